What follows belongs to an exercise in optimizing a design on an open flow for small area; a production flow would make more cautious choices. At most, simulation tests tie the RTL to the original design; equivalence was not proved. Order is by start time. A run may have started before the one above it ended, and the first run may already hold edits. Not every run is shown, and edits may drop behaviour that the tests do not exercise. The RTL of runs 5 to 12 was laid out without a check of its function. Power figures rest on the tool's default switching activity, not on a simulated workload.

`flow/run.sh`:
```
#!/bin/bash
# synth_recipe.tcl (not shown) runs the flow's synth.tcl, then flattens the netlist and writes it again
# the make line also repeats each setting of config.mk as NAME=value (left out here)
make -C /OpenROAD-flow-scripts/flow DESIGN_CONFIG=/design/flow/config.mk WORK_HOME=/design/flow/orfs CLKGATE_MAP_FILE= SYNTH_SCRIPT=/design/flow/synth_recipe.tcl finish
```
`flow/config.mk`:
```
export PLATFORM = sky130hd
export DESIGN_NAME = channel_avg
export DESIGN_NICKNAME = channel_avg
export VERILOG_FILES = /design/flow/design.v
export SDC_FILE = /design/flow/constraint.sdc
export NUM_CORES = 4
export LEC_CHECK = 0
export CAP_MARGIN = 20
export CORE_MARGIN = 2
export CORE_UTILIZATION = 40
export PLACE_DENSITY = 0.6
export SLEW_MARGIN = 20
```
`flow/constraint.sdc`:
```
create_clock -name core_clock -period 10.0 [get_ports {CLK}]
set_input_delay 2.0000 -clock core_clock [delete_from_list [all_inputs] [get_ports {CLK}]]
set_output_delay 2.0000 -clock core_clock [all_outputs]
set_load 0.01 [all_outputs]
```
`flow/design.v`:
```
`timescale 1ns / 1ps
module channel_avg #(
  parameter NCH            = 16,
  parameter OUTCH_WIDTH    = 16,
  parameter INTERNAL_WIDTH = 32,
  parameter INDATA_WIDTH   = 256,
  parameter OUTDATA_WIDTH  = 256
) (
  input                          RESET,
  input                          CLK,
  input      [7:0]               CONFIG,
  input                          TRIG,
  input      [INDATA_WIDTH-1:0]  INDATA_Q,
  output reg                     OUTVALID,
  output     [OUTDATA_WIDTH-1:0] OUTDATA_Q
);
  reg trig_prev;
  reg trig_prev1;
  reg trig_prev2;
  wire trig_synced = (trig_prev2 == 1'b0) && (trig_prev1 == 1'b1);
  wire [3:0] avg_n = CONFIG[3:0];
  reg  [15:0] j;
  wire [15:0] j_now = trig_synced ? ({12'd0, CONFIG[7:4]} + 16'd1) : j;
  genvar g;
  generate
    for (g = 0; g < NCH; g = g + 1) begin : ch
      wire [INTERNAL_WIDTH-1:0] inch_val = {{(INTERNAL_WIDTH-16){INDATA_Q[16*g+15]}}, INDATA_Q[16*g +: 16]};
      reg  [INTERNAL_WIDTH-1:0] internal_val;
      always @(posedge CLK or posedge RESET) begin
        if (RESET) begin
          internal_val <= {INTERNAL_WIDTH{1'b0}};
        end else if (j_now == 16'd1) begin
          internal_val <= inch_val;
        end else begin
          internal_val <= internal_val + inch_val;
        end
      end
      assign OUTDATA_Q[OUTCH_WIDTH*g +: OUTCH_WIDTH] = internal_val[avg_n +: OUTCH_WIDTH];
    end
  endgenerate
  always @(posedge CLK or posedge RESET) begin
    if (RESET) begin
      trig_prev  <= 1'b0;
      trig_prev1 <= 1'b0;
      trig_prev2 <= 1'b0;
    end else begin
      trig_prev  <= TRIG;
      trig_prev1 <= trig_prev;
      trig_prev2 <= trig_prev1;
    end
  end
  always @(posedge CLK or posedge RESET) begin
    if (RESET) begin
      OUTVALID <= 1'b0;
      j        <= 16'd0;
    end else if (j_now[avg_n]) begin
      j        <= 16'd1;
      OUTVALID <= 1'b1;
    end else begin
      j        <= j_now + 16'd1;
      OUTVALID <= 1'b0;
    end
  end
endmodule
```
==> metrics.md, run 1 <==
| Metric | Value |
|---|---|
| CTS buffer count | `76` |
| Slew HR | `13.0%` |
| Worst flop-to-flop path startpoint | `trig_prev2` |
| Endpoint, Worst Hold | `trig_prev1` |
| DIE AREA | `145000 um2` |
| Flop2flop setup slack | `5.56 ns` |
| Share of the synthesized area in the top cell type | `22.7%` |
| Worst Hold Path Cells | `0` |
| Setup Viol. Count Final | `0` |
| Core Footprint | `141000 um2` |
| Share of cells above drive strength 1 | `7.28%` |
| RSZ-0062 raised after global routing | `no` |
| Worst path slowest cell | `o21ai_0` |
| Post-synth EDFFs | `0` |
| Tot GR Track Use | `25.5%` |
| Post-synthesis register bit count | `516` |
| R2R cell count | `10` |
| Final wirelength | `190000 um` |
| WS Path Type | `in -> out` |
| Maximum buffer depth of the clock tree | `3` |
| Fraction of registers with async set/reset | `100%` |
| Initial antenna violation count | `5` |
| Max incr delay on CP | `1.01 ns` |
| Total grt overflow | `0` |
| Hold buffer count at CTS | `0` |
| DR WL/cell | `20.7 um` |
| Worst slew pin tran | `1.29 ns` |
| Sink Count | `516` |
| # DRC | `0` |
| Pre-CTS setup slack | `2.54 ns` |
| Commonest non-fill, non-tap cell in the layout | `nand2_1` |
| Final setup TNS | `0 ns` |
| Worst vdd ir | `0.170 mV` |
| Post-synthesis sequential area ratio | `22.7%` |
| Syn Inst Count | `6991` |
| H-Tree Level Count | `3` |
| Seq pwr share | `20.3%` |
| Psw | `10.4 mW` |
| Root Buffer | `clkbuf_16` |
| Max-cap violations | `0` |
| Mapped Area | `57000 um2` |
| Final Hold Fails | `0` |
| CP startpoint kind | `primary input` |
| Synth cell types | `87` |
| # resized after CTS | `0` |
| Antenna Nets Post-Route | `0` |
| Final WS setup | `2.50 ns` |
| Vias per Instance | `5.82` |
| Total Nets Final | `7999` |
| Max Slew Vio Count | `0` |
| Leakage power | `29.1 nW` |
| FF+latch area | `12900 um2` |
| Area grow syn2layout | `16.2%` |
| Vias | `53417` |
| Largest net degree at the start of global routing | `163` |
| Mapped Avg Cell Area | `8.15 um2` |
| Multi-input logic area | `42000 um2` |
| Synth area leaders | `dfrtp_1 23%, ha_1 11%, mux4_2 8.1%, a21oi_1 6.6%, nand2_1 6.4%` |
| Status | `complete, no violations` |
| FILL cells | `13743` |
| FP Rows | `138` |
| 1st-pass router iterations | `5` |
| Hold crit path type | `reg -> reg` |
| Crit path capture type | `output pin` |
| Final Cycle Share | `75.0%` |
| Vias in the first global route | `51091` |
| Area leader, netlist | `dfrtp_1` |
| Min Tclk post-route | `7.50 ns` |
| Commonest cells after routing, fill and taps aside | `971 x nand2_1, 747 x a21oi_1, 656 x o21ai_0` |
| Tot Pwr | `22.2 mW` |
| Utilization after layout | `46.8%` |
| Fmax | `133 MHz` |
| I/O Pins | `524` |
| Worst Clk Skew | `0.0335 ns` |
| DRT iter0 DRCs | `3876` |
| RePlAce Congestion | `0.908` |
| Initial Util | `40.3%` |
| HP Start | `trig_prev` |
| Crit. Startpoint | `CONFIG[2]` |
| Worst path cell trace | `buf_8 > inv_8 > buf_4 > mux2i_1 > o21ai_0 > clkdlybuf4s50_1` |
| Worst-path clk slew | `0.06 ns` |
| First-pass GRT wire length | `298000 um` |
| Port buffer count | `523` |
| CTS tree | `yes` |
| Critical path peak fanout | `126` |
| Clock latency on the worst-skew pair | `0.68 ns` |
| Die Height | `381 um` |
| CP required | `8.00 ns` |
| Cell-internal power | `11.8 mW` |
| Clock Power Share | `13.3%` |
| Die W | `381 um` |
| DP HPWL | `143000 um` |
| Net Sw Frac | `46.9%` |
| Main synth FF type | `dfrtp_1` |
| P per Cell Area | `336 nW/um2` |
| Crit Reg-Reg Endpoint | `ch[10].internal_val[15]` |
| Combinational power share | `66.4%` |
| Yosys warns | `1` |
| Crit path DAT | `5.50 ns` |
| Post-CTS Setup Inserts | `0` |
==> critical path: cells and delay by family <==
family	cells	cell delay (ns)
muxes	1	0.18
AOI/OAI and AO/OA	1	1.01
buffers and inverters	4	2.16
==> power groups by stage <==
stage,Sequential (mW),Clock [mW],Combinational (mW)
2_1_floorplan,3.94,0,11.0
3_3_place_gp,4.52,0,14.4
3_5_place_dp,4.53,0,14.6
4_1_cts,4.50,3.02,14.7
5_1_grt,4.67,3.08,16.5
6_report,4.52,2.95,14.8
==> cells by family after synthesis <==
| group | after synthesis | synth area share, % |
|---|---|---|
| simple gates | 2122 | 16.3 |
| buf+inv | 529 | 3.55 |
| flops | 516 | 22.7 |
| compound gates | 2275 | 24.1 |
| fa+ha+maj | 499 | 11.2 |
| xor+xnor | 433 | 6.66 |
| mux | 617 | 15.6 |
==> synthesized netlist by cell type (all sizes together) (39+ instances only) <==
| library cell | count |
|---|---|
| nand2 | 971 |
| a21oi | 749 |
| o21ai | 663 |
| nor2 | 567 |
| dfrtp | 516 |
| ha | 483 |
| mux2i | 307 |
| clkbuf | 295 |
| a21o | 283 |
| xnor2 | 233 |
| mux4 | 204 |
| xor2 | 200 |
| inv | 132 |
| nand3 | 115 |
| a211oi | 106 |
| mux2 | 106 |
| a31oi | 104 |
| nor2b | 102 |
| buf | 100 |
| nor3 | 69 |
| o21bai | 65 |
| o21a | 61 |
| and3 | 59 |
| and2 | 48 |
| nand2b | 47 |
| o31ai | 42 |
| nand4 | 39 |
==> layer usage <==
| metal | track usage [%] | up-vias | part of all wire (%) |
|---|---|---|---|
| met3 | 5.69 | 213 | 7.2 |
| met1 | 35.3 | 25695 | 46 |
| met4 | 5.66 | 10 | 2.1 |
| met5 | 0 | - | 0.035 |
| met2 | 40.5 | 1385 | 45 |
| li1 | - | 26114 | - |
==> per-stage QoR <==
| step | cells | instance area [um2] | hold slack [ns] |
|---|---|---|---|
| after floorplan | 6991 | 57000 | 0.331 |
| after global placement | 9045 | 63600 | 0.337 |
| after detailed placement | 9045 | 63600 | 0.338 |
| after CTS | 9181 | 66200 | 0.357 |
| after global routing | 9181 | 66200 | 0.358 |
| final | 9182 | 66200 | 0.355 |
==> flip-flops by register name (all words and copies together), names as in the netlist <==
register         count
trig_prev2           1
trig_prev            1
trig_prev1           1
OUTVALID             1
j                   16
ch.internal_val    496
==> how the worst max path moves through the flow <==
stage / end / cells past startpoint
final: OUTDATA_Q[229] / 6
after global routing: OUTDATA_Q[111] / 10
after CTS: OUTDATA_Q[244] / 8
after detailed placement: OUTDATA_Q[244] / 8
after global placement: OUTDATA_Q[117] / 8
after floorplan: OUTVALID / 1
==> area by class of cell <==
cell class,instances,share of cell area [%]
Antenna cell,1,0.00378
Clock buffer,107,3.35
Clock inverter,29,0.643
Inverter,134,0.788
Multi-Input combinational cell,5946,63.5
Sequential cell,516,19.5
Tap cell,1890,3.57
Timing Repair Buffer,559,8.63
==> run 2: changes to the inputs <==
--- a/flow/design.v
+++ b/flow/design.v
@@ -16,2 +16,3 @@
 );
+  localparam AW = 31;
   reg trig_prev;
@@ -23,17 +24,23 @@
   wire [15:0] j_now = trig_synced ? ({12'd0, CONFIG[7:4]} + 16'd1) : j;
-  genvar g;
+  wire        load  = (j_now == 16'd1);
+  genvar g, b;
   generate
     for (g = 0; g < NCH; g = g + 1) begin : ch
-      wire [INTERNAL_WIDTH-1:0] inch_val = {{(INTERNAL_WIDTH-16){INDATA_Q[16*g+15]}}, INDATA_Q[16*g +: 16]};
-      reg  [INTERNAL_WIDTH-1:0] internal_val;
-      always @(posedge CLK or posedge RESET) begin
-        if (RESET) begin
-          internal_val <= {INTERNAL_WIDTH{1'b0}};
-        end else if (j_now == 16'd1) begin
-          internal_val <= inch_val;
-        end else begin
-          internal_val <= internal_val + inch_val;
-        end
+      wire [15:0]   x = INDATA_Q[16*g +: 16];
+      reg  [AW-1:0] acc;
+      wire [AW-1:0] a = acc & {AW{~load}};
+      wire [AW-1:0] s;
+      wire [AW:0]   c;
+      assign c[0] = 1'b0;
+      for (b = 0; b < AW; b = b + 1) begin : bit_
+        wire xb = (b < 16) ? x[b] : x[15];
+        assign s[b]   = a[b] ^ xb ^ c[b];
+        assign c[b+1] = (a[b] & xb) | (c[b] & (a[b] ^ xb));
       end
-      assign OUTDATA_Q[OUTCH_WIDTH*g +: OUTCH_WIDTH] = internal_val[avg_n +: OUTCH_WIDTH];
+      always @(posedge CLK) acc <= s;
+      wire [22:0] u3 = avg_n[3] ? acc[30:8] : acc[22:0];
+      wire [18:0] u2 = avg_n[2] ? u3[22:4]  : u3[18:0];
+      wire [16:0] u1 = avg_n[1] ? u2[18:2]  : u2[16:0];
+      wire [15:0] u0 = avg_n[0] ? u1[16:1]  : u1[15:0];
+      assign OUTDATA_Q[OUTCH_WIDTH*g +: OUTCH_WIDTH] = u0;
     end
==> metrics.md, run 2 <==
| Metric | Value |
|---|---|
| Share of cells above drive strength 1 | `35.7% (+28 points)` |
| Worst flop-to-flop path startpoint | `j[8]` |
| CP startpoint kind | `primary input` |
| Fmax | `73.3 MHz (-45%)` |
| Clock Power Share | `14.4% (+1.1 points)` |
| Crit path capture type | `flop` |
| Post-synth EDFFs | `0 (unchanged)` |
| Crit path DAT | `14.16 ns (+8.66 ns)` |
| Dpl cells | `4642 (-49%)` |
| Area grow syn2layout | `29.4%` |
| Worst path slowest cell | `fa_2` |
| SO Viols | `negative setup slack` |
| Worst Clk Skew | `0.0280 ns (-0.00553 ns)` |
| Yosys warns | `1 (unchanged)` |
| Crit Reg-Reg Endpoint | `ch[7].acc[30]` |
| I/O Pins | `524 (unchanged)` |
| Final wirelength | `111000 um (-41%)` |
| Cell-internal power | `9.98 mW (-15%)` |
| DIE AREA | `96800 um2 (-33%)` |
| Seq pwr share | `26.7% (+6.4 points)` |
| Net Sw Frac | `38.7% (-8.2 points)` |
| Max-cap violations | `0 (unchanged)` |
| CP required | `10.52 ns (+2.52 ns)` |
| Crit. Startpoint | `CONFIG[5]` |
| Register with the most flip-flops | `ch.acc` |
| FP Rows | `112 (-19%)` |
| Worst-path clk slew | `0.06 ns (about the same)` |
| Leakage power | `18.0 nW (-38%)` |
| Commonest non-fill, non-tap cell in the layout | `clkdlybuf4s50_1` |
| Port buffer count | `523 (unchanged)` |
| Pre-CTS setup slack | `-5.63 ns (-8.17 ns)` |
| Max FFs per register | `496 (unchanged)` |
| Combinational power share | `58.9% (-7.5 points)` |
| Min Tclk post-route | `13.64 ns (+6.15 ns)` |
| RePlAce Congestion | `0.880 (-3.1%)` |
| First-pass GRT wire length | `176000 um (-41%)` |
| Total Nets Final | `4221 (-47%)` |
| Clock latency on the worst-skew pair | `0.64 ns (-0.04 ns)` |
| Initial Util | `40.4% (+0.14 points)` |
| Fraction of registers with async set/reset | `3.88% (-96 points)` |
| Flop2flop setup slack | `-2.59 ns (-8.15 ns)` |
| CTS buffer count | `61 (-20%)` |
| Mapped Avg Cell Area | `13.0 um2 (+59%)` |
| WS Path Type | `in -> reg` |
| Main synth FF type | `dfxtp_1` |
| CP delay by family, top | `adder cells` |
| Maximum buffer depth of the clock tree | `3 (unchanged)` |
| Syn Inst Count | `2911 (-58%)` |
| Final Cycle Share | `136% (+61 points)` |
| # DRC | `0 (unchanged)` |
| Vias in the first global route | `28470 (-44%)` |
| Worst vdd ir | `0.204 mV (+20%)` |
| Final WS setup | `-3.64 ns (-6.15 ns)` |
| Die Height | `311 um (-18%)` |
| Total grt overflow | `0 (unchanged)` |
| Largest registers | `ch.acc: 496 flops, j: 16 flops` |
| Worst Hold Path Cells | `0 (unchanged)` |
| Post-synthesis sequential area ratio | `27.6% (+5.0 points)` |
| Largest net degree at the start of global routing | `177 (+8.6%)` |
| Status | `finished with violations` |
| Hold buffer count at CTS | `0 (unchanged)` |
| RSZ-0062 raised after global routing | `yes` |
| Worst path bufs/invs | `6 (+2)` |
| Vias | `25996 (-51%)` |
| Synth area leaders | `dfxtp_1 26%, fa_1 25%, mux4_2 22%, and2_1 8.0%, mux2i_1 5.1%` |
| Tot GR Track Use | `23.3% (-2.2 points)` |
| Most common cell in the netlist | `dfxtp_1` |
| Top post-synthesis cells by count | `496 x dfxtp_1, 480 x and2_1, 464 x fa_1` |
| Antenna Nets Post-Route | `0 (unchanged)` |
| Commonest cells after routing, fill and taps aside | `515 x clkdlybuf4s50_1, 496 x dfxtp_1, 465 x and2_1` |
| DR WL/cell | `23.3 um (+13%)` |
| Psw | `6.31 mW (-40%)` |
| FILL cells | `7885 (-43%)` |
| Area leader, netlist | `dfxtp_1` |
| 1st-pass router iterations | `5 (unchanged)` |
| Slew HR | `29.3% (+16 points)` |
| Final Hold Fails | `0 (unchanged)` |
| Root Buffer | `clkbuf_16` |
| Vias per Instance | `5.44 (-6.6%)` |
| DRT iter0 DRCs | `1716 (-56%)` |
| Utilization after layout | `52.3% (+5.5 points)` |
| Die W | `311 um (-18%)` |
| Initial antenna violation count | `8 (+3)` |
| Core Footprint | `93300 um2 (-34%)` |
| Fin cells | `4782 (-48%)` |
| Mapped Area | `37700 um2 (-34%)` |
| H-Tree Level Count | `2 (-1)` |
| Setup Viol. Count Final | `177 (+177)` |
| CTS tree | `yes` |
| HP Start | `trig_prev` |
| Share of the synthesized area in the top cell type | `26.3% (+3.7 points)` |
| Post-synthesis register bit count | `516 (unchanged)` |
| Worst slew pin tran | `1.06 ns (-0.231 ns)` |
| Max incr delay on CP | `0.36 ns (-0.65 ns)` |
| Synth cell types | `42 (-52%)` |
| Most used cell along the critical path | `fa_2` |
| WHS | `0.350 ns (-0.00530 ns)` |
| R2R cell count | `42 (+32)` |
| Max Slew Vio Count | `0 (unchanged)` |
| Endpoint, Worst Hold | `trig_prev1` |
| Hold crit path type | `reg -> reg` |
| DP HPWL | `83200 um (-42%)` |
| Sink Count | `516 (unchanged)` |
| P per Cell Area | `334 nW/um2 (-0.61%)` |
| Critical path peak fanout | `6 (-95%)` |
## run 2: kinds of logic (layout without fill, tap and decap cells)
logic type / after synthesis / after routing / synth area share [%]
and+or+nand+nor: 753 / 753 / 11.0
muxes: 605 / 605 / 28.5
DFF: 516 / 516 / 27.6
adders and majority gates: 483 / 483 / 25.3
buffers and inverters: 291 / 903 / 3.44
AOI/OAI and AO/OA: 216 / 216 / 3.15
xor gates and xnor gates: 47 / 47 / 1.09
other: 0 / 5 / 0
## run 2: per-layer routing
metal  vias up  track usage [%]  part of all wire, %
met3       150             3.85                  5.6
li1      11375                -                    -
met2       829             39.5                   50
met1     13636             31.2                   42
met5         -                0                0.024
met4         6             6.12                  2.5
## run 2: final cells by class
type	instances	area (um2)	area share, %
diodes	5	12.5	0.0256
clock inverters	25	292	0.597
inverters	75	290	0.595
clock buffers	90	1810	3.71
repair buffers	713	6930	14.2
well taps	1254	1570	3.21
flip-flops and latches	516	10400	21.4
multi-input cells	2104	27500	56.3
## run 2: worst reg2reg max path: cells and delay by family, from the launching register on
kind | cells | cell delay, ns
xor+xnor | 2 | 0.31
fa+ha+maj | 30 | 10.05
flops | 1 | 0.38
buf+inv | 5 | 0.66
compound gates | 1 | 0.29
simple gates | 4 | 0.81
## run 2: power by group through the flow
stage                     sequential [mW]  clock (mW)  combinational [mW]
after detailed placement             4.34           0                9.59
after CTS                            4.34        2.40                9.72
after floorplan                      3.84           0                6.25
after global placement               4.33           0                9.10
after global routing                 4.50        2.48                10.7
final                                4.36        2.34                9.59
## run 2: stage by stage
stage               TNS (ns)  area [um2]  total power [mW]
floorplan            -543.58       39100              10.1
global placement     -709.11       46100              13.4
detailed placement   -727.33       46100              13.9
CTS                  -345.47       48700              16.5
global route         -380.77       48800              17.7
finish               -347.26       48800              16.3
## run 2: worst max path at each step
stage | endpoint | slack, ns | depth (start not counted)
floorplan | ch[15].acc[30] | -4.73 | 44
global placement | ch[4].acc[30] | -5.51 | 44
detailed placement | ch[0].acc[30] | -5.63 | 45
CTS | ch[1].acc[30] | -3.64 | 45
global route | ch[1].acc[30] | -3.92 | 45
finish | ch[7].acc[30] | -3.64 | 45
## run 2: what timing repair did
| item | CTS | global route |
|---|---|---|
| hold endpoints to repair | 0 | 0 |
| cloned | 3 | 0 |
| gates resized for setup | 95 | 10 |
| pin swaps | 493 | 4 |
| setup buffers | 16 | 1 |
| setup endpoints to repair | 224 | 190 |
==> run 3: changes to the inputs <==
--- a/flow/design.v
+++ b/flow/design.v
@@ -17,2 +17,3 @@
   localparam AW = 31;
+  localparam TB = 18;
   reg trig_prev;
@@ -22,5 +23,14 @@
   wire [3:0] avg_n = CONFIG[3:0];
+  reg [3:0] sh, sh_n;
+  always @(posedge CLK) begin
+    sh   <= avg_n;
+    sh_n <= ~avg_n;
+  end
   reg  [15:0] j;
   wire [15:0] j_now = trig_synced ? ({12'd0, CONFIG[7:4]} + 16'd1) : j;
-  wire        load  = (j_now == 16'd1);
+  wire        wrap  = j_now[avg_n];
+  wire [15:0] j_nxt = wrap ? 16'd1 : j_now + 16'd1;
+  wire trig_synced_nxt = trig_prev & ~trig_prev1;
+  wire load_nxt = trig_synced_nxt ? (CONFIG[7:4] == 4'd0) : (j_nxt == 16'd1);
+  reg  load;
   genvar g, b;
@@ -29,2 +39,3 @@
       wire [15:0]   x = INDATA_Q[16*g +: 16];
+      wire          sg = x[15];
       reg  [AW-1:0] acc;
@@ -32,6 +43,6 @@
       wire [AW-1:0] s;
-      wire [AW:0]   c;
+      wire [TB:0]   c;
       assign c[0] = 1'b0;
-      for (b = 0; b < AW; b = b + 1) begin : bit_
-        wire xb = (b < 16) ? x[b] : x[15];
+      for (b = 0; b < TB; b = b + 1) begin : lo
+        wire xb = (b < 16) ? x[b] : sg;
         assign s[b]   = a[b] ^ xb ^ c[b];
@@ -39,7 +50,25 @@
       end
+      wire          e = c[TB] ^ sg;
+      wire [AW:TB]  p;
+      assign p[TB] = 1'b1;
+      for (b = TB; b < AW; b = b + 1) begin : hi
+        ca_hbit u (.a(a[b]), .sg(sg), .e(e), .p_in(p[b]), .s(s[b]), .p_out(p[b+1]));
+      end
       always @(posedge CLK) acc <= s;
-      wire [22:0] u3 = avg_n[3] ? acc[30:8] : acc[22:0];
-      wire [18:0] u2 = avg_n[2] ? u3[22:4]  : u3[18:0];
-      wire [16:0] u1 = avg_n[1] ? u2[18:2]  : u2[16:0];
-      wire [15:0] u0 = avg_n[0] ? u1[16:1]  : u1[15:0];
+      wire [22:0] u3;
+      wire [18:0] u2;
+      wire [16:0] u1;
+      wire [15:0] u0;
+      for (b = 0; b < 23; b = b + 1) begin : m3
+        ca_sel u (.sn(sh_n[3]), .hi(acc[b+8]), .s(sh[3]), .lo(acc[b]), .y(u3[b]));
+      end
+      for (b = 0; b < 19; b = b + 1) begin : m2
+        ca_sel u (.sn(sh_n[2]), .hi(u3[b+4]), .s(sh[2]), .lo(u3[b]), .y(u2[b]));
+      end
+      for (b = 0; b < 17; b = b + 1) begin : m1
+        ca_sel u (.sn(sh_n[1]), .hi(u2[b+2]), .s(sh[1]), .lo(u2[b]), .y(u1[b]));
+      end
+      for (b = 0; b < 16; b = b + 1) begin : m0
+        ca_sel u (.sn(sh_n[0]), .hi(u1[b+1]), .s(sh[0]), .lo(u1[b]), .y(u0[b]));
+      end
       assign OUTDATA_Q[OUTCH_WIDTH*g +: OUTCH_WIDTH] = u0;
@@ -62,8 +91,7 @@
       j        <= 16'd0;
-    end else if (j_now[avg_n]) begin
-      j        <= 16'd1;
-      OUTVALID <= 1'b1;
+      load     <= 1'b0;
     end else begin
-      j        <= j_now + 16'd1;
-      OUTVALID <= 1'b0;
+      OUTVALID <= wrap;
+      j        <= j_nxt;
+      load     <= load_nxt;
     end
@@ -71 +99,8 @@
 endmodule
+module ca_hbit (input a, input sg, input e, input p_in, output s, output p_out);
+  assign p_out = p_in & (a ^ sg);
+  assign s     = a ^ (e & p_in);
+endmodule
+module ca_sel (input sn, input hi, input s, input lo, output y);
+  assign y = ~((sn | hi) & (s | lo));
+endmodule
--- a/flow/config.mk
+++ b/flow/config.mk
@@ -12 +12,2 @@
 export SLEW_MARGIN = 20
+export SYNTH_HIERARCHICAL = 1
==> metrics.md, run 3 <==
| Metric | Value |
|---|---|
| Total grt overflow | `0 (unchanged)` |
| Initial Util | `40.4% (about the same)` |
| Register with the most flip-flops | `ch.acc` |
| Worst vdd ir | `0.125 mV (-39%)` |
| Pre-CTS setup slack | `-0.655 ns (+4.97 ns)` |
| Fmax | `103 MHz (+40%)` |
| Worst path slowest cell | `fa_1` |
| Vias | `30204 (+16%)` |
| Largest registers | `ch.acc: 496 flops, j: 16 flops` |
| # DRC | `0 (unchanged)` |
| WS Path Type | `in -> reg` |
| Clock latency on the worst-skew pair | `0.61 ns (-0.03 ns)` |
| CTS buffer count | `66 (+8.2%)` |
| Vias in the first global route | `29185 (+2.5%)` |
| Maximum buffer depth of the clock tree | `3 (unchanged)` |
| First-pass GRT wire length | `164000 um (-6.8%)` |
| Min Tclk post-route | `9.73 ns (-3.91 ns)` |
| Final Hold Fails | `0 (unchanged)` |
| Hold crit path type | `reg -> reg` |
| Port buffer count | `523 (unchanged)` |
| 1st-pass router iterations | `6 (+1)` |
| Commonest non-fill, non-tap cell in the layout | `o22ai_1` |
| Mapped Avg Cell Area | `9.45 um2 (-27%)` |
| Syn Inst Count | `3576 (+23%)` |
| Worst-path clk slew | `0.06 ns (about the same)` |
| Total Nets Final | `4764 (+13%)` |
| Vias per Instance | `5.60 (+3.1%)` |
| Worst slew pin tran | `1.09 ns (+0.0302 ns)` |
| Commonest cells after routing, fill and taps aside | `1201 x o22ai_1, 523 x clkdlybuf4s50_1, 496 x dfxtp_1` |
| Max FFs per register | `496 (unchanged)` |
| P per Cell Area | `251 nW/um2 (-25%)` |
| Critical path peak fanout | `13 (+7)` |
| DP HPWL | `77400 um (-7.0%)` |
| Die W | `295 um (-5.3%)` |
| Most used cell along the critical path | `fa_1` |
| I/O Pins | `524 (unchanged)` |
| Crit path capture type | `flop` |
| Worst Hold Path Cells | `0 (unchanged)` |
| Slew HR | `27.0% (-2.2 points)` |
| FP Rows | `106 (-5.4%)` |
| Leakage power | `16.1 nW (-11%)` |
| RePlAce Congestion | `0.861 (-2.2%)` |
| Final wirelength | `106000 um (-5.0%)` |
| Final Cycle Share | `97.3% (-39 points)` |
| Crit path DAT | `10.20 ns (-3.96 ns)` |
| RSZ-0062 raised after global routing | `no` |
| CTS tree | `yes` |
| Sink Count | `525 (+1.7%)` |
| Yosys warns | `7 (+6)` |
| Largest net degree at the start of global routing | `185 (+4.5%)` |
| Worst Clk Skew | `0.0382 ns (+0.0102 ns)` |
| Fin cells | `5391 (+13%)` |
| Area grow syn2layout | `29.0%` |
| Max incr delay on CP | `0.45 ns (+0.09 ns)` |
| Root Buffer | `clkbuf_16` |
| CP startpoint kind | `primary input` |
| DIE AREA | `86900 um2 (-10%)` |
| Initial antenna violation count | `8 (unchanged)` |
| Tot GR Track Use | `23.7% (+0.36 points)` |
| CP required | `10.46 ns (-0.06 ns)` |
| Setup Viol. Count Final | `0 (-100%)` |
| Dpl cells | `5271 (+14%)` |
| Antenna Nets Post-Route | `0 (unchanged)` |
| Core Footprint | `83700 um2 (-10%)` |
| Tot Pwr | `10.9 mW (-33%)` |
| WHS | `0.366 ns (+0.0162 ns)` |
| DRT iter0 DRCs | `2215 (+29%)` |
| Die Height | `295 um (-5.3%)` |
| Status | `complete, no violations` |
| FILL cells | `7766 (-1.5%)` |
| Final WS setup | `0.265 ns (+3.91 ns)` |
| H-Tree Level Count | `3 (+1)` |
| Mapped Area | `33800 um2 (-10%)` |
| Share of cells above drive strength 1 | `6.44% (-29 points)` |
| Max Slew Vio Count | `0 (unchanged)` |
| R2R cell count | `26 (-38%)` |
| Max-cap violations | `0 (unchanged)` |
| DR WL/cell | `19.6 um (-16%)` |
==> run 3: area by class of cell <==
cell class	instances	area [um2]	area share, %
Sequential cell	525	10600	24.4
Timing Repair Buffer	593	6040	13.8
Clock inverter	23	209	0.479
Tap cell	1134	1420	3.25
Antenna cell	1	2.50	0.00574
Clock buffer	95	1930	4.43
Multi-Input combinational cell	2947	23100	52.9
Inverter	73	274	0.628
==> run 3: worst max-delay path, delay by kind of cell <==
kind	cells	cell delay, ns
buffers and inverters	4	0.72
and+or+nand+nor	1	0.07
adders and majority gates	18	7.11
xor gates and xnor gates	2	0.30
==> run 3: power by group <==
part           leakage, nW  switching (mW)  internal [mW]
registers             4.47           0.694           2.95
clock network         1.06           0.989           1.40
logic                 10.6            2.44           2.46
total                 16.1            4.12           6.81
==> run 3: layer usage <==
metal	vias up	GRT usage (%)	routed length, um
li1	14553	-	-
met5	-	0	75
met1	14399	31.5	45900
met3	183	4.44	6630
met4	12	6.84	2690
met2	1057	39.1	50600
==> run 3: path summary, 6_finish.rpt <==
check	slack [ns]	end	startpoint
max	0.27	ch[1].acc[25]	INDATA_Q[16]
min	0.37	trig_prev1	trig_prev
max reg2reg	1.05	ch[0].acc[28]	load
min reg2reg	0.37	trig_prev1	trig_prev
max in group asynchronous	7.54	load	RESET
min in group asynchronous	1.85	j[7]	RESET
==> run 3: stage by stage <==
step	TNS (ns)	area, um2	utilization [%]
2_1_floorplan	0	34000	-
3_3_place_gp	-112.07	41200	49.3
3_5_place_dp	-120.71	41200	49.3
4_1_cts	0	43400	51.9
5_1_grt	0	43600	52.1
6_report	0	43600	52.1
==> run 3: what timing repair did <==
action / CTS / global route
hold buffers: 0 / 0
cloned: 0 / 0
gates resized for setup: 6 / 68
endpoints found under the setup margin: 64 / 208
setup buffers: 0 / 0
pin swaps: 1 / 4
==> run 4: changes to the inputs <==
==> flow/flow/run.sh (new file) <==
#!/bin/bash
set -e
cp standard.sh standard_sh.copy.log
export BUFFER_PORTS_ARGS="-buffer_cell sky130_fd_sc_hd__buf_1"
bash standard.sh > standard.log 2>&1
==> flow/standard.sh (new file) <==
#!/bin/bash
# synth_recipe.tcl (not shown) runs the flow's synth.tcl, then flattens the netlist and writes it again
# the make line also repeats each setting of config.mk as NAME=value (left out here)
make -C /OpenROAD-flow-scripts/flow DESIGN_CONFIG=/design/flow/config.mk WORK_HOME=/design/flow/orfs CLKGATE_MAP_FILE= SYNTH_SCRIPT=/design/flow/synth_recipe.tcl "${@:-finish}"
removed: flow/run.sh
==> metrics.md, run 4 <==
| Metric | Value |
|---|---|
| Setup Viol. Count Final | `0 (unchanged)` |
| Die W | `295 um (unchanged)` |
| Max-cap violations | `0 (unchanged)` |
| Net Sw Frac | `38.3% (+0.54 points)` |
| Area grow syn2layout | `19.3%` |
| Antenna Nets Post-Route | `0 (unchanged)` |
| CTS tree | `yes` |
| Initial Util | `40.4% (unchanged)` |
| # DRC | `0 (unchanged)` |
| P per Cell Area | `264 nW/um2 (+5.5%)` |
| Mapped Avg Cell Area | `9.45 um2 (unchanged)` |
| Placement Cell Area | `38100 um2 (-7.7%)` |
| Worst slew pin tran | `1.12 ns (+0.0314 ns)` |
| Total Nets Final | `4770 (+0.13%)` |
| Worst vdd ir | `0.167 mV (+34%)` |
| Final Hold Fails | `0 (unchanged)` |
| I/O Pins | `524 (unchanged)` |
| Yosys warns | `7 (unchanged)` |
| Vias in the first global route | `29262 (+0.26%)` |
| Combinational power share | `42.2% (-2.6 points)` |
| Mapped Area | `33800 um2 (unchanged)` |
| Fmax | `104 MHz (+0.78%)` |
| Core Footprint | `83700 um2 (unchanged)` |
| Hold crit path type | `reg -> reg` |
| Final wirelength | `104000 um (-1.9%)` |
| DRT iter0 DRCs | `1944 (-12%)` |
| First-pass GRT wire length | `162000 um (-1.1%)` |
| Total grt overflow | `0 (unchanged)` |
| Largest net degree at the start of global routing | `187 (+1.1%)` |
| CP required | `10.47 ns (about the same)` |
| Final WS setup | `0.341 ns (+0.0757 ns)` |
| # resized after CTS | `0 (-6)` |
| Clock latency on the worst-skew pair | `0.60 ns (about the same)` |
| Clock Power Share | `23.7% (+1.8 points)` |
| Leakage power | `14.9 nW (-7.7%)` |
| DP HPWL | `75600 um (-2.4%)` |
| DR WL/cell | `19.2 um (-2.0%)` |
| Min Tclk post-route | `9.66 ns (-0.0757 ns)` |
| Share of cells above drive strength 1 | `4.95% (-1.5 points)` |
| Worst Clk Skew | `0.0198 ns (-0.0183 ns)` |
| Final Cycle Share | `96.6% (-0.76 points)` |
| Seq pwr share | `34.1% (+0.8 points)` |
| Critical path peak fanout | `13 (unchanged)` |
| Maximum buffer depth of the clock tree | `3 (unchanged)` |
| RSZ-0062 raised after global routing | `no` |
| Tot GR Track Use | `23.3% (-0.42 points)` |
| Psw | `4.08 mW (-1.0%)` |
| FP Rows | `106 (unchanged)` |
| Status | `complete, no violations` |
| RePlAce Congestion | `0.867 (+0.66%)` |
| Commonest non-fill, non-tap cell in the layout | `o22ai_1` |
| Crit path capture type | `flop` |
| Die Height | `295 um (unchanged)` |
| Root Buffer | `clkbuf_16` |
| Crit path DAT | `10.13 ns (-0.07 ns)` |
| Commonest cells after routing, fill and taps aside | `1201 x o22ai_1, 523 x buf_1, 496 x dfxtp_1` |
| H-Tree Level Count | `3 (unchanged)` |
| Port buffer count | `523 (unchanged)` |
| CTS buffer count | `67 (+1.5%)` |
| DIE AREA | `86900 um2 (unchanged)` |
| Largest registers | `ch.acc: 496 flops, j: 16 flops` |
| Tot Pwr | `10.7 mW (-2.4%)` |
| WS Path Type | `in -> reg` |
| Post-CTS Setup Inserts | `0 (unchanged)` |
| CP startpoint kind | `primary input` |
| Max FFs per register | `496 (unchanged)` |
| Vias | `30298 (+0.31%)` |
| Register with the most flip-flops | `ch.acc` |
| Slew HR | `25.1% (-1.9 points)` |
| Initial antenna violation count | `8 (unchanged)` |
| 1st-pass router iterations | `5 (-1)` |
| Vias per Instance | `5.61 (+0.22%)` |
| Max Slew Vio Count | `0 (unchanged)` |
| Worst-path clk slew | `0.06 ns (about the same)` |
| Cell-internal power | `6.59 mW (-3.3%)` |
| Hold buffer count at CTS | `0 (unchanged)` |
| Pre-CTS setup slack | `-0.310 ns (+0.346 ns)` |
| Final instance area | `40300 um2 (-7.5%)` |
| Syn Inst Count | `3576 (unchanged)` |
| Sink Count | `525 (unchanged)` |
-- run 4: cell count changes in the layout (fill, tap and decap cells not counted), moves of 4 or more --
cell	change
buf_6	-5
buf_4	+7
buf_12	+4
fa_1	+68
bufinv_16	+6
fa_2	-68
buf_1	+523
clkdlybuf4s50_1	-523
-- run 4: worst paths after layout --
kind / start / end / slack (ns) / depth (start not counted)
setup / recovery: INDATA_Q[96] / ch[6].acc[19] / 0.34 / 25
hold / removal: trig_prev / trig_prev1 / 0.37 / 0
setup reg to reg: load / ch[11].acc[21] / 0.89 / 26
hold reg to reg: trig_prev / trig_prev1 / 0.37 / 0
max in group asynchronous: RESET / load / 7.83 / 2
min in group asynchronous: RESET / j[3] / 1.55 / 2
-- run 4: power groups by stage --
stage	Sequential [mW]	Clock, mW	Combinational [mW]
after floorplan	3.41	0	3.25
after global placement	3.66	0	4.40
after detailed placement	3.65	0	4.53
after CTS	3.63	2.60	4.54
after global routing	3.73	2.68	5.10
final	3.64	2.53	4.50
-- run 4: final cells by class --
type                       count  area, um2
fill                        8083      43400
clock buffer                  96       1950
sequential                   525      10600
clock inverter                22        322
antenna                        1       2.50
multi-input combinational   2947      22900
tap                         1134       1420
timing repair buffer         598       2810
inverter                      73        274
-- run 4: routing by layer --
layer  part of all wire (%)  global-route usage [%]  vias up
met3                    6.0                    3.91      175
met1                     44                    31.3    14516
met4                    2.6                    7.02       10
met5                  0.062                       0        -
li1                       -                       -    14581
met2                     47                    38.3     1016
-- run 4: per-stage QoR --
step	hold slack (ns)	TNS (ns)	utilization [%]	instances
floorplan	0.348	0	-	3607
detailed placement	0.358	-45.78	45.5	5277
global placement	0.351	-35.88	45.5	5277
finish	0.366	0	48.2	5396
global route	0.399	0	48.2	5395
CTS	0.368	0	48.2	5395
-- run 4: critical path: stages --
cell	delay, ns
buf_1	0.08
ha_1	0.18
inv_1	0.07
fa_1	0.17
inv_1	0.05
fa_1	0.43
fa_1	0.46
fa_1	0.44
fa_1	0.43
fa_1	0.43
fa_1	0.43
fa_1	0.43
fa_1	0.44
fa_1	0.43
fa_1	0.45
fa_1	0.45
fa_1	0.43
fa_1	0.46
fa_1	0.44
fa_1	0.44
fa_1	0.45
xor2_2	0.19
buf_12	0.15
nand2_1	0.06
xnor2_1	0.13
==> run 5: changes to the inputs <==
--- a/flow/design.v
+++ b/flow/design.v
@@ -23,7 +23,4 @@
   wire [3:0] avg_n = CONFIG[3:0];
-  reg [3:0] sh, sh_n;
-  always @(posedge CLK) begin
-    sh   <= avg_n;
-    sh_n <= ~avg_n;
-  end
+  wire [3:0] sh   = avg_n;
+  wire [3:0] sh_n = ~avg_n;
   reg  [15:0] j;
@@ -43,14 +40,17 @@
       wire [AW-1:0] s;
-      wire [TB:0]   c;
-      assign c[0] = 1'b0;
-      for (b = 0; b < TB; b = b + 1) begin : lo
-        wire xb = (b < 16) ? x[b] : sg;
-        assign s[b]   = a[b] ^ xb ^ c[b];
-        assign c[b+1] = (a[b] & xb) | (c[b] & (a[b] ^ xb));
+      wire [TB:1]   c;
+      ca_fbit0 ub (.a(a[0]), .x(x[0]), .s(s[0]), .co(c[1]));
+      for (b = 1; b < TB; b = b + 1) begin : lo
+        ca_fbit u (.a(a[b]), .x((b < 16) ? x[b] : sg), .ci(c[b]), .s(s[b]), .co(c[b+1]));
       end
       wire          e = c[TB] ^ sg;
-      wire [AW:TB]  p;
-      assign p[TB] = 1'b1;
-      for (b = TB; b < AW; b = b + 1) begin : hi
-        ca_hbit u (.a(a[b]), .sg(sg), .e(e), .p_in(p[b]), .s(s[b]), .p_out(p[b+1]));
+      wire          e_n = ~e;
+      wire [AW:TB+1] p;
+      ca_hfirst uh (.a(a[TB]), .sg(sg), .e(e), .s(s[TB]), .p_out(p[TB+1]));
+      for (b = TB + 1; b < AW; b = b + 1) begin : hi
+        if ((b - TB) % 2 == 1) begin : odd
+          ca_hodd u (.a(a[b]), .sg(sg), .e(e), .p_in(p[b]), .s(s[b]), .p_out(p[b+1]));
+        end else begin : even
+          ca_heven u (.a(a[b]), .sg(sg), .e_n(e_n), .p_in_n(p[b]), .s(s[b]), .p_out(p[b+1]));
+        end
       end
@@ -99,5 +99,21 @@
 endmodule
-module ca_hbit (input a, input sg, input e, input p_in, output s, output p_out);
-  assign p_out = p_in & (a ^ sg);
+module ca_fbit (input a, input x, input ci, output s, output co);
+  assign s  = a ^ x ^ ci;
+  assign co = (a & x) | (ci & (a ^ x));
+endmodule
+module ca_fbit0 (input a, input x, output s, output co);
+  assign s  = a ^ x;
+  assign co = a & x;
+endmodule
+module ca_hfirst (input a, input sg, input e, output s, output p_out);
+  assign p_out = a ^ sg;
+  assign s     = a ^ e;
+endmodule
+module ca_hodd (input a, input sg, input e, input p_in, output s, output p_out);
+  assign p_out = ~(p_in & (a ^ sg));
   assign s     = a ^ (e & p_in);
+endmodule
+module ca_heven (input a, input sg, input e_n, input p_in_n, output s, output p_out);
+  assign p_out = ~(p_in_n | ~(a ^ sg));
+  assign s     = a ^ ~(e_n | p_in_n);
 endmodule
==> metrics.md, run 5 <==
| Metric | Value |
|---|---|
| Mapped Area | `33000 um2 (-2.4%)` |
| WS Path Type | `in -> reg` |
| First-pass GRT wire length | `161000 um (-0.91%)` |
| 1st-pass router iterations | `8 (+3)` |
| Syn Inst Count | `3502 (-2.1%)` |
| Cell-internal power | `6.54 mW (-0.70%)` |
| RSZ-0062 raised after global routing | `no` |
| Largest registers | `ch.acc: 496 flops, j: 16 flops` |
| Register with the most flip-flops | `ch.acc` |
| DRT iter0 DRCs | `2385 (+23%)` |
| Critical path peak fanout | `6 (-7)` |
| Leakage power | `14.5 nW (-2.8%)` |
| Vias in the first global route | `28911 (-1.2%)` |
| Setup Viol. Count Final | `0 (unchanged)` |
| Psw | `4.35 mW (+6.7%)` |
| Hold crit path type | `reg -> reg` |
| Area grow syn2layout | `17.9%` |
| DIE AREA | `84800 um2 (-2.4%)` |
| Post-CTS Setup Inserts | `0 (unchanged)` |
| Share of cells above drive strength 1 | `4.82% (-0.13 points)` |
| Crit path capture type | `flop` |
| # DRC | `0 (unchanged)` |
| Max Slew Vio Count | `0 (unchanged)` |
| Max FFs per register | `496 (unchanged)` |
| CP startpoint kind | `primary input` |
| Die Height | `291 um (-1.2%)` |
| Commonest cells after routing, fill and taps aside | `1201 x o22ai_1, 515 x buf_1, 497 x nor2b_1` |
| Die W | `291 um (-1.2%)` |
| Sink Count | `517 (-1.5%)` |
| Vias per Instance | `5.72 (+1.8%)` |
| Initial antenna violation count | `10 (+2)` |
| # resized after CTS | `0 (unchanged)` |
| Maximum buffer depth of the clock tree | `3 (unchanged)` |
| Root Buffer | `clkbuf_16` |
| Max-cap violations | `0 (unchanged)` |
| FP Rows | `105 (-0.94%)` |
| Antenna Nets Post-Route | `0 (unchanged)` |
| Hold buffer count at CTS | `0 (unchanged)` |
| DR WL/cell | `19.5 um (+1.6%)` |
| Slew HR | `27.2% (+2.1 points)` |
| Clock Power Share | `22.3% (-1.4 points)` |
| Mapped Avg Cell Area | `9.42 um2 (-0.38%)` |
| Port buffer count | `523 (unchanged)` |
| Worst slew pin tran | `1.09 ns (-0.0309 ns)` |
| Min Tclk post-route | `9.24 ns (-0.414 ns)` |
| Combinational power share | `44.0% (+1.8 points)` |
| RePlAce Congestion | `0.871 (+0.50%)` |
| Final setup TNS | `0 ns (unchanged)` |
| I/O Pins | `524 (unchanged)` |
| Seq pwr share | `33.7% (-0.4 points)` |
| Status | `complete, no violations` |
| Vias | `29859 (-1.4%)` |
| Fin cells | `5222 (-3.2%)` |
| Yosys warns | `7 (unchanged)` |
| CTS tree | `yes` |
| Final Cycle Share | `92.4% (-4.1 points)` |
| DP HPWL | `73100 um (-3.2%)` |
| Final Hold Fails | `0 (unchanged)` |
| Total grt overflow | `0 (unchanged)` |
| P per Cell Area | `280 nW/um2 (+5.9%)` |
| CP required | `10.49 ns (+0.02 ns)` |
| Worst Clk Skew | `0.0374 ns (+0.0176 ns)` |
| Final wirelength | `102000 um (-1.7%)` |
| Fmax | `108 MHz (+4.5%)` |
| Core Footprint | `81800 um2 (-2.2%)` |
| Largest net degree at the start of global routing | `184 (-1.6%)` |
| Dpl cells | `5096 (-3.4%)` |
| Worst vdd ir | `0.137 mV (-18%)` |
| Clock latency on the worst-skew pair | `0.60 ns (about the same)` |
| Initial Util | `40.3% (-0.10 points)` |
| Total Nets Final | `4652 (-2.5%)` |
| Crit path DAT | `9.73 ns (-0.40 ns)` |
| FILL cells | `8037 (-0.57%)` |
| Tot GR Track Use | `23.3% (+0.073 points)` |
| Worst-path clk slew | `0.06 ns (about the same)` |
| Net Sw Frac | `40.0% (+1.7 points)` |
| CTS buffer count | `66 (-1.5%)` |
| Commonest non-fill, non-tap cell in the layout | `o22ai_1` |
| H-Tree Level Count | `3 (unchanged)` |
## run 5: per-stage QoR
step                      hold slack (ns)  cell area (um2)  util [%]  power, mW  worst slack (ns)
final                               0.374            38900      47.5       10.9             0.755
after global routing                0.400            38900      47.5       11.8             0.497
after CTS                           0.375            38900      47.5       10.9             0.850
after detailed placement            0.359            36700      44.8       8.44             0.224
after global placement              0.363            36700      44.8       8.36             0.269
after floorplan                     0.347            33000         -       6.89             0.476
## run 5: power groups by stage
stage / clock network [mW] / logic (mW) / registers [mW]
after floorplan: 0 / 3.53 / 3.37
after global placement: 0 / 4.65 / 3.70
after detailed placement: 0 / 4.76 / 3.69
after CTS: 2.48 / 4.80 / 3.66
after global routing: 2.57 / 5.43 / 3.77
final: 2.43 / 4.79 / 3.67
## run 5: worst paths after layout
check                         startpoint             end  slack [ns]  depth (start not counted)
hold reg to reg                trig_prev      trig_prev1        0.37                          0
max in group asynchronous          RESET            load        7.79                          2
setup / recovery           INDATA_Q[128]   ch[8].acc[24]        0.76                         23
setup reg to reg                    load  ch[11].acc[26]        1.03                         24
hold / removal                 trig_prev      trig_prev1        0.37                          0
min in group asynchronous          RESET       trig_prev        1.57                          2
## run 5: cell type report
cell class              count  area (um2)  area share, %
diodes                      6        15.0         0.0386
clock buffers              90        1900           4.90
clock inverters            30         317          0.814
inverters                  26         124          0.318
multi-input cells        2896       22200           57.0
flip-flops and latches    517       10500           26.9
well taps                1070        1340           3.44
repair buffers            587        2560           6.59
## run 5: worst max-delay path: stages
cell    delay (ns)
buf_1         0.07
ha_1          0.19
fa_1          0.38
fa_1          0.38
fa_1          0.38
fa_1          0.39
fa_1          0.40
fa_1          0.40
fa_1          0.41
fa_1          0.42
fa_1          0.42
fa_1          0.40
fa_1          0.39
fa_1          0.39
fa_1          0.40
fa_1          0.41
fa_1          0.40
fa_1          0.40
fa_1          0.39
xor2_1        0.21
inv_1         0.15
nor2_1        0.15
xor2_1        0.17
## run 5: metal layers
metal / wire (um) / track usage [%] / share of wire [%] / up-vias
met5: 44 / 0 / 0.043 / -
met4: 2370 / 6.65 / 2.3 / 8
met3: 7200 / 4.73 / 7.1 / 169
met2: 47200 / 37.3 / 46 / 1066
met1: 45200 / 31.9 / 44 / 14278
li1: - / - / - / 14338
==> run 6: changes to the inputs <==
--- a/flow/config.mk
+++ b/flow/config.mk
@@ -10,2 +10,5 @@
 export CORE_UTILIZATION = 40
+export CTS_BUF_LIST = sky130_fd_sc_hd__clkbuf_4
+export CTS_CLUSTER_DIAMETER = 60
+export CTS_CLUSTER_SIZE = 10
 export PLACE_DENSITY = 0.6
==> metrics.md, run 6 <==
| Metric | Value |
|---|---|
| Mapped Avg Cell Area | `9.42 um2 (unchanged)` |
| FF+latch area | `10500 um2 (unchanged)` |
| Mapped Area | `33000 um2 (unchanged)` |
| Commonest cells after routing, fill and taps aside | `1201 x o22ai_1, 515 x buf_1, 497 x nor2b_1` |
| Final wirelength | `102000 um (-0.21%)` |
| Commonest non-fill, non-tap cell in the layout | `o22ai_1` |
| Min Tclk post-route | `8.95 ns (-0.296 ns)` |
| Status | `complete, no violations` |
| Fmax | `112 MHz (+3.3%)` |
| Hold buffer count at CTS | `0 (unchanged)` |
| DP HPWL | `73100 um (unchanged)` |
| Vias in the first global route | `28914 (+0.010%)` |
| Root Buffer | `clkbuf_4` |
| Tot GR Track Use | `23.3% (about the same)` |
| Leakage power | `13.9 nW (-4.1%)` |
| Total Nets Final | `4655 (+0.064%)` |
| Worst slew pin tran | `1.08 ns (-0.00795 ns)` |
| Port buffer count | `523 (unchanged)` |
| FILL cells | `8180 (+1.8%)` |
| Die W | `291 um (unchanged)` |
| DR WL/cell | `19.5 um (about the same)` |
| Max-cap violations | `0 (unchanged)` |
| RSZ-0062 raised after global routing | `no` |
| WS Path Type | `reg -> reg` |
| P per Cell Area | `260 nW/um2 (-7.2%)` |
| # resized after CTS | `0 (unchanged)` |
| Largest registers | `ch.acc: 496 flops, j: 16 flops` |
| Final setup TNS | `0 ns (unchanged)` |
| FP Rows | `105 (unchanged)` |
| DIE AREA | `84800 um2 (unchanged)` |
| Vias per Instance | `5.72 (about the same)` |
| Slew HR | `27.7% (+0.53 points)` |
| Flop2flop setup slack | `1.05 ns (+0.02 ns)` |
| Clock latency on the worst-skew pair | `0.90 ns (+0.30 ns)` |
| Setup Viol. Count Final | `0 (unchanged)` |
| Total grt overflow | `0 (unchanged)` |
| Maximum buffer depth of the clock tree | `3 (unchanged)` |
| H-Tree Level Count | `3 (unchanged)` |
| Sink Count | `517 (unchanged)` |
| # DRC | `0 (unchanged)` |
| Worst Clk Skew | `0.0803 ns (+0.0429 ns)` |
| Hold crit path type | `reg -> reg` |
| CTS buffer count | `69 (+4.5%)` |
| Post-CTS Setup Inserts | `0 (unchanged)` |
| 1st-pass router iterations | `7 (-1)` |
| Final Hold Fails | `0 (unchanged)` |
| Initial antenna violation count | `12 (+2)` |
| Antenna Nets Post-Route | `0 (unchanged)` |
| DRT iter0 DRCs | `2231 (-6.5%)` |
| Largest net degree at the start of global routing | `184 (unchanged)` |
| Register with the most flip-flops | `ch.acc` |
| I/O Pins | `524 (unchanged)` |
| Yosys warns | `7 (unchanged)` |
| Utilization after layout | `45.8% (-1.7 points)` |
| Vias | `29795 (-0.21%)` |
| Syn Inst Count | `3502 (unchanged)` |
| Multi-input logic area | `22200 um2 (unchanged)` |
| WHS | `0.391 ns (+0.0173 ns)` |
| CTS tree | `yes` |
| Worst-path clk slew | `0.12 ns (+0.06 ns)` |
| Critical path peak fanout | `67 (+61)` |
| Area grow syn2layout | `13.7%` |
| Crit path DAT | `9.77 ns (+0.04 ns)` |
| Share of cells above drive strength 1 | `4.62% (-0.20 points)` |
| Max Slew Vio Count | `0 (unchanged)` |
| Die Height | `291 um (unchanged)` |
| Final Cycle Share | `89.5% (-3.0 points)` |
| Max FFs per register | `496 (unchanged)` |
| First-pass GRT wire length | `160000 um (-0.22%)` |
| CP required | `10.82 ns (+0.33 ns)` |
| Initial Util | `40.3% (unchanged)` |
| Core Footprint | `81800 um2 (unchanged)` |
| Worst vdd ir | `0.137 mV (-0.25%)` |
| CP startpoint kind | `flop` |
| Crit path capture type | `flop` |
| RePlAce Congestion | `0.871 (unchanged)` |
-- run 6: per-layer routing --
layer	GRT usage [%]	routed length [um]
met2	37.2	47000
met4	6.39	2510
met3	5.11	6860
met5	0	44
met1	31.9	45400
-- run 6: path summary, 6_finish.rpt --
kind / startpoint / to / depth (start not counted)
worst max-delay path: load / ch[11].acc[26] / 24
worst min-delay path: trig_prev / trig_prev1 / 0
worst max register to register: load / ch[11].acc[26] / 24
worst min register to register: trig_prev / trig_prev1 / 0
max in group asynchronous: RESET / load / 2
min in group asynchronous: RESET / trig_prev / 2
-- run 6: cell type report --
cell class                 instances  area share (%)
sequential                       517            27.9
clock inverter                    22           0.527
clock buffer                      84            1.68
multi-input combinational       2896            59.1
timing repair buffer             587            6.83
inverter                          26           0.330
antenna                            9          0.0600
tap                             1070            3.57
-- run 6: stage by stage --
stage | area, um2 | power, mW | setup WS (ns) | cells
after floorplan | 33000 | 6.89 | 0.476 | 3502
after global placement | 36700 | 8.36 | 0.269 | 5096
after detailed placement | 36700 | 8.44 | 0.224 | 5096
after CTS | 37500 | 9.79 | 1.05 | 5202
after global routing | 37500 | 10.6 | 0.650 | 5210
final | 37500 | 9.75 | 1.05 | 5211
-- run 6: power by group --
part           leakage, nW  internal, mW  switching, mW
Combinational         8.97          2.11           2.67
Clock                0.487         0.481          0.818
Sequential            4.40          2.97          0.695
Total                 13.9          5.56           4.18
-- run 6: critical path: stages (launching register included) --
cell     delay (ns)
dfrtp_4        0.74
buf_12         0.34
nor2b_1        0.09
ha_1           0.22
fa_1           0.40
fa_1           0.40
fa_1           0.40
fa_1           0.39
fa_1           0.40
fa_1           0.41
fa_1           0.39
fa_1           0.39
fa_1           0.39
fa_1           0.39
fa_1           0.43
fa_1           0.41
fa_1           0.40
fa_1           0.42
fa_1           0.39
fa_1           0.40
fa_1           0.40
xor2_1         0.19
inv_1          0.15
nor2_1         0.17
xor2_1         0.16
==> run 7: changes to the inputs <==
--- a/flow/config.mk
+++ b/flow/config.mk
@@ -10,5 +10,5 @@
 export CORE_UTILIZATION = 40
-export CTS_BUF_LIST = sky130_fd_sc_hd__clkbuf_4
-export CTS_CLUSTER_DIAMETER = 60
-export CTS_CLUSTER_SIZE = 10
+export CTS_BUF_LIST = sky130_fd_sc_hd__clkbuf_8
+export CTS_CLUSTER_DIAMETER = 80
+export CTS_CLUSTER_SIZE = 18
 export PLACE_DENSITY = 0.6
==> metrics.md, run 7 <==
| Metric | Value |
|---|---|
| Status | `complete, no violations` |
| Yosys warns | `7 (unchanged)` |
| Slew HR | `28.5% (+0.81 points)` |
| Clock latency on the worst-skew pair | `0.66 ns (-0.24 ns)` |
| Commonest cells after routing, fill and taps aside | `1201 x o22ai_1, 515 x buf_1, 497 x nor2b_1` |
| CTS tree | `yes` |
| I/O Pins | `524 (unchanged)` |
| Worst Hold Path Cells | `0 (unchanged)` |
| 1st-pass router iterations | `8 (+1)` |
| DRT iter0 DRCs | `2286 (+2.5%)` |
| Root Buffer | `clkbuf_8` |
| Setup Viol. Count Final | `0 (unchanged)` |
| WS Path Type | `in -> reg` |
| Area grow syn2layout | `14.1%` |
| Dpl cells | `5096 (unchanged)` |
| Critical path peak fanout | `6 (-91%)` |
| Crit path capture type | `flop` |
| Mapped Area | `33000 um2 (unchanged)` |
| Worst slew pin tran | `1.07 ns (-0.0121 ns)` |
| Share of cells above drive strength 1 | `3.90% (-0.72 points)` |
| DR WL/cell | `19.5 um (-0.18%)` |
| Sink Count | `517 (unchanged)` |
| Crit Reg-Reg Endpoint | `ch[11].acc[26]` |
| Initial antenna violation count | `10 (-2)` |
| Max FFs per register | `496 (unchanged)` |
| Die W | `291 um (unchanged)` |
| Total grt overflow | `0 (unchanged)` |
| Largest net degree at the start of global routing | `184 (unchanged)` |
| Total Nets Final | `4629 (-0.56%)` |
| Largest registers | `ch.acc: 496 flops, j: 16 flops` |
| Mapped Avg Cell Area | `9.42 um2 (unchanged)` |
| Worst flop-to-flop path startpoint | `load` |
| Vias in the first global route | `28748 (-0.57%)` |
| Max Slew Vio Count | `0 (unchanged)` |
| FP Rows | `105 (unchanged)` |
| Worst-path clk slew | `0.11 ns (about the same)` |
| Final Cycle Share | `91.4% (+1.9 points)` |
| P per Cell Area | `261 nW/um2 (+0.55%)` |
| Fmax | `109 MHz (-2.0%)` |
| R2R cell count | `24 (unchanged)` |
| Maximum buffer depth of the clock tree | `3 (unchanged)` |
| H-Tree Level Count | `2 (-1)` |
| Port buffer count | `523 (unchanged)` |
| Syn Inst Count | `3502 (unchanged)` |
| Leakage power | `13.8 nW (-0.11%)` |
| Flop2flop setup slack | `1.03 ns (-0.02 ns)` |
| First-pass GRT wire length | `159000 um (-0.55%)` |
| CP required | `10.60 ns (-0.22 ns)` |
| CTS buffer count | `43 (-38%)` |
| Vias per Instance | `5.73 (+0.16%)` |
| HP Start | `trig_prev` |
| Worst Clk Skew | `0.0422 ns (-0.0381 ns)` |
| Worst vdd ir | `0.148 mV (+8.4%)` |
| RSZ-0062 raised after global routing | `no` |
| # DRC | `0 (unchanged)` |
| CP startpoint kind | `primary input` |
| Final wirelength | `101000 um (-0.83%)` |
| RePlAce Congestion | `0.871 (unchanged)` |
| Vias | `29647 (-0.50%)` |
| Post-CTS Setup Inserts | `0 (unchanged)` |
| Commonest non-fill, non-tap cell in the layout | `o22ai_1` |
| Endpoint, Worst Hold | `trig_prev1` |
| Max-cap violations | `0 (unchanged)` |
| DIE AREA | `84800 um2 (unchanged)` |
| Initial Util | `40.3% (unchanged)` |
| Core Footprint | `81800 um2 (unchanged)` |
| Final Hold Fails | `0 (unchanged)` |
| Hold buffer count at CTS | `0 (unchanged)` |
| Crit path DAT | `9.73 ns (-0.04 ns)` |
| Fin cells | `5177 (-0.65%)` |
| Final setup TNS | `0 ns (unchanged)` |
| Die Height | `291 um (unchanged)` |
| Register with the most flip-flops | `ch.acc` |
| Antenna Nets Post-Route | `0 (unchanged)` |
| Min Tclk post-route | `9.14 ns (+0.187 ns)` |
| Tot GR Track Use | `23.1% (-0.26 points)` |
| Hold crit path type | `reg -> reg` |
| # resized after CTS | `0 (unchanged)` |
| DP HPWL | `73100 um (unchanged)` |
==> run 7: where the power goes <==
part	switching (mW)	total [mW]	internal [mW]	leakage (nW)
sequential	0.692	3.66	2.97	4.40
combinational	2.67	4.78	2.11	8.97
clock	0.840	1.39	0.550	0.472
==> run 7: final cells by class <==
class | instances | area [um2]
fillers | 8164 | 44200
multi-input cells | 2896 | 22200
flip-flops and latches | 517 | 10500
repair buffers | 587 | 2560
well taps | 1070 | 1340
clock buffers | 44 | 606
clock inverters | 31 | 352
inverters | 26 | 124
diodes | 6 | 15.0
==> run 7: through the flow <==
step / setup slack [ns] / hold WS [ns] / total power [mW] / utilization (%) / area, um2
CTS: 0.940 / 0.392 / 9.89 / 46.0 / 37600
global placement: 0.269 / 0.363 / 8.36 / 44.8 / 36700
detailed placement: 0.224 / 0.359 / 8.44 / 44.8 / 36700
finish: 0.865 / 0.385 / 9.83 / 46.0 / 37600
floorplan: 0.476 / 0.347 / 6.89 / - / 33000
global route: 0.611 / 0.406 / 10.7 / 46.0 / 37600
==> run 7: metal layers <==
metal	wire, um	GRT usage [%]	vias up
met3	6990	4.38	142
met1	45300	31.9	14191
met5	42	0	-
li1	-	-	14282
met4	1980	5.69	8
met2	46700	37.1	1024
==> run 7: worst max-delay path, stage by stage <==
cell and delay (ns):
buf_1 0.07, ha_1 0.18, fa_1 0.40, fa_1 0.41, fa_1 0.40, fa_1 0.39
fa_1 0.40, fa_1 0.41, fa_1 0.39, fa_1 0.39, fa_1 0.39, fa_1 0.39
fa_1 0.43, fa_1 0.41, fa_1 0.40, fa_1 0.42, fa_1 0.39, fa_1 0.40
fa_1 0.40, xor2_1 0.19, inv_1 0.16, nor2_1 0.17, xor2_1 0.17
==> run 7: how the worst max path moves through the flow <==
stage / startpoint / endpoint
after global placement: INDATA_Q[240] / ch[15].acc[30]
after global routing: INDATA_Q[16] / ch[1].acc[24]
after detailed placement: INDATA_Q[240] / ch[15].acc[22]
final: INDATA_Q[176] / ch[11].acc[26]
after CTS: INDATA_Q[240] / ch[15].acc[24]
after floorplan: INDATA_Q[0] / ch[0].acc[20]
==> run 8: changes to the inputs <==
--- a/flow/config.mk
+++ b/flow/config.mk
@@ -10,5 +10,5 @@
 export CORE_UTILIZATION = 40
-export CTS_BUF_LIST = sky130_fd_sc_hd__clkbuf_8
-export CTS_CLUSTER_DIAMETER = 80
-export CTS_CLUSTER_SIZE = 18
+export CTS_BUF_LIST = sky130_fd_sc_hd__clkbuf_4
+export CTS_CLUSTER_DIAMETER = 50
+export CTS_CLUSTER_SIZE = 8
 export PLACE_DENSITY = 0.6
==> metrics.md, run 8 <==
| Metric | Value |
|---|---|
| Status | `complete, no violations` |
| # resized after CTS | `0 (unchanged)` |
| Commonest non-fill, non-tap cell in the layout | `o22ai_1` |
| DIE AREA | `84800 um2 (unchanged)` |
| Leakage power | `14.0 nW (+0.97%)` |
| Tot Pwr | `9.93 mW (+1.1%)` |
| RSZ-0062 raised after global routing | `no` |
| Psw | `4.22 mW (+0.54%)` |
| Hold crit path type | `reg -> reg` |
| Register with the most flip-flops | `ch.acc` |
| DP HPWL | `73100 um (unchanged)` |
| Combinational power share | `48.1% (-0.5 points)` |
| Crit path capture type | `flop` |
| Critical path peak fanout | `6 (unchanged)` |
| FILL cells | `8170 (+0.073%)` |
| Tot GR Track Use | `23.3% (+0.25 points)` |
| Die Height | `291 um (unchanged)` |
| Core Footprint | `81800 um2 (unchanged)` |
| Worst-path clk slew | `0.10 ns (about the same)` |
| RePlAce Congestion | `0.871 (unchanged)` |
| Fin cells | `5244 (+1.3%)` |
| Setup Viol. Count Final | `0 (unchanged)` |
| Max incr delay on CP | `0.42 ns (about the same)` |
| Worst path cell trace | `buf_1 > ha_1 > fa_1 > fa_1 > fa_1 > fa_1 > fa_1 > fa_1 > fa_1 > fa_1 > fa_1 > fa_1 > fa_1 > fa_1 > fa_1 > fa_1 > fa_1 > fa_1 > fa_1 > xor2_1 > inv_1 > nor2_1 > xor2_1` |
| Mapped Avg Cell Area | `9.42 um2 (unchanged)` |
| Commonest cells after routing, fill and taps aside | `1201 x o22ai_1, 515 x buf_1, 497 x nor2b_1` |
| Placement Cell Area | `36700 um2 (unchanged)` |
| Die W | `291 um (unchanged)` |
| Cell-internal power | `5.71 mW (+1.4%)` |
| P per Cell Area | `263 nW/um2 (+0.65%)` |
| Port buffer count | `523 (unchanged)` |
| DR WL/cell | `19.4 um (-0.66%)` |
| CTS buffer count | `88 (+100%)` |
| Post-CTS Setup Inserts | `0 (unchanged)` |
| CP required | `10.70 ns (+0.10 ns)` |
| Worst slew pin tran | `1.07 ns (+0.00281 ns)` |
| Initial antenna violation count | `12 (+2)` |
| Mapped Area | `33000 um2 (unchanged)` |
| R2R cell count | `24 (unchanged)` |
| Max Slew Vio Count | `0 (unchanged)` |
| Final setup TNS | `0 ns (unchanged)` |
| Most used cell along the critical path | `fa_1` |
| Worst flop-to-flop path startpoint | `load` |
| FF+latch area | `10500 um2 (unchanged)` |
| First-pass GRT wire length | `161000 um (+0.68%)` |
| WS Path Type | `in -> reg` |
| Worst Clk Skew | `0.105 ns (+0.0625 ns)` |
| Largest registers | `ch.acc: 496 flops, j: 16 flops` |
| Area grow syn2layout | `14.6%` |
| Fmax | `111 MHz (+1.4%)` |
| Yosys warns | `7 (unchanged)` |
| Maximum buffer depth of the clock tree | `3 (unchanged)` |
| Seq pwr share | `36.9% (-0.4 points)` |
| Worst path slowest cell | `fa_1` |
| Hold buffer count at CTS | `0 (unchanged)` |
| DRT iter0 DRCs | `2129 (-6.9%)` |
| CTS tree | `yes` |
| Max-cap violations | `0 (unchanged)` |
| 1st-pass router iterations | `5 (-3)` |
| Antenna Nets Post-Route | `0 (unchanged)` |
| Final instance area | `37800 um2 (+0.40%)` |
| Total Nets Final | `4674 (+0.97%)` |
| Sink Count | `517 (unchanged)` |
| Utilization after layout | `46.2% (+0.18 points)` |
| Setup crit end | `ch[8].acc[24]` |
| Net Sw Frac | `42.5% (-0.22 points)` |
| Syn Inst Count | `3502 (unchanged)` |
| Final Hold Fails | `0 (unchanged)` |
| Final Cycle Share | `90.1% (-1.3 points)` |
| Root Buffer | `clkbuf_4` |
| Multi-input logic area | `22200 um2 (unchanged)` |
| Crit path DAT | `9.71 ns (-0.02 ns)` |
| Slew HR | `28.4% (-0.19 points)` |
| Share of cells above drive strength 1 | `5.24% (+1.3 points)` |
| # DRC | `0 (unchanged)` |
| Worst vdd ir | `0.135 mV (-8.8%)` |
| Crit. Startpoint | `INDATA_Q[128]` |
| Vias in the first global route | `29092 (+1.2%)` |
| I/O Pins | `524 (unchanged)` |
| Largest net degree at the start of global routing | `184 (unchanged)` |
| FP Rows | `105 (unchanged)` |
| Vias | `30026 (+1.3%)` |
| H-Tree Level Count | `3 (+1)` |
| Dpl cells | `5096 (unchanged)` |
| CP startpoint kind | `primary input` |
| Min Tclk post-route | `9.01 ns (-0.126 ns)` |
| Clock latency on the worst-skew pair | `0.89 ns (+0.23 ns)` |
| Initial Util | `40.3% (unchanged)` |
| Crit Reg-Reg Endpoint | `ch[11].acc[26]` |
| Total grt overflow | `0 (unchanged)` |
| Max FFs per register | `496 (unchanged)` |
| Clock Power Share | `15.0% (+0.9 points)` |
| Flop2flop setup slack | `1.04 ns (about the same)` |
| Final wirelength | `102000 um (+0.63%)` |
| Vias per Instance | `5.73 (about the same)` |
[run 8: final cells by class]
type                       count  area share, %
antenna                       10         0.0662
inverter                      26          0.328
tap                         1070           3.54
clock buffer                 104           2.07
clock inverter                34          0.841
multi-input combinational   2896           58.7
timing repair buffer         587           6.78
sequential                   517           27.7
[run 8: metal layers]
layer	GRT usage (%)	wire [um]	up-vias
li1	-	-	14415
met1	31.8	45100	14364
met2	37.2	46800	1062
met3	5.24	7270	177
met4	6.41	2450	8
met5	0	44	-
[run 8: critical path: cells and delay by family]
kind                     cells  cell delay [ns]
adder cells (fa/ha/maj)     18             6.92
AND/OR/NAND/NOR              1             0.15
buffers and inverters        2             0.22
XOR/XNOR                     2             0.40
[run 8: worst min-delay path by stage]
stage | start | to | slack, ns | cells past startpoint
after detailed placement | trig_prev | trig_prev1 | 0.36 | 0
after floorplan | trig_prev | trig_prev1 | 0.35 | 0
after CTS | trig_prev | trig_prev1 | 0.39 | 0
after global placement | trig_prev | trig_prev1 | 0.36 | 0
final | trig_prev | trig_prev1 | 0.39 | 0
after global routing | trig_prev | trig_prev1 | 0.41 | 0
[run 8: per-stage QoR]
stage	hold WS (ns)	setup WS, ns
floorplan	0.347	0.476
global placement	0.363	0.269
detailed placement	0.359	0.224
CTS	0.391	1.03
global route	0.405	0.618
finish	0.390	0.991
[run 8: power by group through the flow]
stage / clock (mW) / combinational (mW) / sequential, mW
after floorplan: 0 / 3.53 / 3.37
after global placement: 0 / 4.65 / 3.70
after detailed placement: 0 / 4.76 / 3.69
after CTS: 1.54 / 4.79 / 3.66
after global routing: 1.63 / 5.42 / 3.76
final: 1.49 / 4.78 / 3.67
==> run 9: changes to the inputs <==
--- a/flow/config.mk
+++ b/flow/config.mk
@@ -9,3 +9,3 @@
 export CORE_MARGIN = 2
-export CORE_UTILIZATION = 40
+export CORE_UTILIZATION = 60
 export CTS_BUF_LIST = sky130_fd_sc_hd__clkbuf_4
@@ -13,3 +13,3 @@
 export CTS_CLUSTER_SIZE = 8
-export PLACE_DENSITY = 0.6
+export PLACE_DENSITY = 0.75
 export SLEW_MARGIN = 20
==> metrics.md, run 9 <==
| Metric | Value |
|---|---|
| FP Rows | `85 (-19%)` |
| Slew HR | `30.0% (+1.6 points)` |
| Total grt overflow | `0 (unchanged)` |
| WHS | `0.418 ns (+0.0286 ns)` |
| Worst-path clk slew | `0.10 ns (about the same)` |
| Hold buffer count at CTS | `0 (unchanged)` |
| 1st-pass router iterations | `9 (+4)` |
| Crit. Startpoint | `INDATA_Q[16]` |
| DIE AREA | `56900 um2 (-33%)` |
| Vias | `30491 (+1.5%)` |
| WS Path Type | `in -> reg` |
| Placement Cell Area | `36200 um2 (-1.3%)` |
| DR WL/cell | `19.8 um (+2.2%)` |
| Pre-CTS setup slack | `0.129 ns (-0.0955 ns)` |
| Initial Util | `60.9% (+21 points)` |
| Share of cells above drive strength 1 | `4.81% (-0.42 points)` |
| CP required | `10.77 ns (+0.07 ns)` |
| Setup Viol. Count Final | `0 (unchanged)` |
| Worst flop-to-flop path startpoint | `load` |
| Initial antenna violation count | `25 (+13)` |
| Register with the most flip-flops | `ch.acc` |
| Max FFs per register | `496 (unchanged)` |
| CTS buffer count | `79 (-10%)` |
| CP startpoint kind | `primary input` |
| # resized after CTS | `0 (unchanged)` |
| Tot GR Track Use | `33.2% (+9.9 points)` |
| Total Nets Final | `4665 (-0.19%)` |
| Largest registers | `ch.acc: 496 flops, j: 16 flops` |
| Critical path peak fanout | `6 (unchanged)` |
| Clock latency on the worst-skew pair | `0.87 ns (-0.02 ns)` |
| Die Height | `238 um (-18%)` |
| Die W | `238 um (-18%)` |
| RSZ-0062 raised after global routing | `no` |
| Syn Inst Count | `3502 (unchanged)` |
| Maximum buffer depth of the clock tree | `3 (unchanged)` |
| Tot Pwr | `9.73 mW (-2.0%)` |
| Root Buffer | `clkbuf_4` |
| Final wirelength | `95900 um (-5.6%)` |
| Commonest cells after routing, fill and taps aside | `1201 x o22ai_1, 511 x buf_1, 497 x nor2b_1` |
| Status | `complete, no violations` |
| Crit path capture type | `flop` |
| Vias per Instance | `6.30 (+10%)` |
| Final setup TNS | `0 ns (unchanged)` |
| Mapped Avg Cell Area | `9.42 um2 (unchanged)` |
| Vias in the first global route | `28552 (-1.9%)` |
| Fmax | `110 MHz (-1.3%)` |
| Final WS setup | `0.872 ns (-0.119 ns)` |
| # DRC | `0 (unchanged)` |
| Hold crit path type | `reg -> reg` |
| Yosys warns | `7 (unchanged)` |
| Final Cycle Share | `91.3% (+1.2 points)` |
| Max Slew Vio Count | `0 (unchanged)` |
| Final instance area | `37100 um2 (-1.8%)` |
| CTS tree | `yes` |
| Leakage power | `13.9 nW (-0.52%)` |
| I/O Pins | `524 (unchanged)` |
| Largest net degree at the start of global routing | `215 (+17%)` |
| Antenna Nets Post-Route | `0 (unchanged)` |
| DRT iter0 DRCs | `2714 (+27%)` |
| Sink Count | `517 (unchanged)` |
| Mapped Area | `33000 um2 (unchanged)` |
| H-Tree Level Count | `3 (unchanged)` |
| Worst Clk Skew | `0.0548 ns (-0.0499 ns)` |
| HP Start | `trig_prev` |
| Final Hold Fails | `0 (unchanged)` |
| Worst vdd ir | `0.160 mV (+18%)` |
| Post-CTS Setup Inserts | `0 (unchanged)` |
| P per Cell Area | `262 nW/um2 (-0.25%)` |
| Max-cap violations | `0 (unchanged)` |
| Core Footprint | `54100 um2 (-34%)` |
| Min Tclk post-route | `9.13 ns (+0.119 ns)` |
| Crit path DAT | `9.90 ns (+0.19 ns)` |
| Worst slew pin tran | `1.05 ns (-0.0241 ns)` |
| Port buffer count | `523 (unchanged)` |
| First-pass GRT wire length | `152000 um (-5.3%)` |
| RePlAce Congestion | `0.898 (+3.1%)` |
| Commonest non-fill, non-tap cell in the layout | `o22ai_1` |
| DP HPWL | `68300 um (-6.6%)` |
| Area grow syn2layout | `12.5%` |
run 9: area by class of cell:
cell class,count,area [um2]
fill,4561,17000
inverter,26,124
sequential,517,10500
antenna,10,25.0
tap,696,871
multi-input combinational,2896,22200
timing repair buffer,587,2600
clock buffer,95,713
clock inverter,15,143
run 9: critical path: stages:
cell	delay, ns
buf_1	0.08
ha_1	0.19
fa_1	0.40
fa_1	0.41
fa_1	0.39
fa_1	0.40
fa_1	0.41
fa_1	0.41
fa_1	0.41
fa_1	0.41
fa_1	0.41
fa_1	0.41
fa_1	0.40
fa_1	0.43
fa_1	0.41
fa_1	0.40
fa_1	0.39
fa_1	0.42
fa_1	0.41
xor2_1	0.20
inv_1	0.17
nor2_1	0.18
xor2_1	0.18
run 9: worst paths after layout:
path / endpoint / slack (ns) / depth (start not counted)
setup / recovery: ch[1].acc[24] / 0.87 / 23
hold / removal: trig_prev1 / 0.42 / 0
setup reg to reg: ch[1].acc[24] / 0.95 / 24
hold reg to reg: trig_prev1 / 0.42 / 0
max in group asynchronous: load / 8.00 / 2
min in group asynchronous: trig_prev / 1.29 / 2
run 9: through the flow:
stage | util (%) | instances
2_1_floorplan | - | 3502
3_3_place_gp | 66.8 | 4719
3_5_place_dp | 66.8 | 4719
4_1_cts | 68.4 | 4829
5_1_grt | 68.5 | 4841
6_report | 68.5 | 4842
run 9: per-layer routing:
metal | routed length, um | global-route usage (%) | vias up
met2 | 43100 | 50.3 | 1565
li1 | - | - | 14387
met4 | 3600 | 13.7 | 30
met3 | 8710 | 8.51 | 286
met1 | 40300 | 45.5 | 14223
met5 | 194 | 0 | -
run 9: where the power goes:
part	internal [mW]	total [mW]	leakage (nW)	switching (mW)
Combinational	2.12	4.77	8.99	2.65
Clock	0.518	1.30	0.512	0.777
Sequential	2.97	3.67	4.40	0.693
==> run 10: changes to the inputs <==
--- a/flow/config.mk
+++ b/flow/config.mk
@@ -9,7 +9,7 @@
 export CORE_MARGIN = 2
-export CORE_UTILIZATION = 60
+export CORE_UTILIZATION = 70
 export CTS_BUF_LIST = sky130_fd_sc_hd__clkbuf_4
-export CTS_CLUSTER_DIAMETER = 50
+export CTS_CLUSTER_DIAMETER = 40
 export CTS_CLUSTER_SIZE = 8
-export PLACE_DENSITY = 0.75
+export PLACE_DENSITY = 0.85
 export SLEW_MARGIN = 20
==> metrics.md, run 10 <==
| Metric | Value |
|---|---|
| Total grt overflow | `0 (unchanged)` |
| Fmax | `109 MHz (-0.37%)` |
| Critical path peak fanout | `6 (unchanged)` |
| Area grow syn2layout | `13.2%` |
| Tot GR Track Use | `38.6% (+5.4 points)` |
| Crit path capture type | `flop` |
| Status | `complete, no violations` |
| Die W | `221 um (-7.3%)` |
| Commonest cells after routing, fill and taps aside | `1201 x o22ai_1, 512 x buf_1, 497 x nor2b_1` |
| Mapped Avg Cell Area | `9.42 um2 (unchanged)` |
| Multi-input logic area | `22200 um2 (unchanged)` |
| Antenna Nets Post-Route | `0 (unchanged)` |
| CTS buffer count | `91 (+15%)` |
| Commonest non-fill, non-tap cell in the layout | `o22ai_1` |
| Final setup TNS | `0 ns (unchanged)` |
| # resized after CTS | `0 (unchanged)` |
| Dpl cells | `4628 (-1.9%)` |
| Utilization after layout | `80.2% (+12 points)` |
| Share of cells above drive strength 1 | `5.33% (+0.51 points)` |
| 1st-pass router iterations | `8 (-1)` |
| Largest registers | `ch.acc: 496 flops, j: 16 flops` |
| H-Tree Level Count | `3 (unchanged)` |
| Register with the most flip-flops | `ch.acc` |
| Routing usage on met2 | `60.3% (+10 points)` |
| Initial Util | `70.8% (+9.9 points)` |
| P per Cell Area | `272 nW/um2 (+3.7%)` |
| Max FFs per register | `496 (unchanged)` |
| CP startpoint kind | `primary input` |
| Total Nets Final | `4673 (+0.17%)` |
| DP HPWL | `67800 um (-0.81%)` |
| Mapped Area | `33000 um2 (unchanged)` |
| Clock latency on the worst-skew pair | `0.89 ns (+0.02 ns)` |
| Crit path DAT | `9.94 ns (+0.04 ns)` |
| FF+latch area | `10500 um2 (unchanged)` |
| Leakage power | `14.1 nW (+1.1%)` |
| Die Height | `221 um (-7.3%)` |
| Worst Clk Skew | `0.0415 ns (-0.0132 ns)` |
| # DRC | `0 (unchanged)` |
| Port buffer count | `523 (unchanged)` |
| FP Rows | `79 (-7.1%)` |
| Core Footprint | `46600 um2 (-14%)` |
| Worst vdd ir | `0.204 mV (+27%)` |
| Worst slew pin tran | `1.13 ns (+0.0768 ns)` |
| Post-CTS Setup Inserts | `0 (unchanged)` |
| CTS tree | `yes` |
| Sink Count | `517 (unchanged)` |
| Yosys warns | `7 (unchanged)` |
| Final Hold Fails | `0 (unchanged)` |
| Vias | `31309 (+2.7%)` |
| Initial antenna violation count | `10 (-60%)` |
| GR Layer Usage met3 | `8.17% (-0.35 points)` |
| DR WL/cell | `20.2 um (+1.7%)` |
| Vias per Instance | `6.55 (+3.9%)` |
| Tot Pwr | `10.2 mW (+4.3%)` |
| Pre-CTS setup slack | `0.0796 ns (-0.0489 ns)` |
| FILL cells | `3264 (-28%)` |
| Vias in the first global route | `29393 (+2.9%)` |
| RSZ-0062 raised after global routing | `no` |
| Most Crowded Layer GR | `met2` |
| Final Cycle Share | `91.6% (+0.34 points)` |
| Final wirelength | `96400 um (+0.50%)` |
| Syn Inst Count | `3502 (unchanged)` |
| DIE AREA | `48900 um2 (-14%)` |
| Max Slew Vio Count | `0 (unchanged)` |
| Met1 global-route usage | `52.2% (+6.8 points)` |
| Slew HR | `24.8% (-5.1 points)` |
| Hold crit path type | `reg -> reg` |
| First-pass GRT wire length | `154000 um (+1.4%)` |
| RePlAce Congestion | `0.973 (+8.3%)` |
| I/O Pins | `524 (unchanged)` |
| Worst-path clk slew | `0.09 ns (about the same)` |
| CP required | `10.78 ns (about the same)` |
| Root Buffer | `clkbuf_4` |
| Hold buffer count at CTS | `0 (unchanged)` |
| WS Path Type | `in -> reg` |
| Maximum buffer depth of the clock tree | `3 (unchanged)` |
| Fin cells | `4783 (-1.2%)` |
| DRT iter0 DRCs | `3774 (+39%)` |
| Max-cap violations | `0 (unchanged)` |
| Largest net degree at the start of global routing | `231 (+7.4%)` |
| Min Tclk post-route | `9.16 ns (+0.0339 ns)` |
| Setup Viol. Count Final | `0 (unchanged)` |
| Final WS setup | `0.838 ns (-0.0340 ns)` |
==> run 10: worst paths after layout <==
path                       cells after the start             to  slack [ns]    startpoint
setup / recovery                              23  ch[3].acc[30]        0.84  INDATA_Q[48]
hold / removal                                 0     trig_prev1        0.37     trig_prev
setup reg to reg                              24  ch[3].acc[30]        0.87          load
hold reg to reg                                0     trig_prev1        0.37     trig_prev
max in group asynchronous                      2           load        8.12         RESET
min in group asynchronous                      2           j[2]        1.24         RESET
==> run 10: report_power, final <==
part,total (mW),switching (mW),internal (mW),leakage [nW]
Sequential,3.68,0.706,2.97,4.40
Combinational,4.83,2.70,2.13,8.95
Clock,1.64,0.847,0.790,0.708
==> run 10: per-layer routing <==
metal,share of wire (%),vias to the layer above
met3,9.4,351
met2,46,1892
met5,0.063,-
met1,40,14648
li1,-,14410
met4,4.7,8
==> run 10: cell type report <==
type | instances | area share [%]
clock inverters | 42 | 1.32
multi-input cells | 2896 | 59.4
well taps | 607 | 2.03
clock buffers | 104 | 2.09
flip-flops and latches | 517 | 28.0
diodes | 8 | 0.0536
inverters | 26 | 0.332
repair buffers | 583 | 6.74
==> run 10: metrics by stage <==
step	hold WS (ns)	area, um2
2_1_floorplan	0.347	33000
3_3_place_gp	0.350	36000
3_5_place_dp	0.360	36000
4_1_cts	0.376	37300
5_1_grt	0.393	37300
6_report	0.374	37300
==> run 10: worst max-delay path, stage by stage <==
cell and delay [ns]:
buf_1 0.09, ha_1 0.20, fa_1 0.39, fa_1 0.40, fa_1 0.43, fa_1 0.41, fa_1 0.41, fa_1 0.40
fa_1 0.39, fa_1 0.42, fa_1 0.40, fa_1 0.40, fa_1 0.43, fa_1 0.42, fa_1 0.42, fa_1 0.40
fa_1 0.40, fa_1 0.43, fa_1 0.43, xor2_1 0.22, inv_1 0.16, nor2_1 0.16, xor2_1 0.17
==> run 11: changes to the inputs <==
--- a/flow/design.v
+++ b/flow/design.v
@@ -17,3 +17,3 @@
   localparam AW = 31;
-  localparam TB = 18;
+  localparam TB = 20;
   reg trig_prev;
--- a/flow/config.mk
+++ b/flow/config.mk
@@ -9,7 +9,7 @@
 export CORE_MARGIN = 2
-export CORE_UTILIZATION = 70
+export CORE_UTILIZATION = 60
 export CTS_BUF_LIST = sky130_fd_sc_hd__clkbuf_4
-export CTS_CLUSTER_DIAMETER = 40
+export CTS_CLUSTER_DIAMETER = 50
 export CTS_CLUSTER_SIZE = 8
-export PLACE_DENSITY = 0.85
+export PLACE_DENSITY = 0.75
 export SLEW_MARGIN = 20
==> metrics.md, run 11 <==
| Metric | Value |
|---|---|
| Slew HR | `23.9% (-0.91 points)` |
| Final Cycle Share | `97.4% (+5.7 points)` |
| Combinational power share | `50.8% (+3.2 points)` |
| Hold crit path type | `reg -> reg` |
| Max-cap violations | `0 (unchanged)` |
| Antenna Nets Post-Route | `0 (unchanged)` |
| WS Path Type | `in -> reg` |
| Worst-path clk slew | `0.10 ns (about the same)` |
| Dpl cells | `4629 (+0.022%)` |
| FILL cells | `4467 (+37%)` |
| Worst path bufs/invs | `2 (unchanged)` |
| R2R cell count | `27 (+13%)` |
| CTS buffer count | `78 (-14%)` |
| DRT iter0 DRCs | `2760 (-27%)` |
| H-Tree Level Count | `3 (unchanged)` |
| Clock latency on the worst-skew pair | `0.86 ns (-0.03 ns)` |
| Worst path slowest cell | `fa_1` |
| Max incr delay on CP | `0.44 ns (about the same)` |
| Port buffer count | `523 (unchanged)` |
| Cell-internal power | `5.81 mW (-1.4%)` |
| Initial Util | `60.9% (-10 points)` |
| Area grow syn2layout | `13.6%` |
| Fmax | `103 MHz (-5.9%)` |
| Min Tclk post-route | `9.74 ns (+0.575 ns)` |
| # DRC | `0 (unchanged)` |
| Net Sw Frac | `42.8% (+0.88 points)` |
| Setup crit end | `ch[3].acc[28]` |
| Largest net degree at the start of global routing | `207 (-10%)` |
| Tot GR Track Use | `33.5% (-5.1 points)` |
| Commonest cells after routing, fill and taps aside | `1201 x o22ai_1, 519 x buf_1, 497 x nor2b_1` |
| Worst vdd ir | `0.170 mV (-16%)` |
| Post-CTS Setup Inserts | `0 (unchanged)` |
| Maximum buffer depth of the clock tree | `3 (unchanged)` |
| CP required | `10.75 ns (-0.03 ns)` |
| Seq pwr share | `37.2% (+0.9 points)` |
| WHS | `0.385 ns (+0.0108 ns)` |
| Share of cells above drive strength 1 | `7.15% (+1.8 points)` |
| Vias | `29957 (-4.3%)` |
| Crit path DAT | `10.49 ns (+0.55 ns)` |
| First-pass GRT wire length | `152000 um (-1.4%)` |
| CP delay by family, top | `adder cells` |
| Yosys warns | `7 (unchanged)` |
| FP Rows | `85 (+7.6%)` |
| Clock Power Share | `12.1% (-4.0 points)` |
| P per Cell Area | `273 nW/um2 (+0.27%)` |
| Mapped Avg Cell Area | `9.64 um2 (+2.3%)` |
| Worst Clk Skew | `0.0526 ns (+0.0111 ns)` |
| FF+latch area | `10500 um2 (unchanged)` |
| Hold buffer count at CTS | `0 (unchanged)` |
| Status | `complete, no violations` |
| Crit. Startpoint | `INDATA_Q[48]` |
| Psw | `4.35 mW (+2.2%)` |
| I/O Pins | `524 (unchanged)` |
| 1st-pass router iterations | `8 (unchanged)` |
| Multi-input logic area | `22500 um2 (+1.4%)` |
| Core Footprint | `53900 um2 (+16%)` |
| Flop2flop setup slack | `0.40 ns (-0.47 ns)` |
| Final Hold Fails | `0 (unchanged)` |
| Syn Inst Count | `3406 (-2.7%)` |
| Utilization after layout | `69.1% (-11 points)` |
| Crit Reg-Reg Endpoint | `ch[5].acc[30]` |
| Register with the most flip-flops | `ch.acc` |
| # resized after CTS | `0 (unchanged)` |
| Final wirelength | `96400 um (about the same)` |
| Total Nets Final | `4603 (-1.5%)` |
| Largest registers | `ch.acc: 496 flops, j: 16 flops` |
| RSZ-0062 raised after global routing | `no` |
| Commonest non-fill, non-tap cell in the layout | `o22ai_1` |
| Critical path peak fanout | `7 (+1)` |
| Vias per Instance | `6.31 (-3.5%)` |
| Max Slew Vio Count | `0 (unchanged)` |
| DIE AREA | `56600 um2 (+16%)` |
| Mapped Area | `32800 um2 (-0.49%)` |
| Crit path capture type | `flop` |
| Vias in the first global route | `28280 (-3.8%)` |
| CTS tree | `yes` |
| Sink Count | `517 (unchanged)` |
| Root Buffer | `clkbuf_4` |
| Total grt overflow | `0 (unchanged)` |
| DP HPWL | `68700 um (+1.4%)` |
| Fin cells | `4744 (-0.82%)` |
| Setup Viol. Count Final | `0 (unchanged)` |
| Leakage power | `13.7 nW (-2.5%)` |
| CP startpoint kind | `primary input` |
| Die W | `238 um (+7.6%)` |
| Initial antenna violation count | `8 (-2)` |
| Die Height | `238 um (+7.6%)` |
| Most used cell along the critical path | `fa_1` |
| DR WL/cell | `20.3 um (+0.76%)` |
| CP Depth | `25 (+8.7%)` |
| Max FFs per register | `496 (unchanged)` |
| RePlAce Congestion | `0.902 (-7.2%)` |
| Worst slew pin tran | `1.14 ns (+0.0136 ns)` |
| Worst flop-to-flop path startpoint | `load` |
run 11: cell types whose count changed in the layout (fill, tap and decap cells not counted), sizes merged, moves of 11 or more:
cell	delta
buf	+14
bufinv	-11
clkbuf	-15
clkinv	-14
fa	+32
nand2	-32
nor2	-32
xnor2	-32
xor2	-32
run 11: area by class of cell:
type | count | area share, %
antenna | 5 | 0.0336
clock buffer | 96 | 1.93
clock inverter | 14 | 0.168
inverter | 26 | 0.332
multi-input combinational | 2800 | 60.3
sequential | 517 | 28.1
tap | 696 | 2.34
timing repair buffer | 590 | 6.83
run 11: worst register-to-register path: cells and delay by family (launching register included):
family | cells | cell delay (ns)
DFF | 1 | 0.64
and+or+nand+nor | 2 | 0.20
buffers and inverters | 3 | 0.64
adders and majority gates | 20 | 7.61
xor gates and xnor gates | 2 | 0.42
run 11: worst min path at each step:
stage / endpoint / startpoint / slack (ns) / depth (start not counted)
4_1_cts: trig_prev1 / trig_prev / 0.38 / 0
3_3_place_gp: trig_prev1 / trig_prev / 0.36 / 0
2_1_floorplan: trig_prev1 / trig_prev / 0.35 / 0
5_1_grt: trig_prev1 / trig_prev / 0.42 / 0
3_5_place_dp: trig_prev1 / trig_prev / 0.37 / 0
6_report: trig_prev1 / trig_prev / 0.38 / 0
run 11: power by group through the flow:
stage | Combinational, mW | Sequential [mW] | Clock (mW)
after floorplan | 3.88 | 3.46 | 0
after global placement | 4.93 | 3.79 | 0
after detailed placement | 5.11 | 3.79 | 0
after CTS | 5.14 | 3.76 | 1.25
after global routing | 5.82 | 3.87 | 1.33
final | 5.16 | 3.78 | 1.23
run 11: metrics by stage:
stage          power (mW)  worst slack, ns  setup TNS, ns  instance area, um2
2_1_floorplan        7.35          0.00306              0               33300
3_3_place_gp         8.72           -0.442         -54.35               36500
3_5_place_dp         8.89           -0.557         -69.54               36500
4_1_cts              10.2            0.362              0               37300
5_1_grt              11.0           0.0352              0               37300
6_report             10.2            0.263              0               37300
run 11: routing by layer:
metal  up-vias  wire length, um  track usage, %
met5         -               55               0
met4         8             3660            12.9
met3       239             7200            6.52
met2      1259            44800            52.3
met1     14358            40600            46.2
li1      14093                -               -
==> run 12: changes to the inputs <==
--- a/flow/design.v
+++ b/flow/design.v
@@ -17,3 +17,3 @@
   localparam AW = 31;
-  localparam TB = 20;
+  localparam TB = 18;
   reg trig_prev;
@@ -26,7 +26,11 @@
   reg  [15:0] j;
-  wire [15:0] j_now = trig_synced ? ({12'd0, CONFIG[7:4]} + 16'd1) : j;
-  wire        wrap  = j_now[avg_n];
-  wire [15:0] j_nxt = wrap ? 16'd1 : j_now + 16'd1;
+  wire [4:0]  cfg1 = {1'b0, CONFIG[7:4]} + 5'd1;
+  wire [4:0]  cfg2 = {1'b0, CONFIG[7:4]} + 5'd2;
+  wire [15:0] cfg1_w = {11'd0, cfg1};
+  wire        wrap  = trig_synced ? cfg1_w[avg_n] : j[avg_n];
+  wire [15:0] j_inc = j + 16'd1;
+  wire [15:0] j_nxt = wrap ? 16'd1 : (trig_synced ? {11'd0, cfg2} : j_inc);
   wire trig_synced_nxt = trig_prev & ~trig_prev1;
-  wire load_nxt = trig_synced_nxt ? (CONFIG[7:4] == 4'd0) : (j_nxt == 16'd1);
+  wire load_nxt = trig_synced_nxt ? (CONFIG[7:4] == 4'd0)
+                                  : (wrap | (~trig_synced & (j == 16'd0)));
   reg  load;
@@ -47,5 +51,5 @@
       wire          e_n = ~e;
-      wire [AW:TB+1] p;
+      wire [AW-1:TB+1] p;
       ca_hfirst uh (.a(a[TB]), .sg(sg), .e(e), .s(s[TB]), .p_out(p[TB+1]));
-      for (b = TB + 1; b < AW; b = b + 1) begin : hi
+      for (b = TB + 1; b < AW - 1; b = b + 1) begin : hi
         if ((b - TB) % 2 == 1) begin : odd
@@ -55,2 +59,7 @@
         end
+      end
+      if ((AW - 1 - TB) % 2 == 1) begin : last_odd
+        ca_hlast_odd ul (.a(a[AW-1]), .e(e), .p_in(p[AW-1]), .s(s[AW-1]));
+      end else begin : last_even
+        ca_hlast_even ul (.a(a[AW-1]), .e_n(e_n), .p_in_n(p[AW-1]), .s(s[AW-1]));
       end
@@ -119,2 +128,8 @@
 endmodule
+module ca_hlast_odd (input a, input e, input p_in, output s);
+  assign s = a ^ (e & p_in);
+endmodule
+module ca_hlast_even (input a, input e_n, input p_in_n, output s);
+  assign s = a ^ ~(e_n | p_in_n);
+endmodule
 module ca_sel (input sn, input hi, input s, input lo, output y);
==> metrics.md, run 12 <==
| Metric | Value |
|---|---|
| Mapped Avg Cell Area | `9.44 um2 (-2.0%)` |
| Worst path slowest cell | `fa_1` |
| Worst-path clk slew | `0.10 ns (about the same)` |
| Vias in the first global route | `29113 (+2.9%)` |
| Main synth FF type | `dfxtp_1` |
| Setup Viol. Count Final | `0 (unchanged)` |
| Hold crit path type | `reg -> reg` |
| Die Height | `238 um (+0.13%)` |
| Maximum buffer depth of the clock tree | `3 (unchanged)` |
| Slew HR | `31.6% (+7.7 points)` |
| Die W | `238 um (+0.13%)` |
| Min Tclk post-route | `9.07 ns (-0.671 ns)` |
| CP required | `10.78 ns (+0.03 ns)` |
| Final setup TNS | `0 ns (unchanged)` |
| Status | `complete, no violations` |
| CP delay by family, top | `adder cells` |
| I/O Pins | `524 (unchanged)` |
| Commonest non-fill, non-tap cell in the layout | `o22ai_1` |
| Post-synthesis sequential area ratio | `31.8%` |
| First-pass GRT wire length | `156000 um (+2.3%)` |
| Max FFs per register | `496 (unchanged)` |
| Area leader, netlist | `dfxtp_1` |
| Syn Inst Count | `3486 (+2.3%)` |
| Post-synth EDFFs | `0` |
| Setup crit end | `ch[2].acc[26]` |
| Root Buffer | `clkbuf_4` |
| Sink Count | `517 (unchanged)` |
| Yosys warns | `7 (unchanged)` |
| Area grow syn2layout | `12.3%` |
| Total Nets Final | `4652 (+1.1%)` |
| Worst path bufs/invs | `2 (unchanged)` |
| Worst Clk Skew | `0.0375 ns (-0.0152 ns)` |
| RePlAce Congestion | `0.937 (+3.9%)` |
| Routed metal-1 wirelength | `41800 um (+3.1%)` |
| Leakage power | `13.9 nW (+1.0%)` |
| Worst vdd ir | `0.159 mV (-6.4%)` |
| Crit. Startpoint | `INDATA_Q[32]` |
| Multi-input logic area | `22100 um2 (-1.7%)` |
| DR top layer | `met5` |
| Antenna Nets Post-Route | `0 (unchanged)` |
| RSZ-0062 raised after global routing | `no` |
| Share of cells above drive strength 1 | `4.59% (-2.6 points)` |
| Worst path cell trace | `buf_1 > ha_1 > fa_1 > fa_1 > fa_1 > fa_1 > fa_1 > fa_1 > fa_1 > fa_1 > fa_1 > fa_1 > fa_1 > fa_1 > fa_1 > fa_1 > fa_1 > fa_1 > fa_1 > xor2_1 > inv_1 > nor2_1 > xor2_1` |
| Post-CTS Setup Inserts | `0 (unchanged)` |
| 1st-pass router iterations | `8 (unchanged)` |
| DIE AREA | `56700 um2 (+0.27%)` |
| Worst slew pin tran | `1.03 ns (-0.115 ns)` |
| Synth area leaders | `dfxtp_1 30%, o22ai_1 23%, fa_1 17%, nor2b_1 9.5%, xor2_1 6.5%` |
| CTS tree | `yes` |
| Dpl cells | `4706 (+1.7%)` |
| Max incr delay on CP | `0.43 ns (about the same)` |
| WHS | `0.392 ns (+0.00741 ns)` |
| FILL cells | `4557 (+2.0%)` |
| Mapped Area | `32900 um2 (+0.27%)` |
| Hold buffer count at CTS | `0 (unchanged)` |
| Total grt overflow | `0 (unchanged)` |
| Most common cell in the netlist | `o22ai_1` |
| Final Cycle Share | `90.7% (-6.7 points)` |
| Vias per Instance | `6.32 (+0.12%)` |
| # resized after CTS | `0 (unchanged)` |
| Largest registers | `ch.acc: 496 flops, j: 16 flops` |
| Max Slew Vio Count | `0 (unchanged)` |
| WS Path Type | `in -> reg` |
| Most used cell along the critical path | `fa_1` |
| Utilization after layout | `68.4% (-0.74 points)` |
| Critical path peak fanout | `6 (-1)` |
| DR WL met2 | `44700 um (-0.28%)` |
| Crit Reg-Reg Endpoint | `ch[12].acc[26]` |
| CP Depth | `23 (-8.0%)` |
| Core Footprint | `54000 um2 (+0.20%)` |
| Tot GR Track Use | `34.1% (+0.66 points)` |
| FF+latch area | `10500 um2 (unchanged)` |
| Clock latency on the worst-skew pair | `0.87 ns (about the same)` |
| CP startpoint kind | `primary input` |
| R2R cell count | `24 (-11%)` |
| Share of the synthesized area in the top cell type | `30.2%` |
| DRT iter0 DRCs | `2889 (+4.7%)` |
| Port buffer count | `523 (unchanged)` |
| Final instance area | `36900 um2 (-0.87%)` |
| Post-synthesis register bit count | `517` |
| WL met3 | `7760 um (+7.7%)` |
| Fin cells | `4825 (+1.7%)` |
| Worst flop-to-flop path startpoint | `load` |
| Final Hold Fails | `0 (unchanged)` |
| Largest net degree at the start of global routing | `198 (-4.3%)` |
| Fraction of registers with async set/reset | `4.06%` |
| Initial Util | `60.9% (about the same)` |
| Final wirelength | `97700 um (+1.4%)` |
| P per Cell Area | `249 nW/um2 (-8.5%)` |
| CTS buffer count | `79 (+1.3%)` |
| Placement Cell Area | `36100 um2 (-1.0%)` |
| Fmax | `110 MHz (+7.4%)` |
| FP Rows | `85 (unchanged)` |
| DR WL/cell | `20.2 um (-0.32%)` |
| Initial antenna violation count | `18 (+10)` |
| Top post-synthesis cells by count | `1200 x o22ai_1, 498 x nor2b_1, 496 x dfxtp_1` |
| Register with the most flip-flops | `ch.acc` |
| Flop2flop setup slack | `1.19 ns (+0.79 ns)` |
| # DRC | `0 (unchanged)` |
| DP HPWL | `69500 um (+1.2%)` |
| Crit path capture type | `flop` |
| Commonest cells after routing, fill and taps aside | `1200 x o22ai_1, 514 x buf_1, 498 x nor2b_1` |
| Synth cell types | `45` |
| Crit path DAT | `9.85 ns (-0.64 ns)` |
| H-Tree Level Count | `3 (unchanged)` |
| Vias | `30504 (+1.8%)` |
| Max-cap violations | `0 (unchanged)` |
## run 12: cell types whose count changed in the layout (fill, tap and decap cells not counted), moves of 6 or more
cell     delta
fa_1       +16
inv_2      -18
nor2_2     -16
nor2_1     +45
xor2_1     +48
xor2_4     -16
diode_2     +6
xnor2_1    +33
nand2_1    +34
fa_2       -48
inv_1      +17
## run 12: how the worst min path moves through the flow
stage / startpoint / end / slack (ns) / cells past startpoint
2_1_floorplan: trig_prev / trig_prev1 / 0.35 / 0
3_3_place_gp: trig_prev / trig_prev1 / 0.36 / 0
3_5_place_dp: trig_prev / trig_prev1 / 0.37 / 0
4_1_cts: trig_prev / trig_prev1 / 0.39 / 0
5_1_grt: trig_prev / trig_prev1 / 0.40 / 0
6_report: trig_prev / trig_prev1 / 0.39 / 0
## run 12: area by class of cell
type | count | area share [%]
well taps | 696 | 2.36
multi-input cells | 2881 | 59.8
repair buffers | 587 | 6.92
flip-flops and latches | 517 | 28.3
inverters | 26 | 0.335
diodes | 11 | 0.0745
clock inverters | 16 | 0.339
clock buffers | 91 | 1.85
## run 12: logic make-up (layout without fill, tap and decap cells)
group	after synthesis	in the layout	share of synthesized area, %
compound gates	1220	1220	23.3
buf+inv	88	720	1.07
mux	6	6	0.312
fa+ha+maj	293	293	17.3
flops	517	517	31.8
other cells	0	11	0
xor+xnor	431	431	11.5
simple gates	931	931	14.7
## run 12: layer usage
layer,vias up,global-route usage (%)
li1,14323,-
met1,14536,46.8
met2,1387,53.7
met3,236,7.11
met4,22,12.2
met5,-,0
## run 12: modules after synthesis, one instance, submodules excluded
module         copies in the design  flops+latches  cells  area [um2]
ca_sel                         1200              0      1        6.26
channel_avg                       1            517   1230       14900
ca_heven                         80              0      4        25.0
ca_hlast_even                    16              0      2        12.5
ca_fbit0                         16              0      1        12.5
ca_hodd                          96              0      4        25.0
ca_hfirst                        16              0      2        17.5
ca_fbit                         272              0      1        20.0
## run 12: metrics by stage
stage | setup WS (ns) | power (mW)
2_1_floorplan | 0.477 | 6.49
3_3_place_gp | 0.276 | 7.76
3_5_place_dp | 0.135 | 7.92
4_1_cts | 1.03 | 9.19
5_1_grt | 0.670 | 9.97
6_report | 0.934 | 9.21
## run 12: power breakdown
part | internal (mW) | total [mW] | switching, mW
sequential | 2.91 | 3.54 | 0.636
combinational | 1.93 | 4.41 | 2.48
clock | 0.476 | 1.25 | 0.778
==> run 13: changes to the inputs <==
--- a/flow/design.v
+++ b/flow/design.v
@@ -17,3 +17,3 @@
   localparam AW = 31;
-  localparam TB = 18;
+  localparam TB = 19;
   reg trig_prev;
==> metrics.md, run 13 <==
| Metric | Value |
|---|---|
| Status | `complete, no violations` |
| Routing usage on met2 | `52.5% (-1.2 points)` |
| Worst vdd ir | `0.154 mV (-3.5%)` |
| Sink Count | `517 (unchanged)` |
| Initial antenna violation count | `19 (+1)` |
| Tot Pwr | `9.37 mW (+1.7%)` |
| Largest net degree at the start of global routing | `207 (+4.5%)` |
| CP Depth | `24 (+4.3%)` |
| Total Nets Final | `4623 (-0.62%)` |
| Area grow syn2layout | `12.2% (about the same)` |
| Crit path DAT | `10.16 ns (+0.31 ns)` |
| DRT iter0 DRCs | `3273 (+13%)` |
| Worst slew pin tran | `1.24 ns (+0.215 ns)` |
| First-pass GRT wire length | `153000 um (-1.6%)` |
| Commonest cells after routing, fill and taps aside | `1200 x o22ai_1, 517 x buf_1, 498 x nor2b_1` |
| Mapped Avg Cell Area | `9.55 um2 (+1.1%)` |
| DP HPWL | `69100 um (-0.54%)` |
| Tot GR Track Use | `33.7% (-0.44 points)` |
| DR WL/cell | `20.3 um (about the same)` |
| Met1 global-route usage | `46.6% (-0.16 points)` |
| Vias | `30200 (-1.0%)` |
| P per Cell Area | `254 nW/um2 (+2.1%)` |
| CTS tree | `yes` |
| Leakage power | `13.7 nW (-1.1%)` |
| Pre-CTS setup slack | `-0.182 ns (-0.317 ns)` |
| WS Path Type | `in -> reg` |
| Max Slew Vio Count | `0 (unchanged)` |
| Post-CTS Setup Inserts | `0 (unchanged)` |
| I/O Pins | `524 (unchanged)` |
| GR Layer Usage met3 | `7.60% (+0.49 points)` |
| Worst Hold Path Cells | `0 (unchanged)` |
| Clock latency on the worst-skew pair | `0.87 ns (about the same)` |
| FP Rows | `85 (unchanged)` |
| Most common cell in the netlist | `o22ai_1` |
| Die Height | `238 um (-0.12%)` |
| RSZ-0062 raised after global routing | `no` |
| Main synth FF type | `dfxtp_1` |
| Crit path capture type | `flop` |
| Post-synthesis sequential area ratio | `31.8% (+0.077 points)` |
| 1st-pass router iterations | `8 (unchanged)` |
| Mapped Area | `32800 um2 (-0.24%)` |
| RePlAce Congestion | `0.936 (-0.16%)` |
| Final instance area | `36800 um2 (-0.33%)` |
| Largest registers | `ch.acc: 496 flops, j: 16 flops` |
| Fmax | `107 MHz (-3.4%)` |
| Final wirelength | `96800 um (-0.89%)` |
| Worst path cell trace | `buf_1 > ha_1 > fa_1 > fa_1 > fa_1 > fa_1 > fa_1 > fa_1 > fa_1 > fa_1 > fa_1 > fa_1 > fa_1 > fa_1 > fa_1 > fa_1 > fa_1 > fa_1 > fa_1 > fa_1 > xor2_1 > inv_1 > nor2_1 > xor2_1` |
| Synth cell types | `45 (unchanged)` |
| Share of cells above drive strength 1 | `4.71% (+0.12 points)` |
| Worst path slowest cell | `fa_1` |
| Register with the most flip-flops | `ch.acc` |
| CP delay by family, top | `adder cells` |
| Dpl cells | `4662 (-0.93%)` |
| Share of the synthesized area in the top cell type | `30.2% (+0.074 points)` |
| Min Tclk post-route | `9.38 ns (+0.317 ns)` |
| Final Cycle Share | `93.8% (+3.2 points)` |
| Max FFs per register | `496 (unchanged)` |
| CP startpoint kind | `primary input` |
| Fin cells | `4780 (-0.93%)` |
| Die W | `238 um (-0.12%)` |
| Maximum buffer depth of the clock tree | `3 (unchanged)` |
| Placement Cell Area | `36000 um2 (-0.17%)` |
| Worst Clk Skew | `0.0535 ns (+0.0160 ns)` |
| Max incr delay on CP | `0.43 ns (about the same)` |
| Worst-path clk slew | `0.09 ns (about the same)` |
| # resized after CTS | `0 (unchanged)` |
| Initial Util | `60.9% (about the same)` |
| Synth area leaders | `dfxtp_1 30%, o22ai_1 23%, fa_1 18%, nor2b_1 9.5%, xor2_1 5.7%` |
| Antenna Nets Post-Route | `0 (unchanged)` |
| Fraction of registers with async set/reset | `4.06% (unchanged)` |
| Critical path peak fanout | `5 (-1)` |
| Final Hold Fails | `0 (unchanged)` |
| Setup Viol. Count Final | `0 (unchanged)` |
| Top post-synthesis cells by count | `1200 x o22ai_1, 498 x nor2b_1, 496 x dfxtp_1` |
| DIE AREA | `56600 um2 (-0.24%)` |
| Total grt overflow | `0 (unchanged)` |
| Final WS setup | `0.617 ns (-0.317 ns)` |
| Vias per Instance | `6.32 (about the same)` |
| Max-cap violations | `0 (unchanged)` |
| R2R cell count | `25 (+4.2%)` |
| Root Buffer | `clkbuf_4` |
| Most Crowded Layer GR | `met2` |
| Area leader, netlist | `dfxtp_1` |
| Slew HR | `17.3% (-14 points)` |
| Yosys warns | `7 (unchanged)` |
| Port buffer count | `523 (unchanged)` |
| Utilization after layout | `68.3% (-0.088 points)` |
| CTS buffer count | `79 (unchanged)` |
| Syn Inst Count | `3438 (-1.4%)` |
| Vias in the first global route | `28141 (-3.3%)` |
| Post-synthesis register bit count | `517 (unchanged)` |
| Core Footprint | `53900 um2 (-0.20%)` |
| Hold crit path type | `reg -> reg` |
| CP required | `10.78 ns (about the same)` |
| H-Tree Level Count | `3 (unchanged)` |
| # DRC | `0 (unchanged)` |
| Most used cell along the critical path | `fa_1` |
| Hold buffer count at CTS | `0 (unchanged)` |
| Post-synth EDFFs | `0 (unchanged)` |
| Worst path bufs/invs | `2 (unchanged)` |
| Commonest non-fill, non-tap cell in the layout | `o22ai_1` |
==> run 13: cell count changes in the layout (fill, tap and decap cells not counted), sizes merged, moves of 2 or more <==
| cell | previous run | this run |
|---|---|---|
| xor2 | 246 | 214 |
| nor2 | 192 | 176 |
| buf | 578 | 584 |
| nand2 | 206 | 190 |
| clkbuf | 100 | 98 |
| bufinv | 2 | 0 |
| fa | 272 | 288 |
==> run 13: worst reg2reg max path, stage by stage, from the launching register on <==
cell and delay (ns):
dfrtp_4 0.69, buf_4 0.34, nor2b_1 0.09, ha_1 0.21, fa_1 0.39, fa_1 0.39
fa_1 0.41, fa_1 0.40, fa_1 0.43, fa_1 0.41, fa_1 0.41, fa_1 0.40
fa_1 0.40, fa_1 0.41, fa_1 0.39, fa_1 0.39, fa_1 0.40, fa_1 0.40
fa_1 0.40, fa_1 0.40, fa_1 0.41, fa_1 0.40, xor2_1 0.18, inv_1 0.14
nor2_1 0.15, xor2_1 0.19
==> run 13: kinds of logic (layout without fill, tap and decap cells) <==
logic type	Yosys count	after routing	share of synthesized area, %
AOI/OAI and AO/OA	1220	1220	23.4
and+or+nand+nor	899	899	14.4
DFF	517	517	31.8
adders and majority gates	309	309	18.4
muxes	6	6	0.312
buffers and inverters	88	723	1.07
other	0	11	0
xor gates and xnor gates	399	399	10.6
==> run 13: per-module statistics from Yosys (local to each module, per instance) <==
module / flip-flops and latches / copies in the design / area, um2 / cells
ca_hlast_odd: 0 / 16 / 12.5 / 2
ca_fbit: 0 / 288 / 20.0 / 1
channel_avg: 517 / 1 / 14900 / 1230
ca_heven: 0 / 80 / 25.0 / 4
ca_sel: 0 / 1200 / 6.26 / 1
ca_hodd: 0 / 80 / 25.0 / 4
ca_fbit0: 0 / 16 / 12.5 / 1
ca_hfirst: 0 / 16 / 17.5 / 2
==> run 13: power by group <==
| group | total [mW] | internal, mW | switching, mW |
|---|---|---|---|
| combinational | 4.54 | 2.00 | 2.54 |
| sequential | 3.62 | 2.95 | 0.676 |
| clock | 1.21 | 0.430 | 0.777 |
| total | 9.37 | 5.38 | 4.00 |
==> run 13: metrics by stage <==
| step | setup TNS [ns] | hold WS [ns] |
|---|---|---|
| final | 0 | 0.406 |
| after floorplan | 0 | 0.347 |
| after global routing | 0 | 0.414 |
| after global placement | -3.86 | 0.358 |
| after CTS | 0 | 0.381 |
| after detailed placement | -16.38 | 0.361 |
==> run 13: area by class of cell <==
type	instances	area [um2]
clock buffers	92	691
clock inverters	15	75.1
flip-flops and latches	517	10500
inverters	26	124
well taps	696	871
multi-input cells	2833	22000
repair buffers	590	2560
diodes	11	27.5
fillers	4501	17100
==> run 13: path summary, 6_finish.rpt <==
path,start,to,slack [ns]
worst max-delay path,INDATA_Q[128],ch[8].acc[21],0.62
worst min-delay path,trig_prev,trig_prev1,0.41
worst max register to register,load,ch[8].acc[21],0.70
worst min register to register,trig_prev,trig_prev1,0.41
max in group asynchronous,RESET,load,8.03
min in group asynchronous,RESET,j[0],1.31
==> run 13: per-layer routing <==
layer | part of all wire [%] | up-vias | routed length (um)
li1 | - | 14164 | -
met1 | 42 | 14220 | 40500
met2 | 45 | 1561 | 43700
met3 | 9.6 | 233 | 9310
met4 | 3.3 | 22 | 3220
met5 | 0.15 | - | 144
==> run 14: changes to the inputs <==
--- a/flow/config.mk
+++ b/flow/config.mk
@@ -7,3 +7,3 @@
 export LEC_CHECK = 0
-export CAP_MARGIN = 20
+export CAP_MARGIN = 5
 export CORE_MARGIN = 2
@@ -14,3 +14,3 @@
 export PLACE_DENSITY = 0.75
-export SLEW_MARGIN = 20
+export SLEW_MARGIN = 5
 export SYNTH_HIERARCHICAL = 1
==> metrics.md, run 14 <==
| Metric | Value |
|---|---|
| Status | `complete, no violations` |
| HP Start | `trig_prev` |
| Min Tclk post-route | `9.39 ns (+0.0113 ns)` |
| # resized after CTS | `0 (unchanged)` |
| Root Buffer | `clkbuf_4` |
| Endpoint, Worst Hold | `trig_prev1` |
| DR top layer | `met5` |
| Die Height | `238 um (unchanged)` |
| Max Slew Vio Count | `0 (unchanged)` |
| Synth cell types | `45 (unchanged)` |
| CTS tree | `yes` |
| Routed metal-1 wirelength | `40500 um (about the same)` |
| Utilization after layout | `68.3% (about the same)` |
| Initial antenna violation count | `19 (unchanged)` |
| Setup Viol. Count Final | `0 (unchanged)` |
| Sink Count | `517 (unchanged)` |
| Crit path capture type | `flop` |
| R2R cell count | `25 (unchanged)` |
| Worst slew pin tran | `1.22 ns (-0.0197 ns)` |
| Slew HR | `18.6% (+1.3 points)` |
| Mapped Area | `32800 um2 (unchanged)` |
| Main synth FF type | `dfxtp_1` |
| Dpl cells | `4662 (unchanged)` |
| Post-synthesis register bit count | `517 (unchanged)` |
| Worst-path clk slew | `0.10 ns (about the same)` |
| Fmax | `106 MHz (-0.12%)` |
| Final Cycle Share | `93.9% (+0.11 points)` |
| Total Nets Final | `4623 (unchanged)` |
| Post-CTS Setup Inserts | `0 (unchanged)` |
| Tot GR Track Use | `33.7% (unchanged)` |
| DR WL/cell | `20.2 um (-0.11%)` |
| Top post-synthesis cells by count | `1200 x o22ai_1, 498 x nor2b_1, 496 x dfxtp_1` |
| Synth area leaders | `dfxtp_1 30%, o22ai_1 23%, fa_1 18%, nor2b_1 9.5%, xor2_1 5.7%` |
| CTS buffer count | `79 (unchanged)` |
| Most common cell in the netlist | `o22ai_1` |
| First-pass GRT wire length | `153000 um (unchanged)` |
| Maximum buffer depth of the clock tree | `3 (unchanged)` |
| Vias per Instance | `6.32 (about the same)` |
| Final setup TNS | `0 ns (unchanged)` |
| Crit Reg-Reg Endpoint | `ch[8].acc[21]` |
| Mapped Avg Cell Area | `9.55 um2 (unchanged)` |
| Worst vdd ir | `0.154 mV (+0.11%)` |
| Fraction of registers with async set/reset | `4.06% (unchanged)` |
| CP startpoint kind | `primary input` |
| Die W | `238 um (unchanged)` |
| Post-synthesis sequential area ratio | `31.8% (unchanged)` |
| DIE AREA | `56600 um2 (unchanged)` |
| FP Rows | `85 (unchanged)` |
| Syn Inst Count | `3438 (unchanged)` |
| DR WL met2 | `43600 um (-0.20%)` |
| Hold buffer count at CTS | `0 (unchanged)` |
| Largest registers | `ch.acc: 496 flops, j: 16 flops` |
| Crit path DAT | `10.17 ns (about the same)` |
| Share of the synthesized area in the top cell type | `30.2% (unchanged)` |
| Area grow syn2layout | `12.2% (about the same)` |
| P per Cell Area | `254 nW/um2 (about the same)` |
| Critical path peak fanout | `5 (unchanged)` |
| # DRC | `0 (unchanged)` |
| Final WS setup | `0.606 ns (-0.0113 ns)` |
| WS Path Type | `in -> reg` |
| CP required | `10.78 ns (about the same)` |
| Worst flop-to-flop path startpoint | `load` |
| Flop2flop setup slack | `0.69 ns (about the same)` |
| Max FFs per register | `496 (unchanged)` |
| Pre-CTS setup slack | `-0.182 ns (unchanged)` |
| Initial Util | `60.9% (unchanged)` |
| Fin cells | `4780 (unchanged)` |
| Register with the most flip-flops | `ch.acc` |
| Total grt overflow | `0 (unchanged)` |
| RePlAce Congestion | `0.936 (unchanged)` |
| I/O Pins | `524 (unchanged)` |
| H-Tree Level Count | `3 (unchanged)` |
| Final Hold Fails | `0 (unchanged)` |
| Worst Clk Skew | `0.0524 ns (-0.00106 ns)` |
| Tot Pwr | `9.36 mW (about the same)` |
| Commonest non-fill, non-tap cell in the layout | `o22ai_1` |
| Post-synth EDFFs | `0 (unchanged)` |
| Leakage power | `13.7 nW (about the same)` |
| Port buffer count | `523 (unchanged)` |
| Antenna Nets Post-Route | `0 (unchanged)` |
| RSZ-0062 raised after global routing | `no` |
| Share of cells above drive strength 1 | `4.66% (-0.049 points)` |
| Final wirelength | `96700 um (-0.11%)` |
| Largest net degree at the start of global routing | `207 (unchanged)` |
| Max-cap violations | `0 (unchanged)` |
| Vias in the first global route | `28141 (unchanged)` |
| WL met3 | `9210 um (-1.1%)` |
| Hold crit path type | `reg -> reg` |
| Vias | `30220 (+0.066%)` |
| Commonest cells after routing, fill and taps aside | `1200 x o22ai_1, 519 x buf_1, 498 x nor2b_1` |
| DP HPWL | `69100 um (unchanged)` |
| 1st-pass router iterations | `8 (unchanged)` |
| DRT iter0 DRCs | `3166 (-3.3%)` |
| Yosys warns | `7 (unchanged)` |
| Area leader, netlist | `dfxtp_1` |
| Worst Hold Path Cells | `0 (unchanged)` |
| Clock latency on the worst-skew pair | `0.87 ns (about the same)` |
| Core Footprint | `53900 um2 (unchanged)` |
## run 14: changes by cell type in the layout (fill, tap and decap cells not counted)
cell | previous run | this run
clkbuf_2 | 2 | 0
buf_1 | 517 | 519
## run 14: per-module statistics from Yosys, one instance, submodules excluded, a selection
module,times used,area (um2),cells inside
ca_hfirst,16,17.5,2
ca_hodd,80,25.0,4
ca_fbit,288,20.0,1
ca_hlast_odd,16,12.5,2
ca_sel,1200,6.26,1
ca_fbit0,16,12.5,1
channel_avg,1,14900,1230
## run 14: worst max-delay path by stage
stage / startpoint / endpoint / slack, ns / cells past startpoint
finish: INDATA_Q[128] / ch[8].acc[21] / 0.61 / 24
global route: INDATA_Q[32] / ch[2].acc[23] / 0.33 / 24
CTS: INDATA_Q[32] / ch[2].acc[27] / 0.72 / 24
detailed placement: INDATA_Q[48] / ch[3].acc[30] / -0.18 / 24
global placement: INDATA_Q[176] / ch[11].acc[23] / -0.07 / 24
floorplan: INDATA_Q[0] / ch[0].acc[21] / 0.11 / 23
## run 14: cell type report
cell class | instances | area [um2]
Clock inverter | 15 | 75.1
Inverter | 26 | 124
Antenna cell | 11 | 27.5
Timing Repair Buffer | 590 | 2560
Clock buffer | 92 | 691
Tap cell | 696 | 871
Sequential cell | 517 | 10500
Multi-Input combinational cell | 2833 | 22000
Fill cell | 4501 | 17100
## run 14: cell families (layout without fill, tap and decap cells)
family	count (synthesis)	in the layout	share of synthesized area, %
XOR/XNOR	399	399	10.6
AO/OA/AOI/OAI	1220	1220	23.4
adder cells (fa/ha/maj)	309	309	18.4
flip-flops	517	517	31.8
AND/OR/NAND/NOR	899	899	14.4
buffers and inverters	88	723	1.07
multiplexers	6	6	0.312
other	0	11	0
## run 14: metal layers
layer	up-vias	GRT usage (%)
met2	1538	52.5
met1	14251	46.6
met5	-	0
li1	14159	-
met4	22	11.2
met3	250	7.60
## run 14: per-stage QoR
stage	cell area (um2)	hold slack, ns
2_1_floorplan	32800	0.347
3_3_place_gp	36000	0.358
3_5_place_dp	36000	0.361
4_1_cts	36800	0.381
5_1_grt	36800	0.414
6_report	36800	0.406
## run 14: report_power, final
group | internal (mW) | switching [mW]
logic | 2.00 | 2.54
clock network | 0.430 | 0.775
registers | 2.95 | 0.675
total | 5.38 | 3.99
## run 14: critical path: stages
cell and delay (ns):
buf_1 0.07, ha_1 0.18, fa_1 0.39, fa_1 0.39
fa_1 0.41, fa_1 0.41, fa_1 0.43, fa_1 0.41
fa_1 0.41, fa_1 0.40, fa_1 0.40, fa_1 0.41
fa_1 0.39, fa_1 0.39, fa_1 0.40, fa_1 0.40
fa_1 0.40, fa_1 0.40, fa_1 0.42, fa_1 0.40
xor2_1 0.18, inv_1 0.14, nor2_1 0.15, xor2_1 0.19
==> run 15: changes to the inputs <==
--- a/flow/config.mk
+++ b/flow/config.mk
@@ -13,2 +13,3 @@
 export CTS_CLUSTER_SIZE = 8
+export GPL_TIMING_DRIVEN = 0
 export PLACE_DENSITY = 0.75
==> metrics.md, run 15 <==
| Metric | Value |
|---|---|
| Critical path peak fanout | `8 (+3)` |
| Fmax | `103 MHz (-3.5%)` |
| 1st-pass router iterations | `6 (-2)` |
| Top post-synthesis cells by count | `1200 x o22ai_1, 498 x nor2b_1, 496 x dfxtp_1` |
| Fraction of registers with async set/reset | `4.06% (unchanged)` |
| DIE AREA | `56600 um2 (unchanged)` |
| Area leader, netlist | `dfxtp_1` |
| Antenna Nets Post-Route | `0 (unchanged)` |
| Initial antenna violation count | `22 (+3)` |
| WL met3 | `8600 um (-6.6%)` |
| Final Hold Fails | `0 (unchanged)` |
| CP startpoint kind | `primary input` |
| Worst-path clk slew | `0.10 ns (about the same)` |
| RSZ-0062 raised after global routing | `yes` |
| Mapped Area | `32800 um2 (unchanged)` |
| RePlAce Congestion | `0.928 (-0.80%)` |
| Status | `complete, no violations` |
| DR WL met2 | `45100 um (+3.4%)` |
| DP HPWL | `72900 um (+5.5%)` |
| Post-synthesis register bit count | `517 (unchanged)` |
| Largest net degree at the start of global routing | `158 (-24%)` |
| Leakage power | `14.0 nW (+1.9%)` |
| Register with the most flip-flops | `ch.acc` |
| Total grt overflow | `0 (unchanged)` |
| # DRC | `0 (unchanged)` |
| DR WL/cell | `20.4 um (+1.0%)` |
| Final wirelength | `98500 um (+1.9%)` |
| Mapped Avg Cell Area | `9.55 um2 (unchanged)` |
| Pre-CTS setup slack | `-1.19 ns (-1.01 ns)` |
| CTS tree | `yes` |
| R2R cell count | `26 (+4.0%)` |
| Crit path capture type | `flop` |
| Maximum buffer depth of the clock tree | `3 (unchanged)` |
| Yosys warns | `7 (unchanged)` |
| Setup crit end | `ch[15].acc[27]` |
| Min Tclk post-route | `9.74 ns (+0.344 ns)` |
| Commonest cells after routing, fill and taps aside | `1200 x o22ai_1, 519 x buf_1, 498 x nor2b_1` |
| Synth cell types | `45 (unchanged)` |
| Setup Viol. Count Final | `0 (unchanged)` |
| Post-synth EDFFs | `0 (unchanged)` |
| Max Slew Vio Count | `0 (unchanged)` |
| Commonest non-fill, non-tap cell in the layout | `o22ai_1` |
| Area grow syn2layout | `14.7%` |
| Die W | `238 um (unchanged)` |
| Syn Inst Count | `3438 (unchanged)` |
| Total Nets Final | `4659 (+0.78%)` |
| Max-cap violations | `0 (unchanged)` |
| Crit path DAT | `10.50 ns (+0.33 ns)` |
| Share of the synthesized area in the top cell type | `30.2% (unchanged)` |
| Sink Count | `517 (unchanged)` |
| Routed metal-1 wirelength | `41300 um (+1.9%)` |
| Crit. Startpoint | `INDATA_Q[240]` |
| Flop2flop setup slack | `0.27 ns (-0.42 ns)` |
| Largest registers | `ch.acc: 496 flops, j: 16 flops` |
| Initial Util | `60.9% (unchanged)` |
| WS Path Type | `in -> reg` |
| Most common cell in the netlist | `o22ai_1` |
| Worst slew pin tran | `1.36 ns (+0.141 ns)` |
| Crit Reg-Reg Endpoint | `ch[11].acc[29]` |
| Hold buffer count at CTS | `0 (unchanged)` |
| FP Rows | `85 (unchanged)` |
| CP required | `10.76 ns (-0.02 ns)` |
| Main synth FF type | `dfxtp_1` |
| Port buffer count | `523 (unchanged)` |
| Worst vdd ir | `0.172 mV (+12%)` |
| Die Height | `238 um (unchanged)` |
| Hold crit path type | `reg -> reg` |
| Worst Clk Skew | `0.0568 ns (+0.00441 ns)` |
| Vias per Instance | `6.29 (-0.49%)` |
| Core Footprint | `53900 um2 (unchanged)` |
| Max FFs per register | `496 (unchanged)` |
| Final Cycle Share | `97.4% (+3.4 points)` |
| FILL cells | `4420 (-1.8%)` |
| Worst flop-to-flop path startpoint | `load` |
| H-Tree Level Count | `3 (unchanged)` |
| Tot GR Track Use | `34.3% (+0.62 points)` |
| DRT iter0 DRCs | `2834 (-10%)` |
| First-pass GRT wire length | `155000 um (+1.1%)` |
| Clock latency on the worst-skew pair | `0.86 ns (about the same)` |
| Root Buffer | `clkbuf_4` |
| Slew HR | `9.20% (-9.4 points)` |
| I/O Pins | `524 (unchanged)` |
| Synth area leaders | `dfxtp_1 30%, o22ai_1 23%, fa_1 18%, nor2b_1 9.5%, xor2_1 5.7%` |
| Share of cells above drive strength 1 | `5.08% (+0.41 points)` |
| P per Cell Area | `252 nW/um2 (-1.0%)` |
| Final instance area | `37600 um2 (+2.2%)` |
| Vias in the first global route | `28646 (+1.8%)` |
| CTS buffer count | `81 (+2.5%)` |
| Final WS setup | `0.262 ns (-0.344 ns)` |
| Vias | `30331 (+0.37%)` |
| Placement Cell Area | `36500 um2 (+1.2%)` |
| Post-synthesis sequential area ratio | `31.8% (unchanged)` |
| DR top layer | `met5` |
[run 15: cell counts after synthesis]
Identical to the previous run, type by type.
[run 15: critical path, cell delays in order]
cell	delay (ns)
buf_1	0.10
ha_1	0.20
fa_1	0.38
fa_1	0.39
fa_1	0.39
fa_1	0.41
fa_1	0.41
fa_1	0.40
fa_1	0.39
fa_1	0.42
fa_1	0.41
fa_1	0.40
fa_1	0.41
fa_1	0.40
fa_1	0.40
fa_1	0.39
fa_1	0.38
fa_1	0.39
fa_1	0.41
fa_1	0.42
xor2_2	0.41
inv_1	0.24
nor2_1	0.18
xor2_1	0.15
[run 15: stage by stage]
step                       TNS, ns  instances  utilization, %  total power, mW  hold slack [ns]
after floorplan                  0       3438               -             6.65            0.347
after global placement    -6873.56       4657            66.1             7.95            0.365
after detailed placement   -131.77       4694            67.6             8.08            0.364
after CTS                        0       4808            69.4             9.40            0.384
after global routing       -0.0479       4821            69.8             10.2            0.407
final                            0       4821            69.8             9.47            0.407
[run 15: kinds of logic after synthesis]
logic type	Yosys count	synth area share [%]
muxes	6	0.312
adders and majority gates	309	18.4
buffers and inverters	88	1.07
DFF	517	31.8
and+or+nand+nor	899	14.4
xor gates and xnor gates	399	10.6
AOI/OAI and AO/OA	1220	23.4
[run 15: layout make-up]
type / instances / area, um2 / share of cell area [%]
Multi-Input combinational cell: 2833 / 22300 / 59.1
Sequential cell: 517 / 10500 / 27.8
Timing Repair Buffer: 564 / 2780 / 7.38
Tap cell: 696 / 871 / 2.31
Clock buffer: 99 / 743 / 1.97
Buffer: 60 / 279 / 0.741
Inverter: 26 / 124 / 0.329
Clock inverter: 17 / 113 / 0.299
Antenna cell: 9 / 22.5 / 0.0598
[run 15: repair_timing]
action / 4_1_cts / 5_1_grt
endpoints found under the setup margin: 179 / 130
buffers inserted: 0 / 4
gates resized for setup: 24 / 42
hold endpoints to repair: 0 / 0
[run 15: worst min path at each step]
stage / cells after the start / from / to / slack [ns]
after floorplan: 0 / trig_prev / trig_prev1 / 0.35
after global placement: 0 / trig_prev / trig_prev1 / 0.37
after detailed placement: 0 / trig_prev / trig_prev1 / 0.36
after CTS: 0 / trig_prev1 / trig_prev2 / 0.38
after global routing: 0 / trig_prev1 / trig_prev2 / 0.41
final: 0 / trig_prev1 / trig_prev2 / 0.41
[run 15: modules after synthesis, one instance, submodules excluded]
module        cells inside  copies in the design  flops+latches
ca_hodd                  4                    80              0
ca_heven                 4                    80              0
ca_sel                   1                  1200              0
channel_avg           1230                     1            517
ca_fbit0                 1                    16              0
ca_hfirst                2                    16              0
ca_hlast_odd             2                    16              0
ca_fbit                  1                   288              0
[run 15: per-layer routing]
| layer | vias to the layer above | GRT usage [%] |
|---|---|---|
| met5 | - | 0 |
| li1 | 14292 | - |
| met4 | 26 | 11.9 |
| met3 | 254 | 7.74 |
| met2 | 1401 | 54.2 |
| met1 | 14358 | 46.6 |
[run 15: report_power, final]
| part | switching [mW] | internal (mW) |
|---|---|---|
| clock network | 0.788 | 0.487 |
| logic | 2.58 | 2.02 |
| registers | 0.655 | 2.95 |
==> run 16: changes to the inputs <==
==> flow/config.mk (replaced) <==
export PLATFORM = sky130hd
export DESIGN_NAME = channel_avg
export DESIGN_NICKNAME = channel_avg
export VERILOG_FILES = /design/flow/design.v
export SDC_FILE = /design/flow/constraint.sdc
export NUM_CORES = 4
export LEC_CHECK = 0
export CAP_MARGIN = 20
export CORE_MARGIN = 2
export CORE_UTILIZATION = 60
export CTS_BUF_LIST = sky130_fd_sc_hd__clkbuf_4 sky130_fd_sc_hd__clkbuf_8
export CTS_CLUSTER_DIAMETER = 50
export CTS_CLUSTER_SIZE = 10
export PLACE_DENSITY = 0.75
export SLEW_MARGIN = 20
export SYNTH_HIERARCHICAL = 1
==> metrics.md, run 16 <==
| Metric | Value |
|---|---|
| Worst path slowest cell | `fa_1` |
| Port buffer count | `523 (unchanged)` |
| Worst-path clk slew | `0.07 ns (-0.03 ns)` |
| Routed metal-1 wirelength | `41100 um (-0.52%)` |
| Worst vdd ir | `0.178 mV (+3.3%)` |
| Main synth FF type | `dfxtp_1` |
| Final Hold Fails | `0 (unchanged)` |
| Compound-cell area share of the yosys netlist | `23.4% (unchanged)` |
| Final wirelength | `97400 um (-1.1%)` |
| Largest family of logic cells by synthesized area | `compound AO/OA/AOI/OAI gates` |
| Worst slew pin tran | `1.19 ns (-0.168 ns)` |
| Worst path bufs/invs | `2 (unchanged)` |
| Most common cell in the netlist | `o22ai_1` |
| Total grt overflow | `0 (unchanged)` |
| Root Buffer | `clkbuf_8` |
| Crit path capture type | `flop` |
| CTS tree | `yes` |
| Area grow syn2layout | `14.2%` |
| Vias in the first global route | `28141 (-1.8%)` |
| R2R cell count | `25 (-3.8%)` |
| Initial antenna violation count | `19 (-14%)` |
| Core Footprint | `53900 um2 (unchanged)` |
| Max Slew Vio Count | `0 (unchanged)` |
| 1st-pass router iterations | `6 (unchanged)` |
| I/O Pins | `524 (unchanged)` |
| Register with the most flip-flops | `ch.acc` |
| Share of cells above drive strength 1 | `4.93% (-0.15 points)` |
| Yosys warns | `7 (unchanged)` |
| CTS buffer count | `71 (-12%)` |
| Post-Synth Adder-Cell Area | `18.4% (unchanged)` |
| Fraction of registers with async set/reset | `4.06% (unchanged)` |
| Final instance area | `37500 um2 (-0.44%)` |
| Synth area leaders | `dfxtp_1 30%, o22ai_1 23%, fa_1 18%, nor2b_1 9.5%, xor2_1 5.7%` |
| Max FFs per register | `496 (unchanged)` |
| Post-CTS Setup Inserts | `0 (unchanged)` |
| Fmax | `104 MHz (+1.3%)` |
| Crit Reg-Reg Endpoint | `ch[8].acc[21]` |
| FP Rows | `85 (unchanged)` |
| Tot GR Track Use | `33.9% (-0.38 points)` |
| WS Path Type | `in -> reg` |
| Min Tclk post-route | `9.61 ns (-0.128 ns)` |
| Hold crit path type | `reg -> reg` |
| Post-synthesis register bit count | `517 (unchanged)` |
| RSZ-0062 raised after global routing | `no` |
| Synth Area in Simple Gates | `14.4% (unchanged)` |
| Commonest non-fill, non-tap cell in the layout | `o22ai_1` |
| Placement Cell Area | `36000 um2 (-1.2%)` |
| Leakage power | `14.0 nW (+0.25%)` |
| Max-cap violations | `0 (unchanged)` |
| Synth cell types | `45 (unchanged)` |
| Initial Util | `60.9% (unchanged)` |
| Worst path cell trace | `buf_1 > ha_1 > fa_1 > fa_1 > fa_1 > fa_1 > fa_1 > fa_1 > fa_1 > fa_1 > fa_1 > fa_1 > fa_1 > fa_1 > fa_1 > fa_1 > fa_1 > fa_1 > fa_1 > fa_1 > xor2_1 > inv_1 > nor2_1 > xor2_1` |
| Worst Hold Path Cells | `0 (unchanged)` |
| # DRC | `0 (unchanged)` |
| Worst Clk Skew | `0.0442 ns (-0.0126 ns)` |
| Die Height | `238 um (unchanged)` |
| First-pass GRT wire length | `154000 um (-0.43%)` |
| Maximum buffer depth of the clock tree | `3 (unchanged)` |
| Final Cycle Share | `96.1% (-1.3 points)` |
| Critical path peak fanout | `5 (-3)` |
| CP required | `10.57 ns (-0.19 ns)` |
| Mapped Area | `32800 um2 (unchanged)` |
| DR WL met2 | `44200 um (-1.8%)` |
| DR WL/cell | `20.4 um (-0.31%)` |
| Share of the synthesized area in the top cell type | `30.2% (unchanged)` |
| Flop2flop setup slack | `0.67 ns (+0.40 ns)` |
| Status | `complete, no violations` |
| Syn Inst Count | `3438 (unchanged)` |
| Largest registers | `ch.acc: 496 flops, j: 16 flops` |
| Post-synthesis mux area share | `0.313% (unchanged)` |
| P per Cell Area | `265 nW/um2 (+5.1%)` |
| Slew HR | `20.4% (+11 points)` |
| Commonest cells after routing, fill and taps aside | `1200 x o22ai_1, 517 x buf_1, 498 x nor2b_1` |
| Worst flop-to-flop path startpoint | `load` |
| CP delay by family, top | `adder cells` |
| Most used cell along the critical path | `fa_1` |
| Antenna Nets Post-Route | `0 (unchanged)` |
| DR top layer | `met5` |
| Total Nets Final | `4615 (-0.94%)` |
| Vias | `30106 (-0.74%)` |
| Max incr delay on CP | `0.43 ns (about the same)` |
| Vias per Instance | `6.30 (about the same)` |
| Sink Count | `517 (unchanged)` |
| RePlAce Congestion | `0.936 (+0.81%)` |
| XOR/XNOR Fraction of Synth Area | `10.6% (unchanged)` |
| Largest net degree at the start of global routing | `207 (+31%)` |
| Area leader, netlist | `dfxtp_1` |
| Mapped Avg Cell Area | `9.55 um2 (unchanged)` |
| CP startpoint kind | `primary input` |
| H-Tree Level Count | `3 (unchanged)` |
| Post-synth EDFFs | `0 (unchanged)` |
| HP Start | `trig_prev` |
| # resized after CTS | `0 (-100%)` |
| Endpoint, Worst Hold | `trig_prev1` |
| Top post-synthesis cells by count | `1200 x o22ai_1, 498 x nor2b_1, 496 x dfxtp_1` |
| DP HPWL | `69100 um (-5.2%)` |
| FILL cells | `4419 (-0.023%)` |
| DIE AREA | `56600 um2 (unchanged)` |
| Hold buffer count at CTS | `0 (unchanged)` |
| Crit path DAT | `10.18 ns (-0.32 ns)` |
| Die W | `238 um (unchanged)` |
| Clock latency on the worst-skew pair | `0.67 ns (-0.19 ns)` |
| Tot Pwr | `9.91 mW (+4.7%)` |
| DRT iter0 DRCs | `3323 (+17%)` |
| Setup Viol. Count Final | `0 (unchanged)` |
| Post-synthesis sequential area ratio | `31.8% (unchanged)` |
| WL met3 | `8700 um (+1.1%)` |
## run 16: layout make-up
class	count	area [um2]	area share, %
multi-input combinational	2833	22000	58.8
sequential	517	10500	27.9
inverter	26	124	0.331
clock buffer	95	1210	3.24
antenna	8	20.0	0.0534
clock inverter	17	208	0.554
tap	696	871	2.32
timing repair buffer	590	2560	6.83
## run 16: routing by layer
metal | GRT usage, % | up-vias
li1 | - | 14131
met1 | 47.0 | 14216
met5 | 0 | -
met2 | 52.9 | 1495
met4 | 11.5 | 22
met3 | 7.31 | 242
## run 16: logic make-up after synthesis
logic type,count (synthesis)
AOI/OAI and AO/OA,1220
xor gates and xnor gates,399
adders and majority gates,309
buffers and inverters,88
DFF,517
muxes,6
and+or+nand+nor,899
## run 16: power by group
group          internal, mW  total (mW)  leakage (nW)  switching (mW)
sequential             2.95        3.63          4.41           0.679
clock                 0.893        1.74         0.742           0.847
combinational          2.00        4.55          8.84            2.54
## run 16: stage by stage
step | worst slack [ns] | instances | hold slack, ns | util, % | setup TNS [ns]
3_5_place_dp | -0.182 | 4662 | 0.361 | 66.8 | -16.38
5_1_grt | 0.119 | 4782 | 0.420 | 69.5 | 0
2_1_floorplan | 0.113 | 3438 | 0.347 | - | 0
4_1_cts | 0.513 | 4774 | 0.396 | 69.5 | 0
3_3_place_gp | -0.0705 | 4662 | 0.358 | 66.8 | -3.86
6_report | 0.390 | 4782 | 0.391 | 69.5 | 0
## run 16: worst reg2reg max path, delay by kind of cell (launching register included)
kind	cells	cell delay [ns]
XOR/XNOR	2	0.37
buffers and inverters	2	0.48
AND/OR/NAND/NOR	2	0.24
adder cells (fa/ha/maj)	19	7.48
flip-flops	1	0.69
## run 16: Yosys stat by module, one instance, submodules excluded
module,times used,flops+latches,area (um2),cells
channel_avg,1,517,14900,1230
ca_heven,80,0,25.0,4
ca_hodd,80,0,25.0,4
ca_fbit,288,0,20.0,1
ca_hfirst,16,0,17.5,2
ca_fbit0,16,0,12.5,1
ca_hlast_odd,16,0,12.5,2
ca_sel,1200,0,6.26,1
## run 16: worst max-delay path by stage
| stage | to | from | slack [ns] | cells after the start |
|---|---|---|---|---|
| after floorplan | ch[0].acc[21] | INDATA_Q[0] | 0.11 | 23 |
| after global placement | ch[11].acc[23] | INDATA_Q[176] | -0.07 | 24 |
| after detailed placement | ch[3].acc[30] | INDATA_Q[48] | -0.18 | 24 |
| after CTS | ch[6].acc[30] | INDATA_Q[96] | 0.51 | 24 |
| after global routing | ch[3].acc[21] | INDATA_Q[48] | 0.12 | 24 |
| final | ch[8].acc[21] | INDATA_Q[128] | 0.39 | 24 |
==> run 17: changes to the inputs <==
--- a/flow/config.mk
+++ b/flow/config.mk
@@ -10,5 +10,5 @@
 export CORE_UTILIZATION = 60
-export CTS_BUF_LIST = sky130_fd_sc_hd__clkbuf_4 sky130_fd_sc_hd__clkbuf_8
-export CTS_CLUSTER_DIAMETER = 50
-export CTS_CLUSTER_SIZE = 10
+export CTS_BUF_LIST = sky130_fd_sc_hd__clkbuf_4
+export CTS_CLUSTER_DIAMETER = 45
+export CTS_CLUSTER_SIZE = 9
 export PLACE_DENSITY = 0.75
==> metrics.md, run 17 <==
| Metric | Value |
|---|---|
| Status | `complete, no violations` |
| Total grt overflow | `0 (unchanged)` |
| Vias | `30249 (+0.47%)` |
| Clock latency on the worst-skew pair | `0.86 ns (+0.19 ns)` |
| Largest family of logic cells by synthesized area | `compound AO/OA/AOI/OAI gates` |
| Syn Inst Count | `3438 (unchanged)` |
| Maximum buffer depth of the clock tree | `3 (unchanged)` |
| CTS buffer count | `80 (+13%)` |
| Port buffer count | `523 (unchanged)` |
| Largest registers | `ch.acc: 496 flops, j: 16 flops` |
| Clock Power Share | `14.6% (-2.9 points)` |
| WS Path Type | `in -> reg` |
| Commonest cells after routing, fill and taps aside | `1200 x o22ai_1, 517 x buf_1, 498 x nor2b_1` |
| Synth cell types | `45 (unchanged)` |
| Crit path DAT | `10.21 ns (+0.03 ns)` |
| CP required | `10.78 ns (+0.21 ns)` |
| Critical path peak fanout | `5 (unchanged)` |
| Post-synthesis sequential area ratio | `31.8% (unchanged)` |
| Min Tclk post-route | `9.42 ns (-0.186 ns)` |
| Max Slew Vio Count | `0 (unchanged)` |
| First-pass GRT wire length | `153000 um (-0.49%)` |
| Core Footprint | `53900 um2 (unchanged)` |
| RSZ-0062 raised after global routing | `no` |
| Register with the most flip-flops | `ch.acc` |
| CTS tree | `yes` |
| Fraction of registers with async set/reset | `4.06% (unchanged)` |
| DIE AREA | `56600 um2 (unchanged)` |
| Slew HR | `19.8% (-0.62 points)` |
| Root Buffer | `clkbuf_4` |
| Antenna Nets Post-Route | `0 (unchanged)` |
| Total Nets Final | `4624 (+0.20%)` |
| Area leader, netlist | `dfxtp_1` |
| Initial antenna violation count | `16 (-3)` |
| Post-Synth Adder-Cell Area | `18.4% (unchanged)` |
| Yosys warns | `7 (unchanged)` |
| XOR/XNOR Fraction of Synth Area | `10.6% (unchanged)` |
| Share of cells above drive strength 1 | `4.92% (-0.013 points)` |
| Synth Area in Simple Gates | `14.4% (unchanged)` |
| Vias per Instance | `6.31 (+0.29%)` |
| DR WL/cell | `20.3 um (-0.41%)` |
| Share of the synthesized area in the top cell type | `30.2% (unchanged)` |
| Initial Util | `60.9% (unchanged)` |
| Psw | `4.05 mW (-0.57%)` |
| Dpl cells | `4662 (unchanged)` |
| Synth area leaders | `dfxtp_1 30%, o22ai_1 23%, fa_1 18%, nor2b_1 9.5%, xor2_1 5.7%` |
| Final setup TNS | `0 ns (unchanged)` |
| Worst Clk Skew | `0.0477 ns (+0.00345 ns)` |
| Final wirelength | `97200 um (-0.22%)` |
| Combinational power share | `47.5% (+1.7 points)` |
| Largest net degree at the start of global routing | `207 (unchanged)` |
| Max-cap violations | `0 (unchanged)` |
| # DRC | `0 (unchanged)` |
| Mapped Area | `32800 um2 (unchanged)` |
| I/O Pins | `524 (unchanged)` |
| WHS | `0.406 ns (+0.0148 ns)` |
| CP startpoint kind | `primary input` |
| Max FFs per register | `496 (unchanged)` |
| Fin cells | `4791 (+0.19%)` |
| Post-synthesis mux area share | `0.313% (unchanged)` |
| Commonest non-fill, non-tap cell in the layout | `o22ai_1` |
| Net Sw Frac | `42.3% (+1.2 points)` |
| Seq pwr share | `37.9% (+1.3 points)` |
| Setup Viol. Count Final | `0 (unchanged)` |
| DRT iter0 DRCs | `3334 (+0.33%)` |
| FILL cells | `4480 (+1.4%)` |
| Top post-synthesis cells by count | `1200 x o22ai_1, 498 x nor2b_1, 496 x dfxtp_1` |
| Crit path capture type | `flop` |
| Mapped Avg Cell Area | `9.55 um2 (unchanged)` |
| Sink Count | `517 (unchanged)` |
| Main synth FF type | `dfxtp_1` |
| Utilization after layout | `68.7% (-0.81 points)` |
| Post-CTS Setup Inserts | `0 (unchanged)` |
| Hold crit path type | `reg -> reg` |
| Post-synth EDFFs | `0 (unchanged)` |
| RePlAce Congestion | `0.936 (unchanged)` |
| Final Cycle Share | `94.2% (-1.9 points)` |
| Post-synthesis register bit count | `517 (unchanged)` |
| 1st-pass router iterations | `7 (+1)` |
| DP HPWL | `69100 um (unchanged)` |
| FF+latch area | `10500 um2 (unchanged)` |
| Cell-internal power | `5.53 mW (-5.4%)` |
| Compound-cell area share of the yosys netlist | `23.4% (unchanged)` |
| Worst-path clk slew | `0.10 ns (+0.03 ns)` |
| Tot GR Track Use | `33.7% (-0.21 points)` |
| Die Height | `238 um (unchanged)` |
| Die W | `238 um (unchanged)` |
| H-Tree Level Count | `3 (unchanged)` |
| Worst slew pin tran | `1.20 ns (+0.00926 ns)` |
| Fmax | `106 MHz (+2.0%)` |
| Multi-input logic area | `22000 um2 (unchanged)` |
| Leakage power | `13.8 nW (-1.3%)` |
| # resized after CTS | `0 (unchanged)` |
| Worst vdd ir | `0.172 mV (-3.4%)` |
| Area grow syn2layout | `12.8%` |
| Final Hold Fails | `0 (unchanged)` |
| Hold buffer count at CTS | `0 (unchanged)` |
| FP Rows | `85 (unchanged)` |
| Vias in the first global route | `28288 (+0.52%)` |
| P per Cell Area | `259 nW/um2 (-2.3%)` |
| Most common cell in the netlist | `o22ai_1` |
run 17: Yosys stat by module (local to each module, per instance):
module	times used	cells inside
ca_sel	1200	1
ca_fbit0	16	1
ca_fbit	288	1
channel_avg	1	1230
ca_hodd	80	4
ca_hfirst	16	2
ca_hlast_odd	16	2
ca_heven	80	4
run 17: final cells by class:
class	instances	share of cell area [%]
clock inverter	30	0.794
timing repair buffer	590	6.91
inverter	26	0.334
clock buffer	93	1.88
antenna	6	0.0405
sequential	517	28.2
multi-input combinational	2833	59.5
tap	696	2.35
run 17: cells by family (layout without fill, tap and decap cells):
logic type,count (synthesis),after routing
DFF,517,517
muxes,6,6
AOI/OAI and AO/OA,1220,1220
xor gates and xnor gates,399,399
buffers and inverters,88,739
adders and majority gates,309,309
other,0,6
and+or+nand+nor,899,899
run 17: layer usage:
layer / track usage [%] / routed length (um) / vias up
met5: 0 / 130 / -
met4: 11.5 / 3510 / 20
met3: 7.28 / 9370 / 264
met2: 53.1 / 43900 / 1547
met1: 46.3 / 40400 / 14249
li1: - / - / 14169
run 17: critical path: stages:
cell	delay (ns)
buf_1	0.10
ha_1	0.20
fa_1	0.39
fa_1	0.39
fa_1	0.39
fa_1	0.39
fa_1	0.38
fa_1	0.42
fa_1	0.40
fa_1	0.40
fa_1	0.41
fa_1	0.39
fa_1	0.40
fa_1	0.43
fa_1	0.40
fa_1	0.39
fa_1	0.44
fa_1	0.44
fa_1	0.40
fa_1	0.39
xor2_1	0.19
inv_1	0.14
nor2_1	0.16
xor2_1	0.15
run 17: path summary, 6_finish.rpt:
| check | from | end | slack (ns) | cells past startpoint |
|---|---|---|---|---|
| hold reg to reg | trig_prev | trig_prev1 | 0.41 | 0 |
| setup / recovery | INDATA_Q[32] | ch[2].acc[21] | 0.58 | 24 |
| setup reg to reg | load | ch[8].acc[21] | 0.66 | 25 |
| min in group asynchronous | RESET | trig_prev | 1.31 | 2 |
| hold / removal | trig_prev | trig_prev1 | 0.41 | 0 |
| max in group asynchronous | RESET | load | 8.03 | 2 |
run 17: per-stage QoR:
step / area (um2) / total power, mW / worst slack (ns)
6_report: 37000 / 9.58 / 0.576
5_1_grt: 37000 / 10.3 / 0.283
4_1_cts: 37000 / 9.53 / 0.733
3_5_place_dp: 36000 / 8.10 / -0.182
3_3_place_gp: 36000 / 7.95 / -0.0705
2_1_floorplan: 32800 / 6.65 / 0.113
run 17: power groups by stage:
| stage | clock, mW | sequential (mW) | combinational [mW] |
|---|---|---|---|
| global route | 1.50 | 3.70 | 5.12 |
| floorplan | 0 | 3.33 | 3.32 |
| finish | 1.40 | 3.63 | 4.55 |
| global placement | 0 | 3.64 | 4.31 |
| CTS | 1.42 | 3.60 | 4.50 |
| detailed placement | 0 | 3.63 | 4.47 |
==> run 18: changes to the inputs <==
--- a/flow/design.v
+++ b/flow/design.v
@@ -17,3 +17,3 @@
   localparam AW = 31;
-  localparam TB = 19;
+  localparam TB = 16;
   reg trig_prev;
--- a/flow/config.mk
+++ b/flow/config.mk
@@ -11,4 +11,4 @@
 export CTS_BUF_LIST = sky130_fd_sc_hd__clkbuf_4
-export CTS_CLUSTER_DIAMETER = 45
-export CTS_CLUSTER_SIZE = 9
+export CTS_CLUSTER_DIAMETER = 50
+export CTS_CLUSTER_SIZE = 8
 export PLACE_DENSITY = 0.75
==> metrics.md, run 18 <==
| Metric | Value |
|---|---|
| Tot GR Track Use | `33.6% (-0.15 points)` |
| Largest registers | `ch.acc: 496 flops, j: 16 flops` |
| Worst Clk Skew | `0.0328 ns (-0.0148 ns)` |
| Tot Pwr | `8.92 mW (-6.8%)` |
| # resized after CTS | `0 (unchanged)` |
| Core Footprint | `54800 um2 (+1.6%)` |
| Die W | `239 um (+0.36%)` |
| Main synth FF type | `dfxtp_1` |
| Vias per Instance | `6.23 (-1.3%)` |
| Status | `complete, no violations` |
| Area leader, netlist | `dfxtp_1` |
| Worst-path clk slew | `0.10 ns (about the same)` |
| Most used cell along the critical path | `fa_1` |
| RePlAce Congestion | `0.945 (+0.98%)` |
| Setup Viol. Count Final | `0 (unchanged)` |
| DR WL met2 | `45100 um (+2.8%)` |
| Post-synthesis register bit count | `517 (unchanged)` |
| H-Tree Level Count | `3 (unchanged)` |
| Total Nets Final | `4715 (+2.0%)` |
| Final Cycle Share | `85.1% (-9.1 points)` |
| Post-synthesis sequential area ratio | `31.6% (-0.23 points)` |
| Post-synth EDFFs | `0 (unchanged)` |
| Mapped Avg Cell Area | `9.23 um2 (-3.3%)` |
| Crit path capture type | `flop` |
| Fmax | `118 MHz (+11%)` |
| Vias | `30775 (+1.7%)` |
| Total grt overflow | `0 (unchanged)` |
| Hold crit path type | `reg -> reg` |
| DR WL/cell | `19.8 um (-2.5%)` |
| Min Tclk post-route | `8.51 ns (-0.914 ns)` |
| Worst vdd ir | `0.147 mV (-15%)` |
| Final setup TNS | `0 ns (unchanged)` |
| Crit path DAT | `9.20 ns (-1.01 ns)` |
| Synth area leaders | `dfxtp_1 30%, o22ai_1 23%, fa_1 15%, nor2b_1 9.4%, xor2_1 7.4%` |
| Vias in the first global route | `28566 (+0.98%)` |
| Max Slew Vio Count | `0 (unchanged)` |
| Share of the synthesized area in the top cell type | `30.0% (-0.22 points)` |
| Leakage power | `14.0 nW (+1.5%)` |
| Final wirelength | `97700 um (+0.46%)` |
| Max incr delay on CP | `0.96 ns (+0.52 ns)` |
| Max-cap violations | `0 (unchanged)` |
| CP delay by family, top | `adder cells` |
| Syn Inst Count | `3582 (+4.2%)` |
| DP HPWL | `70100 um (+1.4%)` |
| Yosys warns | `7 (unchanged)` |
| Sink Count | `517 (unchanged)` |
| Routed metal-1 wirelength | `40600 um (+0.51%)` |
| WS Path Type | `reg -> reg` |
| Post-CTS Setup Inserts | `0 (unchanged)` |
| Die Height | `239 um (+0.36%)` |
| Antenna Nets Post-Route | `0 (unchanged)` |
| Most common cell in the netlist | `o22ai_1` |
| Commonest non-fill, non-tap cell in the layout | `o22ai_1` |
| Register with the most flip-flops | `ch.acc` |
| Commonest cells after routing, fill and taps aside | `1200 x o22ai_1, 517 x buf_1, 498 x nor2b_1` |
| I/O Pins | `524 (unchanged)` |
| Critical path peak fanout | `63 (+58)` |
| Worst path bufs/invs | `3 (+1)` |
| DR top layer | `met5` |
| Initial antenna violation count | `26 (+10)` |
| # DRC | `0 (unchanged)` |
| Largest net degree at the start of global routing | `175 (-15%)` |
| DRT iter0 DRCs | `2778 (-17%)` |
| Worst path cell trace | `buf_12 > nor2b_1 > ha_1 > fa_1 > fa_1 > fa_1 > fa_1 > fa_1 > fa_1 > fa_1 > fa_1 > fa_1 > fa_1 > fa_1 > fa_1 > fa_1 > fa_1 > fa_1 > xor2_1 > buf_4 > inv_1 > nor2_1 > xor2_1` |
| Top post-synthesis cells by count | `1200 x o22ai_1, 498 x nor2b_1, 496 x dfxtp_1` |
| Max FFs per register | `496 (unchanged)` |
| Initial Util | `60.4% (-0.51 points)` |
| 1st-pass router iterations | `5 (-2)` |
| Area grow syn2layout | `12.6%` |
| WL met3 | `8830 um (-5.7%)` |
| First-pass GRT wire length | `154000 um (+0.35%)` |
| Port buffer count | `523 (unchanged)` |
| FP Rows | `86 (+1.2%)` |
| Worst path slowest cell | `dfrtp_4` |
| Mapped Area | `33100 um2 (+0.73%)` |
| RSZ-0062 raised after global routing | `no` |
| Final Hold Fails | `0 (unchanged)` |
| CTS tree | `yes` |
| CP startpoint kind | `flop` |
| Fraction of registers with async set/reset | `4.06% (unchanged)` |
| Hold buffer count at CTS | `0 (unchanged)` |
| DIE AREA | `57000 um2 (+0.72%)` |
| CTS buffer count | `80 (unchanged)` |
| CP required | `10.69 ns (-0.09 ns)` |
| Slew HR | `24.6% (+4.8 points)` |
| Share of cells above drive strength 1 | `4.51% (-0.41 points)` |
| Worst slew pin tran | `1.13 ns (-0.0723 ns)` |
| P per Cell Area | `240 nW/um2 (-7.4%)` |
| Maximum buffer depth of the clock tree | `3 (unchanged)` |
| Clock latency on the worst-skew pair | `0.83 ns (-0.03 ns)` |
| Root Buffer | `clkbuf_4` |
| Synth cell types | `45 (unchanged)` |
## run 18: cell count changes after synthesis, sizes merged
cell,delta
xor2,+64
fa,-48
nand2,+48
nor2,+48
xnor2,+32
## run 18: per-layer routing
layer	up-vias	track usage (%)
li1	14607	-
met5	-	0
met2	1380	52.9
met1	14527	45.2
met3	243	8.51
met4	18	11.0
## run 18: where the power goes
| group | total (mW) | internal (mW) | switching (mW) |
|---|---|---|---|
| Combinational | 4.12 | 1.79 | 2.33 |
| Clock | 1.38 | 0.597 | 0.786 |
| Sequential | 3.42 | 2.83 | 0.584 |
| Total | 8.92 | 5.22 | 3.70 |
## run 18: layout make-up
type	count	area (um2)
Tap cell	704	881
Inverter	26	124
Fill cell	4631	17500
Clock inverter	16	228
Multi-Input combinational cell	2977	22300
Sequential cell	517	10500
Clock buffer	95	713
Timing Repair Buffer	585	2540
Antenna cell	18	45.0
## run 18: kinds of logic after synthesis
| kind of cell | Yosys count | share of synthesized area (%) |
|---|---|---|
| AO/OA/AOI/OAI | 1220 | 23.2 |
| XOR/XNOR | 495 | 13.1 |
| adder cells (fa/ha/maj) | 261 | 15.3 |
| buffers and inverters | 88 | 1.06 |
| flip-flops | 517 | 31.6 |
| multiplexers | 6 | 0.310 |
| AND/OR/NAND/NOR | 995 | 15.4 |
## run 18: worst reg2reg max path: stages (launching register included)
cell and delay, ns:
dfrtp_4 0.96, buf_12 0.31, nor2b_1 0.12, ha_1 0.22, fa_1 0.39, fa_1 0.40
fa_1 0.41, fa_1 0.43, fa_1 0.40, fa_1 0.39, fa_1 0.39, fa_1 0.39
fa_1 0.38, fa_1 0.41, fa_1 0.40, fa_1 0.42, fa_1 0.39, fa_1 0.39
fa_1 0.39, xor2_1 0.16, buf_4 0.18, inv_1 0.19, nor2_1 0.09, xor2_1 0.15
## run 18: per-module statistics from Yosys (local to each module, per instance)
module	times used	cells	area, um2	flops+latches
ca_fbit0	16	1	12.5	0
ca_hfirst	16	2	17.5	0
ca_hodd	112	4	25.0	0
ca_sel	1200	1	6.26	0
ca_fbit	240	1	20.0	0
ca_hlast_even	16	2	12.5	0
ca_heven	96	4	25.0	0
channel_avg	1	1230	14900	517
## run 18: stage by stage
stage / cell area [um2] / instances / hold WS [ns] / util, % / worst slack, ns
after floorplan: 33100 / 3582 / 0.347 / - / 0.715
after global placement: 36200 / 4808 / 0.360 / 66.2 / 0.917
after detailed placement: 36200 / 4808 / 0.370 / 66.2 / 0.813
after CTS: 37200 / 4919 / 0.391 / 67.9 / 1.45
after global routing: 37200 / 4929 / 0.398 / 68.0 / 1.10
final: 37200 / 4938 / 0.385 / 68.0 / 1.49
## run 18: path summary, 6_finish.rpt
check | from | to | slack (ns) | depth (start not counted)
setup / recovery | load | ch[14].acc[22] | 1.49 | 23
hold / removal | trig_prev | trig_prev1 | 0.39 | 0
setup reg to reg | load | ch[14].acc[22] | 1.49 | 23
hold reg to reg | trig_prev | trig_prev1 | 0.39 | 0
max in group asynchronous | RESET | load | 8.08 | 2
min in group asynchronous | RESET | j[11] | 1.30 | 2
==> run 19: changes to the inputs <==
--- a/flow/design.v
+++ b/flow/design.v
@@ -17,3 +17,3 @@
   localparam AW = 31;
-  localparam TB = 16;
+  localparam TB = 19;
   reg trig_prev;
--- a/flow/config.mk
+++ b/flow/config.mk
@@ -9,3 +9,3 @@
 export CORE_MARGIN = 2
-export CORE_UTILIZATION = 60
+export CORE_UTILIZATION = 55
 export CTS_BUF_LIST = sky130_fd_sc_hd__clkbuf_4
@@ -13,3 +13,3 @@
 export CTS_CLUSTER_SIZE = 8
-export PLACE_DENSITY = 0.75
+export PLACE_DENSITY = 0.65
 export SLEW_MARGIN = 20
==> metrics.md, run 19 <==
| Metric | Value |
|---|---|
| DRT iter0 DRCs | `2698 (-2.9%)` |
| Most used cell along the critical path | `fa_1` |
| DP HPWL | `73800 um (+5.2%)` |
| Hold buffer count at CTS | `0 (unchanged)` |
| Largest net degree at the start of global routing | `231 (+32%)` |
| Met1 global-route usage | `43.9% (-1.3 points)` |
| Critical path peak fanout | `5 (-92%)` |
| Routing usage on met2 | `50.7% (-2.1 points)` |
| Worst Clk Skew | `0.0593 ns (+0.0265 ns)` |
| Max-cap violations | `0 (unchanged)` |
| Maximum buffer depth of the clock tree | `3 (unchanged)` |
| Post-synth EDFFs | `0 (unchanged)` |
| I/O Pins | `524 (unchanged)` |
| Worst flop-to-flop path startpoint | `load` |
| Final setup TNS | `0 ns (unchanged)` |
| R2R cell count | `25 (+8.7%)` |
| Port buffer count | `523 (unchanged)` |
| Max incr delay on CP | `0.45 ns (-0.51 ns)` |
| Worst path cell trace | `buf_1 > ha_1 > fa_1 > fa_1 > fa_1 > fa_1 > fa_1 > fa_1 > fa_1 > fa_1 > fa_1 > fa_1 > fa_1 > fa_1 > fa_1 > fa_1 > fa_1 > fa_1 > fa_1 > fa_1 > xor2_1 > inv_1 > nor2_1 > xor2_1` |
| Vias per Instance | `6.21 (-0.37%)` |
| FP Rows | `89 (+3.5%)` |
| Antenna Nets Post-Route | `0 (unchanged)` |
| Worst-path clk slew | `0.09 ns (about the same)` |
| Crit. Startpoint | `INDATA_Q[96]` |
| Sink Count | `517 (unchanged)` |
| Post-CTS Setup Inserts | `0 (unchanged)` |
| Final wirelength | `102000 um (+4.0%)` |
| Syn Inst Count | `3438 (-4.0%)` |
| DR WL/cell | `20.8 um (+5.0%)` |
| Root Buffer | `clkbuf_4` |
| CTS buffer count | `86 (+7.5%)` |
| Fraction of registers with async set/reset | `4.06% (unchanged)` |
| Fin cells | `4890 (-0.97%)` |
| GR Layer Usage met3 | `7.25% (-1.3 points)` |
| Initial Util | `55.6% (-4.8 points)` |
| CP required | `10.77 ns (+0.08 ns)` |
| Setup crit end | `ch[6].acc[27]` |
| H-Tree Level Count | `3 (unchanged)` |
| Final Hold Fails | `0 (unchanged)` |
| Vias | `30363 (-1.3%)` |
| Dpl cells | `4738 (-1.5%)` |
| Die Height | `248 um (+4.0%)` |
| Crit Reg-Reg Endpoint | `ch[3].acc[21]` |
| CP startpoint kind | `primary input` |
| Setup Viol. Count Final | `0 (unchanged)` |
| Final instance area | `37300 um2 (about the same)` |
| Worst path slowest cell | `fa_1` |
| Total grt overflow | `0 (unchanged)` |
| WHS | `0.391 ns (+0.00620 ns)` |
| # DRC | `0 (unchanged)` |
| Yosys warns | `7 (unchanged)` |
| # resized after CTS | `0 (unchanged)` |
| Commonest non-fill, non-tap cell in the layout | `o22ai_1` |
| Max Slew Vio Count | `0 (unchanged)` |
| Status | `complete, no violations` |
| Synth cell types | `45 (unchanged)` |
| CTS tree | `yes` |
| Final Cycle Share | `94.9% (+9.8 points)` |
| First-pass GRT wire length | `160000 um (+3.9%)` |
| 1st-pass router iterations | `8 (+3)` |
| Mapped Area | `32800 um2 (-0.73%)` |
| WS Path Type | `in -> reg` |
| Worst slew pin tran | `1.30 ns (+0.166 ns)` |
| Register with the most flip-flops | `ch.acc` |
| Flop2flop setup slack | `0.70 ns (-0.79 ns)` |
| Most common cell in the netlist | `o22ai_1` |
| Placement Cell Area | `36100 um2 (-0.33%)` |
| Most Crowded Layer GR | `met2` |
| Hold crit path type | `reg -> reg` |
| Area leader, netlist | `dfxtp_1` |
| RSZ-0062 raised after global routing | `no` |
| Share of cells above drive strength 1 | `5.15% (+0.64 points)` |
| Synth area leaders | `dfxtp_1 30%, o22ai_1 23%, fa_1 18%, nor2b_1 9.5%, xor2_1 5.7%` |
| Area grow syn2layout | `13.5%` |
| Crit path DAT | `10.26 ns (+1.06 ns)` |
| Clock latency on the worst-skew pair | `0.89 ns (+0.06 ns)` |
| Top post-synthesis cells by count | `1200 x o22ai_1, 498 x nor2b_1, 496 x dfxtp_1` |
| Tot GR Track Use | `32.3% (-1.3 points)` |
| Die W | `248 um (+4.0%)` |
| Tot Pwr | `9.72 mW (+8.9%)` |
| Post-synthesis sequential area ratio | `31.8% (+0.23 points)` |
| Leakage power | `13.9 nW (-0.87%)` |
| Largest registers | `ch.acc: 496 flops, j: 16 flops` |
| Min Tclk post-route | `9.49 ns (+0.979 ns)` |
| RePlAce Congestion | `0.915 (-3.2%)` |
| Share of the synthesized area in the top cell type | `30.2% (+0.22 points)` |
| Commonest cells after routing, fill and taps aside | `1200 x o22ai_1, 516 x buf_1, 498 x nor2b_1` |
| Core Footprint | `59000 um2 (+7.8%)` |
| Post-synthesis register bit count | `517 (unchanged)` |
| Worst vdd ir | `0.177 mV (+21%)` |
| Initial antenna violation count | `22 (-15%)` |
| Mapped Avg Cell Area | `9.55 um2 (+3.4%)` |
| Max FFs per register | `496 (unchanged)` |
| Main synth FF type | `dfxtp_1` |
| Fmax | `105 MHz (-10%)` |
| Slew HR | `13.5% (-11 points)` |
| DIE AREA | `61700 um2 (+8.2%)` |
| Total Nets Final | `4629 (-1.8%)` |
| P per Cell Area | `261 nW/um2 (+8.9%)` |
| Crit path capture type | `flop` |
| Vias in the first global route | `29616 (+3.7%)` |
-- run 19: layout make-up --
cell class | count | area, um2
well taps | 773 | 967
diodes | 17 | 42.5
flip-flops and latches | 517 | 10500
multi-input cells | 2833 | 22000
inverters | 26 | 124
clock buffers | 101 | 758
fillers | 5330 | 21800
clock inverters | 34 | 335
repair buffers | 589 | 2560
-- run 19: power by group --
group | internal [mW] | total, mW | switching [mW]
combinational | 2.01 | 4.57 | 2.56
clock | 0.663 | 1.50 | 0.837
sequential | 2.95 | 3.65 | 0.705
-- run 19: how the worst min path moves through the flow --
stage	startpoint	end	slack, ns	cells past startpoint
after floorplan	trig_prev	trig_prev1	0.35	0
after global placement	trig_prev	trig_prev1	0.36	0
after detailed placement	trig_prev	trig_prev1	0.37	0
after CTS	trig_prev	trig_prev1	0.39	0
after global routing	trig_prev	trig_prev1	0.40	0
final	trig_prev	trig_prev1	0.39	0
-- run 19: stage by stage --
step	setup WS, ns	utilization [%]
6_report	0.510	63.1
4_1_cts	0.647	63.1
2_1_floorplan	0.113	-
3_3_place_gp	-0.174	61.2
3_5_place_dp	-0.275	61.2
5_1_grt	0.287	63.1
-- run 19: per-layer routing --
| metal | share of wire [%] | vias up |
|---|---|---|
| met3 | 8.3 | 229 |
| met5 | 0.076 | - |
| li1 | - | 14184 |
| met2 | 46 | 1302 |
| met1 | 42 | 14636 |
| met4 | 3.2 | 12 |
-- run 19: cells by family (layout without fill, tap and decap cells) --
group                    count (synthesis)  in the layout  share of synthesized area, %
buffers and inverters                   88            750                          1.07
multiplexers                             6              6                         0.312
flip-flops                             517            517                          31.8
AND/OR/NAND/NOR                        899            899                          14.4
AO/OA/AOI/OAI                         1220           1220                          23.4
adder cells (fa/ha/maj)                309            309                          18.4
other                                    0             17                             0
XOR/XNOR                               399            399                          10.6
-- run 19: worst max-delay path: cells and delay by family --
family                   cells  cell delay, ns
adder cells (fa/ha/maj)     19            7.39
XOR/XNOR                     2            0.45
buffers and inverters        2            0.23
AND/OR/NAND/NOR              1            0.16
-- run 19: per-module statistics from Yosys (local to each module, per instance) --
module	area [um2]	times used	flops+latches
ca_hodd	25.0	80	0
ca_hfirst	17.5	16	0
ca_fbit	20.0	288	0
ca_sel	6.26	1200	0
channel_avg	14900	1	517
ca_heven	25.0	80	0
ca_hlast_odd	12.5	16	0
ca_fbit0	12.5	16	0
==> run 20: changes to the inputs <==
==> flow/flow/run.sh (replaced) <==
#!/bin/bash
set -e
export BUFFER_PORTS_ARGS="-buffer_cell sky130_fd_sc_hd__buf_1"
export CTS_ARGS="-sink_clustering_enable -repair_clock_nets -sink_clustering_size 8 -sink_clustering_max_diameter 50 -buf_list sky130_fd_sc_hd__clkbuf_4 -dont_use_dummy_load"
bash standard.sh > standard.log 2>&1
--- a/flow/config.mk
+++ b/flow/config.mk
@@ -9,3 +9,3 @@
 export CORE_MARGIN = 2
-export CORE_UTILIZATION = 55
+export CORE_UTILIZATION = 60
 export CTS_BUF_LIST = sky130_fd_sc_hd__clkbuf_4
@@ -13,3 +13,3 @@
 export CTS_CLUSTER_SIZE = 8
-export PLACE_DENSITY = 0.65
+export PLACE_DENSITY = 0.75
 export SLEW_MARGIN = 20
==> metrics.md, run 20 <==
| Metric | Value |
|---|---|
| Status | `complete, no violations` |
| Synth cell types | `45 (unchanged)` |
| Largest registers | `ch.acc: 496 flops, j: 16 flops` |
| Crit Reg-Reg Endpoint | `ch[11].acc[27]` |
| Tot GR Track Use | `33.7% (+1.4 points)` |
| Top post-synthesis cells by count | `1200 x o22ai_1, 498 x nor2b_1, 496 x dfxtp_1` |
| Commonest non-fill, non-tap cell in the layout | `o22ai_1` |
| Mapped Avg Cell Area | `9.55 um2 (unchanged)` |
| HP Start | `trig_prev1` |
| DRT iter0 DRCs | `3162 (+17%)` |
| Sink Count | `517 (unchanged)` |
| Post-synthesis mux area share | `0.313% (unchanged)` |
| Largest family of logic cells by synthesized area | `compound AO/OA/AOI/OAI gates` |
| Synth Area in Simple Gates | `14.4% (unchanged)` |
| CP required | `10.74 ns (-0.03 ns)` |
| Min Tclk post-route | `9.42 ns (-0.0740 ns)` |
| CTS tree | `yes` |
| CP startpoint kind | `primary input` |
| Most used cell along the critical path | `fa_1` |
| Maximum buffer depth of the clock tree | `3 (unchanged)` |
| Post-Synth Adder-Cell Area | `18.4% (unchanged)` |
| Leakage power | `13.6 nW (-2.0%)` |
| Share of cells above drive strength 1 | `4.15% (-0.99 points)` |
| Final Cycle Share | `94.2% (-0.74 points)` |
| CTS buffer count | `79 (-8.1%)` |
| Final wirelength | `96600 um (-4.8%)` |
| Endpoint, Worst Hold | `trig_prev2` |
| Flop2flop setup slack | `0.74 ns (+0.04 ns)` |
| Port buffer count | `523 (unchanged)` |
| Total grt overflow | `0 (unchanged)` |
| Mapped Area | `32800 um2 (unchanged)` |
| Commonest cells after routing, fill and taps aside | `1200 x o22ai_1, 517 x buf_1, 498 x nor2b_1` |
| Max incr delay on CP | `0.42 ns (-0.03 ns)` |
| Post-synthesis register bit count | `517 (unchanged)` |
| P per Cell Area | `253 nW/um2 (-3.1%)` |
| RSZ-0062 raised after global routing | `no` |
| Hold crit path type | `reg -> reg` |
| DR WL/cell | `20.3 um (-2.1%)` |
| Crit path DAT | `10.15 ns (-0.11 ns)` |
| RePlAce Congestion | `0.936 (+2.3%)` |
| Max-cap violations | `0 (unchanged)` |
| Synth area leaders | `dfxtp_1 30%, o22ai_1 23%, fa_1 18%, nor2b_1 9.5%, xor2_1 5.7%` |
| Vias | `30147 (-0.71%)` |
| Worst vdd ir | `0.144 mV (-19%)` |
| Post-synth EDFFs | `0 (unchanged)` |
| Register with the most flip-flops | `ch.acc` |
| Worst Clk Skew | `0.0801 ns (+0.0208 ns)` |
| Final WS setup | `0.584 ns (+0.0740 ns)` |
| Worst path slowest cell | `fa_1` |
| Tot Pwr | `9.26 mW (-4.7%)` |
| Worst-path clk slew | `0.09 ns (about the same)` |
| WS Path Type | `in -> reg` |
| First-pass GRT wire length | `153000 um (-4.3%)` |
| Worst path bufs/invs | `2 (unchanged)` |
| Vias in the first global route | `28054 (-5.3%)` |
| Worst Hold Path Cells | `0 (unchanged)` |
| Largest net degree at the start of global routing | `207 (-10%)` |
| # DRC | `0 (unchanged)` |
| Final Hold Fails | `0 (unchanged)` |
| Total Nets Final | `4623 (-0.13%)` |
| Initial Util | `60.9% (+5.3 points)` |
| XOR/XNOR Fraction of Synth Area | `10.6% (unchanged)` |
| Antenna Nets Post-Route | `0 (unchanged)` |
| DIE AREA | `56600 um2 (-8.2%)` |
| 1st-pass router iterations | `8 (unchanged)` |
| FILL cells | `4526 (-15%)` |
| Worst slew pin tran | `1.16 ns (-0.139 ns)` |
| Worst flop-to-flop path startpoint | `load` |
| Share of the synthesized area in the top cell type | `30.2% (unchanged)` |
| Fraction of registers with async set/reset | `4.06% (unchanged)` |
| # resized after CTS | `0 (unchanged)` |
| Slew HR | `22.8% (+9.3 points)` |
| CP delay by family, top | `adder cells` |
| Core Footprint | `53900 um2 (-8.6%)` |
| Area leader, netlist | `dfxtp_1` |
| H-Tree Level Count | `3 (unchanged)` |
| FP Rows | `85 (-4.5%)` |
| Main synth FF type | `dfxtp_1` |
| Hold buffer count at CTS | `0 (unchanged)` |
| Root Buffer | `clkbuf_4` |
| Vias per Instance | `6.34 (+2.2%)` |
| Setup Viol. Count Final | `0 (unchanged)` |
| Syn Inst Count | `3438 (unchanged)` |
| Initial antenna violation count | `18 (-18%)` |
| I/O Pins | `524 (unchanged)` |
| Max FFs per register | `496 (unchanged)` |
| Area grow syn2layout | `11.7%` |
| DP HPWL | `69100 um (-6.3%)` |
| Max Slew Vio Count | `0 (unchanged)` |
| Die Height | `238 um (-4.2%)` |
| R2R cell count | `25 (unchanged)` |
| Clock latency on the worst-skew pair | `0.87 ns (-0.02 ns)` |
| Crit path capture type | `flop` |
| Compound-cell area share of the yosys netlist | `23.4% (unchanged)` |
| Worst path cell trace | `buf_1 > ha_1 > fa_1 > fa_1 > fa_1 > fa_1 > fa_1 > fa_1 > fa_1 > fa_1 > fa_1 > fa_1 > fa_1 > fa_1 > fa_1 > fa_1 > fa_1 > fa_1 > fa_1 > fa_1 > xor2_1 > inv_1 > nor2_1 > xor2_1` |
| Die W | `238 um (-4.2%)` |
| Most common cell in the netlist | `o22ai_1` |
| Post-CTS Setup Inserts | `0 (unchanged)` |
| Post-synthesis sequential area ratio | `31.8% (unchanged)` |
| Pre-CTS setup slack | `-0.182 ns (+0.0930 ns)` |
| Fmax | `106 MHz (+0.79%)` |
| Yosys warns | `7 (unchanged)` |
| Critical path peak fanout | `5 (unchanged)` |
## run 20: cell types whose count changed in the layout (fill, tap and decap cells not counted), sizes merged
cell      delta
clkinvlp     -1
diode        -6
buf          +1
bufinv       -7
clkinv      -23
inv          -3
clkbuf      -22
## run 20: cell families (layout without fill, tap and decap cells)
kind of cell,after synthesis,count (layout)
buffers and inverters,88,695
multiplexers,6,6
XOR/XNOR,399,399
flip-flops,517,517
AO/OA/AOI/OAI,1220,1220
adder cells (fa/ha/maj),309,309
AND/OR/NAND/NOR,899,899
other,0,11
## run 20: worst max-delay path by stage
stage / startpoint / depth (start not counted) / endpoint / slack (ns)
floorplan: INDATA_Q[0] / 23 / ch[0].acc[21] / 0.11
global placement: INDATA_Q[176] / 24 / ch[11].acc[23] / -0.07
detailed placement: INDATA_Q[48] / 24 / ch[3].acc[30] / -0.18
CTS: INDATA_Q[96] / 24 / ch[6].acc[25] / 0.70
global route: INDATA_Q[32] / 24 / ch[2].acc[23] / 0.32
finish: INDATA_Q[176] / 24 / ch[11].acc[27] / 0.58
## run 20: area by class of cell
class | instances | area, um2 | share of cell area (%)
Multi-Input combinational cell | 2833 | 22000 | 60.1
Inverter | 26 | 124 | 0.338
Tap cell | 696 | 871 | 2.38
Clock buffer | 79 | 593 | 1.62
Antenna cell | 11 | 27.5 | 0.0751
Timing Repair Buffer | 590 | 2560 | 6.98
Sequential cell | 517 | 10500 | 28.5
## run 20: modules after synthesis (local to each module, per instance), excerpt
module | flops+latches | copies in the design | cells
ca_fbit0 | 0 | 16 | 1
ca_sel | 0 | 1200 | 1
ca_hlast_odd | 0 | 16 | 2
channel_avg | 517 | 1 | 1230
ca_heven | 0 | 80 | 4
ca_hodd | 0 | 80 | 4
ca_hfirst | 0 | 16 | 2
## run 20: power breakdown
group | switching (mW) | internal (mW)
combinational | 2.54 | 2.00
clock | 0.735 | 0.362
sequential | 0.675 | 2.95
## run 20: routing by layer
metal / track usage (%) / vias to the layer above / wire length (um)
li1: - / 14151 / -
met1: 46.6 / 14186 / 40500
met2: 52.7 / 1537 / 43400
met3: 7.40 / 251 / 9170
met4: 11.0 / 22 / 3470
met5: 0 / - / 144
## run 20: through the flow
step	TNS, ns	utilization (%)	hold slack (ns)	cell area, um2	instances
global route	0	68.0	0.371	36700	4752
CTS	0	67.9	0.341	36600	4741
finish	0	68.0	0.355	36700	4752
floorplan	0	-	0.347	32800	3438
global placement	-3.86	66.8	0.358	36000	4662
detailed placement	-16.38	66.8	0.361	36000	4662
## run 20: worst register-to-register path, stage by stage (launching register included)
cell,delay (ns)
dfrtp_4,0.68
buf_12,0.29
nor2b_1,0.10
ha_1,0.23
fa_1,0.40
fa_1,0.40
fa_1,0.40
fa_1,0.40
fa_1,0.40
fa_1,0.41
fa_1,0.39
fa_1,0.42
fa_1,0.40
fa_1,0.40
fa_1,0.40
fa_1,0.40
fa_1,0.40
fa_1,0.39
fa_1,0.41
fa_1,0.40
fa_1,0.39
fa_1,0.40
xor2_1,0.21
inv_1,0.16
nor2_1,0.15
xor2_1,0.14
==> run 21: changes to the inputs <==
==> flow/flow/run.sh (replaced) <==
#!/bin/bash
set -e
export BUFFER_PORTS_ARGS="-buffer_cell sky130_fd_sc_hd__buf_1"
export CTS_ARGS="-sink_clustering_enable -repair_clock_nets -sink_clustering_size 10 -sink_clustering_max_diameter 45 -buf_list sky130_fd_sc_hd__clkbuf_4 -dont_use_dummy_load"
bash standard.sh > standard.log 2>&1
--- a/flow/config.mk
+++ b/flow/config.mk
@@ -11,4 +11,4 @@
 export CTS_BUF_LIST = sky130_fd_sc_hd__clkbuf_4
-export CTS_CLUSTER_DIAMETER = 50
-export CTS_CLUSTER_SIZE = 8
+export CTS_CLUSTER_DIAMETER = 45
+export CTS_CLUSTER_SIZE = 10
 export PLACE_DENSITY = 0.75
==> metrics.md, run 21 <==
| Metric | Value |
|---|---|
| Final Cycle Share | `94.6% (+0.48 points)` |
| Main synth FF type | `dfxtp_1` |
| WHS | `0.347 ns (-0.00869 ns)` |
| Flop2flop setup slack | `0.73 ns (about the same)` |
| RSZ-0062 raised after global routing | `no` |
| CP required | `10.75 ns (about the same)` |
| HP Start | `trig_prev1` |
| Register with the most flip-flops | `ch.acc` |
| Status | `complete, no violations` |
| WS Path Type | `in -> reg` |
| Vias per Instance | `6.35 (+0.12%)` |
| Largest registers | `ch.acc: 496 flops, j: 16 flops` |
| Commonest cells after routing, fill and taps aside | `1200 x o22ai_1, 517 x buf_1, 498 x nor2b_1` |
| Worst Clk Skew | `0.108 ns (+0.0276 ns)` |
| Root Buffer | `clkbuf_4` |
| Synth cell types | `45 (unchanged)` |
| DP HPWL | `69100 um (unchanged)` |
| Top post-synthesis cells by count | `1200 x o22ai_1, 498 x nor2b_1, 496 x dfxtp_1` |
| # DRC | `0 (unchanged)` |
| Post-synthesis register bit count | `517 (unchanged)` |
| DRT iter0 DRCs | `3215 (+1.7%)` |
| Max-cap violations | `0 (unchanged)` |
| Min Tclk post-route | `9.46 ns (+0.0478 ns)` |
| First-pass GRT wire length | `153000 um (-0.32%)` |
| I/O Pins | `524 (unchanged)` |
| Max Slew Vio Count | `0 (unchanged)` |
| Area leader, netlist | `dfxtp_1` |
| Mapped Area | `32800 um2 (unchanged)` |
| Antenna Nets Post-Route | `0 (unchanged)` |
| Most common cell in the netlist | `o22ai_1` |
| Clock latency on the worst-skew pair | `0.86 ns (about the same)` |
| Maximum buffer depth of the clock tree | `3 (unchanged)` |
| Initial Util | `60.9% (unchanged)` |
| Final setup TNS | `0 ns (unchanged)` |
| Final wirelength | `96600 um (about the same)` |
| H-Tree Level Count | `3 (unchanged)` |
| Worst slew pin tran | `1.21 ns (+0.0501 ns)` |
| DIE AREA | `56600 um2 (unchanged)` |
| Post-synth EDFFs | `0 (unchanged)` |
| Syn Inst Count | `3438 (unchanged)` |
| Crit path capture type | `flop` |
| Sink Count | `517 (unchanged)` |
| Synth area leaders | `dfxtp_1 30%, o22ai_1 23%, fa_1 18%, nor2b_1 9.5%, xor2_1 5.7%` |
| Final instance area | `36600 um2 (about the same)` |
| Crit path DAT | `10.21 ns (+0.06 ns)` |
| Hold buffer count at CTS | `0 (unchanged)` |
| Die W | `238 um (unchanged)` |
| Post-CTS Setup Inserts | `0 (unchanged)` |
| Crit. Startpoint | `INDATA_Q[32]` |
| Largest net degree at the start of global routing | `207 (unchanged)` |
| Post-synthesis sequential area ratio | `31.8% (unchanged)` |
| Worst flop-to-flop path startpoint | `load` |
| Die Height | `238 um (unchanged)` |
| Vias | `30150 (+0.010%)` |
| Pre-CTS setup slack | `-0.182 ns (unchanged)` |
| Vias in the first global route | `28028 (-0.093%)` |
| Area grow syn2layout | `11.6% (about the same)` |
| Share of the synthesized area in the top cell type | `30.2% (unchanged)` |
| Core Footprint | `53900 um2 (unchanged)` |
| Placement Cell Area | `36000 um2 (unchanged)` |
| Final Hold Fails | `0 (unchanged)` |
| 1st-pass router iterations | `8 (unchanged)` |
| Hold crit path type | `reg -> reg` |
| P per Cell Area | `252 nW/um2 (about the same)` |
| Total grt overflow | `0 (unchanged)` |
| Fmax | `106 MHz (-0.50%)` |
| CP startpoint kind | `primary input` |
| Yosys warns | `7 (unchanged)` |
| Initial antenna violation count | `17 (-1)` |
| Worst vdd ir | `0.150 mV (+4.0%)` |
| CTS buffer count | `77 (-2.5%)` |
| Tot GR Track Use | `33.5% (-0.15 points)` |
| DR WL/cell | `20.3 um (about the same)` |
| CTS tree | `yes` |
| Fraction of registers with async set/reset | `4.06% (unchanged)` |
| # resized after CTS | `0 (unchanged)` |
| Port buffer count | `523 (unchanged)` |
| FP Rows | `85 (unchanged)` |
| Total Nets Final | `4621 (-0.043%)` |
| Commonest non-fill, non-tap cell in the layout | `o22ai_1` |
| Setup Viol. Count Final | `0 (unchanged)` |
| Share of cells above drive strength 1 | `4.11% (-0.047 points)` |
| Leakage power | `13.6 nW (about the same)` |
| Max FFs per register | `496 (unchanged)` |
| RePlAce Congestion | `0.936 (unchanged)` |
| Final WS setup | `0.537 ns (-0.0478 ns)` |
| Utilization after layout | `67.9% (about the same)` |
| Worst-path clk slew | `0.10 ns (about the same)` |
| Mapped Avg Cell Area | `9.55 um2 (unchanged)` |
| Slew HR | `19.4% (-3.3 points)` |
| Critical path peak fanout | `5 (unchanged)` |
## run 21: through the flow
step | total power, mW | cells
6_report | 9.25 | 4747
5_1_grt | 10.0 | 4747
4_1_cts | 9.21 | 4739
3_5_place_dp | 8.10 | 4662
3_3_place_gp | 7.95 | 4662
2_1_floorplan | 6.65 | 3438
## run 21: report_power, final
| part | total (mW) | switching [mW] | leakage [nW] | internal, mW |
|---|---|---|---|---|
| logic | 4.54 | 2.54 | 8.84 | 2.00 |
| registers | 3.62 | 0.677 | 4.41 | 2.95 |
| clock network | 1.08 | 0.729 | 0.354 | 0.353 |
## run 21: metal layers
metal | vias to the layer above | GRT usage [%] | share of wire (%)
met2 | 1575 | 52.7 | 45
met4 | 22 | 10.1 | 3.2
li1 | 14125 | - | -
met5 | - | 0 | 0.15
met3 | 247 | 7.53 | 9.5
met1 | 14181 | 46.5 | 42
## run 21: modules after synthesis, one instance, submodules excluded
module        cell area, um2  times used  flip-flops and latches
ca_hodd                 25.0          80                       0
ca_hfirst               17.5          16                       0
ca_sel                  6.26        1200                       0
ca_heven                25.0          80                       0
channel_avg            14900           1                     517
ca_fbit                 20.0         288                       0
ca_fbit0                12.5          16                       0
ca_hlast_odd            12.5          16                       0
## run 21: final timing paths
check	to	cells after the start
max	ch[2].acc[27]	24
min	trig_prev2	0
max reg2reg	ch[8].acc[21]	25
min reg2reg	trig_prev2	0
max in group asynchronous	load	2
min in group asynchronous	trig_prev2	2
## run 21: final cells by class
| class | instances | area [um2] |
|---|---|---|
| Multi-Input combinational cell | 2833 | 22000 |
| Sequential cell | 517 | 10500 |
| Fill cell | 4537 | 17300 |
| Timing Repair Buffer | 590 | 2560 |
| Clock buffer | 77 | 578 |
| Tap cell | 696 | 871 |
| Inverter | 26 | 124 |
| Antenna cell | 8 | 20.0 |
## run 21: cells by family after synthesis
| family | after synthesis | share of synthesized area [%] |
|---|---|---|
| AO/OA/AOI/OAI | 1220 | 23.4 |
| AND/OR/NAND/NOR | 899 | 14.4 |
| flip-flops | 517 | 31.8 |
| XOR/XNOR | 399 | 10.6 |
| adder cells (fa/ha/maj) | 309 | 18.4 |
| buffers and inverters | 88 | 1.07 |
| multiplexers | 6 | 0.312 |
## run 21: critical path: stages
cell and delay [ns]:
buf_1 0.11, ha_1 0.20, fa_1 0.39, fa_1 0.39, fa_1 0.39, fa_1 0.39
fa_1 0.38, fa_1 0.42, fa_1 0.40, fa_1 0.40, fa_1 0.42, fa_1 0.39
fa_1 0.40, fa_1 0.43, fa_1 0.40, fa_1 0.39, fa_1 0.43, fa_1 0.43
fa_1 0.40, fa_1 0.40, xor2_1 0.19, inv_1 0.14, nor2_1 0.16, xor2_1 0.15
==> run 22: changes to the inputs <==
==> flow/flow/run.sh (replaced) <==
#!/bin/bash
set -e
export BUFFER_PORTS_ARGS="-buffer_cell sky130_fd_sc_hd__buf_1"
export CTS_ARGS="-sink_clustering_enable -repair_clock_nets -sink_clustering_size 8 -sink_clustering_max_diameter 50 -buf_list sky130_fd_sc_hd__clkbuf_4 -dont_use_dummy_load"
bash standard.sh > standard.log 2>&1
--- a/flow/config.mk
+++ b/flow/config.mk
@@ -9,7 +9,7 @@
 export CORE_MARGIN = 2
-export CORE_UTILIZATION = 60
+export CORE_UTILIZATION = 65
 export CTS_BUF_LIST = sky130_fd_sc_hd__clkbuf_4
-export CTS_CLUSTER_DIAMETER = 45
-export CTS_CLUSTER_SIZE = 10
-export PLACE_DENSITY = 0.75
+export CTS_CLUSTER_DIAMETER = 50
+export CTS_CLUSTER_SIZE = 8
+export PLACE_DENSITY = 0.8
 export SLEW_MARGIN = 20
==> metrics.md, run 22 <==
| Metric | Value |
|---|---|
| Status | `complete, no violations` |
| Worst path cell trace | `buf_1 > ha_1 > fa_1 > fa_1 > fa_1 > fa_1 > fa_1 > fa_1 > fa_1 > fa_1 > fa_1 > fa_1 > fa_1 > fa_1 > fa_1 > fa_1 > fa_1 > fa_1 > fa_1 > fa_1 > xor2_1 > inv_1 > nor2_1 > xor2_1` |
| Worst path bufs/invs | `2 (unchanged)` |
| Final setup TNS | `0 ns (unchanged)` |
| Final WS setup | `0.549 ns (+0.0119 ns)` |
| Largest net degree at the start of global routing | `193 (-6.8%)` |
| CP required | `10.75 ns (about the same)` |
| CP startpoint kind | `primary input` |
| DR WL/cell | `20.2 um (-0.74%)` |
| Post-CTS Setup Inserts | `0 (unchanged)` |
| Vias | `30486 (+1.1%)` |
| WS Path Type | `in -> reg` |
| Tot GR Track Use | `36.1% (+2.6 points)` |
| Area grow syn2layout | `11.6% (about the same)` |
| Setup Viol. Count Final | `0 (unchanged)` |
| Synth area leaders | `dfxtp_1 30%, o22ai_1 23%, fa_1 18%, nor2b_1 9.5%, xor2_1 5.7%` |
| Hold buffer count at CTS | `0 (unchanged)` |
| Final wirelength | `95500 um (-1.1%)` |
| Yosys warns | `7 (unchanged)` |
| Psw | `3.97 mW (+0.57%)` |
| # DRC | `0 (unchanged)` |
| CP delay by family, top | `adder cells` |
| Root Buffer | `clkbuf_4` |
| FILL cells | `3909 (-14%)` |
| Fraction of registers with async set/reset | `4.06% (unchanged)` |
| Worst Clk Skew | `0.0959 ns (-0.0118 ns)` |
| RSZ-0062 raised after global routing | `no` |
| Vias per Instance | `6.45 (+1.5%)` |
| Share of the synthesized area in the top cell type | `30.2% (unchanged)` |
| Port buffer count | `523 (unchanged)` |
| Total grt overflow | `0 (unchanged)` |
| Mapped Avg Cell Area | `9.55 um2 (unchanged)` |
| Max-cap violations | `0 (unchanged)` |
| Worst path slowest cell | `fa_1` |
| Mapped Area | `32800 um2 (unchanged)` |
| Syn Inst Count | `3438 (unchanged)` |
| I/O Pins | `524 (unchanged)` |
| Slew HR | `23.3% (+3.8 points)` |
| Combinational power share | `48.8% (-0.3 points)` |
| Min Tclk post-route | `9.45 ns (-0.0119 ns)` |
| Worst-path clk slew | `0.09 ns (about the same)` |
| Clock latency on the worst-skew pair | `0.88 ns (+0.02 ns)` |
| Die W | `229 um (-3.9%)` |
| Final Hold Fails | `0 (unchanged)` |
| Synth cell types | `45 (unchanged)` |
| Net Sw Frac | `42.8% (+0.11 points)` |
| Max Slew Vio Count | `0 (unchanged)` |
| Initial antenna violation count | `10 (-7)` |
| Antenna Nets Post-Route | `0 (unchanged)` |
| First-pass GRT wire length | `153000 um (+0.47%)` |
| Core Footprint | `50000 um2 (-7.3%)` |
| Most used cell along the critical path | `fa_1` |
| Clock Power Share | `11.9% (+0.2 points)` |
| RePlAce Congestion | `0.942 (+0.64%)` |
| Max incr delay on CP | `0.45 ns (+0.02 ns)` |
| Register with the most flip-flops | `ch.acc` |
| Crit path capture type | `flop` |
| FF+latch area | `10500 um2 (unchanged)` |
| Final Cycle Share | `94.5% (-0.12 points)` |
| Die Height | `229 um (-3.9%)` |
| Multi-input logic area | `22000 um2 (unchanged)` |
| Cell-internal power | `5.31 mW (+0.13%)` |
| Leakage power | `13.6 nW (+0.17%)` |
| Commonest cells after routing, fill and taps aside | `1200 x o22ai_1, 515 x buf_1, 498 x nor2b_1` |
| H-Tree Level Count | `3 (unchanged)` |
| Vias in the first global route | `28666 (+2.3%)` |
| CTS tree | `yes` |
| Commonest non-fill, non-tap cell in the layout | `o22ai_1` |
| Seq pwr share | `39.3% (about the same)` |
| Largest registers | `ch.acc: 496 flops, j: 16 flops` |
| Worst slew pin tran | `1.15 ns (-0.0577 ns)` |
| DRT iter0 DRCs | `4039 (+26%)` |
| Worst vdd ir | `0.179 mV (+19%)` |
| Met1 global-route usage | `51.0% (+4.6 points)` |
| Total Nets Final | `4624 (+0.065%)` |
| P per Cell Area | `253 nW/um2 (+0.27%)` |
| Pre-CTS setup slack | `-0.258 ns (-0.0760 ns)` |
| Post-synth EDFFs | `0 (unchanged)` |
| Most common cell in the netlist | `o22ai_1` |
| GR Layer Usage met3 | `7.22% (-0.31 points)` |
| CTS buffer count | `79 (+2.6%)` |
| Most Crowded Layer GR | `met2` |
| Sink Count | `517 (unchanged)` |
| Maximum buffer depth of the clock tree | `3 (unchanged)` |
| # resized after CTS | `0 (unchanged)` |
| Crit path DAT | `10.20 ns (about the same)` |
| Top post-synthesis cells by count | `1200 x o22ai_1, 498 x nor2b_1, 496 x dfxtp_1` |
| DIE AREA | `52300 um2 (-7.6%)` |
| Max FFs per register | `496 (unchanged)` |
| Initial Util | `65.7% (+4.8 points)` |
| DP HPWL | `67900 um (-1.7%)` |
| Critical path peak fanout | `5 (unchanged)` |
| Share of cells above drive strength 1 | `4.23% (+0.12 points)` |
| Routing usage on met2 | `56.0% (+3.3 points)` |
| Main synth FF type | `dfxtp_1` |
| Fmax | `106 MHz (+0.13%)` |
| Area leader, netlist | `dfxtp_1` |
| Utilization after layout | `73.3% (+5.4 points)` |
| Post-synthesis sequential area ratio | `31.8% (unchanged)` |
| Post-synthesis register bit count | `517 (unchanged)` |
| Tot Pwr | `9.28 mW (+0.32%)` |
| 1st-pass router iterations | `6 (-2)` |
| Hold crit path type | `reg -> reg` |
| FP Rows | `82 (-3.5%)` |
| WHS | `0.389 ns (+0.0425 ns)` |
run 22: changes by cell type in the layout (fill, tap and decap cells not counted), sizes merged:
cell | before | now
buf | 584 | 583
clkbuf | 83 | 87
diode | 8 | 12
run 22: worst paths after layout:
path,start,to,slack [ns],depth (start not counted)
max,INDATA_Q[144],ch[9].acc[29],0.55,24
min,trig_prev,trig_prev1,0.39,0
min in group asynchronous,RESET,j[4],1.26,2
max reg2reg,load,ch[9].acc[29],0.77,25
max in group asynchronous,RESET,load,8.17,2
min reg2reg,trig_prev,trig_prev1,0.39,0
run 22: stage by stage:
stage               std cells  cell area (um2)
floorplan                3438            32800
detailed placement       4638            36000
global route             4729            36600
global placement         4638            36000
finish                   4730            36600
CTS                      4717            36600
run 22: kinds of logic (layout without fill, tap and decap cells):
kind of cell             after synthesis  after routing  synth area share (%)
adder cells (fa/ha/maj)              309            309                  18.4
AND/OR/NAND/NOR                      899            899                  14.4
AO/OA/AOI/OAI                       1220           1220                  23.4
multiplexers                           6              6                 0.312
XOR/XNOR                             399            399                  10.6
other                                  0             12                     0
flip-flops                           517            517                  31.8
buffers and inverters                 88            696                  1.07
run 22: metal layers:
metal  routed length (um)  part of all wire, %
met1                39500                   41
met2                43000                   45
met3                 9610                   10
met4                 3330                  3.5
met5                   29                0.030
run 22: power groups by stage:
stage | Sequential (mW) | Clock (mW) | Combinational (mW)
2_1_floorplan | 3.33 | 0 | 3.32
3_3_place_gp | 3.65 | 0 | 4.26
3_5_place_dp | 3.64 | 0 | 4.45
4_1_cts | 3.61 | 1.12 | 4.48
5_1_grt | 3.73 | 1.19 | 5.10
6_report | 3.65 | 1.11 | 4.52
run 22: worst register-to-register path, delay by kind of cell (launching register included):
family,cells,cell delay [ns]
adders and majority gates,19,7.46
DFF,1,0.57
buffers and inverters,2,0.45
xor gates and xnor gates,2,0.37
and+or+nand+nor,2,0.26
run 22: per-module statistics from Yosys (local to each module, per instance), excerpt:
module / cell area [um2] / cells inside / flops+latches
ca_fbit0: 12.5 / 1 / 0
ca_hlast_odd: 12.5 / 2 / 0
channel_avg: 14900 / 1230 / 517
ca_fbit: 20.0 / 1 / 0
ca_hodd: 25.0 / 4 / 0
ca_sel: 6.26 / 1 / 0
ca_hfirst: 17.5 / 2 / 0
run 22: cell type report:
type                       count  share of cell area, %
sequential                   517                   28.5
tap                          672                   2.29
antenna                       12                 0.0819
timing repair buffer         591                   7.04
inverter                      26                  0.338
multi-input combinational   2833                   60.1
clock buffer                  79                   1.62
==> run 23: changes to the inputs <==
--- a/flow/config.mk
+++ b/flow/config.mk
@@ -9,3 +9,3 @@
 export CORE_MARGIN = 2
-export CORE_UTILIZATION = 65
+export CORE_UTILIZATION = 50
 export CTS_BUF_LIST = sky130_fd_sc_hd__clkbuf_4
@@ -13,3 +13,3 @@
 export CTS_CLUSTER_SIZE = 8
-export PLACE_DENSITY = 0.8
+export PLACE_DENSITY = 0.7
 export SLEW_MARGIN = 20
==> metrics.md, run 23 <==
| Metric | Value |
|---|---|
| Most common cell in the netlist | `o22ai_1` |
| CP required | `10.72 ns (-0.03 ns)` |
| Synth area leaders | `dfxtp_1 30%, o22ai_1 23%, fa_1 18%, nor2b_1 9.5%, xor2_1 5.7%` |
| Final instance area | `36900 um2 (+0.79%)` |
| Synth cell types | `45 (unchanged)` |
| Initial Util | `50.7% (-15 points)` |
| DIE AREA | `67700 um2 (+29%)` |
| Seq pwr share | `39.1% (-0.2 points)` |
| Setup Viol. Count Final | `0 (unchanged)` |
| Sink Count | `517 (unchanged)` |
| Critical path peak fanout | `5 (unchanged)` |
| Worst vdd ir | `0.134 mV (-25%)` |
| Placement Cell Area | `36300 um2 (+0.82%)` |
| WS Path Type | `in -> reg` |
| FILL cells | `5931 (+52%)` |
| Die Height | `260 um (+14%)` |
| H-Tree Level Count | `3 (unchanged)` |
| Post-synthesis mux area share | `0.313% (unchanged)` |
| DR WL/cell | `20.1 um (-0.34%)` |
| Combinational power share | `48.8% (about the same)` |
| Max FFs per register | `496 (unchanged)` |
| Leakage power | `13.7 nW (+0.28%)` |
| RSZ-0062 raised after global routing | `no` |
| FP Rows | `93 (+13%)` |
| Register with the most flip-flops | `ch.acc` |
| Area leader, netlist | `dfxtp_1` |
| Routing usage on met2 | `45.6% (-10 points)` |
| Compound-cell area share of the yosys netlist | `23.4% (unchanged)` |
| CP startpoint kind | `primary input` |
| RePlAce Congestion | `0.942 (about the same)` |
| Utilization after layout | `57.1% (-16 points)` |
| Worst-path clk slew | `0.10 ns (about the same)` |
| Top post-synthesis cells by count | `1200 x o22ai_1, 498 x nor2b_1, 496 x dfxtp_1` |
| CTS buffer count | `83 (+5.1%)` |
| Slew HR | `25.6% (+2.4 points)` |
| Vias in the first global route | `28501 (-0.58%)` |
| Worst Clk Skew | `0.110 ns (+0.0139 ns)` |
| Status | `complete, no violations` |
| Post-synthesis sequential area ratio | `31.8% (unchanged)` |
| Worst Hold Path Cells | `0 (unchanged)` |
| Crit path capture type | `flop` |
| Post-synth EDFFs | `0 (unchanged)` |
| R2R cell count | `25 (unchanged)` |
| Met1 global-route usage | `38.8% (-12 points)` |
| # resized after CTS | `0 (unchanged)` |
| Final Hold Fails | `0 (unchanged)` |
| Most Crowded Layer GR | `met2` |
| Largest registers | `ch.acc: 496 flops, j: 16 flops` |
| Mapped Avg Cell Area | `9.55 um2 (unchanged)` |
| Cell-internal power | `5.32 mW (+0.27%)` |
| Share of cells above drive strength 1 | `4.41% (+0.19 points)` |
| Initial antenna violation count | `18 (+8)` |
| Min Tclk post-route | `9.44 ns (-0.00972 ns)` |
| Tot GR Track Use | `28.7% (-7.4 points)` |
| Flop2flop setup slack | `0.70 ns (-0.07 ns)` |
| First-pass GRT wire length | `156000 um (+1.8%)` |
| Total grt overflow | `0 (unchanged)` |
| Clock Power Share | `12.2% (+0.3 points)` |
| Final wirelength | `99100 um (+3.7%)` |
| Vias | `30070 (-1.4%)` |
| I/O Pins | `524 (unchanged)` |
| Commonest non-fill, non-tap cell in the layout | `o22ai_1` |
| Worst slew pin tran | `1.12 ns (-0.0355 ns)` |
| DP HPWL | `71500 um (+5.3%)` |
| HP Start | `trig_prev` |
| Commonest cells after routing, fill and taps aside | `1200 x o22ai_1, 517 x buf_1, 498 x nor2b_1` |
| Main synth FF type | `dfxtp_1` |
| Syn Inst Count | `3438 (unchanged)` |
| Share of the synthesized area in the top cell type | `30.2% (unchanged)` |
| XOR/XNOR Fraction of Synth Area | `10.6% (unchanged)` |
| P per Cell Area | `252 nW/um2 (-0.46%)` |
| Max-cap violations | `0 (unchanged)` |
| Root Buffer | `clkbuf_4` |
| Die W | `260 um (+14%)` |
| Post-Synth Adder-Cell Area | `18.4% (unchanged)` |
| Hold buffer count at CTS | `0 (unchanged)` |
| Largest net degree at the start of global routing | `190 (-1.6%)` |
| CTS tree | `yes` |
| Psw | `3.99 mW (+0.39%)` |
| Fraction of registers with async set/reset | `4.06% (unchanged)` |
| Final Cycle Share | `94.4% (-0.097 points)` |
| Yosys warns | `7 (unchanged)` |
| Maximum buffer depth of the clock tree | `3 (unchanged)` |
| Post-synthesis register bit count | `517 (unchanged)` |
| Area grow syn2layout | `12.5%` |
| Hold crit path type | `reg -> reg` |
| Fmax | `106 MHz (+0.10%)` |
| Clock latency on the worst-skew pair | `0.88 ns (about the same)` |
| Mapped Area | `32800 um2 (unchanged)` |
| Vias per Instance | `6.11 (-5.2%)` |
| DRT iter0 DRCs | `3004 (-26%)` |
| Max Slew Vio Count | `0 (unchanged)` |
| Crit path DAT | `10.16 ns (-0.04 ns)` |
| Port buffer count | `523 (unchanged)` |
| Total Nets Final | `4634 (+0.22%)` |
| Core Footprint | `64700 um2 (+29%)` |
| Net Sw Frac | `42.8% (about the same)` |
| GR Layer Usage met3 | `6.01% (-1.2 points)` |
| Dpl cells | `4828 (+4.1%)` |
| 1st-pass router iterations | `6 (unchanged)` |
| Largest family of logic cells by synthesized area | `compound AO/OA/AOI/OAI gates` |
| Antenna Nets Post-Route | `0 (unchanged)` |
| Synth Area in Simple Gates | `14.4% (unchanged)` |
| Crit Reg-Reg Endpoint | `ch[5].acc[25]` |
| Post-CTS Setup Inserts | `0 (unchanged)` |
| Fin cells | `4922 (+4.1%)` |
| Worst flop-to-flop path startpoint | `load` |
| # DRC | `0 (unchanged)` |
| Endpoint, Worst Hold | `trig_prev1` |
run 23: cell counts after synthesis:
Identical to the previous run, type by type.
run 23: power groups by stage:
stage / clock, mW / combinational, mW / sequential, mW
floorplan: 0 / 3.32 / 3.33
global placement: 0 / 4.33 / 3.65
detailed placement: 0 / 4.51 / 3.64
CTS: 1.16 / 4.52 / 3.62
global route: 1.24 / 5.13 / 3.71
finish: 1.13 / 4.54 / 3.64
run 23: area by class of cell:
class | instances | area (um2) | share of cell area [%]
Inverter | 26 | 124 | 0.335
Tap cell | 855 | 1070 | 2.90
Clock buffer | 83 | 623 | 1.69
Timing Repair Buffer | 597 | 2610 | 7.07
Antenna cell | 11 | 27.5 | 0.0745
Multi-Input combinational cell | 2833 | 22000 | 59.6
Sequential cell | 517 | 10500 | 28.3
run 23: stage by stage:
step                power [mW]  hold slack, ns  setup WS (ns)  setup TNS [ns]
global placement          7.99           0.364        -0.0863           -5.01
finish                    9.31           0.385          0.558               0
global route              10.1           0.405          0.348               0
detailed placement        8.15           0.377         -0.227          -18.94
floorplan                 6.65           0.347          0.113               0
CTS                       9.30           0.391          0.670               0
run 23: worst max path at each step:
stage             startpoint             end  cells after the start
6_report       INDATA_Q[176]  ch[11].acc[29]                     24
5_1_grt        INDATA_Q[208]  ch[13].acc[23]                     24
4_1_cts         INDATA_Q[96]   ch[6].acc[25]                     24
3_5_place_dp    INDATA_Q[48]   ch[3].acc[27]                     24
3_3_place_gp    INDATA_Q[32]   ch[2].acc[26]                     24
2_1_floorplan    INDATA_Q[0]   ch[0].acc[21]                     23
run 23: metal layers:
metal	share of wire, %	routed length, um	up-vias
met5	0.13	128	-
met4	3.8	3720	18
met3	7.6	7520	268
met2	46	45800	1339
met1	42	41900	14266
li1	-	-	14179
run 23: Yosys stat by module, one instance, submodules excluded:
module	cells	flops+latches	cell area, um2
ca_fbit	1	0	20.0
ca_fbit0	1	0	12.5
ca_heven	4	0	25.0
ca_hfirst	2	0	17.5
ca_hlast_odd	2	0	12.5
ca_hodd	4	0	25.0
ca_sel	1	0	6.26
channel_avg	1230	517	14900
run 23: cells by family after synthesis:
logic type | after synthesis
AO/OA/AOI/OAI | 1220
adder cells (fa/ha/maj) | 309
XOR/XNOR | 399
multiplexers | 6
AND/OR/NAND/NOR | 899
buffers and inverters | 88
flip-flops | 517
run 23: worst max-delay path, stage by stage:
cell	delay, ns
buf_1	0.07
ha_1	0.21
fa_1	0.40
fa_1	0.39
fa_1	0.39
fa_1	0.42
fa_1	0.40
fa_1	0.41
fa_1	0.39
fa_1	0.40
fa_1	0.42
fa_1	0.41
fa_1	0.41
fa_1	0.39
fa_1	0.41
fa_1	0.39
fa_1	0.39
fa_1	0.41
fa_1	0.39
fa_1	0.38
xor2_1	0.22
inv_1	0.14
nor2_1	0.14
xor2_1	0.15
==> run 24: changes to the inputs <==
--- a/flow/design.v
+++ b/flow/design.v
@@ -27,7 +27,6 @@
   wire [4:0]  cfg1 = {1'b0, CONFIG[7:4]} + 5'd1;
-  wire [4:0]  cfg2 = {1'b0, CONFIG[7:4]} + 5'd2;
   wire [15:0] cfg1_w = {11'd0, cfg1};
   wire        wrap  = trig_synced ? cfg1_w[avg_n] : j[avg_n];
-  wire [15:0] j_inc = j + 16'd1;
-  wire [15:0] j_nxt = wrap ? 16'd1 : (trig_synced ? {11'd0, cfg2} : j_inc);
+  wire [15:0] j_now = trig_synced ? cfg1_w : j;
+  wire [15:0] j_nxt = wrap ? 16'd1 : j_now + 16'd1;
   wire trig_synced_nxt = trig_prev & ~trig_prev1;
--- a/flow/config.mk
+++ b/flow/config.mk
@@ -9,3 +9,3 @@
 export CORE_MARGIN = 2
-export CORE_UTILIZATION = 50
+export CORE_UTILIZATION = 60
 export CTS_BUF_LIST = sky130_fd_sc_hd__clkbuf_4
@@ -13,3 +13,3 @@
 export CTS_CLUSTER_SIZE = 8
-export PLACE_DENSITY = 0.7
+export PLACE_DENSITY = 0.75
 export SLEW_MARGIN = 20
==> metrics.md, run 24 <==
| Metric | Value |
|---|---|
| CP startpoint kind | `primary input` |
| Post-synthesis register bit count | `517 (unchanged)` |
| Status | `complete, no violations` |
| Dpl cells | `4652 (-3.6%)` |
| WS Path Type | `in -> reg` |
| DP HPWL | `67600 um (-5.5%)` |
| P per Cell Area | `263 nW/um2 (+4.3%)` |
| Final instance area | `36600 um2 (-0.87%)` |
| FILL cells | `4520 (-24%)` |
| Worst vdd ir | `0.160 mV (+19%)` |
| Fin cells | `4744 (-3.6%)` |
| Hold crit path type | `reg -> reg` |
| Commonest non-fill, non-tap cell in the layout | `o22ai_1` |
| Area grow syn2layout | `11.8%` |
| Maximum buffer depth of the clock tree | `3 (unchanged)` |
| Commonest cells after routing, fill and taps aside | `1200 x o22ai_1, 516 x buf_1, 498 x nor2b_1` |
| Vias per Instance | `6.37 (+4.3%)` |
| Share of the synthesized area in the top cell type | `30.3% (+0.080 points)` |
| Core Footprint | `53900 um2 (-17%)` |
| Max-cap violations | `0 (unchanged)` |
| Max incr delay on CP | `0.44 ns (+0.02 ns)` |
| Fraction of registers with async set/reset | `4.06% (unchanged)` |
| # DRC | `0 (unchanged)` |
| Min Tclk post-route | `9.46 ns (+0.0175 ns)` |
| Share of cells above drive strength 1 | `4.19% (-0.22 points)` |
| Syn Inst Count | `3428 (-0.29%)` |
| Worst-path clk slew | `0.10 ns (about the same)` |
| DRT iter0 DRCs | `3152 (+4.9%)` |
| Final wirelength | `95200 um (-3.9%)` |
| Die Height | `238 um (-8.7%)` |
| Worst path slowest cell | `fa_1` |
| DR WL/cell | `20.1 um (-0.29%)` |
| Initial antenna violation count | `16 (-2)` |
| Tot GR Track Use | `33.3% (+4.6 points)` |
| Total grt overflow | `0 (unchanged)` |
| Placement Cell Area | `36000 um2 (-0.82%)` |
| Setup Viol. Count Final | `0 (unchanged)` |
| I/O Pins | `524 (unchanged)` |
| Post-CTS Setup Inserts | `0 (unchanged)` |
| Worst slew pin tran | `1.09 ns (-0.0279 ns)` |
| Die W | `238 um (-8.7%)` |
| CP required | `10.73 ns (about the same)` |
| Leakage power | `13.6 nW (-0.67%)` |
| Fmax | `106 MHz (-0.19%)` |
| Port buffer count | `523 (unchanged)` |
| Mapped Area | `32700 um2 (-0.26%)` |
| Final setup TNS | `0 ns (unchanged)` |
| Area leader, netlist | `dfxtp_1` |
| Yosys warns | `7 (unchanged)` |
| CTS buffer count | `79 (-4.8%)` |
| # resized after CTS | `0 (unchanged)` |
| Mapped Avg Cell Area | `9.55 um2 (about the same)` |
| Largest net degree at the start of global routing | `187 (-1.6%)` |
| Max Slew Vio Count | `0 (unchanged)` |
| Main synth FF type | `dfxtp_1` |
| H-Tree Level Count | `3 (unchanged)` |
| Top post-synthesis cells by count | `1200 x o22ai_1, 498 x nor2b_1, 496 x dfxtp_1` |
| First-pass GRT wire length | `152000 um (-2.6%)` |
| Hold buffer count at CTS | `0 (unchanged)` |
| Vias | `30217 (+0.49%)` |
| Worst Clk Skew | `0.0696 ns (-0.0401 ns)` |
| Sink Count | `517 (unchanged)` |
| Clock latency on the worst-skew pair | `0.88 ns (about the same)` |
| DIE AREA | `56500 um2 (-17%)` |
| Final Hold Fails | `0 (unchanged)` |
| Crit path capture type | `flop` |
| 1st-pass router iterations | `8 (+2)` |
| Critical path peak fanout | `5 (unchanged)` |
| Largest registers | `ch.acc: 496 flops, j: 16 flops` |
| Post-synthesis sequential area ratio | `31.9% (+0.084 points)` |
| Vias in the first global route | `28776 (+0.96%)` |
| Antenna Nets Post-Route | `0 (unchanged)` |
| FP Rows | `85 (-8.6%)` |
| Root Buffer | `clkbuf_4` |
| Most used cell along the critical path | `fa_1` |
| CTS tree | `yes` |
| Synth cell types | `41 (-8.9%)` |
| Final Cycle Share | `94.6% (+0.18 points)` |
| Most common cell in the netlist | `o22ai_1` |
| Register with the most flip-flops | `ch.acc` |
| Max FFs per register | `496 (unchanged)` |
| Initial Util | `60.7% (+10 points)` |
| Crit path DAT | `10.19 ns (+0.03 ns)` |
| RePlAce Congestion | `0.923 (-2.1%)` |
| Slew HR | `27.5% (+1.9 points)` |
| Worst path cell trace | `buf_1 > ha_1 > fa_1 > fa_1 > fa_1 > fa_1 > fa_1 > fa_1 > fa_1 > fa_1 > fa_1 > fa_1 > fa_1 > fa_1 > fa_1 > fa_1 > fa_1 > fa_1 > fa_1 > fa_1 > xor2_1 > inv_1 > nor2_1 > xor2_1` |
| Synth area leaders | `dfxtp_1 30%, o22ai_1 23%, fa_1 18%, nor2b_1 9.5%, xor2_1 5.8%` |
| Post-synth EDFFs | `0 (unchanged)` |
| Total Nets Final | `4611 (-0.50%)` |
| RSZ-0062 raised after global routing | `no` |
| Utilization after layout | `67.9% (+11 points)` |
==> run 24: changes by cell type in the layout (fill, tap and decap cells not counted), moves of 3 or more <==
cell,change
buf_4,-11
nor2_1,-6
nand2_1,-5
nand3_1,+5
nor3_2,+5
clkbuf_4,-4
a21oi_1,-3
buf_12,+3
==> run 24: cells by family after synthesis <==
group	share of synthesized area [%]
flops	31.9
compound gates	23.3
mux	0.283
xor+xnor	10.7
buf+inv	1.02
simple gates	14.5
fa+ha+maj	18.3
==> run 24: final timing paths <==
kind,from,to,slack [ns],cells past startpoint
max,INDATA_Q[112],ch[7].acc[27],0.54,24
min,trig_prev,trig_prev1,0.40,0
max reg2reg,load,ch[14].acc[21],0.63,25
min reg2reg,trig_prev,trig_prev1,0.40,0
max in group asynchronous,RESET,load,8.05,2
min in group asynchronous,RESET,trig_prev,1.32,2
==> run 24: cell type report <==
cell class | instances | area (um2) | area share (%)
multi-input combinational | 2826 | 22000 | 60.0
sequential | 517 | 10500 | 28.6
timing repair buffer | 589 | 2590 | 7.07
tap | 696 | 871 | 2.38
clock buffer | 79 | 593 | 1.62
inverter | 24 | 116 | 0.318
antenna | 13 | 32.5 | 0.0888
==> run 24: per-module statistics from Yosys (local to each module, per instance) <==
module        area, um2  times used  cells inside  flops+latches
ca_hodd            25.0          80             4              0
ca_fbit            20.0         288             1              0
ca_hfirst          17.5          16             2              0
ca_hlast_odd       12.5          16             2              0
channel_avg       14800           1          1220            517
ca_fbit0           12.5          16             1              0
ca_sel             6.26        1200             1              0
ca_heven           25.0          80             4              0
==> run 24: metrics by stage <==
| stage | power [mW] | hold slack (ns) | setup WS [ns] |
|---|---|---|---|
| after CTS | 9.60 | 0.424 | 0.624 |
| after global routing | 10.4 | 0.422 | 0.282 |
| final | 9.63 | 0.404 | 0.541 |
| after detailed placement | 8.47 | 0.376 | -0.256 |
| after floorplan | 6.94 | 0.347 | 0.113 |
| after global placement | 8.28 | 0.360 | -0.186 |
==> run 24: worst max-delay path: cells and delay by family <==
kind	cells	cell delay, ns
AND/OR/NAND/NOR	1	0.17
buffers and inverters	2	0.25
XOR/XNOR	2	0.35
adder cells (fa/ha/maj)	19	7.44
==> run 24: where the power goes <==
part | leakage [nW] | switching (mW) | internal, mW | total (mW)
Clock | 0.364 | 0.742 | 0.363 | 1.10
Combinational | 8.80 | 2.69 | 2.14 | 4.84
Sequential | 4.41 | 0.693 | 2.99 | 3.69
==> run 24: metal layers <==
| metal | routed length, um | track usage [%] |
|---|---|---|
| met2 | 43000 | 51.4 |
| met3 | 8260 | 6.91 |
| met5 | 40 | 0 |
| met1 | 40500 | 46.2 |
| met4 | 3410 | 12.6 |

## separate check: timing with driven ports
In the flow no input, the clock included, has a driving cell. The finished layouts below were timed again as built, in two steps. Step 1, drivers: a clkbuf_16 drives CLK and a buf_2 each remaining input, both assumed. Step 2, shift: input delay + t, output delay - t, t = (earliest + latest rising clock arrival at the registers) / 2. This alone moves slack from input paths to output paths. a / b / c = no drivers / after step 1 / after step 2; a / b = the first two.
| run | shift t [ns] | setup slack, ns | hold slack, ns | worst slew at a driven data input, ns |
|---|---|---|---|---|
| run 1 | 0.743 | 2.503 / 2.455 / 2.455 | 0.355 / 0.355 / 0.355 | 0.12 |
| run 2 | 0.695 | -3.642 / -3.617 / -4.312 | 0.350 / 0.350 / 0.350 | 0.12 |
| run 3 | 0.661 | 0.265 / 0.282 / -0.379 | 0.366 / 0.366 / 0.366 | 0.16 |
| run 4 | 0.655 | 0.341 / 0.372 / -0.283 | 0.366 / 0.366 / 0.366 | 0.14 |
| run 5 | 0.651 | 0.755 / 0.800 / 0.149 | 0.374 / 0.374 / 0.374 | 0.13 |
| run 6 | 0.916 | 1.052 / 1.052 / 0.182 | 0.391 / 0.391 / 0.391 | 0.13 |
| run 7 | 0.711 | 0.865 / 0.896 / 0.185 | 0.385 / 0.385 / 0.385 | 0.14 |
| run 8 | 0.906 | 0.991 / 1.032 / 0.126 | 0.390 / 0.390 / 0.390 | 0.13 |
| run 9 | 0.899 | 0.872 / 0.908 / 0.009 | 0.418 / 0.418 / 0.418 | 0.13 |
| run 10 | 0.933 | 0.838 / 0.866 / -0.068 | 0.374 / 0.374 / 0.374 | 0.12 |
| run 11 | 0.899 | 0.263 / 0.294 / -0.605 | 0.385 / 0.385 / 0.385 | 0.11 |
| run 12 | 0.913 | 0.934 / 0.972 / 0.058 | 0.392 / 0.392 / 0.392 | 0.13 |
| run 13 | 0.907 | 0.617 / 0.657 / -0.249 | 0.406 / 0.406 / 0.406 | 0.10 |
| run 14 | 0.901 | 0.606 / 0.646 / -0.254 | 0.406 / 0.406 / 0.406 | 0.10 |
| run 15 | 0.893 | 0.262 / 0.275 / -0.611 | 0.407 / 0.407 / 0.407 | 0.11 |
| run 16 | 0.711 | 0.390 / 0.433 / -0.278 | 0.391 / 0.391 / 0.391 | 0.09 |
| run 17 | 0.896 | 0.576 / 0.604 / -0.292 | 0.406 / 0.406 / 0.406 | 0.10 |
| run 18 | 0.883 | 1.490 / 1.490 / 0.789 | 0.385 / 0.385 / 0.385 | 0.15 |
| run 19 | 0.916 | 0.510 / 0.493 / -0.423 | 0.391 / 0.391 / 0.391 | 0.13 |
| run 20 | 0.889 | 0.584 / 0.622 / -0.267 | 0.355 / 0.355 / 0.355 | 0.10 |
| run 21 | 0.865 | 0.537 / 0.563 / -0.302 | 0.347 / 0.347 / 0.347 | 0.10 |
| run 22 | 0.893 | 0.549 / 0.569 / -0.324 | 0.389 / 0.389 / 0.389 | 0.12 |
| run 23 | 0.883 | 0.558 / 0.590 / -0.293 | 0.385 / 0.385 / 0.385 | 0.14 |
| run 24 | 0.882 | 0.541 / 0.578 / -0.304 | 0.404 / 0.404 / 0.404 | 0.20 |
With both steps, setup timing fails in 15 of these runs, where it was met with ideal ports. For run 19, which loses most, drivers alone change the setup slack by -0.017 ns; drivers and shift together by -0.933 ns.
